From an optimization exercise on the open Yosys and OpenROAD flow, aimed at small area and a short achievable clock period; shortcuts taken in it are not production practice. Only simulation tests tie the RTL to the original design; equivalence was not proved. Order is by start time. A run may have started before the one above it ended, and the first run may already hold edits. The series may have gaps, and a smaller design here may also do less where the tests do not look. Power figures rest on the tool's default switching activity, not on a simulated workload.

[flow/config.mk]
export PLATFORM = sky130hd
export DESIGN_NAME = cpu
export DESIGN_NICKNAME = cpu
export VERILOG_FILES = /design/flow/design.v
export SDC_FILE = /design/flow/constraint.sdc
export NUM_CORES = 4
export LEC_CHECK = 0
export CAP_MARGIN = 20
export CORE_MARGIN = 2
export CORE_UTILIZATION = 40
export SLEW_MARGIN = 20
[flow/constraint.sdc]
create_clock -name core_clock -period 20.0 [get_ports {clk}]
set_input_delay 4.0000 -clock core_clock [delete_from_list [all_inputs] [get_ports {clk}]]
set_output_delay 4.0000 -clock core_clock [all_outputs]
set_load 0.01 [all_outputs]
[flow/design.v]
module add (a, b, c, g, p, s);                    
    input  a, b, c;                               
    output g, p, s;                               
    assign s = a ^ b ^ c;                         
    assign g = a & b;                             
    assign p = a | b;                             
endmodule
module gp (g,p,c_in,g_out,p_out,c_out);  
    input [1:0] g, p;                        
    input       c_in;                        
    output      g_out,p_out,c_out;           
    assign      g_out = g[1] | p[1] & g[0];  
    assign      p_out = p[1] & p[0];         
    assign      c_out = g[0] | p[0] & c_in;  
endmodule
module cla_2 (a, b, c_in, g_out, p_out, s);    
    input  [1:0] a, b;                                   
    input        c_in;                                   
    output       g_out, p_out;                           
    output [1:0] s;                                      
    wire   [1:0] g, p;                                   
    wire         c_out;                                  
    add a0 (a[0], b[0], c_in,  g[0], p[0], s[0]);        
    add a1 (a[1], b[1], c_out, g[1], p[1], s[1]);        
    gp gp0 (g, p, c_in, g_out, p_out, c_out);            
endmodule
module cla_4 (a,b,c_in,g_out,p_out,s);         
    input  [3:0] a, b;                                   
    input        c_in;                                   
    output       g_out, p_out;                           
    output [3:0] s;                                      
    wire   [1:0] g, p;                                   
    wire         c_out;                                  
    cla_2 a0 (a[1:0],b[1:0],c_in, g[0],p[0],s[1:0]);     
    cla_2 a1 (a[3:2],b[3:2],c_out,g[1],p[1],s[3:2]);     
    gp   gp0 (g,p,c_in, g_out,p_out,c_out);              
endmodule
module cla_8 (a,b,c_in,g_out,p_out,s);         
    input  [7:0] a, b;                                   
    input        c_in;                                   
    output       g_out, p_out;                           
    output [7:0] s;                                      
    wire   [1:0] g, p;                                   
    wire         c_out;                                  
    cla_4 a0 (a[3:0],b[3:0],c_in, g[0],p[0],s[3:0]);     
    cla_4 a1 (a[7:4],b[7:4],c_out,g[1],p[1],s[7:4]);     
    gp   gp0 (g,p,c_in, g_out,p_out,c_out);              
endmodule
module cla_16 (a,b,c_in,g_out,p_out,s);       
    input  [15:0] a, b;                                  
    input         c_in;                                  
    output        g_out, p_out;                          
    output [15:0] s;                                     
    wire    [1:0] g, p;                                  
    wire          c_out;                                 
    cla_8 a0 (a[7:0], b[7:0], c_in, g[0],p[0],s[7:0]);   
    cla_8 a1 (a[15:8],b[15:8],c_out,g[1],p[1],s[15:8]);  
    gp   gp0 (g,p,c_in, g_out,p_out,c_out);              
endmodule
module cla_32 (a,b,c_in,g_out,p_out,s);       
    input  [31:0] a, b;                                  
    input         c_in;                                  
    output        g_out, p_out;                          
    output [31:0] s;                                     
    wire    [1:0] g, p;                                  
    wire          c_out;                                 
    cla_16 a0 (a[15:0], b[15:0], c_in, g[0],p[0],s[15:0]);    
    cla_16 a1 (a[31:16],b[31:16],c_out,g[1],p[1],s[31:16]);   
    gp    gp0 (g,p,c_in,g_out,p_out,c_out);
endmodule
module cla32 (a,b,ci,s, cout);     
    input  [31:0] a, b;                                  
    input         ci;                                    
    output [31:0] s;                                     
    output cout;
	 wire          g_out, p_out;                          
	 cla_32 cla (a, b, ci, g_out, p_out, s);              
	 assign cout = g_out | (p_out & ci);
endmodule
module addsub32 (a,b,sub,s, c);                       
    input  [31:0] a, b;                            
    input         sub;                             
    output [31:0] s;                               
	 output c;
    wire   [31:0] b_xor_sub = b ^ {32{sub}};       
    cla32 as32 (a, b_xor_sub, sub, s, c);             
endmodule
module mux2x32 (a0,a1,s,y);                     
    input  [31:0] a0, a1;                       
    input         s;                            
    output [31:0] y;                            
    assign        y = s ? a1 : a0;              
endmodule
module mux4x32 (a0,a1,a2,a3,s,y);  
    input  [31:0] a0, a1, a2, a3;  
    input   [1:0] s;               
    output [31:0] y;               
    function  [31:0] select;       
        input [31:0] a0,a1,a2,a3;  
        input  [1:0] s;            
        case (s)                   
            2'b00: select = a0;    
            2'b01: select = a1;    
            2'b10: select = a2;    
            2'b11: select = a3;    
        endcase
    endfunction
    assign y = select(a0,a1,a2,a3,s);    
endmodule
module mul_signed (a,b,z);                           
    input   [15:0] a, b;                              
    output [31:0] z;                                 
    wire    [15:0] ab0 = a & {16{b[0]}};               
    wire    [15:0] ab1 = a & {16{b[1]}};               
    wire    [15:0] ab2 = a & {16{b[2]}};               
    wire    [15:0] ab3 = a & {16{b[3]}};               
    wire    [15:0] ab4 = a & {16{b[4]}};               
    wire    [15:0] ab5 = a & {16{b[5]}};               
    wire    [15:0] ab6 = a & {16{b[6]}};               
    wire    [15:0] ab7 = a & {16{b[7]}};               
	 wire    [15:0]  ab8 = a & {16{b[8]}};               
    wire    [15:0]  ab9 = a & {16{b[9]}};               
    wire    [15:0] ab10 = a & {16{b[10]}};               
    wire    [15:0] ab11 = a & {16{b[11]}};               
    wire    [15:0] ab12 = a & {16{b[12]}};               
    wire    [15:0] ab13 = a & {16{b[13]}};               
    wire    [15:0] ab14 = a & {16{b[14]}};               
    wire    [15:0] ab15 = a & {16{b[15]}};               
	 assign z = (({16'b1,~ab0[15], ab0[14:0]}        +   
                 {15'b0,~ab1[15], ab1[14:0],1'b0})  +   
                ({14'b0,~ab2[15], ab2[14:0],2'b0}   +   
                 {13'b0,~ab3[15], ab3[14:0],3'b0})) +   
					(({12'b0,~ab4[15], ab4[14:0],4'b0}   +   
                 {11'b0,~ab5[15], ab5[14:0],5'b0})  +   
                ({10'b0,~ab6[15], ab6[14:0],6'b0}   +   
                 { 9'b0,~ab7[15], ab7[14:0],7'b0})) +   
					(({ 8'b0,~ab8[15], ab8[14:0],8'b0}   +   
                 { 7'b0,~ab9[15], ab9[14:0],9'b0})  +   
                ({ 6'b0,~ab10[15],ab10[14:0],10'b0}   +   
                 { 5'b0,~ab11[15], ab11[14:0],11'b0})) +   
					(({ 4'b0,~ab12[15], ab12[14:0],12'b0}   +   
                 { 3'b0,~ab13[15], ab13[14:0],13'b0})  +   
                ({ 2'b0,~ab14[15], ab14[14:0],14'b0}   +   
                 { 1'b1, ab15[15], ~ab15[14:0],15'b0}));   
endmodule
module shift_mux (d,sa,right,arith,sh, c);          
    input  [31:0] d;                             
    input   [4:0] sa;                            
    input         right;                         
    input         arith;                         
    output [31:0] sh;                            
	 output c;                                    
    wire   [31:0] t0, t1, t2, t3, t4;            
    wire   [31:0] s1, s2, s3, s4;                
    wire          a = d[31] & arith;             
    wire   [15:0] e = {16{a}};                   
    parameter     z = 16'b0;                     
	 wire   [31:0] sdl4,sdl3,sdl2,sdl1,sdl0;      
    wire   [31:0] sdr4,sdr3,sdr2,sdr1,sdr0;      
	 wire   c_sdl4,c_sdl3,c_sdl2,c_sdl1,c_sdl0;      
    wire   c_sdr4,c_sdr3,c_sdr2,c_sdr1,c_sdr0;      
	 wire clr0, clr1, clr2, clr3, clr4;                 
	 wire c1, c2, c3, c4;                         
	 assign  sdl4  =  {d[15:0],  z};              
    assign  sdl3  =  {s4[23:0], z[7:0]};         
    assign  sdl2  =  {s3[27:0], z[3:0]};         
    assign  sdl1  =  {s2[29:0], z[1:0]};         
    assign  sdl0  =  {s1[30:0], z[0]};           
	 assign  c_sdl4  =  d[16];          
    assign  c_sdl3  =  s4[24];         
    assign  c_sdl2  =  s3[28];         
    assign  c_sdl1  =  s2[30];         
    assign  c_sdl0  =  s1[31];         
	 assign  sdr4  =  {e,        d[31:16]};       
    assign  sdr3  =  {e[7:0],   s4[31:8]};       
    assign  sdr2  =  {e[3:0],   s3[31:4]};       
    assign  sdr1  =  {e[1:0],   s2[31:2]};       
    assign  sdr0  =  {e[0],     s1[31:1]};       
	 assign  c_sdr4  =  d[15];       
    assign  c_sdr3  =  s4[7];       
    assign  c_sdr2  =  s3[3];       
    assign  c_sdr1  =  s2[1];       
    assign  c_sdr0  =  s1[0];       
	 mux2x32 m_right4 (sdl4, sdr4, right, t4);    
    mux2x32 m_right3 (sdl3, sdr3, right, t3);    
    mux2x32 m_right2 (sdl2, sdr2, right, t2);    
    mux2x32 m_right1 (sdl1, sdr1, right, t1);    
    mux2x32 m_right0 (sdl0, sdr0, right, t0);    
	 mux2x32 c_right4 (c_sdl4, c_sdr4, right, clr4);    
    mux2x32 c_right3 (c_sdl3, c_sdr3, right, clr3);    
    mux2x32 c_right2 (c_sdl2, c_sdr2, right, clr2);    
    mux2x32 c_right1 (c_sdl1, c_sdr1, right, clr1);    
    mux2x32 c_right0 (c_sdl0, c_sdr0, right, clr0);    
	 mux2x32 m_shift4 (d,      t4, sa[4], s4);    
    mux2x32 m_shift3 (s4,     t3, sa[3], s3);    
    mux2x32 m_shift2 (s3,     t2, sa[2], s2);    
    mux2x32 m_shift1 (s2,     t1, sa[1], s1);    
    mux2x32 m_shift0 (s1,     t0, sa[0], sh);    
	 mux2x32 c_shift4 (1'b0,      clr4, sa[4], c4);    
    mux2x32 c_shift3 (c4,     clr3, sa[3], c3);    
    mux2x32 c_shift2 (c3,     clr2, sa[2], c2);    
    mux2x32 c_shift1 (c2,     clr1, sa[1], c1);    
    mux2x32 c_shift0 (c1,     clr0, sa[0], c);    
endmodule
module alu (a,b,op,r,zf,sf,cf);            
    input  [31:0] a, b;               
    input   [3:0] op;               
    output [31:0] r;                  
    output        zf;                  
	 output        sf;					   
	 output        cf; 					   
    wire   [31:0] d_and = a & b;                              
    wire   [31:0] d_or  = a | b;                              
    wire   [31:0] d_xor = a ^ b;                              
	 wire [31:0] d_andor, d_andor_xor;
    mux2x32 select_andor     (d_and   ,d_or  ,op[2] ,d_andor);	 
    mux2x32 select_andor_xor (d_andor ,d_xor ,op[3] ,d_andor_xor);	 
    wire   [31:0] d_as, d_sh, d_mul;  
	 wire cf1, cf2;
    addsub32 as32 (a,b,op[2],d_as, cf1);                         
	 mul_signed mul32 ( a[15:0], b[15:0], d_mul);          
    shift_mux shifter (a,b[4:0],op[2],op[3],d_sh, cf2);            
    mux4x32 res (d_as,d_mul,d_andor_xor,d_sh,op[1:0],r);   
    assign zf = ~|r;                 
	 assign cf = (cf1 & ~op[1] & ~op[0]) | (cf2 & op[1] & op[0]);				 
	 assign sf = r[31];
endmodule
module dff32 (d,clk,clrn,q);                             
    input      [31:0] d;                                 
    input             clk, clrn;                         
    output reg [31:0] q;                                 
    always @(negedge clrn or posedge clk)
        if (!clrn) q <= 0;                               
        else       q <= d;                               
endmodule
module dffe1 (d,clk,clrn,e,q);                          
    input             d;                                 
    input             e;                                 
    input             clk, clrn;                         
    output reg        q;                                 
    always @(negedge clrn or posedge clk)
        if (!clrn)  q <= 0;                              
        else if (e) q <= d;                              
endmodule
module flag_registers (zf,sf,cf,clk,clrn,dzf,dsf,dcf);
    input zf,sf,cf;                                 
    input clk, clrn;                                  
	 output dzf,dsf,dcf;                                 
	 wire [31:0] e = 32'b1;
    wire  register[2:0];  
	 dffe1 reg01  (zf,clk,clrn,e,register[0]);     
    dffe1 reg02  (sf,clk,clrn,e,register[1]);     
    dffe1 reg03  (cf,clk,clrn,e,register[2]);     
	 assign dzf = register[0];
	 assign dsf = register[1];
	 assign dcf = register[2];
endmodule
module regfile (ra1,ra2,rwd,rw,we,clk,clrn,rd1,rd2,reg1,reg2);
    input   [4:0] ra1,ra2,rw;                                 
    input  [31:0] rwd;                                          
    input         we;                                         
    input         clk, clrn;                                  
    output [31:0] rd1,rd2;                                      
    output [31:0] reg1,reg2;                                      
	 wire   [31:0] e;                                          
	 reg [31:0] register [1:5];  
	 assign rd1 = ((ra1 == 0) || (ra1 > 5))? 0 : register[ra1];  
	 assign rd2 = ((ra2 == 0) || (ra2 > 5))? 0 : register[ra2];  
	 assign reg1 = register[5];  
	 assign reg2 = register[4];  
	integer i;
	always @(posedge clk or negedge clrn)  
	if (!clrn)
		for (i = 1; i < 6; i = i + 1)
		register[i] <= 0;  
	else
		if ((rw != 0) && (rw <= 5) && we)  
			register[rw] <= rwd;  
endmodule
module controlunit (op,zf, sf, cf, alu_op, wreg, imm_select, jmp_select);             
	  input  [5:0] op;                           
	  input        zf;                               
	  input        sf;                               
	  input        cf;                               
	  output [3:0] alu_op;                               
	  output       wreg;                              	 
	  output       imm_select;                     		 
	  output       jmp_select;                     		 
	  wire i_add  = ~op[5] & ~op[4] & ~op[3] & ~op[2] & ~op[1] & ~op[0];  
	  wire i_sub  = ~op[5] & ~op[4] & ~op[3] & ~op[2] & ~op[1] &  op[0];  
	  wire i_mul  = ~op[5] & ~op[4] & ~op[3] & ~op[2] &  op[1] & ~op[0];  
	  wire i_and  = ~op[5] & ~op[4] & ~op[3] & ~op[2] &  op[1] &  op[0];  
	  wire i_or   = ~op[5] & ~op[4] & ~op[3] &  op[2] & ~op[1] & ~op[0];  
	  wire i_xor  = ~op[5] & ~op[4] & ~op[3] &  op[2] & ~op[1] &  op[0];  
	  wire i_sll  = ~op[5] & ~op[4] & ~op[3] &  op[2] &  op[1] & ~op[0];  
	  wire i_srl  = ~op[5] & ~op[4] & ~op[3] &  op[2] &  op[1] &  op[0];  
	  wire i_sra  = ~op[5] & ~op[4] &  op[3] & ~op[2] & ~op[1] & ~op[0];  
	  wire i_cmp  = ~op[5] & ~op[4] &  op[3] & ~op[2] & ~op[1] &  op[0];  
	  wire i_addi  = ~op[5] &  op[4] & ~op[3] & ~op[2] & ~op[1] & ~op[0];  
	  wire i_subi  = ~op[5] &  op[4] & ~op[3] & ~op[2] & ~op[1] &  op[0];  
	  wire i_muli  = ~op[5] &  op[4] & ~op[3] & ~op[2] &  op[1] & ~op[0];  
	  wire i_andi  = ~op[5] &  op[4] & ~op[3] & ~op[2] &  op[1] &  op[0];  
	  wire i_ori   = ~op[5] &  op[4] & ~op[3] &  op[2] & ~op[1] & ~op[0];  
	  wire i_xori  = ~op[5] &  op[4] & ~op[3] &  op[2] & ~op[1] &  op[0];  
	  wire i_slli  = ~op[5] &  op[4] & ~op[3] &  op[2] &  op[1] & ~op[0];  
	  wire i_srli  = ~op[5] &  op[4] & ~op[3] &  op[2] &  op[1] &  op[0];  
	  wire i_srai  = ~op[5] &  op[4] &  op[3] & ~op[2] & ~op[1] & ~op[0];  
	  wire i_cmpi  = ~op[5] &  op[4] &  op[3] & ~op[2] & ~op[1] &  op[0];  
	  wire i_jmp   =  op[5] &  op[4] & ~op[3] & ~op[2] & ~op[1] & ~op[0];  
	  wire i_je    =  op[5] &  op[4] & ~op[3] & ~op[2] & ~op[1] &  op[0];  
	  wire i_jne   =  op[5] &  op[4] & ~op[3] & ~op[2] &  op[1] & ~op[0];  
	  wire i_jl    =  op[5] &  op[4] & ~op[3] & ~op[2] &  op[1] &  op[0];  
	  wire i_jle   =  op[5] &  op[4] & ~op[3] &  op[2] & ~op[1] & ~op[0];  
	  wire i_jg    =  op[5] &  op[4] & ~op[3] &  op[2] & ~op[1] &  op[0];  
	  wire i_jge   =  op[5] &  op[4] & ~op[3] &  op[2] &  op[1] & ~op[0];  
	  wire i_jc    =  op[5] &  op[4] & ~op[3] &  op[2] &  op[1] &  op[0];  
	  wire i_jnc   =  op[5] &  op[4] &  op[3] & ~op[2] & ~op[1] & ~op[0];  
	  wire i_jz    =  op[5] &  op[4] &  op[3] & ~op[2] & ~op[1] &  op[0];  
	  wire i_jnz   =  op[5] &  op[4] &  op[3] & ~op[2] &  op[1] & ~op[0];  
	  assign wreg    = i_add  | i_sub  |  i_mul | i_and  | i_or  | i_xor  | i_sll  | i_srl  | i_sra  |
							 i_addi | i_subi |  i_muli| i_andi | i_ori | i_xori | i_slli | i_srli | i_srai;
	  assign imm_select = ~op[5] &  op[4];
	  assign alu_op[3] = i_sra | i_srai | i_xor | i_xori;                         
	  assign alu_op[2] = i_sub  | i_subi | i_srl  | i_srli  | i_or  | i_ori | i_sra | i_srai | i_cmp |i_cmpi;
	  assign alu_op[1] = i_and  | i_andi  | i_or  | i_ori  | i_xor | i_xori | 
							  i_sll | i_slli  | i_srl | i_srli | i_sra | i_srai;
	  assign alu_op[0] = i_mul  | i_muli | i_sll | i_slli  | i_srl | i_srli | i_sra | i_srai;
	  assign jmp_select = i_jmp | (i_je & zf & ~sf) | (i_jne & ~zf) | (i_jl & (sf & ~zf)) | (i_jle & (sf | zf)) |
								 (i_jg & ~sf & ~zf) | (i_jge & (~sf | zf)) | (i_jc & cf) | (i_jnc & ~cf) |
								  (i_jz & zf) | (i_jnz & ~zf);
endmodule
module cpu (clk,clrn,inst,pc,alu_out,reg1,reg2);
    input  [31:0] inst;                            
    input         clk, clrn;                       
	 output [31:0] pc;                              
    output [31:0] alu_out;                             
	 output [31:0] reg1,reg2;                                      
    wire    [5:0] op   = inst[31:26];              
    wire    [4:0] rc   = inst[25:21];              
    wire    [4:0] ra   = inst[20:16];              
    wire    [4:0] rb   = inst[15:11];              
    wire   [15:0] imm  = inst[15:00];              
    wire   [7:0] addr = inst[25:18];              
    wire    [3:0] alu_op;                          
	 wire          imm_select;                      
    wire          wreg;                            
    wire          jmp_select;                      
    wire   [31:0] p1;                              
    wire   [31:0] npc;                             
	 wire   [31:0] alua;                            
    wire   [31:0] alub;                            
    wire   [31:0] r;                               
	 wire   [31:0] rwd;                              
    wire   [31:0] rd1;                              
    wire   [31:0] rd2;                              
	 wire   [15:0] s16 = {16{imm_select & inst[15]}};     
	 wire   [31:0] i32 = {s16,imm};                 
	 wire   [23:0] s24  = {24{1'b0}};
	 wire   [31:0] addr_ext = {s24,addr};
	 wire          zf;                               
	 wire          sf;                               
	 wire          cf;                               
	 wire          dzf;                              
	 wire          dsf;                              
	 wire          dcf;                              
	 controlunit cu(op,dzf, dsf, dcf, alu_op, wreg, imm_select, jmp_select);
	 cla32 pcplus1 (pc,32'h1,1'b0,p1);                
	 mux2x32 ok(p1,addr_ext, jmp_select, npc);
    dff32 inst_pointer (npc,clk,clrn,pc);            
	 mux2x32 iselect (rd2,i32,imm_select,alub);
	 regfile rf (ra,rb,rwd,rc,wreg,clk,clrn,rd1,rd2,reg1,reg2);  
	 assign alua = rd1;
    alu alunit (alua,alub,alu_op,r,zf,sf,cf);   
    flag_registers flag (zf,sf,cf,clk,clrn,dzf,dsf,dcf);  
	 assign alu_out = r;
	 assign rwd = r;
endmodule
[flow/run.sh]
#!/bin/bash
# synth_recipe.tcl (not shown) runs the flow's synth.tcl, then flattens the netlist and writes it again
# the make line also repeats each setting of config.mk as NAME=value (left out here)
make -C /OpenROAD-flow-scripts/flow DESIGN_CONFIG=/design/flow/config.mk WORK_HOME=/design/flow/orfs CLKGATE_MAP_FILE= SYNTH_SCRIPT=/design/flow/synth_recipe.tcl finish
==> run summary, run 1 <==
STA:
- Final hold analysis gives a worst-case slack of 0.497 ns.
- The final-report hold violation count came to 0.
- The time the worst path needs with I/O delays and setup is 18.92 ns.
- The final critical path takes up 94.6% of the cycle.
- The final worst clock skew is 0.0300 ns.
- Setup repair after global routing left no endpoint under its margin.
- For the final routed database, the setup TNS stands at 0 ns.
- Setup violations remaining at the end of the flow were counted as 0.
- Headroom to the max-slew limit came out at 21.6%.
- The worst path meets setup with 1.08 ns of slack.
- The max-slew violation count came to 0.
- At the pin with the least slew margin, the transition time is 1.17 ns.
- The maximum frequency from static timing analysis is 52.9 MHz.

Final layout:
- In the final layout, the share of cells above drive strength 1 is 12.2%.
- The area growth from synthesis to layout is 10.9%.
- The final layout contains 3766 nets.
- Leaving out fill and tap cells, the most frequent cells in the layout are sky130_fd_sc_hd__nor2_1 (338), sky130_fd_sc_hd__inv_1 (318), sky130_fd_sc_hd__nand2_1 (304).
- The commonest non-fill, non-tap cell in the layout is sky130_fd_sc_hd__nor2_1.

Routing:
- The detailed-route vias per instance is 6.24.
- The count of unresolved DRC violations after routing is 0.
- The average wire per cell in the routed design is 28.5 um.
- The initial DRC count is 3433.
- The residual antenna-violating net count after detailed routing is 0.
- The total wirelength of the detailed-routed design is 120000 um.
- The first TritonRoute pass finished after 6 iterations.
- The total number of vias is 26395.

GRT:
- The number of antenna violations at the first check in global routing is 7.
- The global-route usage over all layers is 33.3%.
- The overall overflow remaining after global route is 0.
- The number of global-route vias before repair came to 25862.
- The first-pass GRT wire length is 176000 um.
- The largest net degree at the start of global routing is 97.

Critical path:
- The category of the critical setup timing path is in -> out.
- STA puts the critical path data arrival time at 14.92 ns.
- The critical path launch point type is a primary input.
- The element type at the critical path end is a primary output.
- STA puts the critical path data required time at 16.00 ns.
- In this run the worst path has a maximum fanout of 20.
- The largest single stage delay on the critical path is 1.08 ns.
- The most repeated library cell on the critical path is sky130_fd_sc_hd__fa_1.
- The depth of the most critical reg-to-reg path is 30.
- The slowest stage cell on the critical path is sky130_fd_sc_hd__and3b_1.

Run status:
- The flow ran to the end and the layout has no timing, DRC or antenna violations.

Synthesis:
- Summed over its instances, the top area cell type makes up 17.6% of the synthesized netlist area.
- Sequential cells were found to cover 17.6% of the synthesized design area.
- The most common flop cell mapped by yosys is sky130_fd_sc_hd__dfrtp_1.
- In the post-synthesis netlist, the biggest area contributors are sky130_fd_sc_hd__dfrtp_1 (18%), sky130_fd_sc_hd__fa_1 (15%), sky130_fd_sc_hd__ha_1 (11%).
- The most area-hungry cell type in the Yosys netlist is sky130_fd_sc_hd__dfrtp_1.
- The warning count from the yosys run is 38.
- Synthesis inferred 195 register bits.
- Counting flops with a built-in enable in the synthesized netlist gives 0.
- The fraction of registers with async set or reset after synthesis is 100%.
- Synthesis produced a netlist whose cell count is 3248.
- The cell area that synthesis handed to floorplanning was 0.0278 sq mm.
- The number of library cell types mapped by synthesis is 111.
- Dividing the synthesized area by the synthesized cell count gives 8.55 sq um.
- The number of nets in the synthesized netlist is 3734.

Placed design:
- The global placement routability congestion is 1.03.
- The worst setup timing slack at the placement stage is 1.42 ns.
- The post-DP HPWL is 90100 um.
- The total of buffers placed on input and output ports is 161.

Floorplanning:
- The floorplan step defined a core boundary enclosing 0.0687 sq mm.
- The die covers 0.0716 sq mm.
- For this configuration, the core starts out at a cell density of 40.4%.
- The die is 268 um wide.
- The number of top-level pins is 162.
- In this run the core area contains 96 standard-cell rows.
- From bottom edge to top edge, the die measures 268 um.

Clock tree:
- The number of hold buffers added after CTS was 0.
- The tree built by TritonCTS fans out to 195 sinks.
- The number of buffers created by CTS is 17.
- The maximum count of clock buffers along a single path is 2.
- The post-CTS clock slew at the launch and capture registers of the worst setup and hold paths is 0.08 ns.
- The buffer type at the clock tree root is sky130_fd_sc_hd__clkbuf_16.
- The H-tree was split into 4 levels.
- The number of setup buffers added after CTS is 0.
- The post-cts repair resize count is 0.
- TritonCTS built the clock tree.
- The later pin in the worst-skew pair is clocked with a latency of 0.46 ns.

Pwr:
- In this run the power spent charging and discharging nets is 608 uW.
- In this run the static leakage power is 0.0138 uW.
- The combinational share of power is 39.3%.
- IR analysis of the VDD net gives a maximum drop of 54.0 uV.
- The internal power is 823 uW.
- For this design the ratio of total power to cell area is 46.5 mW/mm^2.
- Of the total power, the share spent switching nets is 42.5%.
- The relative contribution of sequential cells to total power is 33.9%.
- The clock network is responsible for 26.8% of the overall power.

Run:
- The max-cap check violation count is 0.

Min path:
- The hold path depth is 1.
- The min-delay analysis places its worst path in the category reg -> reg.
-- Yosys cell counts (all sizes together), types with 20 or more instances --
cell and count:
inv 328, mux2i 72, buf 142, a211oi 69, mux2 169, o22ai 31
nor3 65, dfrtp 195, a31oi 20, o31ai 21, a22o 34, a22oi 37
and2 21, nand3 47, ha 239, o2bb2ai 30, a221oi 25, o211ai 40
o21ai 153, xnor2 61, a21oi 164, clkbuf 108, nor2 349, fa 213
nand2 305
-- per-stage QoR --
stage / cell area, sq um / total power [uW] / util [%] / instances
floorplan: 27800 / 790 / - / 3248
global placement: 30100 / 1030 / 43.8 / 4189
detailed placement: 30100 / 1030 / 43.9 / 4191
CTS: 30800 / 1420 / 44.8 / 4223
global route: 30800 / 1490 / 44.8 / 4224
finish: 30800 / 1430 / 44.8 / 4228
-- power groups by stage --
| stage | clock (uW) | combinational (uW) | sequential (uW) |
|---|---|---|---|
| floorplan | 0 | 309 | 481 |
| global placement | 0 | 542 | 491 |
| detailed placement | 0 | 543 | 492 |
| CTS | 389 | 546 | 484 |
| global route | 404 | 592 | 490 |
| finish | 383 | 563 | 485 |
-- worst max-delay path: cells and delay by family --
family,cells,cell delay [ns]
AOI/OAI and AO/OA,9,2.67
xor gates and xnor gates,1,0.11
adders and majority gates,7,3.17
buffers and inverters,9,2.70
and+or+nand+nor,5,2.20
-- worst paths after layout --
kind	startpoint	end	slack (ns)
worst max-delay path	inst[17]	alu_out[31]	1.08
worst min-delay path	inst_pointer.q[0]	inst_pointer.q[0]	0.50
worst max register to register	rf.register[2][13]	flag.reg01.q	9.89
worst min register to register	inst_pointer.q[0]	inst_pointer.q[0]	0.50
max in group asynchronous	clrn	rf.register[4][24]	15.28
min in group asynchronous	clrn	inst_pointer.q[24]	3.55
-- logic make-up (layout without fill, tap and decap cells) --
kind of cell	Yosys count	count (layout)	synth area share, %
simple gates	902	902	14.4
compound gates	793	793	20.6
buf+inv	585	630	9.31
fa+ha+maj	452	452	26.1
mux	241	241	9.45
flops	195	195	17.6
xor+xnor	80	80	2.52
other cells	0	4	0
-- cell type report --
cell class                      count  area (sq um)
Fill cell                        6924         37900
Multi-Input combinational cell   2468         20400
Sequential cell                   195          4880
Timing Repair Buffer              263          2430
Inverter                          335          1260
Tap cell                          931          1160
Clock buffer                       17           425
Clock inverter                     15           216
Antenna cell                        4          10.0
-- flip-flops by register name (all words and copies together) (netlist names) --
| name | cells |
|---|---|
| flag.reg01.q | 1 |
| flag.reg02.q | 1 |
| rf.register | 160 |
| inst_pointer.q | 32 |
| flag.reg03.q | 1 |
-- routing by layer --
layer	wire length [um]	part of all wire [%]	GRT usage, %
met4	7580	6.3	17.7
met3	12300	10	7.82
met1	48000	40	43.8
met2	52300	43	50.7
met5	54	0.045	0
==> run 2: changes to the inputs <==
==> flow/design.v (replaced) <==
module cpu (clk,clrn,inst,pc,alu_out,reg1,reg2);
    input  [31:0] inst;
    input         clk, clrn;
    output [31:0] pc;
    output [31:0] alu_out;
    output [31:0] reg1, reg2;
    wire [5:0] op = inst[31:26];
    wire [4:0] rc = inst[25:21];
    wire [4:0] ra = inst[20:16];
    wire [4:0] rb = inst[15:11];
    wire [3:0] f  = op[3:0];
    reg  [31:0] pc_q;
    reg  [31:0] r1, r2, r3, r4, r5;
    reg         zf_q, sf_q, cf_q;
    assign pc   = pc_q;
    assign reg1 = r5;
    assign reg2 = r4;
    wire [31:0] a = ({32{ra == 5'd1}} & r1) | ({32{ra == 5'd2}} & r2) |
                    ({32{ra == 5'd3}} & r3) | ({32{ra == 5'd4}} & r4) |
                    ({32{ra == 5'd5}} & r5);
    wire        imm_sel = ~op[5] & op[4];
    wire [31:0] b = ({32{~imm_sel & (rb == 5'd1)}} & r1) | ({32{~imm_sel & (rb == 5'd2)}} & r2) |
                    ({32{~imm_sel & (rb == 5'd3)}} & r3) | ({32{~imm_sel & (rb == 5'd4)}} & r4) |
                    ({32{~imm_sel & (rb == 5'd5)}} & r5) |
                    ({32{imm_sel}} & {{16{inst[15]}}, inst[15:0]});
    wire alu_grp = ~op[5];
    wire d_sub = alu_grp & ((f == 4'd1) | (f == 4'd9));
    wire d_mul = alu_grp & (f == 4'd2);
    wire d_and = alu_grp & (f == 4'd3);
    wire d_or  = alu_grp & (f == 4'd4);
    wire d_xor = alu_grp & (f == 4'd5);
    wire d_sll = alu_grp & (f == 4'd6);
    wire d_srl = alu_grp & (f == 4'd7);
    wire d_sra = alu_grp & (f == 4'd8);
    wire d_sum = ~(d_and | d_or | d_xor | d_sll | d_srl | d_sra);
    wire [15:0] ma = a[15:0];
    wire [15:0] mb = b[15:0];
    wire one0 = mb[0];
    wire two0 = mb[1] & ~mb[0];
    wire neg0 = mb[1];
    wire pp0_0 = (one0 & ma[0]) ^ neg0;
    wire pp0_1 = ((one0 & ma[1]) | (two0 & ma[0])) ^ neg0;
    wire pp0_2 = ((one0 & ma[2]) | (two0 & ma[1])) ^ neg0;
    wire pp0_3 = ((one0 & ma[3]) | (two0 & ma[2])) ^ neg0;
    wire pp0_4 = ((one0 & ma[4]) | (two0 & ma[3])) ^ neg0;
    wire pp0_5 = ((one0 & ma[5]) | (two0 & ma[4])) ^ neg0;
    wire pp0_6 = ((one0 & ma[6]) | (two0 & ma[5])) ^ neg0;
    wire pp0_7 = ((one0 & ma[7]) | (two0 & ma[6])) ^ neg0;
    wire pp0_8 = ((one0 & ma[8]) | (two0 & ma[7])) ^ neg0;
    wire pp0_9 = ((one0 & ma[9]) | (two0 & ma[8])) ^ neg0;
    wire pp0_10 = ((one0 & ma[10]) | (two0 & ma[9])) ^ neg0;
    wire pp0_11 = ((one0 & ma[11]) | (two0 & ma[10])) ^ neg0;
    wire pp0_12 = ((one0 & ma[12]) | (two0 & ma[11])) ^ neg0;
    wire pp0_13 = ((one0 & ma[13]) | (two0 & ma[12])) ^ neg0;
    wire pp0_14 = ((one0 & ma[14]) | (two0 & ma[13])) ^ neg0;
    wire pp0_15 = ((one0 & ma[15]) | (two0 & ma[14])) ^ neg0;
    wire pp0_16 = ((one0 & ma[15]) | (two0 & ma[15])) ^ neg0;
    wire one1 = mb[2] ^ mb[1];
    wire two1 = (mb[3] & ~mb[2] & ~mb[1]) | (~mb[3] & mb[2] & mb[1]);
    wire neg1 = mb[3];
    wire pp1_0 = (one1 & ma[0]) ^ neg1;
    wire pp1_1 = ((one1 & ma[1]) | (two1 & ma[0])) ^ neg1;
    wire pp1_2 = ((one1 & ma[2]) | (two1 & ma[1])) ^ neg1;
    wire pp1_3 = ((one1 & ma[3]) | (two1 & ma[2])) ^ neg1;
    wire pp1_4 = ((one1 & ma[4]) | (two1 & ma[3])) ^ neg1;
    wire pp1_5 = ((one1 & ma[5]) | (two1 & ma[4])) ^ neg1;
    wire pp1_6 = ((one1 & ma[6]) | (two1 & ma[5])) ^ neg1;
    wire pp1_7 = ((one1 & ma[7]) | (two1 & ma[6])) ^ neg1;
    wire pp1_8 = ((one1 & ma[8]) | (two1 & ma[7])) ^ neg1;
    wire pp1_9 = ((one1 & ma[9]) | (two1 & ma[8])) ^ neg1;
    wire pp1_10 = ((one1 & ma[10]) | (two1 & ma[9])) ^ neg1;
    wire pp1_11 = ((one1 & ma[11]) | (two1 & ma[10])) ^ neg1;
    wire pp1_12 = ((one1 & ma[12]) | (two1 & ma[11])) ^ neg1;
    wire pp1_13 = ((one1 & ma[13]) | (two1 & ma[12])) ^ neg1;
    wire pp1_14 = ((one1 & ma[14]) | (two1 & ma[13])) ^ neg1;
    wire pp1_15 = ((one1 & ma[15]) | (two1 & ma[14])) ^ neg1;
    wire pp1_16 = ((one1 & ma[15]) | (two1 & ma[15])) ^ neg1;
    wire one2 = mb[4] ^ mb[3];
    wire two2 = (mb[5] & ~mb[4] & ~mb[3]) | (~mb[5] & mb[4] & mb[3]);
    wire neg2 = mb[5];
    wire pp2_0 = (one2 & ma[0]) ^ neg2;
    wire pp2_1 = ((one2 & ma[1]) | (two2 & ma[0])) ^ neg2;
    wire pp2_2 = ((one2 & ma[2]) | (two2 & ma[1])) ^ neg2;
    wire pp2_3 = ((one2 & ma[3]) | (two2 & ma[2])) ^ neg2;
    wire pp2_4 = ((one2 & ma[4]) | (two2 & ma[3])) ^ neg2;
    wire pp2_5 = ((one2 & ma[5]) | (two2 & ma[4])) ^ neg2;
    wire pp2_6 = ((one2 & ma[6]) | (two2 & ma[5])) ^ neg2;
    wire pp2_7 = ((one2 & ma[7]) | (two2 & ma[6])) ^ neg2;
    wire pp2_8 = ((one2 & ma[8]) | (two2 & ma[7])) ^ neg2;
    wire pp2_9 = ((one2 & ma[9]) | (two2 & ma[8])) ^ neg2;
    wire pp2_10 = ((one2 & ma[10]) | (two2 & ma[9])) ^ neg2;
    wire pp2_11 = ((one2 & ma[11]) | (two2 & ma[10])) ^ neg2;
    wire pp2_12 = ((one2 & ma[12]) | (two2 & ma[11])) ^ neg2;
    wire pp2_13 = ((one2 & ma[13]) | (two2 & ma[12])) ^ neg2;
    wire pp2_14 = ((one2 & ma[14]) | (two2 & ma[13])) ^ neg2;
    wire pp2_15 = ((one2 & ma[15]) | (two2 & ma[14])) ^ neg2;
    wire pp2_16 = ((one2 & ma[15]) | (two2 & ma[15])) ^ neg2;
    wire one3 = mb[6] ^ mb[5];
    wire two3 = (mb[7] & ~mb[6] & ~mb[5]) | (~mb[7] & mb[6] & mb[5]);
    wire neg3 = mb[7];
    wire pp3_0 = (one3 & ma[0]) ^ neg3;
    wire pp3_1 = ((one3 & ma[1]) | (two3 & ma[0])) ^ neg3;
    wire pp3_2 = ((one3 & ma[2]) | (two3 & ma[1])) ^ neg3;
    wire pp3_3 = ((one3 & ma[3]) | (two3 & ma[2])) ^ neg3;
    wire pp3_4 = ((one3 & ma[4]) | (two3 & ma[3])) ^ neg3;
    wire pp3_5 = ((one3 & ma[5]) | (two3 & ma[4])) ^ neg3;
    wire pp3_6 = ((one3 & ma[6]) | (two3 & ma[5])) ^ neg3;
    wire pp3_7 = ((one3 & ma[7]) | (two3 & ma[6])) ^ neg3;
    wire pp3_8 = ((one3 & ma[8]) | (two3 & ma[7])) ^ neg3;
    wire pp3_9 = ((one3 & ma[9]) | (two3 & ma[8])) ^ neg3;
    wire pp3_10 = ((one3 & ma[10]) | (two3 & ma[9])) ^ neg3;
    wire pp3_11 = ((one3 & ma[11]) | (two3 & ma[10])) ^ neg3;
    wire pp3_12 = ((one3 & ma[12]) | (two3 & ma[11])) ^ neg3;
    wire pp3_13 = ((one3 & ma[13]) | (two3 & ma[12])) ^ neg3;
    wire pp3_14 = ((one3 & ma[14]) | (two3 & ma[13])) ^ neg3;
    wire pp3_15 = ((one3 & ma[15]) | (two3 & ma[14])) ^ neg3;
    wire pp3_16 = ((one3 & ma[15]) | (two3 & ma[15])) ^ neg3;
    wire one4 = mb[8] ^ mb[7];
    wire two4 = (mb[9] & ~mb[8] & ~mb[7]) | (~mb[9] & mb[8] & mb[7]);
    wire neg4 = mb[9];
    wire pp4_0 = (one4 & ma[0]) ^ neg4;
    wire pp4_1 = ((one4 & ma[1]) | (two4 & ma[0])) ^ neg4;
    wire pp4_2 = ((one4 & ma[2]) | (two4 & ma[1])) ^ neg4;
    wire pp4_3 = ((one4 & ma[3]) | (two4 & ma[2])) ^ neg4;
    wire pp4_4 = ((one4 & ma[4]) | (two4 & ma[3])) ^ neg4;
    wire pp4_5 = ((one4 & ma[5]) | (two4 & ma[4])) ^ neg4;
    wire pp4_6 = ((one4 & ma[6]) | (two4 & ma[5])) ^ neg4;
    wire pp4_7 = ((one4 & ma[7]) | (two4 & ma[6])) ^ neg4;
    wire pp4_8 = ((one4 & ma[8]) | (two4 & ma[7])) ^ neg4;
    wire pp4_9 = ((one4 & ma[9]) | (two4 & ma[8])) ^ neg4;
    wire pp4_10 = ((one4 & ma[10]) | (two4 & ma[9])) ^ neg4;
    wire pp4_11 = ((one4 & ma[11]) | (two4 & ma[10])) ^ neg4;
    wire pp4_12 = ((one4 & ma[12]) | (two4 & ma[11])) ^ neg4;
    wire pp4_13 = ((one4 & ma[13]) | (two4 & ma[12])) ^ neg4;
    wire pp4_14 = ((one4 & ma[14]) | (two4 & ma[13])) ^ neg4;
    wire pp4_15 = ((one4 & ma[15]) | (two4 & ma[14])) ^ neg4;
    wire pp4_16 = ((one4 & ma[15]) | (two4 & ma[15])) ^ neg4;
    wire one5 = mb[10] ^ mb[9];
    wire two5 = (mb[11] & ~mb[10] & ~mb[9]) | (~mb[11] & mb[10] & mb[9]);
    wire neg5 = mb[11];
    wire pp5_0 = (one5 & ma[0]) ^ neg5;
    wire pp5_1 = ((one5 & ma[1]) | (two5 & ma[0])) ^ neg5;
    wire pp5_2 = ((one5 & ma[2]) | (two5 & ma[1])) ^ neg5;
    wire pp5_3 = ((one5 & ma[3]) | (two5 & ma[2])) ^ neg5;
    wire pp5_4 = ((one5 & ma[4]) | (two5 & ma[3])) ^ neg5;
    wire pp5_5 = ((one5 & ma[5]) | (two5 & ma[4])) ^ neg5;
    wire pp5_6 = ((one5 & ma[6]) | (two5 & ma[5])) ^ neg5;
    wire pp5_7 = ((one5 & ma[7]) | (two5 & ma[6])) ^ neg5;
    wire pp5_8 = ((one5 & ma[8]) | (two5 & ma[7])) ^ neg5;
    wire pp5_9 = ((one5 & ma[9]) | (two5 & ma[8])) ^ neg5;
    wire pp5_10 = ((one5 & ma[10]) | (two5 & ma[9])) ^ neg5;
    wire pp5_11 = ((one5 & ma[11]) | (two5 & ma[10])) ^ neg5;
    wire pp5_12 = ((one5 & ma[12]) | (two5 & ma[11])) ^ neg5;
    wire pp5_13 = ((one5 & ma[13]) | (two5 & ma[12])) ^ neg5;
    wire pp5_14 = ((one5 & ma[14]) | (two5 & ma[13])) ^ neg5;
    wire pp5_15 = ((one5 & ma[15]) | (two5 & ma[14])) ^ neg5;
    wire pp5_16 = ((one5 & ma[15]) | (two5 & ma[15])) ^ neg5;
    wire one6 = mb[12] ^ mb[11];
    wire two6 = (mb[13] & ~mb[12] & ~mb[11]) | (~mb[13] & mb[12] & mb[11]);
    wire neg6 = mb[13];
    wire pp6_0 = (one6 & ma[0]) ^ neg6;
    wire pp6_1 = ((one6 & ma[1]) | (two6 & ma[0])) ^ neg6;
    wire pp6_2 = ((one6 & ma[2]) | (two6 & ma[1])) ^ neg6;
    wire pp6_3 = ((one6 & ma[3]) | (two6 & ma[2])) ^ neg6;
    wire pp6_4 = ((one6 & ma[4]) | (two6 & ma[3])) ^ neg6;
    wire pp6_5 = ((one6 & ma[5]) | (two6 & ma[4])) ^ neg6;
    wire pp6_6 = ((one6 & ma[6]) | (two6 & ma[5])) ^ neg6;
    wire pp6_7 = ((one6 & ma[7]) | (two6 & ma[6])) ^ neg6;
    wire pp6_8 = ((one6 & ma[8]) | (two6 & ma[7])) ^ neg6;
    wire pp6_9 = ((one6 & ma[9]) | (two6 & ma[8])) ^ neg6;
    wire pp6_10 = ((one6 & ma[10]) | (two6 & ma[9])) ^ neg6;
    wire pp6_11 = ((one6 & ma[11]) | (two6 & ma[10])) ^ neg6;
    wire pp6_12 = ((one6 & ma[12]) | (two6 & ma[11])) ^ neg6;
    wire pp6_13 = ((one6 & ma[13]) | (two6 & ma[12])) ^ neg6;
    wire pp6_14 = ((one6 & ma[14]) | (two6 & ma[13])) ^ neg6;
    wire pp6_15 = ((one6 & ma[15]) | (two6 & ma[14])) ^ neg6;
    wire pp6_16 = ((one6 & ma[15]) | (two6 & ma[15])) ^ neg6;
    wire one7 = mb[14] ^ mb[13];
    wire two7 = (mb[15] & ~mb[14] & ~mb[13]) | (~mb[15] & mb[14] & mb[13]);
    wire neg7 = mb[15];
    wire pp7_0 = (one7 & ma[0]) ^ neg7;
    wire pp7_1 = ((one7 & ma[1]) | (two7 & ma[0])) ^ neg7;
    wire pp7_2 = ((one7 & ma[2]) | (two7 & ma[1])) ^ neg7;
    wire pp7_3 = ((one7 & ma[3]) | (two7 & ma[2])) ^ neg7;
    wire pp7_4 = ((one7 & ma[4]) | (two7 & ma[3])) ^ neg7;
    wire pp7_5 = ((one7 & ma[5]) | (two7 & ma[4])) ^ neg7;
    wire pp7_6 = ((one7 & ma[6]) | (two7 & ma[5])) ^ neg7;
    wire pp7_7 = ((one7 & ma[7]) | (two7 & ma[6])) ^ neg7;
    wire pp7_8 = ((one7 & ma[8]) | (two7 & ma[7])) ^ neg7;
    wire pp7_9 = ((one7 & ma[9]) | (two7 & ma[8])) ^ neg7;
    wire pp7_10 = ((one7 & ma[10]) | (two7 & ma[9])) ^ neg7;
    wire pp7_11 = ((one7 & ma[11]) | (two7 & ma[10])) ^ neg7;
    wire pp7_12 = ((one7 & ma[12]) | (two7 & ma[11])) ^ neg7;
    wire pp7_13 = ((one7 & ma[13]) | (two7 & ma[12])) ^ neg7;
    wire pp7_14 = ((one7 & ma[14]) | (two7 & ma[13])) ^ neg7;
    wire pp7_15 = ((one7 & ma[15]) | (two7 & ma[14])) ^ neg7;
    wire pp7_16 = ((one7 & ma[15]) | (two7 & ma[15])) ^ neg7;
    wire hs1 = neg5 ^ pp0_10;
    wire hc2 = neg5 & pp0_10;
    wire hs3 = pp0_11 ^ pp1_9;
    wire hc4 = pp0_11 & pp1_9;
    wire fs5 = neg6 ^ pp0_12 ^ pp1_10;
    wire fc6 = (neg6 & pp0_12) | (neg6 & pp1_10) | (pp0_12 & pp1_10);
    wire hs7 = pp2_8 ^ pp3_6;
    wire hc8 = pp2_8 & pp3_6;
    wire fs9 = pp0_13 ^ pp1_11 ^ pp2_9;
    wire fc10 = (pp0_13 & pp1_11) | (pp0_13 & pp2_9) | (pp1_11 & pp2_9);
    wire hs11 = pp3_7 ^ pp4_5;
    wire hc12 = pp3_7 & pp4_5;
    wire fs13 = neg7 ^ pp0_14 ^ pp1_12;
    wire fc14 = (neg7 & pp0_14) | (neg7 & pp1_12) | (pp0_14 & pp1_12);
    wire fs15 = pp2_10 ^ pp3_8 ^ pp4_6;
    wire fc16 = (pp2_10 & pp3_8) | (pp2_10 & pp4_6) | (pp3_8 & pp4_6);
    wire hs17 = pp5_4 ^ pp6_2;
    wire hc18 = pp5_4 & pp6_2;
    wire fs19 = pp0_15 ^ pp1_13 ^ pp2_11;
    wire fc20 = (pp0_15 & pp1_13) | (pp0_15 & pp2_11) | (pp1_13 & pp2_11);
    wire fs21 = pp3_9 ^ pp4_7 ^ pp5_5;
    wire fc22 = (pp3_9 & pp4_7) | (pp3_9 & pp5_5) | (pp4_7 & pp5_5);
    wire hs23 = pp6_3 ^ pp7_1;
    wire hc24 = pp6_3 & pp7_1;
    wire fs25 = pp0_16 ^ pp1_14 ^ pp2_12;
    wire fc26 = (pp0_16 & pp1_14) | (pp0_16 & pp2_12) | (pp1_14 & pp2_12);
    wire fs27 = pp3_10 ^ pp4_8 ^ pp5_6;
    wire fc28 = (pp3_10 & pp4_8) | (pp3_10 & pp5_6) | (pp4_8 & pp5_6);
    wire hs29 = pp6_4 ^ pp7_2;
    wire hc30 = pp6_4 & pp7_2;
    wire fs31 = pp0_16 ^ pp1_15 ^ pp2_13;
    wire fc32 = (pp0_16 & pp1_15) | (pp0_16 & pp2_13) | (pp1_15 & pp2_13);
    wire fs33 = pp3_11 ^ pp4_9 ^ pp5_7;
    wire fc34 = (pp3_11 & pp4_9) | (pp3_11 & pp5_7) | (pp4_9 & pp5_7);
    wire hs35 = pp6_5 ^ pp7_3;
    wire hc36 = pp6_5 & pp7_3;
    wire fs37 = ~pp0_16 ^ ~pp1_16 ^ pp2_14;
    wire fc38 = (~pp0_16 & ~pp1_16) | (~pp0_16 & pp2_14) | (~pp1_16 & pp2_14);
    wire fs39 = pp3_12 ^ pp4_10 ^ pp5_8;
    wire fc40 = (pp3_12 & pp4_10) | (pp3_12 & pp5_8) | (pp4_10 & pp5_8);
    wire hs41 = pp6_6 ^ pp7_4;
    wire hc42 = pp6_6 & pp7_4;
    wire fs43 = 1'b1 ^ pp2_15 ^ pp3_13;
    wire fc44 = (1'b1 & pp2_15) | (1'b1 & pp3_13) | (pp2_15 & pp3_13);
    wire fs45 = pp4_11 ^ pp5_9 ^ pp6_7;
    wire fc46 = (pp4_11 & pp5_9) | (pp4_11 & pp6_7) | (pp5_9 & pp6_7);
    wire fs47 = ~pp2_16 ^ pp3_14 ^ pp4_12;
    wire fc48 = (~pp2_16 & pp3_14) | (~pp2_16 & pp4_12) | (pp3_14 & pp4_12);
    wire hs49 = 1'b1 ^ pp3_15;
    wire hc50 = 1'b1 & pp3_15;
    wire hs51 = neg3 ^ pp0_6;
    wire hc52 = neg3 & pp0_6;
    wire hs53 = pp0_7 ^ pp1_5;
    wire hc54 = pp0_7 & pp1_5;
    wire fs55 = neg4 ^ pp0_8 ^ pp1_6;
    wire fc56 = (neg4 & pp0_8) | (neg4 & pp1_6) | (pp0_8 & pp1_6);
    wire hs57 = pp2_4 ^ pp3_2;
    wire hc58 = pp2_4 & pp3_2;
    wire fs59 = pp0_9 ^ pp1_7 ^ pp2_5;
    wire fc60 = (pp0_9 & pp1_7) | (pp0_9 & pp2_5) | (pp1_7 & pp2_5);
    wire hs61 = pp3_3 ^ pp4_1;
    wire hc62 = pp3_3 & pp4_1;
    wire fs63 = pp1_8 ^ pp2_6 ^ pp3_4;
    wire fc64 = (pp1_8 & pp2_6) | (pp1_8 & pp3_4) | (pp2_6 & pp3_4);
    wire fs65 = pp4_2 ^ pp5_0 ^ hs1;
    wire fc66 = (pp4_2 & pp5_0) | (pp4_2 & hs1) | (pp5_0 & hs1);
    wire fs67 = pp2_7 ^ pp3_5 ^ pp4_3;
    wire fc68 = (pp2_7 & pp3_5) | (pp2_7 & pp4_3) | (pp3_5 & pp4_3);
    wire fs69 = pp5_1 ^ hc2 ^ hs3;
    wire fc70 = (pp5_1 & hc2) | (pp5_1 & hs3) | (hc2 & hs3);
    wire fs71 = pp4_4 ^ pp5_2 ^ pp6_0;
    wire fc72 = (pp4_4 & pp5_2) | (pp4_4 & pp6_0) | (pp5_2 & pp6_0);
    wire fs73 = hc4 ^ hs7 ^ fs5;
    wire fc74 = (hc4 & hs7) | (hc4 & fs5) | (hs7 & fs5);
    wire fs75 = pp5_3 ^ pp6_1 ^ hc8;
    wire fc76 = (pp5_3 & pp6_1) | (pp5_3 & hc8) | (pp6_1 & hc8);
    wire fs77 = hs11 ^ fc6 ^ fs9;
    wire fc78 = (hs11 & fc6) | (hs11 & fs9) | (fc6 & fs9);
    wire fs79 = pp7_0 ^ hc12 ^ hs17;
    wire fc80 = (pp7_0 & hc12) | (pp7_0 & hs17) | (hc12 & hs17);
    wire fs81 = fc10 ^ fs13 ^ fs15;
    wire fc82 = (fc10 & fs13) | (fc10 & fs15) | (fs13 & fs15);
    wire fs83 = hc18 ^ hs23 ^ fc14;
    wire fc84 = (hc18 & hs23) | (hc18 & fc14) | (hs23 & fc14);
    wire fs85 = fc16 ^ fs19 ^ fs21;
    wire fc86 = (fc16 & fs19) | (fc16 & fs21) | (fs19 & fs21);
    wire fs87 = hc24 ^ hs29 ^ fc20;
    wire fc88 = (hc24 & hs29) | (hc24 & fc20) | (hs29 & fc20);
    wire fs89 = fc22 ^ fs25 ^ fs27;
    wire fc90 = (fc22 & fs25) | (fc22 & fs27) | (fs25 & fs27);
    wire fs91 = hc30 ^ hs35 ^ fc26;
    wire fc92 = (hc30 & hs35) | (hc30 & fc26) | (hs35 & fc26);
    wire fs93 = fc28 ^ fs31 ^ fs33;
    wire fc94 = (fc28 & fs31) | (fc28 & fs33) | (fs31 & fs33);
    wire fs95 = hc36 ^ hs41 ^ fc32;
    wire fc96 = (hc36 & hs41) | (hc36 & fc32) | (hs41 & fc32);
    wire fs97 = fc34 ^ fs37 ^ fs39;
    wire fc98 = (fc34 & fs37) | (fc34 & fs39) | (fs37 & fs39);
    wire fs99 = pp7_5 ^ hc42 ^ fc38;
    wire fc100 = (pp7_5 & hc42) | (pp7_5 & fc38) | (hc42 & fc38);
    wire fs101 = fc40 ^ fs43 ^ fs45;
    wire fc102 = (fc40 & fs43) | (fc40 & fs45) | (fs43 & fs45);
    wire fs103 = pp5_10 ^ pp6_8 ^ pp7_6;
    wire fc104 = (pp5_10 & pp6_8) | (pp5_10 & pp7_6) | (pp6_8 & pp7_6);
    wire fs105 = fc44 ^ fc46 ^ fs47;
    wire fc106 = (fc44 & fc46) | (fc44 & fs47) | (fc46 & fs47);
    wire fs107 = pp4_13 ^ pp5_11 ^ pp6_9;
    wire fc108 = (pp4_13 & pp5_11) | (pp4_13 & pp6_9) | (pp5_11 & pp6_9);
    wire fs109 = pp7_7 ^ hs49 ^ fc48;
    wire fc110 = (pp7_7 & hs49) | (pp7_7 & fc48) | (hs49 & fc48);
    wire fs111 = ~pp3_16 ^ pp4_14 ^ pp5_12;
    wire fc112 = (~pp3_16 & pp4_14) | (~pp3_16 & pp5_12) | (pp4_14 & pp5_12);
    wire fs113 = pp6_10 ^ pp7_8 ^ hc50;
    wire fc114 = (pp6_10 & pp7_8) | (pp6_10 & hc50) | (pp7_8 & hc50);
    wire fs115 = 1'b1 ^ pp4_15 ^ pp5_13;
    wire fc116 = (1'b1 & pp4_15) | (1'b1 & pp5_13) | (pp4_15 & pp5_13);
    wire hs117 = pp6_11 ^ pp7_9;
    wire hc118 = pp6_11 & pp7_9;
    wire fs119 = ~pp4_16 ^ pp5_14 ^ pp6_12;
    wire fc120 = (~pp4_16 & pp5_14) | (~pp4_16 & pp6_12) | (pp5_14 & pp6_12);
    wire hs121 = 1'b1 ^ pp5_15;
    wire hc122 = 1'b1 & pp5_15;
    wire hs123 = neg2 ^ pp0_4;
    wire hc124 = neg2 & pp0_4;
    wire hs125 = pp0_5 ^ pp1_3;
    wire hc126 = pp0_5 & pp1_3;
    wire fs127 = pp1_4 ^ pp2_2 ^ pp3_0;
    wire fc128 = (pp1_4 & pp2_2) | (pp1_4 & pp3_0) | (pp2_2 & pp3_0);
    wire fs129 = pp2_3 ^ pp3_1 ^ hc52;
    wire fc130 = (pp2_3 & pp3_1) | (pp2_3 & hc52) | (pp3_1 & hc52);
    wire fs131 = pp4_0 ^ hc54 ^ hs57;
    wire fc132 = (pp4_0 & hc54) | (pp4_0 & hs57) | (hc54 & hs57);
    wire fs133 = hc58 ^ hs61 ^ fc56;
    wire fc134 = (hc58 & hs61) | (hc58 & fc56) | (hs61 & fc56);
    wire fs135 = hc62 ^ fc60 ^ fs63;
    wire fc136 = (hc62 & fc60) | (hc62 & fs63) | (fc60 & fs63);
    wire fs137 = fc64 ^ fs67 ^ fc66;
    wire fc138 = (fc64 & fs67) | (fc64 & fc66) | (fs67 & fc66);
    wire fs139 = fc68 ^ fs71 ^ fc70;
    wire fc140 = (fc68 & fs71) | (fc68 & fc70) | (fs71 & fc70);
    wire fs141 = fc72 ^ fs75 ^ fc74;
    wire fc142 = (fc72 & fs75) | (fc72 & fc74) | (fs75 & fc74);
    wire fs143 = fc76 ^ fs79 ^ fc78;
    wire fc144 = (fc76 & fs79) | (fc76 & fc78) | (fs79 & fc78);
    wire fs145 = fc80 ^ fs83 ^ fc82;
    wire fc146 = (fc80 & fs83) | (fc80 & fc82) | (fs83 & fc82);
    wire fs147 = fc84 ^ fs87 ^ fc86;
    wire fc148 = (fc84 & fs87) | (fc84 & fc86) | (fs87 & fc86);
    wire fs149 = fc88 ^ fs91 ^ fc90;
    wire fc150 = (fc88 & fs91) | (fc88 & fc90) | (fs91 & fc90);
    wire fs151 = fc92 ^ fs95 ^ fc94;
    wire fc152 = (fc92 & fs95) | (fc92 & fc94) | (fs95 & fc94);
    wire fs153 = fc96 ^ fs99 ^ fc98;
    wire fc154 = (fc96 & fs99) | (fc96 & fc98) | (fs99 & fc98);
    wire fs155 = fs103 ^ fc100 ^ fc102;
    wire fc156 = (fs103 & fc100) | (fs103 & fc102) | (fc100 & fc102);
    wire fs157 = fc104 ^ fs107 ^ fs109;
    wire fc158 = (fc104 & fs107) | (fc104 & fs109) | (fs107 & fs109);
    wire fs159 = fc108 ^ fs111 ^ fs113;
    wire fc160 = (fc108 & fs111) | (fc108 & fs113) | (fs111 & fs113);
    wire fs161 = hs117 ^ fc112 ^ fs115;
    wire fc162 = (hs117 & fc112) | (hs117 & fs115) | (fc112 & fs115);
    wire fs163 = pp7_10 ^ hc118 ^ fc116;
    wire fc164 = (pp7_10 & hc118) | (pp7_10 & fc116) | (hc118 & fc116);
    wire fs165 = pp6_13 ^ pp7_11 ^ hs121;
    wire fc166 = (pp6_13 & pp7_11) | (pp6_13 & hs121) | (pp7_11 & hs121);
    wire fs167 = ~pp5_16 ^ pp6_14 ^ pp7_12;
    wire fc168 = (~pp5_16 & pp6_14) | (~pp5_16 & pp7_12) | (pp6_14 & pp7_12);
    wire hs169 = 1'b1 ^ pp6_15;
    wire hc170 = 1'b1 & pp6_15;
    wire hs171 = neg1 ^ pp0_2;
    wire hc172 = neg1 & pp0_2;
    wire hs173 = pp0_3 ^ pp1_1;
    wire hc174 = pp0_3 & pp1_1;
    wire fs175 = pp1_2 ^ pp2_0 ^ hs123;
    wire fc176 = (pp1_2 & pp2_0) | (pp1_2 & hs123) | (pp2_0 & hs123);
    wire fs177 = pp2_1 ^ hc124 ^ hs125;
    wire fc178 = (pp2_1 & hc124) | (pp2_1 & hs125) | (hc124 & hs125);
    wire fs179 = hc126 ^ hs51 ^ fs127;
    wire fc180 = (hc126 & hs51) | (hc126 & fs127) | (hs51 & fs127);
    wire fs181 = hs53 ^ fc128 ^ fs129;
    wire fc182 = (hs53 & fc128) | (hs53 & fs129) | (fc128 & fs129);
    wire fs183 = fs55 ^ fc130 ^ fs131;
    wire fc184 = (fs55 & fc130) | (fs55 & fs131) | (fc130 & fs131);
    wire fs185 = fs59 ^ fc132 ^ fs133;
    wire fc186 = (fs59 & fc132) | (fs59 & fs133) | (fc132 & fs133);
    wire fs187 = fs65 ^ fc134 ^ fs135;
    wire fc188 = (fs65 & fc134) | (fs65 & fs135) | (fc134 & fs135);
    wire fs189 = fs69 ^ fc136 ^ fs137;
    wire fc190 = (fs69 & fc136) | (fs69 & fs137) | (fc136 & fs137);
    wire fs191 = fs73 ^ fc138 ^ fs139;
    wire fc192 = (fs73 & fc138) | (fs73 & fs139) | (fc138 & fs139);
    wire fs193 = fs77 ^ fc140 ^ fs141;
    wire fc194 = (fs77 & fc140) | (fs77 & fs141) | (fc140 & fs141);
    wire fs195 = fs81 ^ fc142 ^ fs143;
    wire fc196 = (fs81 & fc142) | (fs81 & fs143) | (fc142 & fs143);
    wire fs197 = fs85 ^ fc144 ^ fs145;
    wire fc198 = (fs85 & fc144) | (fs85 & fs145) | (fc144 & fs145);
    wire fs199 = fs89 ^ fc146 ^ fs147;
    wire fc200 = (fs89 & fc146) | (fs89 & fs147) | (fc146 & fs147);
    wire fs201 = fs93 ^ fc148 ^ fs149;
    wire fc202 = (fs93 & fc148) | (fs93 & fs149) | (fc148 & fs149);
    wire fs203 = fs97 ^ fc150 ^ fs151;
    wire fc204 = (fs97 & fc150) | (fs97 & fs151) | (fc150 & fs151);
    wire fs205 = fs101 ^ fc152 ^ fs153;
    wire fc206 = (fs101 & fc152) | (fs101 & fs153) | (fc152 & fs153);
    wire fs207 = fs105 ^ fc154 ^ fs155;
    wire fc208 = (fs105 & fc154) | (fs105 & fs155) | (fc154 & fs155);
    wire fs209 = fc106 ^ fc156 ^ fs157;
    wire fc210 = (fc106 & fc156) | (fc106 & fs157) | (fc156 & fs157);
    wire fs211 = fc110 ^ fs159 ^ fc158;
    wire fc212 = (fc110 & fs159) | (fc110 & fc158) | (fs159 & fc158);
    wire fs213 = fc114 ^ fs161 ^ fc160;
    wire fc214 = (fc114 & fs161) | (fc114 & fc160) | (fs161 & fc160);
    wire fs215 = fs119 ^ fs163 ^ fc162;
    wire fc216 = (fs119 & fs163) | (fs119 & fc162) | (fs163 & fc162);
    wire fs217 = fc120 ^ fs165 ^ fc164;
    wire fc218 = (fc120 & fs165) | (fc120 & fc164) | (fs165 & fc164);
    wire fs219 = hc122 ^ fs167 ^ fc166;
    wire fc220 = (hc122 & fs167) | (hc122 & fc166) | (fs167 & fc166);
    wire fs221 = pp7_13 ^ hs169 ^ fc168;
    wire fc222 = (pp7_13 & hs169) | (pp7_13 & fc168) | (hs169 & fc168);
    wire fs223 = ~pp6_16 ^ pp7_14 ^ hc170;
    wire fc224 = (~pp6_16 & pp7_14) | (~pp6_16 & hc170) | (pp7_14 & hc170);
    wire hs225 = 1'b1 ^ pp7_15;
    wire hc226 = 1'b1 & pp7_15;
    wire [31:0] ms = {1'b1, ~pp7_16, hs225, fs223, fs221, fs219, fs217, fs215, fs213, fs211, fs209, fs207, fs205, fs203, fs201, fs199, fs197, fs195, fs193, fs191, fs189, fs187, fs185, fs183, fs181, fs179, fs177, fs175, hs173, hs171, pp0_1, neg0};
    wire [31:0] mc = {1'b0, hc226, fc224, fc222, fc220, fc218, fc216, fc214, fc212, fc210, fc208, fc206, fc204, fc202, fc200, fc198, fc196, fc194, fc192, fc190, fc188, fc186, fc184, fc182, fc180, fc178, fc176, hc174, hc172, pp1_0, 1'b0, pp0_0};
    wire [31:0] x = d_mul ? ms : a;
    wire [31:0] y = d_mul ? mc : (b ^ {32{d_sub}});
    wire        cin = d_sub;
    wire g0_0 = x[0] & y[0];
    wire p0_0 = x[0] ^ y[0];
    wire g0_1 = x[1] & y[1];
    wire p0_1 = x[1] ^ y[1];
    wire g0_2 = x[2] & y[2];
    wire p0_2 = x[2] ^ y[2];
    wire g0_3 = x[3] & y[3];
    wire p0_3 = x[3] ^ y[3];
    wire g0_4 = x[4] & y[4];
    wire p0_4 = x[4] ^ y[4];
    wire g0_5 = x[5] & y[5];
    wire p0_5 = x[5] ^ y[5];
    wire g0_6 = x[6] & y[6];
    wire p0_6 = x[6] ^ y[6];
    wire g0_7 = x[7] & y[7];
    wire p0_7 = x[7] ^ y[7];
    wire g0_8 = x[8] & y[8];
    wire p0_8 = x[8] ^ y[8];
    wire g0_9 = x[9] & y[9];
    wire p0_9 = x[9] ^ y[9];
    wire g0_10 = x[10] & y[10];
    wire p0_10 = x[10] ^ y[10];
    wire g0_11 = x[11] & y[11];
    wire p0_11 = x[11] ^ y[11];
    wire g0_12 = x[12] & y[12];
    wire p0_12 = x[12] ^ y[12];
    wire g0_13 = x[13] & y[13];
    wire p0_13 = x[13] ^ y[13];
    wire g0_14 = x[14] & y[14];
    wire p0_14 = x[14] ^ y[14];
    wire g0_15 = x[15] & y[15];
    wire p0_15 = x[15] ^ y[15];
    wire g0_16 = x[16] & y[16];
    wire p0_16 = x[16] ^ y[16];
    wire g0_17 = x[17] & y[17];
    wire p0_17 = x[17] ^ y[17];
    wire g0_18 = x[18] & y[18];
    wire p0_18 = x[18] ^ y[18];
    wire g0_19 = x[19] & y[19];
    wire p0_19 = x[19] ^ y[19];
    wire g0_20 = x[20] & y[20];
    wire p0_20 = x[20] ^ y[20];
    wire g0_21 = x[21] & y[21];
    wire p0_21 = x[21] ^ y[21];
    wire g0_22 = x[22] & y[22];
    wire p0_22 = x[22] ^ y[22];
    wire g0_23 = x[23] & y[23];
    wire p0_23 = x[23] ^ y[23];
    wire g0_24 = x[24] & y[24];
    wire p0_24 = x[24] ^ y[24];
    wire g0_25 = x[25] & y[25];
    wire p0_25 = x[25] ^ y[25];
    wire g0_26 = x[26] & y[26];
    wire p0_26 = x[26] ^ y[26];
    wire g0_27 = x[27] & y[27];
    wire p0_27 = x[27] ^ y[27];
    wire g0_28 = x[28] & y[28];
    wire p0_28 = x[28] ^ y[28];
    wire g0_29 = x[29] & y[29];
    wire p0_29 = x[29] ^ y[29];
    wire g0_30 = x[30] & y[30];
    wire p0_30 = x[30] ^ y[30];
    wire g0_31 = x[31] & y[31];
    wire p0_31 = x[31] ^ y[31];
    wire gg0 = g0_0 | (p0_0 & cin);
    wire G227 = g0_1 | (p0_1 & gg0);
    wire G229 = g0_3 | (p0_3 & g0_2);
    wire P230 = p0_3 & p0_2;
    wire G231 = g0_5 | (p0_5 & g0_4);
    wire P232 = p0_5 & p0_4;
    wire G233 = g0_7 | (p0_7 & g0_6);
    wire P234 = p0_7 & p0_6;
    wire G235 = g0_9 | (p0_9 & g0_8);
    wire P236 = p0_9 & p0_8;
    wire G237 = g0_11 | (p0_11 & g0_10);
    wire P238 = p0_11 & p0_10;
    wire G239 = g0_13 | (p0_13 & g0_12);
    wire P240 = p0_13 & p0_12;
    wire G241 = g0_15 | (p0_15 & g0_14);
    wire P242 = p0_15 & p0_14;
    wire G243 = g0_17 | (p0_17 & g0_16);
    wire P244 = p0_17 & p0_16;
    wire G245 = g0_19 | (p0_19 & g0_18);
    wire P246 = p0_19 & p0_18;
    wire G247 = g0_21 | (p0_21 & g0_20);
    wire P248 = p0_21 & p0_20;
    wire G249 = g0_23 | (p0_23 & g0_22);
    wire P250 = p0_23 & p0_22;
    wire G251 = g0_25 | (p0_25 & g0_24);
    wire P252 = p0_25 & p0_24;
    wire G253 = g0_27 | (p0_27 & g0_26);
    wire P254 = p0_27 & p0_26;
    wire G255 = g0_29 | (p0_29 & g0_28);
    wire P256 = p0_29 & p0_28;
    wire G257 = g0_31 | (p0_31 & g0_30);
    wire P258 = p0_31 & p0_30;
    wire G259 = g0_2 | (p0_2 & G227);
    wire G261 = G229 | (P230 & G227);
    wire G263 = g0_6 | (p0_6 & G231);
    wire P264 = p0_6 & P232;
    wire G265 = G233 | (P234 & G231);
    wire P266 = P234 & P232;
    wire G267 = g0_10 | (p0_10 & G235);
    wire P268 = p0_10 & P236;
    wire G269 = G237 | (P238 & G235);
    wire P270 = P238 & P236;
    wire G271 = g0_14 | (p0_14 & G239);
    wire P272 = p0_14 & P240;
    wire G273 = G241 | (P242 & G239);
    wire P274 = P242 & P240;
    wire G275 = g0_18 | (p0_18 & G243);
    wire P276 = p0_18 & P244;
    wire G277 = G245 | (P246 & G243);
    wire P278 = P246 & P244;
    wire G279 = g0_22 | (p0_22 & G247);
    wire P280 = p0_22 & P248;
    wire G281 = G249 | (P250 & G247);
    wire P282 = P250 & P248;
    wire G283 = g0_26 | (p0_26 & G251);
    wire P284 = p0_26 & P252;
    wire G285 = G253 | (P254 & G251);
    wire P286 = P254 & P252;
    wire G287 = g0_30 | (p0_30 & G255);
    wire P288 = p0_30 & P256;
    wire G289 = G257 | (P258 & G255);
    wire P290 = P258 & P256;
    wire G291 = g0_4 | (p0_4 & G261);
    wire G293 = G231 | (P232 & G261);
    wire G295 = G263 | (P264 & G261);
    wire G297 = G265 | (P266 & G261);
    wire G299 = g0_12 | (p0_12 & G269);
    wire P300 = p0_12 & P270;
    wire G301 = G239 | (P240 & G269);
    wire P302 = P240 & P270;
    wire G303 = G271 | (P272 & G269);
    wire P304 = P272 & P270;
    wire G305 = G273 | (P274 & G269);
    wire P306 = P274 & P270;
    wire G307 = g0_20 | (p0_20 & G277);
    wire P308 = p0_20 & P278;
    wire G309 = G247 | (P248 & G277);
    wire P310 = P248 & P278;
    wire G311 = G279 | (P280 & G277);
    wire P312 = P280 & P278;
    wire G313 = G281 | (P282 & G277);
    wire P314 = P282 & P278;
    wire G315 = g0_28 | (p0_28 & G285);
    wire P316 = p0_28 & P286;
    wire G317 = G255 | (P256 & G285);
    wire P318 = P256 & P286;
    wire G319 = G287 | (P288 & G285);
    wire P320 = P288 & P286;
    wire G321 = G289 | (P290 & G285);
    wire P322 = P290 & P286;
    wire G323 = g0_8 | (p0_8 & G297);
    wire G325 = G235 | (P236 & G297);
    wire G327 = G267 | (P268 & G297);
    wire G329 = G269 | (P270 & G297);
    wire G331 = G299 | (P300 & G297);
    wire G333 = G301 | (P302 & G297);
    wire G335 = G303 | (P304 & G297);
    wire G337 = G305 | (P306 & G297);
    wire G339 = g0_24 | (p0_24 & G313);
    wire P340 = p0_24 & P314;
    wire G341 = G251 | (P252 & G313);
    wire P342 = P252 & P314;
    wire G343 = G283 | (P284 & G313);
    wire P344 = P284 & P314;
    wire G345 = G285 | (P286 & G313);
    wire P346 = P286 & P314;
    wire G347 = G315 | (P316 & G313);
    wire P348 = P316 & P314;
    wire G349 = G317 | (P318 & G313);
    wire P350 = P318 & P314;
    wire G351 = G319 | (P320 & G313);
    wire P352 = P320 & P314;
    wire G353 = G321 | (P322 & G313);
    wire P354 = P322 & P314;
    wire G355 = g0_16 | (p0_16 & G337);
    wire G357 = G243 | (P244 & G337);
    wire G359 = G275 | (P276 & G337);
    wire G361 = G277 | (P278 & G337);
    wire G363 = G307 | (P308 & G337);
    wire G365 = G309 | (P310 & G337);
    wire G367 = G311 | (P312 & G337);
    wire G369 = G313 | (P314 & G337);
    wire G371 = G339 | (P340 & G337);
    wire G373 = G341 | (P342 & G337);
    wire G375 = G343 | (P344 & G337);
    wire G377 = G345 | (P346 & G337);
    wire G379 = G347 | (P348 & G337);
    wire G381 = G349 | (P350 & G337);
    wire G383 = G351 | (P352 & G337);
    wire G385 = G353 | (P354 & G337);
    wire [31:0] g = {g0_31, g0_30, g0_29, g0_28, g0_27, g0_26, g0_25, g0_24, g0_23, g0_22, g0_21, g0_20, g0_19, g0_18, g0_17, g0_16, g0_15, g0_14, g0_13, g0_12, g0_11, g0_10, g0_9, g0_8, g0_7, g0_6, g0_5, g0_4, g0_3, g0_2, g0_1, g0_0};
    wire [31:0] p = {p0_31, p0_30, p0_29, p0_28, p0_27, p0_26, p0_25, p0_24, p0_23, p0_22, p0_21, p0_20, p0_19, p0_18, p0_17, p0_16, p0_15, p0_14, p0_13, p0_12, p0_11, p0_10, p0_9, p0_8, p0_7, p0_6, p0_5, p0_4, p0_3, p0_2, p0_1, p0_0};
    wire [31:0] c = {G383, G381, G379, G377, G375, G373, G371, G369, G367, G365, G363, G361, G359, G357, G355, G337, G335, G333, G331, G329, G327, G325, G323, G297, G295, G293, G291, G261, G259, G227, gg0, cin};
    wire        cout = G385;
    wire [31:0] sum = p ^ c;
    wire        right = d_srl | d_sra;
    wire        fill  = d_sra & a[31];
    reg  [31:0] a_rev;
    integer i;
    always @* for (i = 0; i < 32; i = i + 1) a_rev[i] = a[31-i];
    wire [32:0] sw = {right ? a : a_rev, 1'b0};
    wire [4:0]  n  = b[4:0];
    wire [32:0] s0 = n[0] ? {{1{fill}},  sw[32:1]}  : sw;
    wire [32:0] s1 = n[1] ? {{2{fill}},  s0[32:2]}  : s0;
    wire [32:0] s2 = n[2] ? {{4{fill}},  s1[32:4]}  : s1;
    wire [32:0] s3 = n[3] ? {{8{fill}},  s2[32:8]}  : s2;
    wire [32:0] s4 = n[4] ? {{16{fill}}, s3[32:16]} : s3;
    reg  [31:0] shl;
    always @* for (i = 0; i < 32; i = i + 1) shl[i] = s4[32-i];
    wire [31:0] r = ({32{d_sum}} & sum) |
                    ({32{d_and | d_or}} & g) |
                    ({32{d_or | d_xor}} & p) |
                    ({32{d_sll}} & shl) |
                    ({32{right}} & s4[32:1]);
    wire cf = (d_sum & ~d_mul & cout) | ((d_sll | right) & s4[0]);
    assign alu_out = r;
    wire wreg = alu_grp & (f <= 4'd8);
    always @(posedge clk or negedge clrn)
        if (!clrn) begin
            r1 <= 0; r2 <= 0; r3 <= 0; r4 <= 0; r5 <= 0;
        end else if (wreg) begin
            if (rc == 5'd1) r1 <= r;
            if (rc == 5'd2) r2 <= r;
            if (rc == 5'd3) r3 <= r;
            if (rc == 5'd4) r4 <= r;
            if (rc == 5'd5) r5 <= r;
        end
    always @(posedge clk or negedge clrn)
        if (!clrn) begin
            zf_q <= 0; sf_q <= 0; cf_q <= 0;
        end else begin
            zf_q <= ~|r; sf_q <= r[31]; cf_q <= cf;
        end
    reg take;
    always @* begin
        case (f)
            4'd0:  take = 1'b1;
            4'd1:  take = zf_q & ~sf_q;
            4'd2:  take = ~zf_q;
            4'd3:  take = sf_q & ~zf_q;
            4'd4:  take = sf_q | zf_q;
            4'd5:  take = ~sf_q & ~zf_q;
            4'd6:  take = ~sf_q | zf_q;
            4'd7:  take = cf_q;
            4'd8:  take = ~cf_q;
            4'd9:  take = zf_q;
            4'd10: take = ~zf_q;
            default: take = 1'b0;
        endcase
    end
    wire jmp = op[5] & op[4] & take;
    wire [32:0] ic;
    assign ic[0] = 1'b1;
    genvar k;
    generate for (k = 0; k < 32; k = k + 1) begin : inc
        assign ic[k+1] = ic[k] & pc_q[k];
    end endgenerate
    wire [31:0] pc1 = pc_q ^ ic[31:0];
    always @(posedge clk or negedge clrn)
        if (!clrn) pc_q <= 0;
        else       pc_q <= jmp ? {24'b0, inst[25:18]} : pc1;
endmodule
==> run 2 against run 1 <==
Effect of this change: still clean on timing, DRC and antenna; critical path depth is 3 lower; power is 2.0% higher; flip-flop and latch count stayed put; synthesized cell count is 13% lower; area after synthesis is 17% lower; setup slack better by 0.62 ns; fmax is 3.4% higher; critical endpoint is now alu_out[17]; largest power group unchanged.
==> run summary, run 2 <==
Run status:
- The run finished with no timing, DRC or antenna violations.

GRT:
- The number of global-route vias before repair came to 23421.
- The global-route usage over all layers is 36.6%.
- Global routing finished with a remaining overflow of 0.
- The number of antenna violations at the first check in global routing is 3.
- The largest net degree at the start of global routing is 114.
- The first-pass GRT wire length is 163000 um.

Critical path:
- Along the worst path, the maximum fanout reaches 31.
- The slowest stage cell on the critical path is sky130_fd_sc_hd__a211oi_1.
- The element type at the critical path end is a primary output.
- STA puts the critical path data required time at 16.00 ns.
- The critical path's largest stage delay is 0.85 ns.
- The critical path launch point type is a primary input.
- On the critical path the largest part of the delay comes from compound AO/OA/AOI/OAI gates.
- Counting both buffers and inverters, the worst setup path holds a total of 5.
- The arrival time reported for the critical path endpoint is 14.30 ns.
- In this design, the critical path's most frequently occurring cell is sky130_fd_sc_hd__fa_1.
- The worst register-to-register path begins at r4[2].
- The timing startpoint of the critical path is inst[30].
- The category of the critical setup timing path is in -> out.

Routing:
- The number of iterations in the first detailed-routing pass is 7.
- The count of unresolved DRC violations after routing is 0.
- The initial DRC count is 3104.
- The detailed-route vias per instance is 6.77.
- Wires add up to 111000 um.
- In the final routed layout, each cell accounts on average for 30.8 um.
- The total number of vias is 24447.
- The residual antenna-violating net count after detailed routing is 0.

STA:
- The time the worst path needs with I/O delays and setup is 18.30 ns.
- The final-report hold violation count is 0.
- After routing, the total negative slack on setup checks comes to 0 ns.
- The setup-violating endpoint count in the final report is 0.
- In this run the tightest slew margin relative to its limit is 19.6%.
- The final worst clock skew is 0.0155 ns.
- The measured slew at the worst slew-check pin is 1.20 ns.
- Setup repair after global routing left no endpoint under its margin.
- In the finished design, the share of the clock period the worst path needs comes to 91.5%.
- For this run, the top clock speed supported by timing is 54.7 MHz.
- The max-slew violation count was 0.

Final layout:
- The number of diodes added for antenna fixing is 0.
- The final core utilization is 45.6%.
- The final-stage net count is 3045.
- The post-synthesis to final-layout area growth is 13.3%.
- The commonest non-fill, non-tap cell in the layout is sky130_fd_sc_hd__o21ai_0.
- The ratio of cells with drive above 1 in the final layout is 12.5%.
- Leaving out fill and tap cells, the most frequent cells in the layout are sky130_fd_sc_hd__o21ai_0 (267), sky130_fd_sc_hd__a21oi_1 (249), sky130_fd_sc_hd__nor2_1 (237).

Synthesis:
- By count the netlist is led by sky130_fd_sc_hd__o21ai_0 (268), sky130_fd_sc_hd__a21oi_1 (249), sky130_fd_sc_hd__nor2_1 (238), sky130_fd_sc_hd__clkbuf_1 (222), sky130_fd_sc_hd__dfrtp_1 (195).
- The library cell with the highest instance count after synthesis is sky130_fd_sc_hd__o21ai_0.
- A synthesized cell averages 8.15 sq um.
- Sequential elements use 21.1% of the synthesized area.
- The synthesized netlist contains 97 unique library cells.
- After synthesis the cells add up to 0.0231 sq mm.
- The cell count after synthesis came out at 2840.
- The number of nets in the synthesized netlist is 3050.
- For this run, the number of Yosys warnings is 1.
- In the post-synthesis netlist, the biggest area contributors are sky130_fd_sc_hd__dfrtp_1 (21%), sky130_fd_sc_hd__fa_1 (8.2%), sky130_fd_sc_hd__mux2i_1 (7.0%).
- In this run the biggest area consumer among cell types represents 21.1% of the synthesized area.
- The synthesized design contains 195 register bits.
- Among all flip-flop cells after synthesis, the most frequent one is sky130_fd_sc_hd__dfrtp_1.
- The fraction of registers with async set or reset after synthesis is 100%.
- The most area-hungry cell type in the Yosys netlist is sky130_fd_sc_hd__dfrtp_1.
- The number of flops mapped to enable cells by yosys is 0.

Pwr:
- The maximum VDD drop is 64.1 uV.
- The internal power is 855 uW.
- The relative contribution of sequential cells to total power is 34.1%.
- The power per cell area is 55.7 mW/mm^2.
- The combinational share of power is 41.8%.
- The share of power burned in the clock network is 24.1%.
- In this run the static leakage power is 0.0109 uW.
- Summed over all nets, the switching power comes to 605 uW.
- In this run switching power makes up 41.4% of total power.

Floorplanning:
- The floorplan die width is 245 um.
- The full die area is 0.0598 sq mm.
- Pin placement for this block handled 162 I/O pins.
- The die outline height is 245 um.
- For this configuration, the core starts out at a cell density of 40.3%.
- The floorplan row count is 88.
- The placeable core region is 0.0575 sq mm.

Clock tree:
- TritonCTS created 17 clock buffers.
- The H-tree was split into 4 levels.
- The tree built by TritonCTS fans out to 195 sinks.
- The maximum count of clock buffers along a single path is 2.
- The post-CTS clock slew at the launch and capture registers of the worst setup and hold paths is 0.08 ns.
- Clock latency on the worst-skew pair, taken at its later pin, is 0.47 ns.
- The number of setup buffers added after CTS is 0.
- The post-cts repair resize count is 0.
- The number of hold buffers added after cts is 0.
- TritonCTS built the clock tree.
- In this run the clock root is driven by a sky130_fd_sc_hd__clkbuf_16.

Placed design:
- At the end of routability-driven placement, the weighted congestion stood at 1.01.
- The total of buffers placed on input and output ports is 161.
- Detailed placement ended at an HPWL of 81500 um.

Min path:
- The origin of the worst min-delay path is pc_q[0].
- The type of the tightest min-delay check is reg -> reg.

Run:
- The max-cap check violation count is 0.
-- run 2: changes by cell type in the layout (fill, tap and decap cells not counted), moves of 47 or more --
cell	change
sky130_fd_sc_hd__ha_1	-158
sky130_fd_sc_hd__o21ai_0	+140
sky130_fd_sc_hd__inv_1	-196
sky130_fd_sc_hd__nor2_1	-101
sky130_fd_sc_hd__mux2i_1	+90
sky130_fd_sc_hd__a21oi_1	+92
sky130_fd_sc_hd__o221ai_1	+47
sky130_fd_sc_hd__nand2_1	-131
sky130_fd_sc_hd__o22ai_1	+106
sky130_fd_sc_hd__fa_1	-118
-- run 2: layout make-up --
class / instances / area (sq um)
fill: 5762 / 31300
multi-input combinational: 2232 / 16900
sequential: 195 / 4880
timing repair buffer: 265 / 2380
tap: 765 / 957
inverter: 124 / 465
clock buffer: 19 / 443
clock inverter: 13 / 154
-- run 2: power by group through the flow --
stage	logic [uW]	registers [uW]	clock network (uW)
after floorplan	321	497	0
after global placement	588	502	0
after detailed placement	593	505	0
after CTS	599	498	357
after global routing	652	505	373
final	610	499	352
-- run 2: worst paths after layout --
| path | endpoint | slack [ns] | cells past startpoint |
|---|---|---|---|
| setup / recovery | alu_out[17] | 1.70 | 28 |
| hold / removal | pc_q[0] | 0.50 | 1 |
| setup reg to reg | zf_q | 10.31 | 31 |
| hold reg to reg | pc_q[0] | 0.50 | 1 |
| max in group asynchronous | r3[6] | 15.06 | 2 |
| min in group asynchronous | pc_q[11] | 3.65 | 1 |
-- run 2: stage by stage --
stage / power [uW] / hold WS (ns) / area, sq um / std cells / setup WS (ns)
2_1_floorplan: 817 / 0.467 / 23100 / 2840 / 4.65
3_3_place_gp: 1090 / 0.481 / 25600 / 3580 / 1.79
3_5_place_dp: 1100 / 0.487 / 25600 / 3580 / 1.90
4_1_cts: 1450 / 0.502 / 26200 / 3612 / 1.88
5_1_grt: 1530 / 0.537 / 26200 / 3613 / 1.26
6_report: 1460 / 0.499 / 26200 / 3613 / 1.70
-- run 2: per-layer routing --
layer / global-route usage, % / vias to the layer above / share of wire (%)
met3: 6.71 / 286 / 9.0
met1: 48.4 / 12168 / 40
li1: - / 10531 / -
met2: 57.8 / 1458 / 45
met5: 0 / - / 0.017
met4: 17.0 / 4 / 5.4
-- run 2: logic make-up after synthesis --
group           Yosys count  synth area share [%]
compound gates         1047                  29.2
xor+xnor                 61                  2.31
fa+ha+maj               192                  13.3
buf+inv                 413                  7.30
flops                   195                  21.1
mux                     296                  14.1
simple gates            636                  12.7
==> run 3: changes to the inputs <==
--- a/flow/config.mk
+++ b/flow/config.mk
@@ -5,6 +5,7 @@
 export SDC_FILE = /design/flow/constraint.sdc
 export NUM_CORES = 4
 export LEC_CHECK = 0
+export ABC_AREA = 1
 export CAP_MARGIN = 20
 export CORE_MARGIN = 2
 export CORE_UTILIZATION = 40
==> run 3 against run 2 <==
Effect of this change: wire length shrank 11%; power is 23% higher; largest cell class unchanged; highest routed layer unchanged; area after synthesis shrank 7.6%; combinational power rose by 48%; sequential power grew 6.8%; hold slack better by 0.025 ns.
==> run summary, run 3 <==
Final layout:
- The number of diodes added for antenna fixing is 0.
- The number of filler cells placed in the layout is 5497.
- The top cell types in the final layout, fill and taps aside, are sky130_fd_sc_hd__nand2_1 (550), sky130_fd_sc_hd__nand3_1 (470), sky130_fd_sc_hd__inv_1 (401).
- The ratio of cells with drive above 1 in the final layout is 6.84%.
- The final-stage net count is 3310.
- The area used by sequential logic in the layout is 0.00488 sq mm.
- The post-synthesis to final-layout area growth is 12.3%.
- The area used by multi-input combinational logic is 0.0141 sq mm.
- The final design area excluding fillers is 0.0240 sq mm.
- The commonest non-fill, non-tap cell in the layout is sky130_fd_sc_hd__nand2_1.

STA:
- Setup violations remaining at the end of the flow were counted as 0.
- The setup total negative slack is 0 ns.
- Setup repair after global routing left no endpoint under its margin.
- The worst path in the final design needs a cycle of 18.23 ns, including I/O delays and setup.
- The final-report hold violation count was 0.
- The setup slack after layout is 1.77 ns.
- The worst slew slack as a fraction of its limit is 22.8%.
- Between clock sinks in the finished design, the worst skew comes to 0.0163 ns.
- For this run, the top clock speed supported by timing is 54.9 MHz.
- In the finished design, the share of the clock period the worst path needs comes to 91.2%.
- The max-slew violation count is 0.
- For the pin with the worst max-slew slack, the measured transition is 1.13 ns.

Critical path:
- For this run, the slowest stage of the critical path takes 1.00 ns.
- STA classifies the critical path endpoint as a primary output.
- The reg-to-reg startpoint is r5[5].
- In this design, the largest share of critical-path delay is due to simple AND/OR/NAND/NOR gates.
- STA puts the critical path data required time at 16.00 ns.
- The depth of the most critical reg-to-reg path is 29.
- The end of the worst register-to-register path is zf_q.
- Setup slack on the worst reg-to-reg path comes out at 10.71 ns.
- The number of stages on the worst setup path is 29.
- Counting stages on the worst path, the most repeated cell is sky130_fd_sc_hd__fa_1.
- For this design, the slowest cell found on the critical path is sky130_fd_sc_hd__o21ai_1.
- The critical path ends at alu_out[17].
- The timing startpoint of the critical path is inst[30].
- The buffer and inverter count on the worst path is 6.
- The critical-path maximum fanout is 24.
- The critical path launch point type is a primary input.
- By startpoint and endpoint, the worst setup path is classified as in -> out.
- At the worst endpoint, the arrival time is 14.23 ns.

Pwr:
- The combinational share of power is 50.4%.
- VDD sags by at most 68.1 uV.
- The power spent charging and discharging nets is 808 uW.
- The clock network accounts for 19.8% of the total power.
- The power per cell area is 74.7 mW/mm^2.
- The analysis attributes to cell leakage a power of 0.0118 uW.
- The total design power is 1790 uW.
- The fraction of power spent switching nets is 45.1%.
- The relative contribution of sequential cells to total power is 29.8%.
- Internal power comes to 984 uW.

GRT:
- The global-route usage over all layers is 35.0%.
- The met1 demand-to-capacity share in global routing is 49.3%.
- The largest net degree at the start of global routing is 85.
- The number of global-route vias before repair was 21863.
- The number of antenna violations at the first check in global routing is 1.
- The global routing stage identified its most utilized layer as met2.
- Global routing used 6.94% of the available met3 tracks.
- The first-pass GRT wire length is 146000 um.
- The overall overflow remaining after global route is 0.
- The met2 usage is 51.8%.

Synthesis:
- The top cell type by area accounts for 22.8% of the synthesized area.
- The most area-hungry cell type in the Yosys netlist is sky130_fd_sc_hd__dfrtp_1.
- The library cell with the highest instance count after synthesis is sky130_fd_sc_hd__nand2_1.
- Sorting the synthesized cells by area gives the leading types as sky130_fd_sc_hd__dfrtp_1 (23%), sky130_fd_sc_hd__nand3_1 (11%), sky130_fd_sc_hd__nand2_1 (9.7%).
- The most common flop cell mapped by yosys is sky130_fd_sc_hd__dfrtp_1.
- The combined area of all synthesized cells is 0.0214 sq mm.
- The gate count of the mapped netlist is 3068.
- The number of flops mapped to enable cells by yosys is 0.
- The share of the Yosys chip area taken by registers is 22.8%.
- The number of nets in the synthesized netlist is 3278.
- For this run, the number of Yosys warnings is 1.
- Synthesis inferred 195 register bits.
- The commonest cells after synthesis are sky130_fd_sc_hd__nand2_1 (551), sky130_fd_sc_hd__nand3_1 (470), sky130_fd_sc_hd__inv_1 (402), sky130_fd_sc_hd__o21ai_0 (219), sky130_fd_sc_hd__nor2_1 (218).
- The fraction of registers with async set or reset after synthesis is 100%.
- The average size of a mapped cell is 6.97 sq um.
- The number of library cell types mapped by synthesis is 54.

Clock tree:
- After clock tree synthesis, the setup repair step added 0 buffers.
- The buffer type at the clock tree root is sky130_fd_sc_hd__clkbuf_16.
- Counting the buffers created by CTS gives 17.
- The maximum count of clock buffers along a single path is 2.
- The insertion delay to the later sink of the worst-skew pair is 0.46 ns.
- For this design, the sink count on the clock tree is 195.
- The post-CTS clock slew at the launch and capture registers of the worst setup and hold paths is 0.07 ns.
- TritonCTS built the clock tree.
- CTS built an H-tree with a depth of 4.
- The post-cts repair resize count is 0.
- In this run, post-CTS hold repair placed 0 buffers.

Routing:
- In the final routed layout, each cell accounts on average for 26.0 um.
- Once detail routing completed, the nets flagged for antenna violations numbered 0.
- The first TritonRoute pass finished after 6 iterations.
- The initial DRC count is 3000.
- The detailed-route vias per instance is 6.06.
- The total number of vias is 23023.
- The count of unresolved DRC violations after routing is 0.
- The total wirelength of the detailed-routed design is 98800 um.

Floorplanning:
- The floorplan die width is 235 um.
- The starting density of the core is 40.6%.
- The floorplan row count is 84.
- The placeable core region is 0.0527 sq mm.
- The die covers 0.0553 sq mm.
- The floorplan step set the die height to 235 um.
- 162 I/O pins were placed.

Placed design:
- The post-DP HPWL is 73300 um.
- In this run the tool buffered the top-level ports with 161 buffer cells.
- The congestion estimate from routability-driven global placement came to 1.02.
- Prior to clock tree synthesis, the placed netlist has a worst setup slack of 2.10 ns.
- After detailed placement, the total cell area comes to 0.0234 sq mm.

Min path:
- The origin of the worst min-delay path is pc_q[0].
- In this run the worst hold path is classified as reg -> reg.

Run:
- Max-cap violations in this run came to 0.

Run status:
- The flow ran to the end and the layout has no timing, DRC or antenna violations.
==> run 3: changes by cell type after synthesis, sizes merged, moves of 63 or more <==
cell    before  now
nand3       51  492
nand2      174  560
inv        123  415
a21oi      252   61
mux2i      163    0
xor2        20  143
clkbuf     222  101
mux2       122   39
a211oi      66    1
o221ai      66    3
==> run 3: cell type report <==
| cell class | count | share of cell area (%) |
|---|---|---|
| clock buffer | 18 | 1.83 |
| inverter | 423 | 6.64 |
| multi-input combinational | 2260 | 58.8 |
| sequential | 195 | 20.3 |
| tap | 688 | 3.59 |
| clock inverter | 13 | 0.615 |
| timing repair buffer | 203 | 8.18 |
==> run 3: cell families after synthesis <==
group | share of synthesized area (%)
XOR/XNOR | 6.27
adder cells (fa/ha/maj) | 13.6
buffers and inverters | 11.6
multiplexers | 2.05
AND/OR/NAND/NOR | 29.0
flip-flops | 22.8
AO/OA/AOI/OAI | 14.7
==> run 3: worst min-delay path by stage <==
stage                   end  depth (start not counted)
floorplan            r1[31]                          1
global placement    pc_q[0]                          1
detailed placement  pc_q[0]                          1
CTS                 pc_q[0]                          1
global route        pc_q[0]                          1
finish              pc_q[0]                          1
==> run 3: power groups by stage <==
| stage | Sequential (uW) | Clock (uW) | Combinational (uW) |
|---|---|---|---|
| after CTS | 532 | 360 | 887 |
| after global placement | 536 | 0 | 872 |
| after global routing | 542 | 376 | 981 |
| after floorplan | 538 | 0 | 487 |
| final | 533 | 355 | 903 |
| after detailed placement | 539 | 0 | 876 |
==> run 3: through the flow <==
step / hold slack, ns / utilization (%) / cells
after CTS: 0.532 / 45.5 / 3798
after detailed placement: 0.517 / 44.4 / 3767
final: 0.524 / 45.6 / 3800
after global routing: 0.554 / 45.6 / 3800
after global placement: 0.505 / 44.4 / 3767
after floorplan: 0.504 / - / 3068
==> run 3: metal layers <==
metal | part of all wire, % | vias up | wire length (um)
met1 | 42 | 11085 | 41900
li1 | - | 10254 | -
met5 | 0.013 | - | 13
met3 | 10 | 249 | 9950
met4 | 5.0 | 2 | 4920
met2 | 43 | 1433 | 42100
==> run 4: changes to the inputs <==
--- a/flow/config.mk
+++ b/flow/config.mk
@@ -9,4 +9,5 @@
 export CAP_MARGIN = 20
 export CORE_MARGIN = 2
 export CORE_UTILIZATION = 40
+export SETUP_SLACK_MARGIN = 5
 export SLEW_MARGIN = 20
==> run 4 against run 3 <==
Effect of this change: setup slack better by 3.3 ns; final area grew 11%; register-to-register slack improved by 1.7 ns; clock skew is 0.0014 ns higher; sequential power about the same; first-iteration DRC count grew 8.6%; wire length is 8.2% higher; synthesized cell count stayed put; combinational power rose by 13%; non-clock buffer count rose by 173; largest power group unchanged.
==> run summary, run 4 <==
STA:
- The final-report hold violation count is 0.
- Dividing the final minimum period by the clock period gives 74.5%.
- The setup total negative slack is 0 ns.
- After layout, the minimum clock period comes to 14.91 ns.
- Hold is met by 0.519 ns.
- The setup slack after layout is 5.09 ns.
- The worst slew slack as a fraction of its limit is 15.1%.
- The max-slew violation count is 0.
- Setup repair after global routing could not meet its margin everywhere.
- The maximum frequency from static timing analysis is 67.1 MHz.
- The measured slew at the worst slew-check pin is 1.27 ns.
- Setup violations remaining at the end of the flow were counted as 0.
- Clock skew on the completed layout was measured at 0.0177 ns.

Placed design:
- Detailed placement ended at an HPWL of 73300 um.
- The total placed instance area is 0.0234 sq mm.
- Port buffering added 161 buffers.
- Prior to clock tree synthesis, the placed netlist has a worst setup slack of 2.10 ns.
- The congestion estimate from routability-driven global placement came to 1.02.

Routing:
- The number of iterations in the first detailed-routing pass is 6.
- In the routed layout, each cell is associated on average with a via count of 6.14.
- Summed over all layers, the routed wires come to 107000 um.
- The initial DRC count is 3258.
- In the routed design, unresolved DRC markers number 0.
- The total number of vias is 24437.
- The average wire per cell in the routed design is 26.9 um.
- The residual antenna-violating net count after detailed routing is 0.

Floorplanning:
- The placeable core region is 0.0527 sq mm.
- 162 I/O pins were placed.
- The die is 235 um tall.
- The full die area is 0.0553 sq mm.
- The floorplan row count is 84.
- The initial utilization of the core area, before any placement, comes to 40.6%.
- In this run the horizontal extent of the chip is 235 um.

Critical path:
- The category of the critical setup timing path is in -> out.
- The worst setup path is launched from a primary input.
- The critical path's largest stage delay is 0.58 ns.
- The slowest stage of the critical path is the sky130_fd_sc_hd__clkdlybuf4s50_1 cell.
- For the worst setup path, the data arrival time is 10.91 ns.
- Of all nets on the critical path, the largest fanout is 17.
- At the worst endpoint, the required time is 16.00 ns.
- STA classifies the critical path endpoint as a primary output.
- Counting stages on the worst path, the most repeated cell is sky130_fd_sc_hd__nor2_1.

Clock tree:
- The number of buffers created by CTS is 17.
- The maximum count of clock buffers along a single path is 2.
- After clock tree synthesis, the clock-pin slew on the worst setup and hold paths is 0.07 ns.
- The number of hold buffers added after CTS was 0.
- CTS saw 195 sinks.
- The clock tree from TritonCTS is done.
- The number of H-tree branching levels is 4.
- The insertion delay to the later sink of the worst-skew pair is 0.47 ns.
- The buffer type at the clock tree root is sky130_fd_sc_hd__clkbuf_16.

GRT:
- The first global-routing pass estimated 153000 um of wire.
- The largest net degree at the start of global routing is 85.
- The number of antenna violations at the first check in global routing came to 3.
- Global routing finished with a remaining overflow of 0.
- The global-route usage over all layers is 36.9%.
- The number of global-route vias before repair is 22831.

Synthesis:
- The area share of the largest cell type after synthesis is 22.8%.
- After synthesis the cells add up to 0.0214 sq mm.
- The gate count of the mapped netlist is 3068.
- The fraction of registers with async set or reset after synthesis is 100%.
- Synthesis produced a netlist with a net count of 3278.
- In the post-synthesis netlist, the cell with the most instances is sky130_fd_sc_hd__nand2_1.
- Summed over all instances, the cell type with the most area after synthesis is sky130_fd_sc_hd__dfrtp_1.
- The number of library cell types mapped by synthesis is 54.
- The synthesized design contains 195 register bits.
- The share of the Yosys chip area taken by registers is 22.8%.
- The number of flops mapped to enable cells by yosys is 0.
- The warning count from the yosys run is 1.
- Yosys attributes the largest share of cell area to sky130_fd_sc_hd__dfrtp_1 (23%), sky130_fd_sc_hd__nand3_1 (11%), sky130_fd_sc_hd__nand2_1 (9.7%).
- The most common flop cell mapped by yosys is sky130_fd_sc_hd__dfrtp_1.
- A synthesized cell averages 6.97 sq um.
- In the synthesized netlist, the cells that appear most often are sky130_fd_sc_hd__nand2_1 (551), sky130_fd_sc_hd__nand3_1 (470), sky130_fd_sc_hd__inv_1 (402), sky130_fd_sc_hd__o21ai_0 (219), sky130_fd_sc_hd__nor2_1 (218).

Min path:
- The type of the tightest min-delay check is reg -> reg.

Run status:
- The flow ran to the end and the layout has no timing, DRC or antenna violations.

Final layout:
- In the final layout, flip-flops and latches occupy 0.00488 sq mm.
- Leaving out fill and tap cells, the most frequent cells in the layout are sky130_fd_sc_hd__nand2_1 (525), sky130_fd_sc_hd__nand3_1 (466), sky130_fd_sc_hd__inv_1 (373).
- In the final layout, the multi-input gates occupy 0.0150 sq mm.
- Compared with the post-synthesis result, the final layout area differs by 25.1%.
- Fill cells in the final layout number 5252.
- The ratio of cells with drive above 1 in the final layout is 16.3%.
- The final design area excluding fillers is 0.0268 sq mm.
- At the end of the flow, the number of nets in the layout was 3488.
- The library cell used most frequently in the layout, excluding fill and tap cells, is sky130_fd_sc_hd__nand2_1.

Run:
- The max-cap check violation count is 0.

Pwr:
- The worst-case IR drop observed on VDD is 66.0 uV.
- Power spread over the standard cell area amounts to 71.3 mW/mm^2.
- The analysis attributes to cell leakage a power of 0.0131 uW.
==> run 4: cell families after synthesis <==
group,share of synthesized area (%)
AOI/OAI and AO/OA,14.7
xor gates and xnor gates,6.27
adders and majority gates,13.6
DFF,22.8
and+or+nand+nor,29.0
muxes,2.05
buffers and inverters,11.6
==> run 4: critical path, delay by kind of cell <==
family | cells | cell delay (ns)
buf+inv | 8 | 2.14
xor+xnor | 1 | 0.20
fa+ha+maj | 4 | 2.05
simple gates | 8 | 1.20
compound gates | 7 | 1.28
==> run 4: final timing paths <==
check,depth (start not counted),endpoint,slack [ns],startpoint
min reg2reg,1,pc_q[0],0.52,pc_q[0]
min in group asynchronous,1,r3[4],3.46,clrn
min,1,pc_q[0],0.52,pc_q[0]
max reg2reg,34,zf_q,12.40,r4[11]
max,28,alu_out[13],5.09,inst[20]
max in group asynchronous,2,r5[21],15.16,clrn
==> run 4: report_power, final <==
group / switching, uW / internal, uW / leakage [uW]
sequential: 63.3 / 472 / 0.00230
clock: 177 / 180 / 0.000284
combinational: 622 / 393 / 0.0105
total: 863 / 1040 / 0.0131
==> run 4: metrics by stage <==
| stage | utilization [%] | power [uW] | std cells |
|---|---|---|---|
| floorplan | - | 1020 | 3068 |
| global placement | 44.4 | 1410 | 3767 |
| detailed placement | 44.4 | 1410 | 3767 |
| CTS | 48.9 | 1840 | 3911 |
| global route | 50.8 | 2010 | 3979 |
| finish | 50.8 | 1910 | 3979 |
==> run 4: timing repair <==
item / CTS / global route
pin swaps: 34 / 40
setup endpoints to repair: 26 / 22
gates resized for setup: 214 / 136
setup buffers: 105 / 60
gates cloned: 8 / 7
==> run 4: routing by layer <==
metal	GRT usage, %	share of wire (%)	vias up
li1	-	-	10628
met1	50.1	40	11757
met2	54.4	42	1718
met3	8.75	11	332
met4	19.4	6.7	2
met5	0	0.0094	-
==> run 4: layout make-up <==
class | count | area share [%]
antenna | 1 | 0.00935
clock buffer | 18 | 1.64
clock inverter | 13 | 0.552
inverter | 423 | 6.56
multi-input combinational | 2265 | 55.9
sequential | 195 | 18.2
tap | 688 | 3.22
timing repair buffer | 376 | 13.9
==> run 5: changes to the inputs <==
==> flow/flow/run.sh (new file) <==
#!/bin/bash
# The standard layout, with the port buffers made from sky130_fd_sc_hd__buf_1
# cells instead of the cell buffer_ports picks by default, and gates off the
# critical paths downsized after global routing (RECOVER_POWER).
set -euo pipefail
bash standard.sh synth > synth.log 2>&1
bash standard.sh "BUFFER_PORTS_ARGS=-buffer_cell sky130_fd_sc_hd__buf_1" RECOVER_POWER=100 finish > layout.log 2>&1
==> flow/standard.sh (new file) <==
#!/bin/bash
# synth_recipe.tcl (not shown) runs the flow's synth.tcl, then flattens the netlist and writes it again
# the make line also repeats each setting of config.mk as NAME=value (left out here)
make -C /OpenROAD-flow-scripts/flow DESIGN_CONFIG=/design/flow/config.mk WORK_HOME=/design/flow/orfs CLKGATE_MAP_FILE= SYNTH_SCRIPT=/design/flow/synth_recipe.tcl "${@:-finish}"
--- a/flow/config.mk
+++ b/flow/config.mk
@@ -9,5 +9,6 @@
 export CAP_MARGIN = 20
 export CORE_MARGIN = 2
 export CORE_UTILIZATION = 40
+export CTS_BUF_LIST = sky130_fd_sc_hd__clkbuf_4 sky130_fd_sc_hd__clkbuf_8
 export SETUP_SLACK_MARGIN = 5
 export SLEW_MARGIN = 20
removed: flow/run.sh
==> run 5 against run 4 <==
Effect of this change: the layout now fails its checks (capacitance limit, slew limit); combinational power fell by 11%; sequential share of layout area grew 1.5 points; fmax is 14% lower; area after synthesis did not move; critical path type unchanged.
==> run summary, run 5 <==
Placed design:
- Once detailed placement completed, the half-perimeter wirelength came to 73500 um.
- Port buffering added 161 buffers.
- At the end of routability-driven placement, the weighted congestion stood at 0.974.

Critical path:
- The critical path is of the in -> out type.
- For this design, the slowest cell found on the critical path is sky130_fd_sc_hd__clkbuf_1.
- The required arrival time at the worst endpoint is 16.00 ns.
- The critical-path maximum fanout is 28.
- The critical path launch point type is a primary input.
- The largest single stage delay on the critical path is 1.44 ns.
- In this design, the critical path's most frequently occurring cell is sky130_fd_sc_hd__nand2_1.
- The arrival time reported for the critical path endpoint is 13.25 ns.
- The element type at the critical path end is a primary output.
- The setup slack on the worst flop-to-flop path is 12.60 ns.

Synthesis:
- The number of flops mapped to enable cells by yosys is 0.
- The fraction of registers with async set or reset after synthesis is 100%.
- The commonest cells after synthesis are sky130_fd_sc_hd__nand2_1 (551), sky130_fd_sc_hd__nand3_1 (470), sky130_fd_sc_hd__inv_1 (402), sky130_fd_sc_hd__o21ai_0 (219), sky130_fd_sc_hd__nor2_1 (218).
- The area share of the largest cell type after synthesis is 22.8%.
- A synthesized cell averages 6.97 sq um.
- The synthesized netlist contains 54 unique library cells.
- The biggest area contributor in the post-synthesis netlist is sky130_fd_sc_hd__dfrtp_1.
- The number of nets handed over by synthesis was 3278.
- Yosys attributes the largest share of cell area to sky130_fd_sc_hd__dfrtp_1 (23%), sky130_fd_sc_hd__nand3_1 (11%), sky130_fd_sc_hd__nand2_1 (9.7%).
- The library cell with the highest instance count after synthesis is sky130_fd_sc_hd__nand2_1.
- The synthesis-stage register bit count is 195.
- For this run, the leading register cell type out of synthesis is sky130_fd_sc_hd__dfrtp_1.
- After synthesis the cells add up to 0.0214 sq mm.
- Summing the sequential cell areas from Yosys gives 22.8% of the chip area.
- For this run, the number of Yosys warnings is 1.
- After technology mapping, the gate count stands at 3068.

Routing:
- The first routing iteration left 3194 violations.
- The count of unresolved DRC violations after routing is 0.
- After detailed routing, the met3 layer carries 10700 um of wire.
- The top layer reached by signal wires is met4.
- The routed length on met1 is 42000 um.
- The total number of vias is 23890.
- The number of iterations in the first detailed-routing pass is 6.
- The count of nets left with antenna violations once routing finished came out at 0.
- Summed over all nets, wire length on met2 after detailed routing comes to 44900 um.
- The detailed-route vias per instance is 6.06.
- In the final routed layout, each cell accounts on average for 26.1 um.
- After detailed routing, the total wire length is 103000 um.

STA:
- After layout, the worst path uses 86.2% of the clock period.
- The maximum frequency from static timing analysis is 58.0 MHz.
- Setup repair after global routing left no endpoint under its margin.
- The max-slew violation count is 231.
- The tightest hold path in the finished design has a slack of 0.559 ns.
- The final-report hold violation count came to 0.
- Setup violations remaining at the end of the flow were counted as 0.
- For the finished layout, the period the worst path requires is 17.25 ns.
- The worst slew slack as a fraction of its limit is -173%.
- The final worst clock skew is 0.0265 ns.
- The measured slew at the worst slew-check pin is 4.09 ns.
- Setup total negative slack on the finished layout was measured at 0 ns.

Final layout:
- Leaving out fill and tap cells, the most frequent cell in the layout is sky130_fd_sc_hd__nand2_1.
- The post-synthesis to final-layout area growth is 15.8%.
- Leaving out fill and tap cells, the most frequent cells in the layout are sky130_fd_sc_hd__nand2_1 (537), sky130_fd_sc_hd__nand3_1 (479), sky130_fd_sc_hd__inv_1 (378).
- For this run, the post-layout net count is 3452.
- Counting the fill cells in the layout gives 5380.
- The ratio of cells with drive above 1 in the final layout is 13.0%.

Floorplanning:
- The starting density of the core is 40.6%.
- The floorplan step set the die height to 235 um.
- The placeable core region is 0.0527 sq mm.
- The full die area is 0.0553 sq mm.
- Pin placement for this block handled 162 I/O pins.
- In this run the horizontal extent of the chip is 235 um.
- The floorplan row count is 84.

Pwr:
- The maximum VDD drop is 85.5 uV.
- The leakage power of the design is 0.0120 uW.
- After layout, the design draws a total of 1720 uW.
- The power per cell area is 69.3 mW/mm^2.

Clock tree:
- The clock tree from TritonCTS is done.
- After clock tree synthesis, the clock-pin slew on the worst setup and hold paths is 0.11 ns.
- The buffer type at the clock tree root is sky130_fd_sc_hd__clkbuf_8.
- For the worst-skew pair, the clock arrives at the later sink with an insertion delay of 0.54 ns.
- The number of H-tree branching levels is 4.
- The number of hold buffers added after cts is 0.
- In this run the deepest clock path goes through 2 buffers.
- Counting every sink on the clock net gives 195.
- Buffers inserted during clock tree synthesis total 17.

GRT:
- The first global-routing pass estimated 150000 um of wire.
- The number of antenna violations at the first check in global routing is 1.
- The number of global-route vias before repair is 22755.
- The largest net degree at the start of global routing is 93.
- After global routing the overflow that remains totals 0.
- Across every metal layer, demand over resource in global routing totals 36.0%.

Run status:
- The reasons given for failing layout checks are capacitance limit, slew limit.
- The flow ran to the end, but the layout failed its checks.

Run:
- The max-cap check violation count is 5.

Min path:
- The type of the tightest min-delay check is reg -> reg.
-- run 5: cell counts after synthesis --
Identical to the previous run, type by type.
-- run 5: cell families (layout without fill, tap and decap cells) --
family / Yosys count / in the layout / share of synthesized area, %
XOR/XNOR: 153 / 153 / 6.27
AO/OA/AOI/OAI: 528 / 528 / 14.7
flip-flops: 195 / 195 / 22.8
AND/OR/NAND/NOR: 1364 / 1369 / 29.0
buffers and inverters: 613 / 795 / 11.6
other: 0 / 1 / 0
multiplexers: 39 / 39 / 2.05
adder cells (fa/ha/maj): 176 / 176 / 13.6
-- run 5: cell type report --
type | instances | area (sq um) | share of cell area (%)
diodes | 1 | 2.50 | 0.0101
clock buffers | 21 | 283 | 1.14
clock inverters | 11 | 115 | 0.465
inverters | 423 | 1720 | 6.93
multi-input cells | 2265 | 14600 | 59.0
flip-flops and latches | 195 | 4880 | 19.7
well taps | 688 | 861 | 3.48
repair buffers | 340 | 2300 | 9.31
-- run 5: report_power, final --
part           internal [uW]  switching, uW  leakage [uW]
combinational            306            604       0.00955
clock                    113            160      0.000204
sequential               472           60.8       0.00230
total                    891            825        0.0120
-- run 5: metal layers --
metal / track usage (%) / up-vias
li1: - / 10558
met4: 16.1 / 0
met5: 0 / -
met3: 7.38 / 244
met2: 54.8 / 1440
met1: 49.2 / 11648
-- run 5: what timing repair did --
action / 4_1_cts / 5_1_grt
gates resized for setup: 115 / 104
buffers inserted: 61 / 69
gates cloned: 6 / 4
endpoints found under the setup margin: 24 / 19
pin swaps: 14 / 43
-- run 5: critical path: cells and delay by family --
kind	cells	cell delay [ns]
compound gates	6	1.10
xor+xnor	1	0.13
fa+ha+maj	4	1.95
buf+inv	12	3.91
simple gates	13	2.07
-- run 5: final timing paths --
check	to	cells after the start	from
min in group asynchronous	r3[6]	1	clrn
max	alu_out[29]	36	inst[17]
max in group asynchronous	cf_q	3	clrn
min	r3[9]	1	r3[9]
max reg2reg	zf_q	33	r2[0]
min reg2reg	r3[9]	1	r3[9]
-- run 5: stage by stage --
step                      utilization (%)  instance area, sq um  std cells  setup slack (ns)
after floorplan                         -                 21400       3068              5.94
after global placement               42.5                 22400       3770              3.09
after detailed placement             42.5                 22400       3770              2.96
after CTS                            45.2                 23800       3869              5.01
after global routing                 47.0                 24800       3943              2.51
final                                47.0                 24800       3944              2.75
==> run 6: changes to the inputs <==
==> flow/flow/run.sh (replaced) <==
#!/bin/bash
# The standard layout, with the port buffers made from sky130_fd_sc_hd__buf_1
# cells instead of the cell buffer_ports picks by default.
set -euo pipefail
bash standard.sh synth > synth.log 2>&1
bash standard.sh "BUFFER_PORTS_ARGS=-buffer_cell sky130_fd_sc_hd__buf_1" finish > layout.log 2>&1
--- a/flow/config.mk
+++ b/flow/config.mk
@@ -9,6 +9,6 @@
 export CAP_MARGIN = 20
 export CORE_MARGIN = 2
 export CORE_UTILIZATION = 40
-export CTS_BUF_LIST = sky130_fd_sc_hd__clkbuf_4 sky130_fd_sc_hd__clkbuf_8
 export SETUP_SLACK_MARGIN = 5
 export SLEW_MARGIN = 20
+export TNS_END_PERCENT = 10
==> run 6 against run 5 <==
Effect of this change: the run now finishes clean; via count rose by 0.11%; wire length is 0.44% lower; synthesized cell count unchanged; register-to-register slack improved by 0.17 ns; flip-flop and latch count unchanged; global-route usage rose by 0.067 points; area after synthesis is the same; critical path type unchanged; highest routed layer is now met5.
==> run summary, run 6 <==
Pwr:
- Of the total power, the clock network draws 19.8%.
- In this run switching power makes up 46.5% of total power.
- The power spent charging and discharging nets is 834 uW.
- The analysis attributes to cell leakage a power of 0.0122 uW.
- The combinational share of power is 50.5%.
- The internal power is 960 uW.
- The worst-case IR drop observed on VDD is 75.1 uV.
- The power per cell area is 72.0 mW/mm^2.
- In this run, flip-flops and latches consume 29.8% of the power.

Synthesis:
- The synthesis-stage register bit count is 195.
- The most used flip-flop cell after synthesis is sky130_fd_sc_hd__dfrtp_1.
- The number of library cell types mapped by synthesis is 54.
- When the netlist entered floorplanning its net count stood at 3278.
- Sorting the synthesized cells by how often they occur yields sky130_fd_sc_hd__nand2_1 (551), sky130_fd_sc_hd__nand3_1 (470), sky130_fd_sc_hd__inv_1 (402), sky130_fd_sc_hd__o21ai_0 (219), sky130_fd_sc_hd__nor2_1 (218).
- For this run, asynchronously set or reset flops after synthesis account for 100%.
- Summing the sequential cell areas from Yosys gives 22.8% of the chip area.
- The gate count of the mapped netlist is 3068.
- Each instance of the synthesized netlist takes up on average 6.97 sq um.
- The area share of the largest cell type after synthesis is 22.8%.
- The number of flops mapped to enable cells by yosys is 0.
- The most area-hungry cell type in the Yosys netlist is sky130_fd_sc_hd__dfrtp_1.
- The combined area of all synthesized cells is 0.0214 sq mm.
- For this run, the number of Yosys warnings is 1.
- The library cell with the highest instance count after synthesis is sky130_fd_sc_hd__nand2_1.
- After synthesis, the cell types taking the most area are sky130_fd_sc_hd__dfrtp_1 (23%), sky130_fd_sc_hd__nand3_1 (11%), sky130_fd_sc_hd__nand2_1 (9.7%).

STA:
- For the pin with the worst max-slew slack, the measured transition is 1.12 ns.
- The worst slew slack as a fraction of its limit is 23.3%.
- Setup repair after global routing could not meet its margin everywhere.
- The maximum frequency from static timing analysis is 67.3 MHz.
- Dividing the final minimum period by the clock period gives 74.3%.
- After routing, the total negative slack on setup checks comes to 0 ns.
- On the final layout, the worst hold slack is 0.546 ns.
- The setup-violating endpoint count in the final report is 0.
- The max-slew violation count was 0.
- The final worst clock skew is 0.0199 ns.
- The time the worst path needs with I/O delays and setup is 14.86 ns.
- The final-report hold violation count is 0.

Placed design:
- The post-DP HPWL is 73500 um.
- The global placement routability congestion is 0.974.
- The total of buffers placed on input and output ports is 161.

Clock tree:
- After clock tree synthesis, the clock-pin slew on the worst setup and hold paths is 0.08 ns.
- The number of hold buffers added after cts is 0.
- The insertion delay to the later sink of the worst-skew pair is 0.47 ns.
- The H-tree was split into 4 levels.
- The number of sinks on the clock net is 195.
- The clock tree from TritonCTS is done.
- No sink is reached through more buffers than the 2 on the longest clock path.
- The buffer type at the clock tree root is sky130_fd_sc_hd__clkbuf_16.
- Buffers inserted during clock tree synthesis total 17.

Run:
- The max-cap check violation count is 0.

Critical path:
- The worst setup path is launched from a primary input.
- The reg-to-reg startpoint is r2[0].
- The setup slack on the worst flop-to-flop path is 12.77 ns.
- The worst setup path is captured at a primary output.
- The depth of the most critical reg-to-reg path is 33.
- In this run the worst setup path terminates at alu_out[17].
- Data on the critical path is required at its endpoint by 16.00 ns.
- On the worst path, the slowest cell contributes a delay of 0.56 ns.
- The timing startpoint of the critical path is inst[12].
- STA puts the critical path data arrival time at 10.86 ns.
- The largest individual stage delay along the critical path comes from the cell sky130_fd_sc_hd__fa_1.
- Along the worst path, the maximum fanout reaches 12.
- The end of the worst register-to-register path is zf_q.
- The setup path with the least slack is of type in -> out.
- The most repeated library cell on the critical path is sky130_fd_sc_hd__inv_1.

Floorplanning:
- The floorplan step defined a die boundary enclosing 0.0553 sq mm.
- The initialized floorplan defines 84 standard-cell rows.
- 162 I/O pins were placed.
- The core region is 0.0527 sq mm.
- Measured along the x axis, the die boundary spans 235 um.
- The starting density of the core is 40.6%.
- The die outline height is 235 um.

GRT:
- The number of global-route vias before repair is 22828.
- The first global-routing pass estimated 151000 um of wire.
- The number of antenna violations at the first check in global routing came to 1.
- Entering global routing, the biggest net connects 93 pins.
- The global-route usage over all layers is 36.1%.
- The overall overflow remaining after global route is 0.

Routing:
- Before antenna repair, the detailed router went through 6 iterations.
- The residual antenna-violating net count after detailed routing is 0.
- The detailed router finished its first iteration with 3159 violations.
- The total wirelength of the detailed-routed design is 103000 um.
- Dividing the detail-routed wire length by the instance count gives 26.1 um.
- For this block, the via count after detailed routing is 23916.
- After detailed routing, the number of remaining DRC violations is 0.
- The detailed-route vias per instance is 6.09.

Min path:
- The origin of the worst min-delay path is pc_q[0].
- The type of the tightest min-delay check is reg -> reg.

Final layout:
- The net count of the finished layout is 3435.
- The library cell used most frequently in the layout, excluding fill and tap cells, is sky130_fd_sc_hd__nand2_1.
- The area growth from synthesis to layout is 16.4%.
- Leaving out fill and tap cells, the most frequent cells in the layout are sky130_fd_sc_hd__nand2_1 (537), sky130_fd_sc_hd__nand3_1 (467), sky130_fd_sc_hd__inv_1 (379).
- Of the cells placed in the final design, the portion with a size suffix greater than 1 is 13.1%.
- Fill cells in the final layout number 5338.
- The number of antenna diodes in the final layout is 0.

Run status:
- The flow ran to the end and the layout has no timing, DRC or antenna violations.
-- run 6: final cells by class --
| class | instances | area [sq um] | share of cell area [%] |
|---|---|---|---|
| Clock buffer | 21 | 470 | 1.89 |
| Clock inverter | 11 | 115 | 0.463 |
| Inverter | 423 | 1720 | 6.90 |
| Multi-Input combinational cell | 2266 | 14700 | 59.0 |
| Sequential cell | 195 | 4880 | 19.6 |
| Tap cell | 688 | 861 | 3.46 |
| Timing Repair Buffer | 322 | 2170 | 8.71 |
-- run 6: worst max-delay path, delay by kind of cell --
| kind | cells | cell delay (ns) |
|---|---|---|
| xor+xnor | 2 | 0.30 |
| compound gates | 7 | 1.12 |
| fa+ha+maj | 5 | 2.38 |
| simple gates | 8 | 1.42 |
| buf+inv | 12 | 1.61 |
-- run 6: what timing repair did --
item | 4_1_cts | 5_1_grt
pin swaps | 12 | 38
resized for setup | 115 | 82
setup buffers | 55 | 58
setup endpoints to repair | 24 | 20
gates cloned | 6 | 4
-- run 6: how the worst min path moves through the flow --
stage,end,slack [ns],cells past startpoint
floorplan,r1[31],0.50,1
global placement,pc_q[0],0.50,1
detailed placement,r3[11],0.53,1
CTS,r3[11],0.54,1
global route,r1[30],0.57,1
finish,pc_q[0],0.55,1
-- run 6: per-stage QoR --
| stage | util (%) | instances | power (uW) | worst slack [ns] | cell area [sq um] |
|---|---|---|---|---|---|
| after global placement | 42.5 | 3770 | 1340 | 3.09 | 22400 |
| after floorplan | - | 3068 | 1020 | 5.94 | 21400 |
| after global routing | 47.3 | 3926 | 1900 | 4.90 | 24900 |
| final | 47.3 | 3926 | 1790 | 5.14 | 24900 |
| after detailed placement | 42.5 | 3770 | 1350 | 2.96 | 22400 |
| after CTS | 45.5 | 3863 | 1740 | 5.00 | 24000 |
-- run 6: layer usage --
layer,share of wire (%),global-route usage (%),vias up
li1,-,-,10532
met1,41,49.3,11645
met2,43,54.5,1492
met3,9.9,7.67,245
met4,5.4,16.6,2
met5,0.013,0,-
-- run 6: cell families after synthesis --
logic type | count (synthesis) | share of synthesized area [%]
AOI/OAI and AO/OA | 528 | 14.7
xor gates and xnor gates | 153 | 6.27
adders and majority gates | 176 | 13.6
buffers and inverters | 613 | 11.6
DFF | 195 | 22.8
muxes | 39 | 2.05
and+or+nand+nor | 1364 | 29.0
-- run 6: power by group through the flow --
| stage | logic (uW) | registers, uW | clock network [uW] |
|---|---|---|---|
| 2_1_floorplan | 487 | 538 | 0 |
| 3_5_place_dp | 811 | 538 | 0 |
| 3_3_place_gp | 805 | 535 | 0 |
| 6_report | 905 | 533 | 354 |
| 4_1_cts | 854 | 531 | 360 |
| 5_1_grt | 987 | 542 | 375 |
==> run 7: changes to the inputs <==
--- a/flow/config.mk
+++ b/flow/config.mk
@@ -8,7 +8,8 @@
 export ABC_AREA = 1
 export CAP_MARGIN = 20
 export CORE_MARGIN = 2
-export CORE_UTILIZATION = 40
+export CORE_UTILIZATION = 60
+export PLACE_DENSITY = 0.75
 export SETUP_SLACK_MARGIN = 5
 export SLEW_MARGIN = 20
 export TNS_END_PERCENT = 10
==> run 7 against run 6 <==
Effect of this change: area after synthesis unchanged; largest cell class unchanged; sequential power is 0.8% higher; still clean; register-to-register slack got worse by 0.25 ns; final area is 1.2% lower; critical path depth increased by 1; clock power is 1% lower.
==> run summary, run 7 <==
Floorplanning:
- The floorplan has 69 rows.
- The full die area is 0.0372 sq mm.
- The starting density of the core is 60.6%.
- In this run the vertical extent of the chip is 193 um.
- The number of top-level pins is 162.
- The floorplan die width is 193 um.
- The placeable core region is 0.0353 sq mm.

STA:
- Setup repair after global routing could not meet its margin everywhere.
- The worst slew slack as a fraction of its limit is 19.5%.
- For the pin with the worst max-slew slack, the measured transition is 1.20 ns.
- The final worst clock skew is 0.0170 ns.
- The setup total negative slack is 0 ns.
- The final-report hold violation count is 0.
- The max-slew violation count came to 0.
- Setup violations remaining at the end of the flow were counted as 0.
- The final critical path takes up 75.3% of the cycle.
- The maximum frequency from static timing analysis is 66.4 MHz.
- The smallest clock period supported by the final layout is computed as 15.05 ns.

Routing:
- Summed over all layers, the routed wires come to 97600 um.
- The total number of vias is 25022.
- In the final routed layout, each cell accounts on average for 26.4 um.
- The count of unresolved DRC violations after routing is 0.
- The initial DRC count is 4182.
- The pre-antenna-repair detailed-routing pass consisted of 10 iterations.
- The detailed-route vias per instance is 6.78.
- In this run the remaining antenna-violating nets after routing total 0.

Pwr:
- The maximum VDD drop is 105 uV.
- The leakage power of the design is 0.0122 uW.
- The internal power is 943 uW.
- Combinational cells account for 50.2% of the total power.
- Sequential cells burn 30.2% of the power.
- For this design the ratio of total power to cell area is 72.3 mW/mm^2.
- The fraction of power spent switching nets is 46.9%.
- The share of power burned in the clock network is 19.6%.
- The power spent charging and discharging nets is 833 uW.

Critical path:
- STA classifies the critical path startpoint as a primary input.
- Counting both buffers and inverters, the worst setup path holds a total of 10.
- The number of stages on the worst setup path is 35.
- The startpoint identified for the worst register-to-register timing path is r2[11].
- The largest single stage delay on the critical path is 0.48 ns.
- The worst setup path is of the in -> out kind.
- The setup slack on the worst flop-to-flop path is 12.52 ns.
- Along the worst path, the maximum fanout reaches 15.
- The depth of the most critical reg-to-reg path is 33.
- Data on the critical path is required at its endpoint by 16.00 ns.
- The slowest stage cell on the critical path is sky130_fd_sc_hd__fa_1.
- STA puts the critical path data arrival time at 11.05 ns.
- The end of the worst register-to-register path is zf_q.
- Among cell families on the critical path, the largest total delay comes from adder cells.
- The element type at the critical path end is a primary output.

Synthesis:
- Synthesis produced a netlist whose cell count is 3068.
- The average size of a mapped cell is 6.97 sq um.
- The most area-hungry cell type in the Yosys netlist is sky130_fd_sc_hd__dfrtp_1.
- Among all cell types in the netlist, the one instantiated most often is sky130_fd_sc_hd__nand2_1.
- For this run, the number of Yosys warnings is 1.
- The number of flops mapped to enable cells by yosys is 0.
- The fraction of registers with async set or reset after synthesis is 100%.
- By count the netlist is led by sky130_fd_sc_hd__nand2_1 (551), sky130_fd_sc_hd__nand3_1 (470), sky130_fd_sc_hd__inv_1 (402), sky130_fd_sc_hd__o21ai_0 (219), sky130_fd_sc_hd__nor2_1 (218).
- The sequential cell area fraction in the yosys report is 22.8%.
- The mapped netlist covers 0.0214 sq mm.
- In the synthesized netlist the dominant register cell turns out to be sky130_fd_sc_hd__dfrtp_1.
- Synthesis produced a netlist with a net count of 3278.
- By area the synthesized netlist is led by sky130_fd_sc_hd__dfrtp_1 (23%), sky130_fd_sc_hd__nand3_1 (11%), sky130_fd_sc_hd__nand2_1 (9.7%).
- The number of different library cells used by synthesis comes to 54.
- The synthesis-stage register bit count is 195.
- The area share of the largest cell type after synthesis is 22.8%.

Clock tree:
- In this run the number of H-tree levels came out at 4.
- Clock-pin slew was measured on the worst setup and hold paths at 0.09 ns.
- The number of buffers created by CTS is 17.
- The buffer type at the clock tree root is sky130_fd_sc_hd__clkbuf_16.
- The clock tree from TritonCTS is done.
- The number of hold buffers added after cts is 0.
- The maximum count of clock buffers along a single path is 2.
- The number of sinks on the clock net is 195.
- The insertion delay to the later sink of the worst-skew pair is 0.47 ns.

GRT:
- Global routing finished with a remaining overflow of 0.
- The largest net degree at the start of global routing is 101.
- The number of antenna violations at the first check in global routing came to 2.
- The number of global-route vias before repair is 22634.
- Global routing consumed, over all layers together, 50.2% of the routing resources.
- The first global-routing pass estimated 138000 um of wire.

Final layout:
- The ratio of cells with drive above 1 in the final layout is 13.4%.
- The top cell types in the final layout, fill and taps aside, are sky130_fd_sc_hd__nand2_1 (531), sky130_fd_sc_hd__nand3_1 (466), sky130_fd_sc_hd__inv_1 (376).
- Relative to the synthesized area, the layout overhead comes to 15.0%.
- Once layout is complete, the cells apart from fillers number 3693.
- The commonest non-fill, non-tap cell in the layout is sky130_fd_sc_hd__nand2_1.
- Cells fill 69.6% of the core in the end.
- Summing all non-filler instances in the final layout gives an area of 0.0246 sq mm.
- The number of diodes added for antenna fixing is 0.
- For this run, the post-layout net count is 3429.

Run status:
- The run finished with no timing, DRC or antenna violations.

Run:
- The tool flagged a number of max-cap violations equal to 0.

Min path:
- The hold path depth is 1.
- The min-delay analysis places its worst path in the category reg -> reg.
- The origin of the worst min-delay path is pc_q[0].
- The end point of the worst hold path is pc_q[0].

Placed design:
- The global placement routability congestion is 1.09.
- The post-DP HPWL is 65400 um.
- The placed instances occupy a cell area of 0.0220 sq mm.
- The total of buffers placed on input and output ports is 161.
- The number of placed instances, taps included is 3535.
[run 7: cell counts after synthesis]
No cell type changed its count.
[run 7: cell families after synthesis]
group	Yosys count	share of synthesized area, %
and+or+nand+nor	1364	29.0
buffers and inverters	613	11.6
AOI/OAI and AO/OA	528	14.7
DFF	195	22.8
adders and majority gates	176	13.6
xor gates and xnor gates	153	6.27
muxes	39	2.05
[run 7: timing repair]
item	4_1_cts	5_1_grt
resized for setup	90	119
buffers inserted	54	64
cloned	3	5
setup endpoints to repair	24	19
pin swaps	14	28
[run 7: how the worst max path moves through the flow]
stage	start	end	slack (ns)
3_5_place_dp	inst[30]	alu_out[17]	3.09
5_1_grt	inst[18]	alu_out[31]	4.61
6_report	inst[12]	alu_out[25]	4.95
4_1_cts	inst[31]	alu_out[17]	4.98
2_1_floorplan	inst[30]	alu_out[17]	5.94
3_3_place_gp	inst[30]	alu_out[24]	3.25
[run 7: worst reg2reg max path, delay by kind of cell, from the launching register on]
kind | cells | cell delay [ns]
flops | 1 | 0.41
buf+inv | 7 | 1.02
xor+xnor | 2 | 0.32
fa+ha+maj | 6 | 2.73
compound gates | 6 | 0.85
simple gates | 12 | 2.05
[run 7: per-layer routing]
metal	wire length, um	track usage, %	part of all wire (%)	vias to the layer above
met5	26	0	0.027	-
met4	8490	30.6	8.7	4
met3	15600	16.3	16	620
met2	39500	73.0	41	2343
met1	33900	64.6	35	11538
li1	-	-	-	10517
[run 7: layout make-up]
cell class / count / area, sq um
well taps: 461 / 577
flip-flops and latches: 195 / 4880
repair buffers: 318 / 2160
clock buffers: 18 / 439
multi-input cells: 2264 / 14700
fillers: 2841 / 10700
clock inverters: 14 / 138
inverters: 423 / 1710
[run 7: power groups by stage]
stage	sequential [uW]	clock, uW	combinational, uW
6_report	537	349	891
5_1_grt	541	365	957
4_1_cts	529	347	803
3_5_place_dp	536	0	770
3_3_place_gp	531	0	752
2_1_floorplan	538	0	487
[run 7: metrics by stage]
step / power, uW / hold slack [ns] / setup WS [ns]
CTS: 1680 / 0.504 / 4.98
floorplan: 1020 / 0.504 / 5.94
detailed placement: 1310 / 0.493 / 3.09
global placement: 1280 / 0.489 / 3.25
global route: 1860 / 0.532 / 4.61
finish: 1780 / 0.508 / 4.95
==> run 8: changes to the inputs <==
==> flow/config.mk (replaced) <==
export PLATFORM = sky130hd
export DESIGN_NAME = cpu
export DESIGN_NICKNAME = cpu
export VERILOG_FILES = /design/flow/design.v
export SDC_FILE = /design/flow/constraint.sdc
export NUM_CORES = 4
export LEC_CHECK = 0
export CAP_MARGIN = 20
export CORE_MARGIN = 2
export CORE_UTILIZATION = 40
export SETUP_SLACK_MARGIN = 5
export SLEW_MARGIN = 20
export TNS_END_PERCENT = 10
==> run 8 against run 7 <==
Effect of this change: largest power group unchanged; sequential share of layout area down 2.5 points; via count is 3.7% higher; area after synthesis is 8.3% higher.
==> run summary, run 8 <==
STA:
- The final-report hold violation count is 0.
- Setup violations remaining at the end of the flow were counted as 0.
- The worst slew slack as a fraction of its limit is 21.9%.
- The time the worst path needs with I/O delays and setup is 14.99 ns.
- The maximum frequency from static timing analysis is 66.7 MHz.
- The clock arrives with 0.0156 ns of skew.
- Of the available clock period, the critical path in the final layout requires 75.0%.
- At the pin with the least slew margin, the transition time is 1.17 ns.
- The max-slew violation count is 0.
- Setup repair after global routing could not meet its margin everywhere.
- Setup total negative slack on the finished layout was measured at 0 ns.

Placed design:
- The number of placed instances, taps included is 3573.
- Routability-driven placement finished with a final weighted congestion of 1.06.
- Detailed placement ended at an HPWL of 78200 um.
- The total of buffers placed on input and output ports is 161.

Min path:
- The type of the tightest min-delay check is reg -> reg.

Synthesis:
- Yosys attributes the largest share of cell area to sky130_fd_sc_hd__dfrtp_1 (21%), sky130_fd_sc_hd__fa_1 (8.2%), sky130_fd_sc_hd__mux2i_1 (7.0%).
- The sequential cell area fraction in the yosys report is 21.1%.
- After synthesis the netlist holds a flip-flop and latch count of 195.
- Averaged over all synthesized cells, the footprint is 8.15 sq um.
- The most area-hungry cell type in the Yosys netlist is sky130_fd_sc_hd__dfrtp_1.
- Synthesis produced a netlist whose cell count is 2840.
- Counting instances in the post-synthesis netlist gives the leading cell types as sky130_fd_sc_hd__o21ai_0 (268), sky130_fd_sc_hd__a21oi_1 (249), sky130_fd_sc_hd__nor2_1 (238), sky130_fd_sc_hd__clkbuf_1 (222), sky130_fd_sc_hd__dfrtp_1 (195).
- The top cell type by area accounts for 21.1% of the synthesized area.
- The fraction of registers with async set or reset after synthesis is 100%.
- The number of flops mapped to enable cells by yosys is 0.
- The most used flip-flop cell after synthesis is sky130_fd_sc_hd__dfrtp_1.
- The warning count from the yosys run is 1.
- Counting every net in the synthesized netlist gives 3050.
- The library cell with the highest instance count after synthesis is sky130_fd_sc_hd__o21ai_0.
- The cell area that synthesis handed to floorplanning was 0.0231 sq mm.
- The number of library cell types mapped by synthesis is 97.

Run:
- The max-cap check violation count is 0.

Final layout:
- The final-stage net count is 3187.
- The commonest non-fill, non-tap cell in the layout is sky130_fd_sc_hd__o21ai_0.
- Of the cells placed in the final design, the portion with a size suffix greater than 1 is 22.4%.
- The filler cells instantiated in the layout total 5552.
- The post-synthesis to final-layout area growth is 21.8%.
- For this run, the number of standard cells in the final layout without fillers is 3755.
- The library cells used most frequently in the layout, excluding fill and tap cells, are sky130_fd_sc_hd__o21ai_0 (245), sky130_fd_sc_hd__a21oi_1 (234), sky130_fd_sc_hd__nor2_1 (214).

Routing:
- The total number of vias is 25937.
- In the routed design, unresolved DRC markers number 0.
- The routed design has 116000 um of wire.
- The residual antenna-violating net count after detailed routing is 0.
- The initial DRC count is 3738.
- The detailed-route vias per instance is 6.91.
- After detailed routing, the average wire length per cell comes to 30.9 um.
- The number of iterations in the first detailed-routing pass is 6.

Floorplanning:
- The die outline height is 245 um.
- The floorplan row count is 88.
- The full die area is 0.0598 sq mm.
- The floorplan step set the die width to 245 um.
- The starting density of the core is 40.3%.
- The placeable core region is 0.0575 sq mm.
- The number of top-level pins is 162.

Run status:
- The flow ran to the end and the layout has no timing, DRC or antenna violations.

GRT:
- The number of antenna violations at the first check in global routing is 11.
- Entering global routing, the biggest net connects 78 pins.
- The first-pass GRT wire length is 163000 um.
- The overall overflow remaining after global route is 0.
- The global-route usage over all layers is 36.5%.
- The number of global-route vias before repair is 23841.

Critical path:
- The buffer and inverter count on the worst path is 12.
- Data on the critical path is required at its endpoint by 16.00 ns.
- On the critical path the largest part of the delay comes from compound AO/OA/AOI/OAI gates.
- The arrival time reported for the critical path endpoint is 10.99 ns.
- The element type at the critical path end is a primary output.
- The largest individual stage delay along the critical path comes from the cell sky130_fd_sc_hd__a211oi_2.
- The critical-path maximum fanout is 11.
- The critical path is of the in -> out type.
- The critical path's largest stage delay is 0.80 ns.
- The most repeated library cell on the critical path is sky130_fd_sc_hd__buf_4.
- The critical path launch point type is a primary input.

Clock tree:
- The maximum count of clock buffers along a single path is 2.
- At the later pin of the worst-skew pair, clock insertion delay measures 0.46 ns.
- In this run, post-CTS hold repair placed 0 buffers.
- Counting every sink on the clock net gives 195.
- The number of H-tree branching levels is 4.
- The clock tree from TritonCTS is done.
- The post-CTS clock slew at the launch and capture registers of the worst setup and hold paths is 0.08 ns.
- The buffer type at the clock tree root is sky130_fd_sc_hd__clkbuf_16.
- TritonCTS created 17 clock buffers.

Pwr:
- IR analysis of the VDD net gives a maximum drop of 61.5 uV.
- The power per cell area is 52.2 mW/mm^2.
- The leakage power of the design is 0.0117 uW.
## run 8: cell types whose count changed in the layout (fill, tap and decap cells not counted), moves of 123 or more
| cell | change |
|---|---|
| sky130_fd_sc_hd__nand3_1 | -419 |
| sky130_fd_sc_hd__a21oi_1 | +178 |
| sky130_fd_sc_hd__xor2_1 | -123 |
| sky130_fd_sc_hd__inv_1 | -264 |
| sky130_fd_sc_hd__nand2_1 | -378 |
| sky130_fd_sc_hd__mux2i_1 | +162 |
## run 8: layout make-up
cell class                 instances  area (sq um)  share of cell area (%)
timing repair buffer             400          3330                    11.8
sequential                       195          4880                    17.3
timing repair inverter             3          18.8                  0.0665
inverter                         124           510                    1.81
antenna                            2          5.00                  0.0177
clock inverter                    11           111                   0.395
clock buffer                      19           443                    1.57
tap                              765           957                    3.39
multi-input combinational       2236         18000                    63.6
## run 8: path summary, 6_finish.rpt
kind	from	end	slack, ns	cells past startpoint
worst min-delay path	pc_q[0]	pc_q[0]	0.48	1
min in group asynchronous	clrn	pc_q[8]	3.58	1
worst max register to register	r4[4]	zf_q	11.91	33
worst min register to register	pc_q[0]	pc_q[0]	0.48	1
max in group asynchronous	clrn	r2[8]	14.96	2
worst max-delay path	inst[30]	alu_out[13]	5.01	31
## run 8: cells by family after synthesis
group / after synthesis / synth area share, %
AND/OR/NAND/NOR: 636 / 12.7
buffers and inverters: 413 / 7.30
XOR/XNOR: 61 / 2.31
AO/OA/AOI/OAI: 1047 / 29.2
flip-flops: 195 / 21.1
multiplexers: 296 / 14.1
adder cells (fa/ha/maj): 192 / 13.3
## run 8: through the flow
step	util [%]	power, uW	setup WS (ns)	instance area, sq um	hold slack, ns
global route	49.1	1530	4.82	28200	0.521
CTS	46.1	1410	4.94	26500	0.486
global placement	42.8	1040	2.56	24600	0.472
floorplan	-	818	5.01	23200	0.467
finish	49.1	1470	5.01	28200	0.485
detailed placement	42.8	1040	2.32	24600	0.476
## run 8: layer usage
layer  global-route usage, %  part of all wire, %  vias to the layer above
met5                       0                0.054                        -
met2                    56.9                   44                     1953
met3                    8.00                   12                      525
met4                    22.2                  8.0                       10
li1                        -                    -                    10829
met1                    46.3                   37                    12620
## run 8: timing repair
| item | CTS | global route |
|---|---|---|
| endpoints found under the hold margin | 0 | 0 |
| buffers inserted | 57 | 65 |
| cloned | 11 | 17 |
| setup endpoints to repair | 25 | 20 |
| pin swaps | 28 | 90 |
| resized for setup | 188 | 205 |
## run 8: power by group
part	total, uW	internal, uW	switching (uW)
clock network	337	167	170
registers	500	443	57.3
logic	635	239	397
==> run 9: changes to the inputs <==
==> flow/flow/run.sh (replaced) <==
#!/bin/bash
# The standard layout, with the port buffers made from sky130_fd_sc_hd__buf_1
# cells instead of the cell buffer_ports picks by default, and timing repair
# aiming at a setup slack margin of 4.5 ns.
set -euo pipefail
bash standard.sh synth > synth.log 2>&1
bash standard.sh "BUFFER_PORTS_ARGS=-buffer_cell sky130_fd_sc_hd__buf_1" SETUP_SLACK_MARGIN=4.5 finish > layout.log 2>&1
--- a/flow/config.mk
+++ b/flow/config.mk
@@ -5,6 +5,7 @@
 export SDC_FILE = /design/flow/constraint.sdc
 export NUM_CORES = 4
 export LEC_CHECK = 0
+export ABC_AREA = 1
 export CAP_MARGIN = 20
 export CORE_MARGIN = 2
 export CORE_UTILIZATION = 40
==> run 9 against run 8 <==
Effect of this change: fmax shrank 3.3%; non-clock buffer count shrank 140; die area decreased by 7.5%; power is 19% higher; critical path type unchanged; largest cell class unchanged.
==> run summary, run 9 <==
Run status:
- The flow ran to the end and the layout has no timing, DRC or antenna violations.

Clock tree:
- The tree built by TritonCTS fans out to 195 sinks.
- The insertion delay to the later sink of the worst-skew pair is 0.47 ns.
- CTS placed an instance of sky130_fd_sc_hd__clkbuf_16 at the clock tree root.
- The post-CTS clock slew at the launch and capture registers of the worst setup and hold paths is 0.08 ns.
- The maximum count of clock buffers along a single path is 2.
- The number of hold buffers added after CTS was 0.
- TritonCTS built the clock tree.
- The number of H-tree branching levels is 4.
- The number of buffers created by CTS is 17.

Pwr:
- The internal power is 938 uW.
- Registers are responsible for 30.3% of the overall power.
- The share of power burned in the clock network is 20.2%.
- The share of total power dissipated in combinational logic is 49.5%.
- The maximum VDD drop is 75.1 uV.
- The power per cell area is 73.5 mW/mm^2.
- For this design the total switching power over the nets is 819 uW.
- The leakage power of the design is 0.0117 uW.
- Net switching is 46.6% of the power.

Critical path:
- The arrival time reported for the critical path endpoint is 11.51 ns.
- The timing startpoint of the critical path is inst[18].
- The critical path's largest stage delay is 0.56 ns.
- The cell that appears most often on the critical path is sky130_fd_sc_hd__fa_1.
- The startpoint identified for the worst register-to-register timing path is r5[8].
- The element type at the critical path end is a primary output.
- For the worst setup path, the data required time is 16.00 ns.
- The worst setup path is launched from a primary input.
- In this run the worst path has a maximum fanout of 37.
- The category of the critical setup timing path is in -> out.
- On the critical path the largest part of the delay comes from adder cells.
- The largest individual stage delay along the critical path comes from the cell sky130_fd_sc_hd__inv_1.
- The number of buffers and inverters on the critical path is 6.

Synthesis:
- The most common flop cell mapped by yosys is sky130_fd_sc_hd__dfrtp_1.
- After synthesis the netlist holds a flip-flop and latch count of 195.
- Ranked by instance count, the synthesized netlist is headed by sky130_fd_sc_hd__nand2_1 (551), sky130_fd_sc_hd__nand3_1 (470), sky130_fd_sc_hd__inv_1 (402), sky130_fd_sc_hd__o21ai_0 (219), sky130_fd_sc_hd__nor2_1 (218).
- The top cell type by area accounts for 22.8% of the synthesized area.
- The combined area of all synthesized cells is 0.0214 sq mm.
- For this run, the number of Yosys warnings is 1.
- The number of library cell types mapped by synthesis is 54.
- Sequential elements use 22.8% of the synthesized area.
- The number of flops mapped to enable cells by yosys is 0.
- Counting every instance in the synthesized netlist gives 3068.
- The number of nets in the synthesized netlist is 3278.
- The most area-hungry cell type in the Yosys netlist is sky130_fd_sc_hd__dfrtp_1.
- In the post-synthesis netlist, the biggest area contributors are sky130_fd_sc_hd__dfrtp_1 (23%), sky130_fd_sc_hd__nand3_1 (11%), sky130_fd_sc_hd__nand2_1 (9.7%).
- Of all flip-flops after synthesis, the portion carrying an async set or reset was 100%.
- sky130_fd_sc_hd__nand2_1 is the most common cell in the netlist.
- The average instance in the mapped netlist occupies 6.97 sq um.

Routing:
- The number of iterations in the first detailed-routing pass is 9.
- The count of unresolved DRC violations after routing is 0.
- Dividing the detail-routed via count by the number of cells gives 6.05.
- The total number of vias is 23377.
- The total wirelength of the detailed-routed design is 100000 um.
- The initial DRC count is 3020.
- The average wire per cell in the routed design is 26.0 um.
- Once detail routing completed, the nets flagged for antenna violations numbered 0.

STA:
- For this run, the top clock speed supported by timing is 64.5 MHz.
- The measured slew at the worst slew-check pin is 1.24 ns.
- The max-slew violation count is 0.
- Of the available clock period, the critical path in the final layout requires 77.5%.
- Setup violations remaining at the end of the flow were counted as 0.
- The worst path needs 15.51 ns of the cycle, external delays included.
- Setup repair after global routing could not meet its margin everywhere.
- The final worst clock skew is 0.0185 ns.
- The worst slew slack as a fraction of its limit is 15.5%.
- The final-report hold violation count is 0.
- The setup total negative slack is 0 ns.

Final layout:
- Measured on the finished design, the core utilization comes to 45.4%.
- The commonest non-fill, non-tap cell in the layout is sky130_fd_sc_hd__nand2_1.
- The number of diodes added for antenna fixing is 0.
- The library cells used most frequently in the layout, excluding fill and tap cells, are sky130_fd_sc_hd__nand2_1 (542), sky130_fd_sc_hd__nand3_1 (468), sky130_fd_sc_hd__inv_1 (386).
- The net count of the finished layout is 3371.
- The post-synthesis to final-layout area growth is 11.8%.
- Cells with a size suffix above 1 make up 10.1% of the layout.

Min path:
- In this run the most critical hold path is launched from pc_q[0].
- The min-delay analysis places its worst path in the category reg -> reg.

Floorplanning:
- For this configuration, the core starts out at a cell density of 40.6%.
- The floorplan row count is 84.
- The floorplan die width is 235 um.
- The full die area is 0.0553 sq mm.
- In this run the vertical extent of the chip is 235 um.
- The number of top-level pins is 162.
- The placeable core region is 0.0527 sq mm.

GRT:
- Across every metal layer, demand over resource in global routing totals 35.6%.
- The number of antenna violations at the first check in global routing was 0.
- The global-route track usage on met3 is 6.97%.
- Entering global routing, the biggest net connects 93 pins.
- Global routing consumed, on the met1 layer, 49.2% of the routing resources.
- The number of global-route vias before repair was 22525.
- The met2 usage is 54.1%.
- Global routing finished with a remaining overflow of 0.
- The first global-routing pass estimated 149000 um of wire.
- The layer carrying the most global-route usage is met2.

Placed design:
- The post-DP HPWL is 73500 um.
- The total of buffers placed on input and output ports is 161.
- The congestion estimate from routability-driven global placement came to 0.974.

Run:
- Across the run, the number of max-cap violations was 0.
## run 9: changes by cell type in the layout (fill, tap and decap cells not counted), moves of 80 or more
cell                      change
sky130_fd_sc_hd__mux2i_1    -162
sky130_fd_sc_hd__buf_4       -80
sky130_fd_sc_hd__a21oi_1    -175
sky130_fd_sc_hd__nand2_1    +389
sky130_fd_sc_hd__xor2_1     +123
sky130_fd_sc_hd__mux2_2      -83
sky130_fd_sc_hd__inv_1      +274
sky130_fd_sc_hd__nand3_1    +421
## run 9: per-stage QoR
stage          area [sq um]  worst slack (ns)  hold slack, ns  total power (uW)  instances
2_1_floorplan         21400              5.94           0.504              1020       3068
3_3_place_gp          22400              3.09           0.499              1340       3770
3_5_place_dp          22400              2.96           0.526              1350       3770
4_1_cts               23500              4.47           0.544              1730       3835
5_1_grt               23900              4.35           0.571              1870       3862
6_report              23900              4.49           0.549              1760       3862
## run 9: worst paths after layout
check,to,slack (ns),cells past startpoint
max in group asynchronous,pc_q[19],14.87,3
max reg2reg,zf_q,12.28,28
max,alu_out[17],4.49,27
min reg2reg,pc_q[0],0.55,1
min in group asynchronous,r3[6],3.52,1
min,pc_q[0],0.55,1
## run 9: cells by family after synthesis
family / after synthesis / share of synthesized area, %
fa+ha+maj: 176 / 13.6
mux: 39 / 2.05
flops: 195 / 22.8
xor+xnor: 153 / 6.27
simple gates: 1364 / 29.0
buf+inv: 613 / 11.6
compound gates: 528 / 14.7
## run 9: metal layers
metal | routed length [um] | share of wire [%]
met5 | 0 | 0
met4 | 4730 | 4.7
met3 | 10000 | 10
met2 | 43900 | 44
met1 | 41700 | 42
## run 9: timing repair
action | CTS | global route
gates cloned | 3 | 1
gates resized for setup | 55 | 46
setup endpoints to repair | 24 | 17
buffers inserted | 30 | 25
endpoints found under the hold margin | 0 | 0
pin swaps | 8 | 4
## run 9: layout make-up
type | instances | area (sq um)
fill | 5454 | 28800
sequential | 195 | 4880
clock buffer | 21 | 470
clock inverter | 11 | 115
timing repair buffer | 260 | 1500
tap | 688 | 861
inverter | 423 | 1670
multi-input combinational | 2264 | 14400
## run 9: power by group through the flow
stage          Clock [uW]  Combinational [uW]  Sequential (uW)
2_1_floorplan           0                 487              538
3_3_place_gp            0                 805              535
3_5_place_dp            0                 811              538
4_1_cts               360                 838              531
5_1_grt               374                 952              541
6_report              355                 869              533
==> run 10: changes to the inputs <==
==> flow/flow/run.sh (replaced) <==
#!/bin/bash
# The standard layout, with the port buffers made from sky130_fd_sc_hd__buf_1
# cells instead of the cell buffer_ports picks by default, and timing repair
# aiming at a setup slack margin of 5.5 ns.
set -euo pipefail
bash standard.sh synth > synth.log 2>&1
bash standard.sh "BUFFER_PORTS_ARGS=-buffer_cell sky130_fd_sc_hd__buf_1" SETUP_SLACK_MARGIN=5.5 finish > layout.log 2>&1
==> run 10 against run 9 <==
Effect of this change: non-clock buffer count up 163; clock-buffer cell count unchanged; combinational power up 14%; clock skew up 0.0023 ns; largest cell class unchanged.
==> run summary, run 10 <==
Run status:
- The run finished with no timing, DRC or antenna violations.

GRT:
- Entering global routing, the biggest net connects 93 pins.
- The number of global-route vias before repair is 23076.
- The first global-routing pass estimated 153000 um of wire.
- The overall overflow remaining after global route is 0.
- Global routing used 36.8% of the available tracks across all layers.
- The number of antenna violations at the first check in global routing is 1.

Min path:
- The min-delay analysis places its worst path in the category reg -> reg.
- The path with the worst hold slack has its endpoint at r3[11].
- Counting instances, the worst hold path has a depth of 1.
- In this run the most critical hold path is launched from r3[11].

STA:
- The final worst clock skew is 0.0208 ns.
- The final-report hold violation count is 0.
- For the pin with the worst max-slew slack, the measured transition is 1.05 ns.
- The maximum frequency from static timing analysis is 69.2 MHz.
- The max-slew violation count is 0.
- For the final routed database, the setup TNS stands at 0 ns.
- The final critical path takes up 72.2% of the cycle.
- Setup repair after global routing could not meet its margin everywhere.
- The clock period could shrink to 14.45 ns.
- The worst pin sits at a relative slew slack of 27.9%.
- Setup violations remaining at the end of the flow were counted as 0.

Routing:
- The initial DRC count is 3290.
- In this run the remaining antenna-violating nets after routing total 0.
- Wires add up to 107000 um.
- The routed layout has 24773 vias.
- The average wire per cell in the routed design is 26.5 um.
- The detailed-route vias per instance is 6.14.
- The count of unresolved DRC violations after routing is 0.
- The number of iterations in the first detailed-routing pass is 6.

Critical path:
- The arrival time reported for the critical path endpoint is 10.45 ns.
- The critical path's largest stage delay is 0.49 ns.
- At the worst endpoint, the required time is 16.00 ns.
- The critical path launch point type is a primary input.
- The reg-to-reg startpoint is r2[6].
- The worst setup path is captured at a primary output.
- In this run the critical register-to-register path is captured at zf_q.
- For this design, the slowest cell found on the critical path is sky130_fd_sc_hd__fa_1.
- For flop-to-flop paths, the worst setup slack is 12.97 ns.
- Counting cells, the worst reg-to-reg path comes to 37.
- Of all nets on the critical path, the largest fanout is 8.
- The category of the critical setup timing path is in -> out.

Synthesis:
- The portion of synthesized area spent on multiplexers is 2.05%.
- The warning count from the yosys run is 1.
- The fraction of registers with async set or reset after synthesis is 100%.
- The area share of the largest cell type after synthesis is 22.8%.
- The synthesis-stage register bit count is 195.
- The synthesized-area fraction occupied by ao, oa, aoi and oai cells is 14.7%.
- The number of nets in the synthesized netlist is 3278.
- The largest family of logic cells by synthesized area is simple AND/OR/NAND/NOR gates.
- In this run the cell area of the synthesized design comes to 0.0214 sq mm.
- The number of library cell types mapped by synthesis is 54.
- Ranked by instance count, the synthesized netlist is headed by sky130_fd_sc_hd__nand2_1 (551), sky130_fd_sc_hd__nand3_1 (470), sky130_fd_sc_hd__inv_1 (402), sky130_fd_sc_hd__o21ai_0 (219), sky130_fd_sc_hd__nor2_1 (218).
- The number of flops mapped to enable cells by yosys is 0.
- The most common cell in the synthesized netlist is sky130_fd_sc_hd__nand2_1.
- The sequential cell area fraction in the yosys report is 22.8%.
- The biggest area contributor in the post-synthesis netlist is sky130_fd_sc_hd__dfrtp_1.
- Synthesis produced a netlist whose cell count is 3068.
- After Yosys synthesis, full adders, half adders and majority gates account for 13.6% of the synthesized area.
- The basic-gate share of the synthesized area counting and, or, nand and nor cells is 29.0%.
- In the synthesized netlist the dominant register cell turns out to be sky130_fd_sc_hd__dfrtp_1.
- In the post-synthesis netlist, the biggest area contributors are sky130_fd_sc_hd__dfrtp_1 (23%), sky130_fd_sc_hd__nand3_1 (11%), sky130_fd_sc_hd__nand2_1 (9.7%).
- The xor/xnor share of the synthesized area is 6.27%.
- The average size of a mapped cell is 6.97 sq um.

Pwr:
- The worst-case IR drop observed on VDD is 75.7 uV.
- The power per cell area is 70.5 mW/mm^2.
- The analysis attributes to cell leakage a power of 0.0129 uW.

Run:
- Max-cap violations in this run came to 0.

Placed design:
- The global placement routability congestion is 0.974.
- The post-DP HPWL is 73500 um.
- The total of buffers placed on input and output ports is 161.
- The number of placed instances, taps included is 3770.

Clock tree:
- Clock latency on the worst-skew pair, taken at its later pin, is 0.47 ns.
- The number of sinks on the clock net is 195.
- The H-tree generated during clock tree synthesis spans 4 levels.
- The maximum count of clock buffers along a single path is 2.
- The post-CTS clock slew at the launch and capture registers of the worst setup and hold paths is 0.08 ns.
- The clock tree from TritonCTS is done.
- The number of buffers created by CTS is 17.
- The buffer type at the clock tree root is sky130_fd_sc_hd__clkbuf_16.

Floorplanning:
- The die outline height is 235 um.
- In this run the core area contains 84 standard-cell rows.
- In this run the standard cell core region covers 0.0527 sq mm.
- During I/O placement, the number of pins put on the boundary was 162.
- Measured along the x axis, the die boundary spans 235 um.
- The die covers 0.0553 sq mm.
- Once the floorplan was initialized, standard cells occupied 40.6% of the core.

Final layout:
- Leaving out fill and tap cells, the most frequent cell in the layout is sky130_fd_sc_hd__nand2_1.
- The final standard cell count with taps included and fillers excluded is 4032.
- The final-stage net count is 3540.
- The ratio of cells with drive above 1 in the final layout is 19.7%.
- The top cell types in the final layout, fill and taps aside, are sky130_fd_sc_hd__nand2_1 (520), sky130_fd_sc_hd__nand3_1 (461), sky130_fd_sc_hd__inv_1 (362).
- Relative to the synthesized area, the layout overhead comes to 24.8%.
- The layout has 5190 filler cells.
run 10: cell counts after synthesis:
No cell type changed its count.
run 10: critical path, delay by kind of cell:
kind	cells	cell delay, ns
xor gates and xnor gates	1	0.19
AOI/OAI and AO/OA	7	0.94
buffers and inverters	12	1.48
adders and majority gates	5	2.30
and+or+nand+nor	12	1.51
run 10: how the worst max path moves through the flow:
stage	from	endpoint
after floorplan	inst[30]	alu_out[17]
after global placement	inst[30]	alu_out[17]
after detailed placement	inst[30]	alu_out[17]
after CTS	inst[20]	alu_out[29]
after global routing	inst[13]	alu_out[18]
final	inst[12]	alu_out[29]
run 10: timing repair:
item / 4_1_cts / 5_1_grt
gates resized for setup: 207 / 226
gates cloned: 11 / 7
endpoints found under the setup margin: 26 / 22
buffers inserted: 103 / 107
pin swaps: 41 / 104
hold buffers: 0 / 0
run 10: report_power, final:
group | leakage, uW | switching [uW] | internal (uW) | total, uW
combinational | 0.0103 | 637 | 354 | 991
sequential | 0.00230 | 62.1 | 472 | 534
clock | 0.000287 | 171 | 185 | 356
run 10: layout make-up:
| cell class | count | area (sq um) | share of cell area (%) |
|---|---|---|---|
| repair buffers | 423 | 3290 | 12.3 |
| repair inverters | 1 | 8.76 | 0.0328 |
| multi-input cells | 2269 | 15300 | 57.3 |
| clock buffers | 21 | 470 | 1.76 |
| flip-flops and latches | 195 | 4880 | 18.3 |
| well taps | 688 | 861 | 3.23 |
| diodes | 1 | 2.50 | 0.00938 |
| clock inverters | 11 | 115 | 0.431 |
| inverters | 423 | 1770 | 6.64 |
run 10: per-layer routing:
metal,global-route usage [%],share of wire (%),up-vias
li1,-,-,10729
met1,49.4,40,12097
met2,56.0,44,1646
met3,8.26,11,299
met4,17.6,5.6,2
met5,0,0.016,-
run 10: cell families after synthesis:
| logic type | count (synthesis) |
|---|---|
| AO/OA/AOI/OAI | 528 |
| XOR/XNOR | 153 |
| adder cells (fa/ha/maj) | 176 |
| buffers and inverters | 613 |
| flip-flops | 195 |
| multiplexers | 39 |
| AND/OR/NAND/NOR | 1364 |
run 10: metrics by stage:
step / total power, uW / area [sq um] / setup slack (ns) / utilization (%) / hold WS (ns)
global route: 1990 / 26700 / 5.33 / 50.7 / 0.563
global placement: 1340 / 22400 / 3.09 / 42.5 / 0.499
CTS: 1770 / 24900 / 5.38 / 47.2 / 0.544
finish: 1880 / 26700 / 5.55 / 50.7 / 0.547
detailed placement: 1350 / 22400 / 2.96 / 42.5 / 0.526
floorplan: 1020 / 21400 / 5.94 / - / 0.504
==> run 11: changes to the inputs <==
==> flow/flow/run.sh (replaced) <==
#!/bin/bash
# The standard layout, with the port buffers made from sky130_fd_sc_hd__buf_1
# cells instead of the cell buffer_ports picks by default.
set -euo pipefail
bash standard.sh synth > synth.log 2>&1
bash standard.sh "BUFFER_PORTS_ARGS=-buffer_cell sky130_fd_sc_hd__buf_1" finish > layout.log 2>&1
--- a/flow/config.mk
+++ b/flow/config.mk
@@ -6,9 +6,9 @@
 export NUM_CORES = 4
 export LEC_CHECK = 0
 export ABC_AREA = 1
-export CAP_MARGIN = 20
+export CAP_MARGIN = 5
 export CORE_MARGIN = 2
 export CORE_UTILIZATION = 40
 export SETUP_SLACK_MARGIN = 5
-export SLEW_MARGIN = 20
+export SLEW_MARGIN = 5
 export TNS_END_PERCENT = 10
==> run 11 against run 10 <==
Effect of this change: still clean on timing, DRC and antenna; combinational power fell by 9.0%; synthesized cell count stayed put; fmax decreased by 3.3%; via count is 4.7% lower; largest cell class unchanged.
==> run summary, run 11 <==
Floorplanning:
- The floorplan die width is 235 um.
- The full die area is 0.0553 sq mm.
- The floorplan step set the die height to 235 um.
- Once the floorplan was initialized, standard cells occupied 40.6% of the core.
- The floorplan has 84 rows.
- The number of top-level pins is 162.
- The placeable core region is 0.0527 sq mm.

Final layout:
- The ratio of cells with drive above 1 in the final layout is 12.5%.
- For this run, the post-layout net count is 3424.
- The post-synthesis to final-layout area growth is 15.6%.
- The number of filler cells placed in the layout is 5444.
- The number of diodes added for antenna fixing is 0.
- The final core utilization is 46.9%.
- The commonest non-fill, non-tap cell in the layout is sky130_fd_sc_hd__nand2_1.
- After routing the design area is 0.0247 sq mm.
- The sequential cells in the finished layout cover a total of 0.00488 sq mm.
- In the final layout, the multi-input gates occupy 0.0146 sq mm.
- In the layout the commonest cells are sky130_fd_sc_hd__nand2_1 (539), sky130_fd_sc_hd__nand3_1 (468), sky130_fd_sc_hd__inv_1 (380).

Critical path:
- The required arrival time at the worst endpoint is 16.00 ns.
- The critical path in this run is classified as in -> out.
- The critical path's largest stage delay is 0.65 ns.
- In this run the critical register-to-register path is launched from r5[5].
- At the worst endpoint, the arrival time is 10.93 ns.
- The worst setup path is launched from a primary input.
- The depth of the most critical reg-to-reg path is 32.
- The largest individual stage delay along the critical path comes from the cell sky130_fd_sc_hd__fa_1.
- STA classifies the critical path endpoint as a primary output.
- The critical-path maximum fanout is 28.
- The end of the worst register-to-register path is zf_q.
- Setup slack on the worst reg-to-reg path comes out at 12.70 ns.
- Together, buffers and inverters on the worst path number 11.
- The top cell family by delay on the critical path is adder cells.

Placed design:
- Before CTS, the worst setup slack after placement is 2.94 ns.
- After legalization and detailed placement, the total HPWL measured 73500 um.
- The total placed instance area is 0.0224 sq mm.
- The total of buffers placed on input and output ports is 161.
- The global placement routability congestion is 0.974.

Clock tree:
- No sink is reached through more buffers than the 2 on the longest clock path.
- After clock tree synthesis, the clock-pin slew on the worst setup and hold paths is 0.08 ns.
- The insertion delay to the later sink of the worst-skew pair is 0.46 ns.
- The number of buffers created by CTS is 17.
- The number of H-tree branching levels is 4.
- TritonCTS built the clock tree.
- The tree is rooted in a sky130_fd_sc_hd__clkbuf_16.
- The clock drives 195 sinks.

Routing:
- Dividing the detail-routed wire length by the instance count gives 26.1 um.
- The total number of vias is 23603.
- The initial DRC count is 2895.
- Using the TritonRoute via totals, the vias-per-cell ratio works out to 6.03.
- Wires add up to 102000 um.
- The top layer reached by signal wires is met4.
- The residual antenna-violating net count after detailed routing is 0.
- The wire length on met3 is 10900 um.
- For this block, wires on met1 add up to 41000 um.
- Detailed routing placed a total of 44000 um of wire on met2.
- In the routed design, unresolved DRC markers number 0.
- Before antenna repair, the detailed router went through 6 iterations.

STA:
- The max-slew violation count is 0.
- Setup slack closes at 5.07 ns.
- The clock period could shrink to 14.93 ns.
- The final-report hold violation count is 0.
- Setup violations remaining at the end of the flow were counted as 0.
- Across the routed clock network, the largest skew measured is 0.0149 ns.
- Setup repair after global routing could not meet its margin everywhere.
- The maximum frequency from static timing analysis is 67.0 MHz.
- The worst slew slack as a fraction of its limit is 8.79%.
- The measured slew at the worst slew-check pin is 1.36 ns.
- For the final routed database, the setup TNS stands at 0 ns.
- After layout, the worst path uses 74.7% of the clock period.

Synthesis:
- sky130_fd_sc_hd__nand2_1 is the most common cell in the netlist.
- The number of nets in the synthesized netlist is 3278.
- Counting distinct cell types in the post-synthesis netlist gives 54.
- The synthesis-stage register bit count is 195.
- Dividing the synthesized area by the synthesized cell count gives 6.97 sq um.
- In the synthesized netlist the async set-or-reset flop fraction comes to 100%.
- By area the synthesized netlist is led by sky130_fd_sc_hd__dfrtp_1 (23%), sky130_fd_sc_hd__nand3_1 (11%), sky130_fd_sc_hd__nand2_1 (9.7%).
- In the synthesized netlist the dominant register cell turns out to be sky130_fd_sc_hd__dfrtp_1.
- The most area-hungry cell type in the Yosys netlist is sky130_fd_sc_hd__dfrtp_1.
- The commonest cells after synthesis are sky130_fd_sc_hd__nand2_1 (551), sky130_fd_sc_hd__nand3_1 (470), sky130_fd_sc_hd__inv_1 (402), sky130_fd_sc_hd__o21ai_0 (219), sky130_fd_sc_hd__nor2_1 (218).
- The sequential cell area fraction in the yosys report is 22.8%.
- The synthesized design devotes to its leading area cell type 22.8% of total area.
- After synthesis the cells add up to 0.0214 sq mm.
- The warning count from the yosys run is 1.
- The gate count of the mapped netlist is 3068.
- The number of flops mapped to enable cells by yosys is 0.

Run:
- Across the run, the number of max-cap violations was 0.

GRT:
- The overall overflow remaining after global route is 0.
- The number of global-route vias before repair came to 22841.
- Global routing used 36.1% of the available tracks across all layers.
- The first global-routing pass estimated 150000 um of wire.
- The largest net degree at the start of global routing is 93.
- The number of antenna violations at the first check in global routing is 2.

Run status:
- The flow ran to the end and the layout has no timing, DRC or antenna violations.

Pwr:
- The power per cell area is 71.9 mW/mm^2.
- Across the VDD grid, the largest voltage drop is 93.6 uV.
- Overall power consumption after layout is estimated at 1780 uW.
- The leakage power of the design is 0.0121 uW.

Min path:
- Along the worst hold path, the cell count comes to 1.
- For hold timing, the worst endpoint is r3[11].
- The type of the tightest min-delay check is reg -> reg.
- The origin of the worst min-delay path is r3[11].
## run 11: cell types whose count changed in the layout (fill, tap and decap cells not counted), sizes merged, moves of 2 or more
cell	change
buf	-108
nand2	-4
bufbuf	-3
clkbuf	-2
clkinv	+2
## run 11: final cells by class
cell class | count | area share, %
inverter | 423 | 6.95
tap | 688 | 3.48
clock inverter | 13 | 0.501
sequential | 195 | 19.7
multi-input combinational | 2264 | 59.2
clock buffer | 18 | 1.74
timing repair buffer | 313 | 8.41
## run 11: metal layers
metal / track usage (%) / up-vias
li1: - / 10495
met1: 48.9 / 11407
met2: 54.6 / 1450
met3: 7.83 / 251
met4: 17.5 / 0
met5: 0 / -
## run 11: worst max path at each step
stage | start | to | slack, ns | depth (start not counted)
after floorplan | inst[30] | alu_out[17] | 5.94 | 37
after global placement | inst[30] | alu_out[17] | 3.09 | 31
after detailed placement | inst[30] | alu_out[17] | 2.94 | 29
after CTS | inst[17] | alu_out[29] | 4.97 | 34
after global routing | inst[15] | alu_out[29] | 4.84 | 35
final | inst[17] | alu_out[29] | 5.07 | 34
## run 11: repair_timing
item | CTS | global route
buffers inserted | 65 | 41
pin swaps | 11 | 27
gates cloned | 5 | 2
endpoints found under the setup margin | 24 | 20
hold buffers | 0 | 0
resized for setup | 114 | 78
## run 11: through the flow
| stage | std cells | hold WS, ns |
|---|---|---|
| 5_1_grt | 3914 | 0.571 |
| 3_3_place_gp | 3770 | 0.499 |
| 4_1_cts | 3871 | 0.541 |
| 3_5_place_dp | 3770 | 0.525 |
| 2_1_floorplan | 3068 | 0.504 |
| 6_report | 3914 | 0.544 |
## run 11: kinds of logic (layout without fill, tap and decap cells)
logic type      count (synthesis)  count (layout)  share of synthesized area, %
compound gates                528             528                          14.7
xor+xnor                      153             153                          6.27
buf+inv                       613             767                          11.6
flops                         195             195                          22.8
mux                            39              39                          2.05
simple gates                 1364            1368                          29.0
fa+ha+maj                     176             176                          13.6
## run 11: worst register-to-register path, delay by kind of cell, from the launching register on
| family | cells | cell delay (ns) |
|---|---|---|
| compound gates | 5 | 0.71 |
| xor+xnor | 2 | 0.28 |
| fa+ha+maj | 6 | 2.75 |
| buf+inv | 5 | 0.65 |
| flops | 1 | 0.45 |
| simple gates | 14 | 2.32 |
## run 11: power breakdown
part	leakage [uW]	switching, uW	total (uW)	internal (uW)
clock network	0.000270	169	343	174
registers	0.00230	60.7	533	472
logic	0.00950	602	902	300
total	0.0121	832	1780	946
==> run 12: changes to the inputs <==
--- a/flow/config.mk
+++ b/flow/config.mk
@@ -6,9 +6,10 @@
 export NUM_CORES = 4
 export LEC_CHECK = 0
 export ABC_AREA = 1
-export CAP_MARGIN = 5
+export CAP_MARGIN = 20
 export CORE_MARGIN = 2
 export CORE_UTILIZATION = 40
+export PLACE_DENSITY = 0.45
 export SETUP_SLACK_MARGIN = 5
-export SLEW_MARGIN = 5
+export SLEW_MARGIN = 20
 export TNS_END_PERCENT = 10
==> run 12 against run 11 <==
Effect of this change: still clean on timing, DRC and antenna; sequential power is essentially flat; critical path depth grew 1; flip-flop and latch count is the same; non-clock buffer count grew 8; fmax shrank 0.12%; clock power grew 9.9%; sequential share of layout area shrank 0.24 points; power grew 1.5%; register-to-register slack lost 0.12 ns; via count shrank 0.36%.
==> run summary, run 12 <==
Pwr:
- The combinational share of power is 49.7%.
- The clock network is responsible for 20.9% of the overall power.
- The leakage power of the design is 0.0121 uW.
- The power per cell area is 72.1 mW/mm^2.
- Cell internal power was estimated by the tool at 951 uW.
- The fraction of power spent switching nets is 47.3%.
- The relative contribution of sequential cells to total power is 29.5%.
- The power spent charging and discharging nets is 853 uW.
- The maximum VDD drop is 97.5 uV.
- The total design power is 1800 uW.

Placed design:
- Once detailed placement completed, the half-perimeter wirelength came to 74200 um.
- The number of placed instances, taps included is 3767.
- Routability-driven placement finished with a final weighted congestion of 0.992.
- The total of buffers placed on input and output ports is 161.

Final layout:
- The ratio of cells with drive above 1 in the final layout is 13.0%.
- Counting the fill cells in the layout gives 5430.
- The commonest non-fill, non-tap cell in the layout is sky130_fd_sc_hd__nand2_1.
- The final standard cell count with taps included and fillers excluded is 3924.
- The final core utilization is 47.5%.
- The library cells used most frequently in the layout, excluding fill and tap cells, are sky130_fd_sc_hd__nand2_1 (536), sky130_fd_sc_hd__nand3_1 (467), sky130_fd_sc_hd__inv_1 (377).
- From synthesis to final layout, the design area changed by 17.0%.
- In the final design database the tool counted 3432 nets.

STA:
- The ratio of final minimum period to clock period is 74.8%.
- Derived from the worst setup path, the maximum achievable clock frequency is 66.9 MHz.
- In this run the tightest slew margin relative to its limit is 18.7%.
- The setup-violating endpoint count in the final report is 0.
- The routed design could run at a clock period as short as 14.95 ns.
- The final hold slack is 0.505 ns.
- Setup repair after global routing could not meet its margin everywhere.
- The max-slew violation count is 0.
- The final-report hold violation count came to 0.
- For the pin with the worst max-slew slack, the measured transition is 1.22 ns.
- The setup total negative slack is 0 ns.
- Clock skew on the completed layout was measured at 0.0202 ns.

GRT:
- The number of global-route vias before repair is 21922.
- The number of antenna violations at the first check in global routing is 1.
- After global routing the overflow that remains totals 0.
- In the global route stage, overall resource usage came out at 36.1%.
- The first global-routing pass estimated 149000 um of wire.
- The largest net degree at the start of global routing is 86.

Critical path:
- The arrival time reported for the critical path endpoint is 10.95 ns.
- Among all stages on the critical path, the largest delay is contributed by sky130_fd_sc_hd__fa_1.
- The required arrival time at the worst endpoint is 16.00 ns.
- In this run the worst path has a maximum fanout of 15.
- The worst setup path is launched from a primary input.
- The category of the critical setup timing path is in -> out.
- The largest single stage delay on the critical path is 0.55 ns.
- The worst setup path is captured at a primary output.

Synthesis:
- The average size of a mapped cell is 6.97 sq um.
- The sequential cell area fraction in the yosys report is 22.8%.
- The number of flops mapped to enable cells by yosys is 0.
- The area share of the largest cell type after synthesis is 22.8%.
- The number of library cell types mapped by synthesis is 54.
- Counting instances in the post-synthesis netlist gives the leading cell types as sky130_fd_sc_hd__nand2_1 (551), sky130_fd_sc_hd__nand3_1 (470), sky130_fd_sc_hd__inv_1 (402), sky130_fd_sc_hd__o21ai_0 (219), sky130_fd_sc_hd__nor2_1 (218).
- The fraction of registers with async set or reset after synthesis is 100%.
- The most area-hungry cell type in the Yosys netlist is sky130_fd_sc_hd__dfrtp_1.
- The synthesized design contains 195 register bits.
- In the synthesized netlist the dominant register cell turns out to be sky130_fd_sc_hd__dfrtp_1.
- The gate count of the mapped netlist is 3068.
- The library cell with the highest instance count after synthesis is sky130_fd_sc_hd__nand2_1.
- Sorting the synthesized cells by area gives the leading types as sky130_fd_sc_hd__dfrtp_1 (23%), sky130_fd_sc_hd__nand3_1 (11%), sky130_fd_sc_hd__nand2_1 (9.7%).
- The warning count from the yosys run is 1.
- Synthesis produced a netlist with a net count of 3278.
- The combined area of all synthesized cells is 0.0214 sq mm.

Routing:
- The count of unresolved DRC violations after routing is 0.
- The detailed router placed 23518 vias in this run.
- The initial DRC count is 2926.
- The residual antenna-violating net count after detailed routing is 0.
- In the final routed layout, each cell accounts on average for 26.2 um.
- The number of iterations in the first detailed-routing pass is 6.
- Using the TritonRoute via totals, the vias-per-cell ratio works out to 5.99.
- The total wirelength of the detailed-routed design is 103000 um.

Floorplanning:
- The die covers 0.0553 sq mm.
- The die outline height is 235 um.
- The floorplan step set the die width to 235 um.
- The floorplan row count is 84.
- The starting density of the core is 40.6%.
- For this design the top-level I/O count stands at 162.
- The region available for standard cell placement spans 0.0527 sq mm.

Clock tree:
- The later pin in the worst-skew pair is clocked with a latency of 0.51 ns.
- In this run, CTS created clock tree buffers numbering 17.
- After clock tree synthesis, the clock-pin slew on the worst setup and hold paths is 0.08 ns.
- TritonCTS built the clock tree.
- In this run the deepest clock path goes through 2 buffers.
- The buffer type at the clock tree root is sky130_fd_sc_hd__clkbuf_16.
- The clock drives 195 sinks.
- The number of hold buffers added after cts is 0.
- The H-tree was split into 4 levels.

Run status:
- The run finished with no timing, DRC or antenna violations.

Min path:
- The type of the tightest min-delay check is reg -> reg.

Run:
- The max-cap check violation count is 0.
-- run 12: changes by cell type in the layout (fill, tap and decap cells not counted), moves of 4 or more --
cell                       delta
sky130_fd_sc_hd__o21ai_0      +7
sky130_fd_sc_hd__o21ai_1      -6
sky130_fd_sc_hd__buf_12       +5
sky130_fd_sc_hd__clkinv_8     +5
sky130_fd_sc_hd__inv_12       +5
sky130_fd_sc_hd__buf_4        +4
sky130_fd_sc_hd__clkinv_2     -4
sky130_fd_sc_hd__nand2_2      +4
-- run 12: what timing repair did --
| item | CTS | global route |
|---|---|---|
| pin swaps | 13 | 19 |
| buffers inserted | 65 | 51 |
| setup endpoints to repair | 24 | 19 |
| cloned | 3 | 4 |
| gates resized for setup | 113 | 102 |
-- run 12: per-stage QoR --
step / cell area (sq um) / worst slack [ns]
6_report: 25000 / 5.05
5_1_grt: 25000 / 4.81
4_1_cts: 24100 / 4.91
3_5_place_dp: 22400 / 3.04
3_3_place_gp: 22400 / 2.89
2_1_floorplan: 21400 / 5.94
-- run 12: final timing paths --
check	start	end	slack, ns	cells past startpoint
max	inst[31]	alu_out[16]	5.05	35
min	pc_q[0]	pc_q[0]	0.50	1
max reg2reg	r5[5]	zf_q	12.58	37
min reg2reg	pc_q[0]	pc_q[0]	0.50	1
max in group asynchronous	clrn	r4[17]	13.85	4
min in group asynchronous	clrn	pc_q[15]	3.46	1
-- run 12: per-layer routing --
| metal | wire length (um) | vias up | track usage (%) |
|---|---|---|---|
| li1 | - | 10531 | - |
| met1 | 44000 | 11512 | 50.8 |
| met2 | 45300 | 1263 | 54.5 |
| met3 | 8980 | 212 | 7.19 |
| met4 | 4530 | 0 | 13.9 |
| met5 | 0 | - | 0 |
-- run 12: power by group through the flow --
stage / clock network [uW] / registers, uW / logic [uW]
2_1_floorplan: 0 / 538 / 487
3_3_place_gp: 0 / 535 / 802
3_5_place_dp: 0 / 537 / 804
4_1_cts: 386 / 530 / 848
5_1_grt: 401 / 540 / 979
6_report: 377 / 532 / 896
-- run 12: layout make-up --
type / instances / area [sq um] / area share, %
clock inverters: 15 / 209 / 0.835
inverters: 423 / 1730 / 6.92
clock buffers: 17 / 425 / 1.70
repair buffers: 321 / 2190 / 8.74
well taps: 688 / 861 / 3.44
multi-input cells: 2264 / 14700 / 58.8
flip-flops and latches: 195 / 4880 / 19.5
diodes: 1 / 2.50 / 0.0100
-- run 12: critical path: cells and delay by family --
kind	cells	cell delay (ns)
fa+ha+maj	6	2.62
xor+xnor	1	0.17
simple gates	8	1.02
buf+inv	12	1.64
compound gates	8	1.43
-- run 12: logic make-up (layout without fill, tap and decap cells) --
group,count (synthesis),count (layout),share of synthesized area [%]
adders and majority gates,176,176,13.6
and+or+nand+nor,1364,1368,29.0
AOI/OAI and AO/OA,528,528,14.7
buffers and inverters,613,776,11.6
DFF,195,195,22.8
xor gates and xnor gates,153,153,6.27
other,0,1,0
muxes,39,39,2.05
==> run 13: changes to the inputs <==
--- a/flow/design.v
+++ b/flow/design.v
@@ -624,7 +624,6 @@
     wire [31:0] p = {p0_31, p0_30, p0_29, p0_28, p0_27, p0_26, p0_25, p0_24, p0_23, p0_22, p0_21, p0_20, p0_19, p0_18, p0_17, p0_16, p0_15, p0_14, p0_13, p0_12, p0_11, p0_10, p0_9, p0_8, p0_7, p0_6, p0_5, p0_4, p0_3, p0_2, p0_1, p0_0};
     wire [31:0] c = {G383, G381, G379, G377, G375, G373, G371, G369, G367, G365, G363, G361, G359, G357, G355, G337, G335, G333, G331, G329, G327, G325, G323, G297, G295, G293, G291, G261, G259, G227, gg0, cin};
     wire        cout = G385;
-    wire [31:0] sum = p ^ c;
     wire        right = d_srl | d_sra;
     wire        fill  = d_sra & a[31];
     reg  [31:0] a_rev;
@@ -639,11 +638,11 @@
     wire [32:0] s4 = n[4] ? {{16{fill}}, s3[32:16]} : s3;
     reg  [31:0] shl;
     always @* for (i = 0; i < 32; i = i + 1) shl[i] = s4[32-i];
-    wire [31:0] r = ({32{d_sum}} & sum) |
-                    ({32{d_and | d_or}} & g) |
-                    ({32{d_or | d_xor}} & p) |
-                    ({32{d_sll}} & shl) |
-                    ({32{right}} & s4[32:1]);
+    wire [31:0] pr = ({32{d_sum | d_or | d_xor}} & p) |
+                     ({32{d_and | d_or}} & g) |
+                     ({32{d_sll}} & shl) |
+                     ({32{right}} & s4[32:1]);
+    wire [31:0] r = pr ^ ({32{d_sum}} & c);
     wire cf = (d_sum & ~d_mul & cout) | ((d_sll | right) & s4[0]);
     assign alu_out = r;
     wire wreg = alu_grp & (f <= 4'd8);
--- a/flow/config.mk
+++ b/flow/config.mk
@@ -9,7 +9,6 @@
 export CAP_MARGIN = 20
 export CORE_MARGIN = 2
 export CORE_UTILIZATION = 40
-export PLACE_DENSITY = 0.45
 export SETUP_SLACK_MARGIN = 5
 export SLEW_MARGIN = 20
 export TNS_END_PERCENT = 10
==> run 13 against run 12 <==
Effect of this change: still clean on timing, DRC and antenna; via count rose by 3.7%; synthesized cell count rose by 2.6%; final area fell by 2.6%; core utilization fell by 0.88 points; clock-buffer cell count rose by 1; fmax rose by 0.66%; non-clock buffer count fell by 2.
==> run summary, run 13 <==
Synthesis:
- Counting flops with an async set or reset pin after synthesis yields a share of 100%.
- Of the synthesized area, sequential elements account for 23.2%.
- The average size of a mapped cell is 6.68 sq um.
- The library cell with the highest instance count after synthesis is sky130_fd_sc_hd__nand2_1.
- By count the netlist is led by sky130_fd_sc_hd__nand2_1 (649), sky130_fd_sc_hd__nand3_1 (464), sky130_fd_sc_hd__inv_1 (404), sky130_fd_sc_hd__o21ai_0 (249), sky130_fd_sc_hd__nor2_1 (242).
- The area share of the largest cell type after synthesis is 23.2%.
- When the netlist entered floorplanning its net count stood at 3351.
- By area the synthesized netlist is led by sky130_fd_sc_hd__dfrtp_1 (23%), sky130_fd_sc_hd__nand2_1 (12%), sky130_fd_sc_hd__nand3_1 (11%).
- The most common flop cell mapped by yosys is sky130_fd_sc_hd__dfrtp_1.
- For this run, the number of Yosys warnings is 1.
- After synthesis the cells add up to 0.0210 sq mm.
- The most area-hungry cell type in the Yosys netlist is sky130_fd_sc_hd__dfrtp_1.
- Counting distinct cell types in the post-synthesis netlist gives 48.
- The number of flops mapped to enable cells by yosys is 0.
- The gate count of the mapped netlist is 3148.
- The synthesis-stage register bit count is 195.

Clock tree:
- The post-CTS clock slew at the launch and capture registers of the worst setup and hold paths is 0.08 ns.
- The number of buffers created by CTS is 17.
- TritonCTS built the clock tree.
- The insertion delay to the later sink of the worst-skew pair is 0.48 ns.
- In this run the number of H-tree levels came out at 4.
- The maximum count of clock buffers along a single path is 2.
- The number of hold buffers added after cts is 0.
- The buffer type at the clock tree root is sky130_fd_sc_hd__clkbuf_16.
- Clock tree synthesis found a total of 195 sinks.

Critical path:
- The critical-path maximum fanout is 20.
- The largest single stage delay on the critical path is 0.52 ns.
- STA classifies the critical path endpoint as a primary output.
- STA puts the critical path data arrival time at 10.85 ns.
- The critical path is of the in -> out type.
- STA puts the critical path data required time at 16.00 ns.
- The worst setup path is launched from a primary input.
- The most repeated library cell on the critical path is sky130_fd_sc_hd__inv_1.
- The slowest stage cell on the critical path is sky130_fd_sc_hd__fa_1.

GRT:
- The largest net degree at the start of global routing is 94.
- The first global-routing pass estimated 146000 um of wire.
- The global-route usage over all layers is 36.7%.
- The number of antenna violations at the first check in global routing is 2.
- The number of global-route vias before repair is 22133.
- The total overflow left after global routing is 0.

Final layout:
- Leaving out fill and tap cells, the most frequent cells in the layout are sky130_fd_sc_hd__nand2_1 (617), sky130_fd_sc_hd__nand3_1 (461), sky130_fd_sc_hd__inv_1 (390).
- The post-synthesis to final-layout area growth is 15.9%.
- Leaving out fill and tap cells, the most frequent cell in the layout is sky130_fd_sc_hd__nand2_1.
- The final design area excluding fillers is 0.0244 sq mm.
- Cells with a size suffix above 1 make up 10.7% of the layout.
- The final layout contains 3508 nets.
- The final standard cell count with taps included and fillers excluded is 4008.

Routing:
- The detailed router finished its first iteration with 3282 violations.
- The detailed-route vias per instance is 6.08.
- The total wirelength of the detailed-routed design is 103000 um.
- The final route contains 24381 vias.
- The residual antenna-violating net count after detailed routing is 0.
- Before antenna repair, the detailed router went through 7 iterations.
- The average wire per cell in the routed design is 25.7 um.
- For this run, design rule violations remaining after detail routing come to 0.

STA:
- The final-report hold violation count is 0.
- After layout, the minimum clock period comes to 14.85 ns.
- Setup violations remaining at the end of the flow were counted as 0.
- The ratio of final minimum period to clock period is 74.3%.
- The measured slew at the worst slew-check pin is 0.983 ns.
- The setup slack after layout is 5.15 ns.
- The setup total negative slack is 0 ns.
- The final worst clock skew is 0.0167 ns.
- The worst pin sits at a relative slew slack of 34.5%.
- Timing would allow up to 67.3 MHz.
- Setup repair after global routing could not meet its margin everywhere.
- Final hold analysis gives a worst-case slack of 0.533 ns.
- The max-slew violation count is 0.

Placed design:
- The global placement routability congestion is 1.04.
- Prior to clock tree synthesis, the placed netlist has a worst setup slack of 3.27 ns.
- The number of placed instances, taps included is 3861.
- The total of buffers placed on input and output ports is 161.
- The placed instances occupy a cell area of 0.0222 sq mm.
- Detailed placement ended at an HPWL of 76000 um.

Floorplanning:
- The floorplan die width is 233 um.
- The placeable core region is 0.0522 sq mm.
- The number of top-level pins is 162.
- The full die area is 0.0544 sq mm.
- The floorplan has 84 rows.
- The die outline height is 233 um.
- The initial utilization of the core area, before any placement, comes to 40.2%.

Pwr:
- Summed over all cells, the static leakage comes to 0.0119 uW.
- The maximum VDD drop is 56.7 uV.
- The combinational share of power is 53.3%.
- Per report_power, the clock group accounts for 18.6% of the total.
- The internal power is 981 uW.
- Of the total power, registers draw 28.0%.
- Power spread over the standard cell area amounts to 78.9 mW/mm^2.
- The power spent charging and discharging nets is 940 uW.
- The fraction of power spent switching nets is 48.9%.

Min path:
- In this run the worst hold path is classified as reg -> reg.

Run status:
- The flow ran to the end and the layout has no timing, DRC or antenna violations.

Run:
- The max-cap check violation count is 0.
## run 13: power by group through the flow
stage	combinational [uW]	sequential, uW	clock, uW
finish	1020	538	358
global route	1110	545	375
CTS	977	536	360
detailed placement	950	543	0
global placement	944	540	0
floorplan	570	540	0
## run 13: final cells by class
class	instances	area [sq um]
fill	5394	27900
multi-input combinational	2339	14200
sequential	195	4880
timing repair buffer	319	2100
inverter	433	1700
tap	688	861
clock buffer	18	439
clock inverter	14	135
antenna	2	5.00
## run 13: worst max-delay path: cells and delay by family
family | cells | cell delay [ns]
compound gates | 4 | 0.67
xor+xnor | 1 | 0.35
fa+ha+maj | 5 | 2.34
buf+inv | 10 | 1.36
simple gates | 13 | 2.09
## run 13: repair_timing
action | CTS | global route
setup endpoints to repair | 22 | 17
hold endpoints to repair | 0 | 0
cloned | 3 | 5
pin swaps | 7 | 34
setup buffers | 45 | 59
resized for setup | 89 | 90
## run 13: per-stage QoR
step	util, %	total power (uW)
CTS	44.9	1870
floorplan	-	1110
detailed placement	42.4	1490
global placement	42.4	1480
global route	46.6	2030
finish	46.6	1920
## run 13: kinds of logic (layout without fill, tap and decap cells)
logic type,Yosys count,after routing,synth area share [%]
simple gates,1461,1466,30.4
other cells,0,2,0
compound gates,564,564,15.7
fa+ha+maj,169,169,13.2
flops,195,195,23.2
xor+xnor,140,140,5.83
buf+inv,619,784,11.6
## run 13: final timing paths
check                          from     endpoint  slack, ns  depth (start not counted)
max                        inst[20]  alu_out[31]       5.15                         33
min                         pc_q[0]      pc_q[0]       0.53                          1
max reg2reg                   r5[3]         zf_q      12.46                         37
min reg2reg                 pc_q[0]      pc_q[0]       0.53                          1
max in group asynchronous      clrn        r3[1]      14.91                          2
min in group asynchronous      clrn       r1[28]       3.61                          1
## run 13: per-layer routing
metal  up-vias  part of all wire [%]  GRT usage, %
li1      10776                     -             -
met1     11789                    40          49.4
met2      1523                    45          58.0
met3       291                   8.9          4.87
met4         2                   5.8          17.6
met5         -                 0.013             0
==> run 14: changes to the inputs <==
--- a/flow/config.mk
+++ b/flow/config.mk
@@ -6,9 +6,9 @@
 export NUM_CORES = 4
 export LEC_CHECK = 0
 export ABC_AREA = 1
-export CAP_MARGIN = 20
+export CAP_MARGIN = 5
 export CORE_MARGIN = 2
 export CORE_UTILIZATION = 40
 export SETUP_SLACK_MARGIN = 5
-export SLEW_MARGIN = 20
+export SLEW_MARGIN = 5
 export TNS_END_PERCENT = 10
==> run 14 against run 13 <==
Effect of this change: flip-flop and latch count is the same; largest cell class unchanged; critical endpoint unchanged; highest routed layer unchanged; sequential power about the same; global-route usage unchanged; core utilization about the same.
==> run summary, run 14 <==
Routing:
- The total number of vias is 24339.
- In the routed design, unresolved DRC markers number 0.
- The initial DRC count is 3273.
- The residual antenna-violating net count after detailed routing is 0.
- Dividing the detail-routed wire length by the instance count gives 25.7 um.
- The wire length on met3 is 9050 um.
- In the detailed route, the total length drawn on met2 is 46100 um.
- The routed length on met1 is 41700 um.
- The first detailed-routing pass took 6 iterations.
- The total wirelength of the detailed-routed design is 103000 um.
- The detailed router used layers up to and including met5.
- After detailed routing, the number of vias per cell comes to 6.07.

Synthesis:
- In the synthesized netlist the async set-or-reset flop fraction comes to 100%.
- In the post-synthesis netlist, the biggest area contributors are sky130_fd_sc_hd__dfrtp_1 (23%), sky130_fd_sc_hd__nand2_1 (12%), sky130_fd_sc_hd__nand3_1 (11%).
- The number of flops mapped to enable cells by yosys is 0.
- The synthesized design devotes to its leading area cell type 23.2% of total area.
- The gate count of the mapped netlist is 3148.
- The most common flop cell mapped by yosys is sky130_fd_sc_hd__dfrtp_1.
- The warning count from the yosys run is 1.
- The commonest cells after synthesis are sky130_fd_sc_hd__nand2_1 (649), sky130_fd_sc_hd__nand3_1 (464), sky130_fd_sc_hd__inv_1 (404), sky130_fd_sc_hd__o21ai_0 (249), sky130_fd_sc_hd__nor2_1 (242).
- The cell area that synthesis handed to floorplanning was 0.0210 sq mm.
- The biggest area contributor in the post-synthesis netlist is sky130_fd_sc_hd__dfrtp_1.
- Dividing the synthesized area by the synthesized cell count gives 6.68 sq um.
- After synthesis, the netlist uses 48 different library cells.
- Among all cell types in the netlist, the one instantiated most often is sky130_fd_sc_hd__nand2_1.
- Counting flops and latches in the post-synthesis netlist gives 195.
- The number of nets handed over by synthesis was 3351.
- The sequential cell area fraction in the yosys report is 23.2%.

Pwr:
- The fraction of power spent switching nets is 48.9%.
- The power spent charging and discharging nets is 938 uW.
- The relative contribution of sequential cells to total power is 28.1%.
- The leakage power of the design is 0.0119 uW.
- The total design power is 1920 uW.
- Power spread over the standard cell area amounts to 78.8 mW/mm^2.
- The maximum VDD drop is 56.6 uV.
- The internal power is 981 uW.
- Combinational logic burns 53.3% of the power.
- The clock network is responsible for 18.7% of the overall power.

STA:
- The max-slew violation count is 0.
- The measured slew at the worst slew-check pin is 1.04 ns.
- The maximum frequency from static timing analysis is 67.4 MHz.
- The worst path meets setup with 5.17 ns of slack.
- Adding up every negative setup slack in the final design gives 0 ns.
- The time the worst path needs with I/O delays and setup is 14.83 ns.
- Between clock sinks in the finished design, the worst skew comes to 0.0180 ns.
- Setup violations remaining at the end of the flow were counted as 0.
- Setup repair after global routing could not meet its margin everywhere.
- The worst slew slack as a fraction of its limit is 30.7%.
- The final-report hold violation count is 0.
- The ratio of final minimum period to clock period is 74.1%.

Critical path:
- In this design, the critical path's most frequently occurring cell is sky130_fd_sc_hd__inv_1.
- The arrival time reported for the critical path endpoint is 10.83 ns.
- The end of the worst register-to-register path is zf_q.
- The depth of the most critical reg-to-reg path is 37.
- The reg-to-reg startpoint is r5[3].
- The largest individual stage delay along the critical path comes from the cell sky130_fd_sc_hd__fa_1.
- The setup slack on the worst flop-to-flop path is 12.45 ns.
- The category of the critical setup timing path is in -> out.
- The worst setup path is launched from a primary input.
- At the worst endpoint, the required time is 16.00 ns.
- The critical path's largest stage delay is 0.53 ns.
- The element type at the critical path end is a primary output.
- Of all nets on the critical path, the largest fanout is 19.

Clock tree:
- The number of sinks on the clock net is 195.
- The number of hold buffers added after cts is 0.
- The insertion delay to the later sink of the worst-skew pair is 0.48 ns.
- The number of buffers created by CTS is 17.
- CTS built an H-tree with a depth of 4.
- The root buffer cell chosen for the clock tree is sky130_fd_sc_hd__clkbuf_16.
- The maximum count of clock buffers along a single path is 2.
- After clock tree synthesis, the clock-pin slew on the worst setup and hold paths is 0.08 ns.
- TritonCTS built the clock tree.

Placed design:
- The post-DP HPWL is 76000 um.
- The worst setup timing slack at the placement stage is 3.27 ns.
- The global placement routability congestion is 1.04.
- The total of buffers placed on input and output ports is 161.

Floorplanning:
- The floorplan row count is 84.
- The placeable core region is 0.0522 sq mm.
- The full die area is 0.0544 sq mm.
- 162 I/O pins were placed.
- The starting density of the core is 40.2%.
- From left edge to right edge, the die measures 233 um.
- The die outline height is 233 um.

GRT:
- The first global-routing pass estimated 146000 um of wire.
- The number of global-route vias before repair is 22133.
- The global-route usage over all layers is 36.7%.
- The overall overflow remaining after global route is 0.
- The number of antenna violations at the first check in global routing is 2.
- Entering global routing, the biggest net connects 94 pins.

Final layout:
- The top cell types in the final layout, fill and taps aside, are sky130_fd_sc_hd__nand2_1 (617), sky130_fd_sc_hd__nand3_1 (461), sky130_fd_sc_hd__inv_1 (390).
- The number of filler cells placed in the layout is 5396.
- The final core utilization is 46.6%.
- The final-stage net count is 3507.
- Relative to the synthesized area, the layout overhead comes to 15.8%.
- The commonest non-fill, non-tap cell in the layout is sky130_fd_sc_hd__nand2_1.
- The post-route netlist has 10.6% of its cells at a drive strength greater than 1.

Min path:
- The worst hold path belongs to the class reg -> reg.
- The end point of the worst hold path is pc_q[0].
- The origin of the worst min-delay path is pc_q[0].
- Counting instances, the worst hold path has a depth of 1.

Run:
- Max-cap violations in this run came to 0.

Run status:
- The run finished with no timing, DRC or antenna violations.
-- run 14: worst max-delay path, delay by kind of cell --
| family | cells | cell delay [ns] |
|---|---|---|
| xor+xnor | 1 | 0.23 |
| fa+ha+maj | 5 | 2.28 |
| compound gates | 3 | 0.52 |
| simple gates | 15 | 1.91 |
| buf+inv | 12 | 1.86 |
-- run 14: area by class of cell --
class | count | area, sq um | share of cell area, %
Clock inverter | 14 | 135 | 0.555
Sequential cell | 195 | 4880 | 20.0
Timing Repair Buffer | 318 | 2080 | 8.56
Inverter | 433 | 1700 | 6.97
Clock buffer | 18 | 439 | 1.80
Multi-Input combinational cell | 2339 | 14200 | 58.5
Tap cell | 688 | 861 | 3.54
Antenna cell | 3 | 7.51 | 0.0308
-- run 14: power by group through the flow --
stage | Sequential (uW) | Combinational, uW | Clock [uW]
2_1_floorplan | 540 | 570 | 0
3_3_place_gp | 540 | 944 | 0
3_5_place_dp | 543 | 950 | 0
4_1_cts | 536 | 977 | 360
5_1_grt | 545 | 1110 | 375
6_report | 538 | 1020 | 358
-- run 14: how the worst max path moves through the flow --
stage             start     endpoint  slack (ns)  cells after the start
3_3_place_gp   inst[31]  alu_out[30]        3.42                     37
4_1_cts        inst[19]  alu_out[29]        5.00                     34
5_1_grt        inst[31]  alu_out[24]        4.88                     35
2_1_floorplan  inst[31]  alu_out[29]        5.86                     36
6_report       inst[18]  alu_out[31]        5.17                     36
3_5_place_dp   inst[31]  alu_out[29]        3.27                     37
-- run 14: cells by family (layout without fill, tap and decap cells) --
logic type	Yosys count	count (layout)	share of synthesized area (%)
fa+ha+maj	169	169	13.2
other cells	0	3	0
flops	195	195	23.2
buf+inv	619	783	11.6
simple gates	1461	1466	30.4
compound gates	564	564	15.7
xor+xnor	140	140	5.83
-- run 14: routing by layer --
layer  track usage (%)  vias up
met3              4.87      311
met1              49.4    11753
li1                  -    10788
met4              17.6        2
met2              58.0     1485
met5                 0        -
-- run 14: through the flow --
stage	hold WS [ns]	instance area (sq um)	std cells
6_report	0.535	24300	4008
5_1_grt	0.553	24300	4005
4_1_cts	0.528	23400	3941
3_5_place_dp	0.520	22200	3861
3_3_place_gp	0.495	22200	3861
2_1_floorplan	0.475	21000	3148
-- run 14: what timing repair did --
action / in CTS / in global routing
gates resized for setup: 89 / 89
setup endpoints to repair: 22 / 17
setup buffers: 45 / 59
gates cloned: 3 / 5
pin swaps: 7 / 33
==> run 15: changes to the inputs <==
==> flow/flow/run.sh (replaced) <==
#!/bin/bash
# The standard layout, with the port buffers made from sky130_fd_sc_hd__buf_1
# cells instead of the cell buffer_ports picks by default, and timing repair
# aiming at a setup slack margin of 4.5 ns.
set -euo pipefail
bash standard.sh synth > synth.log 2>&1
bash standard.sh "BUFFER_PORTS_ARGS=-buffer_cell sky130_fd_sc_hd__buf_1" SETUP_SLACK_MARGIN=4.5 finish > layout.log 2>&1
--- a/flow/config.mk
+++ b/flow/config.mk
@@ -6,9 +6,9 @@
 export NUM_CORES = 4
 export LEC_CHECK = 0
 export ABC_AREA = 1
-export CAP_MARGIN = 5
+export CAP_MARGIN = 20
 export CORE_MARGIN = 2
 export CORE_UTILIZATION = 40
 export SETUP_SLACK_MARGIN = 5
-export SLEW_MARGIN = 5
+export SLEW_MARGIN = 20
 export TNS_END_PERCENT = 10
==> run 15 against run 14 <==
Effect of this change: still clean; area after synthesis unchanged; combinational power about the same; synthesized cell count unchanged; first-iteration DRC count down 6.3%; critical path depth down 2; die area unchanged; register-to-register slack worse by 0.22 ns; clock power about the same; sequential share of layout area up 0.73 points; setup slack worse by 0.49 ns; final area down 3.5%; critical path type unchanged; critical endpoint unchanged.
==> run summary, run 15 <==
Synthesis:
- The synthesis-stage register bit count is 195.
- The gate count of the mapped netlist is 3148.
- The netlist uses 48 different library cells.
- In this run the mean area of a mapped cell was 6.68 sq um.
- By area the synthesized netlist is led by sky130_fd_sc_hd__dfrtp_1 (23%), sky130_fd_sc_hd__nand2_1 (12%), sky130_fd_sc_hd__nand3_1 (11%).
- The sequential cell area fraction in the yosys report is 23.2%.
- Counting flops with a built-in enable in the synthesized netlist gives 0.
- The fraction of registers with async set or reset after synthesis is 100%.
- By count the netlist is led by sky130_fd_sc_hd__nand2_1 (649), sky130_fd_sc_hd__nand3_1 (464), sky130_fd_sc_hd__inv_1 (404), sky130_fd_sc_hd__o21ai_0 (249), sky130_fd_sc_hd__nor2_1 (242).
- Of all cell types, the one taking the most synthesized area is sky130_fd_sc_hd__dfrtp_1.
- The warning count from the yosys run is 1.
- The top cell type by area accounts for 23.2% of the synthesized area.
- Among all cell types in the netlist, the one instantiated most often is sky130_fd_sc_hd__nand2_1.
- The number of nets in the synthesized netlist is 3351.
- The combined area of all synthesized cells is 0.0210 sq mm.
- Among all flip-flop cells after synthesis, the most frequent one is sky130_fd_sc_hd__dfrtp_1.

Placed design:
- Summed over all nets, the half-perimeter wirelength after detailed placement is 76000 um.
- The total of buffers placed on input and output ports is 161.
- The congestion estimate from routability-driven global placement came to 1.04.
- The total placed instance area is 0.0222 sq mm.

STA:
- The worst path needs 15.32 ns of the cycle, external delays included.
- For the final routed database, the setup TNS stands at 0 ns.
- Static timing analysis puts the maximum clock frequency at 65.3 MHz.
- Dividing the final minimum period by the clock period gives 76.6%.
- The max-slew violation count is 0.
- Setup violations remaining at the end of the flow were counted as 0.
- The final-report hold violation count is 0.
- Final hold analysis gives a worst-case slack of 0.526 ns.
- For the final database, setup skew stands at 0.0159 ns.
- Setup repair after global routing could not meet its margin everywhere.
- Measured against its own limit, the worst slew margin works out to 33.3%.
- The measured slew at the worst slew-check pin is 1.00 ns.

GRT:
- Global routing used 36.3% of the available tracks.
- Entering global routing, the biggest net connects 94 pins.
- The first global-routing pass estimated 145000 um of wire.
- The number of global-route vias before repair came to 21906.
- The number of antenna violations at the first check in global routing was 2.
- Global routing finished with a remaining overflow of 0.

Critical path:
- The critical path's largest stage delay is 0.53 ns.
- The required arrival time at the worst endpoint is 16.00 ns.
- Along the worst path, the maximum fanout reaches 19.
- Among all stages on the critical path, the largest delay is contributed by sky130_fd_sc_hd__fa_1.
- The arrival time reported for the critical path endpoint is 11.32 ns.
- The element type at the critical path end is a primary output.
- In this run the worst setup path begins at inst[18].
- The critical path is of the in -> out type.
- The critical path launch point type is a primary input.
- The worst register-to-register path begins at r2[2].

Floorplanning:
- The initial utilization of the core area, before any placement, comes to 40.2%.
- The die covers 0.0544 sq mm.
- The placeable core region is 0.0522 sq mm.
- The die outline height is 233 um.
- In this run the horizontal extent of the chip is 233 um.
- The floorplan has 84 rows.
- 162 I/O pins were placed.

Routing:
- In the routed design, unresolved DRC markers number 0.
- In this run the remaining antenna-violating nets after routing total 0.
- The number of iterations in the first detailed-routing pass is 6.
- Wires add up to 101000 um.
- The detailed-route vias per instance is 6.06.
- After detailed routing, the average wire length per cell comes to 25.5 um.
- The total number of vias is 23925.
- The initial DRC count is 3068.

Run status:
- The flow ran to the end and the layout has no timing, DRC or antenna violations.

Min path:
- The path class of the tightest hold or removal check is reg -> reg.
- The origin of the worst min-delay path is pc_q[0].

Final layout:
- The top cell types in the final layout, fill and taps aside, are sky130_fd_sc_hd__nand2_1 (627), sky130_fd_sc_hd__nand3_1 (462), sky130_fd_sc_hd__inv_1 (392).
- The final layout contains 3443 nets.
- Compared with the post-synthesis result, the final layout area differs by 11.8%.
- In the final layout, the share of cells above drive strength 1 is 7.69%.
- After routing the design area is 0.0235 sq mm.
- The commonest non-fill, non-tap cell in the layout is sky130_fd_sc_hd__nand2_1.

Clock tree:
- In this run, post-CTS hold repair placed 0 buffers.
- For the worst-skew pair, the clock arrives at the later sink with an insertion delay of 0.48 ns.
- In this run, CTS created clock tree buffers numbering 17.
- The clock tree from TritonCTS is done.
- In this run the deepest clock path goes through 2 buffers.
- The number of sinks on the clock net is 195.
- Clock-pin slew was measured on the worst setup and hold paths at 0.08 ns.
- CTS placed an instance of sky130_fd_sc_hd__clkbuf_16 at the clock tree root.
- The number of H-tree branching levels is 4.

Pwr:
- The power per cell area is 80.1 mW/mm^2.
- The design draws 1880 uW.
- The leakage power of the design is 0.0115 uW.
- Across the VDD grid, the largest voltage drop is 56.5 uV.

Run:
- The max-cap check violation count is 0.
run 15: area by class of cell:
type / count / area (sq um)
multi-input cells: 2337 / 14000
flip-flops and latches: 195 / 4880
inverters: 433 / 1680
well taps: 688 / 861
clock buffers: 18 / 439
repair buffers: 256 / 1470
fillers: 5452 / 28700
diodes: 4 / 10.0
clock inverters: 14 / 135
run 15: worst max-delay path, delay by kind of cell:
family                     cells  cell delay [ns]
buffers and inverters         12             2.08
and+or+nand+nor               13             2.20
xor gates and xnor gates       1             0.24
AOI/OAI and AO/OA              3             0.51
adders and majority gates      5             2.23
run 15: repair_timing:
action                     4_1_cts  5_1_grt
gates resized for setup         44       55
buffers inserted                 9       34
setup endpoints to repair       18       16
pin swaps                        2        5
cloned                           1        3
run 15: path summary, 6_finish.rpt:
kind / to / slack (ns) / cells past startpoint
worst min register to register: pc_q[0] / 0.53 / 1
max in group asynchronous: r4[1] / 14.90 / 2
worst max register to register: zf_q / 12.23 / 31
worst max-delay path: alu_out[31] / 4.68 / 34
worst min-delay path: pc_q[0] / 0.53 / 1
min in group asynchronous: r1[28] / 3.61 / 1
run 15: kinds of logic after synthesis:
| logic type | Yosys count | share of synthesized area (%) |
|---|---|---|
| flip-flops | 195 | 23.2 |
| AO/OA/AOI/OAI | 564 | 15.7 |
| XOR/XNOR | 140 | 5.83 |
| AND/OR/NAND/NOR | 1461 | 30.4 |
| adder cells (fa/ha/maj) | 169 | 13.2 |
| buffers and inverters | 619 | 11.6 |
run 15: metal layers:
| layer | track usage (%) | up-vias | part of all wire (%) | wire length (um) |
|---|---|---|---|---|
| met5 | 0 | - | 0 | 0 |
| li1 | - | 10649 | - | - |
| met1 | 49.0 | 11582 | 40 | 40800 |
| met3 | 4.85 | 256 | 9.0 | 9100 |
| met4 | 16.3 | 0 | 5.5 | 5500 |
| met2 | 57.9 | 1438 | 45 | 45400 |
run 15: power by group:
| group | switching (uW) | leakage [uW] | internal, uW | total [uW] |
|---|---|---|---|---|
| combinational | 671 | 0.00896 | 315 | 986 |
| sequential | 64.3 | 0.00225 | 474 | 538 |
| clock | 188 | 0.000283 | 169 | 357 |
| total | 923 | 0.0115 | 958 | 1880 |
run 15: per-stage QoR:
step                      util (%)  cells  setup slack [ns]
after global placement        42.4   3861              3.42
after CTS                     43.9   3903              4.50
final                         45.0   3945              4.68
after global routing          45.0   3941              4.44
after detailed placement      42.4   3861              3.27
after floorplan                  -   3148              5.86
==> run 16: changes to the inputs <==
--- a/flow/config.mk
+++ b/flow/config.mk
@@ -9,6 +9,7 @@
 export CAP_MARGIN = 20
 export CORE_MARGIN = 2
 export CORE_UTILIZATION = 40
+export CTS_BUF_LIST = sky130_fd_sc_hd__clkbuf_8 sky130_fd_sc_hd__clkbuf_16
 export SETUP_SLACK_MARGIN = 5
 export SLEW_MARGIN = 20
 export TNS_END_PERCENT = 10
==> run 16 against run 15 <==
Effect of this change: largest cell class unchanged; power is the same; critical endpoint unchanged; global-route usage is the same; register-to-register slack is essentially flat; fmax is the same; highest routed layer unchanged; area after synthesis is the same; combinational power is essentially flat; final cell count is the same.
==> run summary, run 16 <==
Routing:
- The first detailed-routing pass ran for 6 iterations.
- The detailed router placed 23925 vias in this run.
- The detailed-route vias per instance is 6.06.
- For this block, the initial DRC count from the detailed router was 3068.
- In the routed design, unresolved DRC markers number 0.
- In this run the remaining antenna-violating nets after routing total 0.
- The total wirelength of the detailed-routed design is 101000 um.
- The average wire per cell in the routed design is 25.5 um.

GRT:
- Global routing consumed, over all layers together, 36.3% of the routing resources.
- Entering global routing, the biggest net connects 94 pins.
- The number of antenna violations at the first check in global routing was 2.
- The number of global-route vias before repair is 21906.
- The overall overflow remaining after global route is 0.
- The first global-routing pass estimated 145000 um of wire.

Placed design:
- The global placement routability congestion is 1.04.
- The post-DP HPWL is 76000 um.
- The count of buffers added on input and output ports is 161.

Synthesis:
- The warning count from the yosys run is 1.
- The area share of the largest cell type after synthesis is 23.2%.
- Counting distinct cell types in the post-synthesis netlist gives 48.
- By count the netlist is led by sky130_fd_sc_hd__nand2_1 (649), sky130_fd_sc_hd__nand3_1 (464), sky130_fd_sc_hd__inv_1 (404), sky130_fd_sc_hd__o21ai_0 (249), sky130_fd_sc_hd__nor2_1 (242).
- The number of nets in the synthesized netlist is 3351.
- The sequential cell area fraction in the yosys report is 23.2%.
- The library cell with the highest instance count after synthesis is sky130_fd_sc_hd__nand2_1.
- Sorting the synthesized cells by area gives the leading types as sky130_fd_sc_hd__dfrtp_1 (23%), sky130_fd_sc_hd__nand2_1 (12%), sky130_fd_sc_hd__nand3_1 (11%).
- The combined area of all synthesized cells is 0.0210 sq mm.
- The average size of a mapped cell is 6.68 sq um.
- The most common flop cell mapped by yosys is sky130_fd_sc_hd__dfrtp_1.
- In this run, synthesis produced a sequential element count of 195.
- The most area-hungry cell type in the Yosys netlist is sky130_fd_sc_hd__dfrtp_1.
- For this run, asynchronously set or reset flops after synthesis account for 100%.
- Yosys mapped a number of flops with a built-in enable equal to 0.
- After technology mapping, the gate count stands at 3148.

Critical path:
- Tracing the worst setup path back leads to its startpoint at inst[18].
- The slowest stage of the critical path belongs to the cell sky130_fd_sc_hd__fa_1.
- The critical path launch point type is a primary input.
- The critical path's largest stage delay is 0.53 ns.
- The required arrival time at the worst endpoint is 16.00 ns.
- The critical path is of the in -> out type.
- The buffer and inverter count on the worst path is 12.
- The element type at the critical path end is a primary output.
- STA puts the critical path data arrival time at 11.32 ns.
- The critical-path maximum fanout is 19.
- In this run the critical register-to-register path is launched from r2[2].
- The top cell family by delay on the critical path is adder cells.

STA:
- The worst pin sits at a relative slew slack of 33.3%.
- Derived from the worst setup path, the maximum achievable clock frequency is 65.3 MHz.
- The measured slew at the worst slew-check pin is 1.00 ns.
- The setup total negative slack is 0 ns.
- The max-slew violation count is 0.
- Dividing the final minimum period by the clock period gives 76.6%.
- The final-report hold violation count is 0.
- Setup violations remaining at the end of the flow were counted as 0.
- The final worst clock skew is 0.0159 ns.
- The time the worst path needs with I/O delays and setup is 15.32 ns.
- Setup repair after global routing could not meet its margin everywhere.

Run status:
- The flow ran to the end and the layout has no timing, DRC or antenna violations.

Pwr:
- Of the total power, registers draw 28.6%.
- The internal power is 958 uW.
- Of the total power, the clock network draws 19.0%.
- Power spread over the standard cell area amounts to 80.1 mW/mm^2.
- Net switching is 49.1% of the power.
- VDD sags by at most 56.5 uV.
- In this run the power spent charging and discharging nets is 923 uW.
- The analysis attributes to cell leakage a power of 0.0115 uW.
- The combinational share of power is 52.4%.

Final layout:
- The library cell used most frequently in the layout, excluding fill and tap cells, is sky130_fd_sc_hd__nand2_1.
- The final core utilization is 45.0%.
- The filler cells instantiated in the layout total 5452.
- Compared with the post-synthesis result, the final layout area differs by 11.8%.
- In the layout the commonest cells are sky130_fd_sc_hd__nand2_1 (627), sky130_fd_sc_hd__nand3_1 (462), sky130_fd_sc_hd__inv_1 (392).
- The post-route netlist has 7.69% of its cells at a drive strength greater than 1.
- After the last flow step, the layout net total stands at 3443.

Clock tree:
- The number of buffers created by CTS is 17.
- The number of sinks on the clock net is 195.
- The number of H-tree branching levels is 4.
- TritonCTS built the clock tree.
- The later pin in the worst-skew pair is clocked with a latency of 0.48 ns.
- The clock passes through at most 2 buffers.
- Clock-pin slew was measured on the worst setup and hold paths at 0.08 ns.
- The number of hold buffers added after cts is 0.
- Clock tree synthesis selected as its root buffer the cell sky130_fd_sc_hd__clkbuf_16.

Floorplanning:
- The floorplan die width is 233 um.
- The number of top-level pins is 162.
- After floorplanning, the core was divided into 84 placement rows.
- The full die area is 0.0544 sq mm.
- The die outline height is 233 um.
- For this configuration, the core starts out at a cell density of 40.2%.
- The total area inside the core boundary comes to 0.0522 sq mm.

Min path:
- In this run the most critical hold path is launched from pc_q[0].
- The type of the tightest min-delay check is reg -> reg.

Run:
- The max-cap check violation count is 0.
run 16: cell counts in the layout (fill, tap and decap cells not counted):
Identical to the previous run, type by type.
run 16: final timing paths:
check,endpoint,slack (ns),depth (start not counted)
setup / recovery,alu_out[31],4.68,34
hold / removal,pc_q[0],0.53,1
setup reg to reg,zf_q,12.23,31
hold reg to reg,pc_q[0],0.53,1
max in group asynchronous,r4[1],14.90,2
min in group asynchronous,r1[28],3.61,1
run 16: cell type report:
| cell class | count | area [sq um] | share of cell area, % |
|---|---|---|---|
| Inverter | 433 | 1680 | 7.14 |
| Multi-Input combinational cell | 2337 | 14000 | 59.7 |
| Timing Repair Buffer | 256 | 1470 | 6.25 |
| Antenna cell | 4 | 10.0 | 0.0426 |
| Clock buffer | 18 | 439 | 1.87 |
| Sequential cell | 195 | 4880 | 20.8 |
| Tap cell | 688 | 861 | 3.66 |
| Clock inverter | 14 | 135 | 0.575 |
run 16: cells by family after synthesis:
logic type | synth area share [%]
simple gates | 30.4
buf+inv | 11.6
compound gates | 15.7
flops | 23.2
fa+ha+maj | 13.2
xor+xnor | 5.83
run 16: per-stage QoR:
| stage | setup WS, ns | cell area (sq um) | std cells | power, uW | hold slack, ns |
|---|---|---|---|---|---|
| 6_report | 4.68 | 23500 | 3945 | 1880 | 0.526 |
| 5_1_grt | 4.44 | 23500 | 3941 | 2000 | 0.553 |
| 4_1_cts | 4.50 | 22900 | 3903 | 1860 | 0.528 |
| 3_5_place_dp | 3.27 | 22200 | 3861 | 1490 | 0.520 |
| 3_3_place_gp | 3.42 | 22200 | 3861 | 1480 | 0.495 |
| 2_1_floorplan | 5.86 | 21000 | 3148 | 1110 | 0.475 |
run 16: what timing repair did:
item | 4_1_cts | 5_1_grt
buffers inserted | 9 | 34
gates cloned | 1 | 3
setup endpoints to repair | 18 | 16
pin swaps | 2 | 5
gates resized for setup | 44 | 55
run 16: power groups by stage:
stage / clock, uW / sequential, uW / combinational [uW]
after floorplan: 0 / 540 / 570
after global placement: 0 / 540 / 944
after detailed placement: 0 / 543 / 950
after CTS: 360 / 536 / 964
after global routing: 375 / 545 / 1080
final: 357 / 538 / 986
run 16: layer usage:
metal	vias to the layer above	track usage, %	part of all wire (%)
met3	256	4.85	9.0
met2	1438	57.9	45
met4	0	16.3	5.5
met1	11582	49.0	40
li1	10649	-	-
met5	-	0	0
==> run 17: changes to the inputs <==
==> flow/flow/run.sh (replaced) <==
#!/bin/bash
# The standard layout, with the port buffers made from sky130_fd_sc_hd__buf_1
# cells instead of the cell buffer_ports picks by default, and timing repair
# aiming at a setup slack margin of 4.75 ns.
set -euo pipefail
bash standard.sh synth > synth.log 2>&1
bash standard.sh "BUFFER_PORTS_ARGS=-buffer_cell sky130_fd_sc_hd__buf_1" SETUP_SLACK_MARGIN=4.75 finish > layout.log 2>&1
--- a/flow/config.mk
+++ b/flow/config.mk
@@ -9,7 +9,6 @@
 export CAP_MARGIN = 20
 export CORE_MARGIN = 2
 export CORE_UTILIZATION = 40
-export CTS_BUF_LIST = sky130_fd_sc_hd__clkbuf_8 sky130_fd_sc_hd__clkbuf_16
 export SETUP_SLACK_MARGIN = 5
 export SLEW_MARGIN = 20
-export TNS_END_PERCENT = 10
+export TNS_END_PERCENT = 0
==> run 17 against run 16 <==
Effect of this change: still clean on timing, DRC and antenna; power rose by 0.98%; core utilization is 1.0 points higher; register-to-register slack improved by 0.16 ns; final cell count rose by 0.89%; sequential share of layout area is 0.46 points lower; first-iteration DRC count increased by 1.0%; die area unchanged; combinational power about the same; non-clock buffer count increased by 32; hold slack better by 0.0082 ns; wire length up 1.9%; critical path type unchanged; highest routed layer unchanged.
==> run summary, run 17 <==
Min path:
- The type of the tightest min-delay check is reg -> reg.

Synthesis:
- The fraction of registers with async set or reset after synthesis is 100%.
- Yosys mapped a number of flops with a built-in enable equal to 0.
- Of the total synthesized cell area, the portion taken by XOR and XNOR cells is 5.83%.
- When the netlist entered floorplanning its net count stood at 3351.
- The gate count of the mapped netlist is 3148.
- The synthesized netlist devotes 30.4% of its cell area to simple gates.
- Yosys mapped the design onto 48 distinct sky130hd cell types.
- The adder-cell share of the synthesized area is 13.2%.
- In the synthesized netlist, the cells that appear most often are sky130_fd_sc_hd__nand2_1 (649), sky130_fd_sc_hd__nand3_1 (464), sky130_fd_sc_hd__inv_1 (404), sky130_fd_sc_hd__o21ai_0 (249), sky130_fd_sc_hd__nor2_1 (242).
- After synthesis, the cell types taking the most area are sky130_fd_sc_hd__dfrtp_1 (23%), sky130_fd_sc_hd__nand2_1 (12%), sky130_fd_sc_hd__nand3_1 (11%).
- After synthesis, the largest family of logic cells by area is simple AND/OR/NAND/NOR gates.
- The mapped netlist covers 0.0210 sq mm.
- After synthesis, the mean cell area works out to 6.68 sq um.
- For this run, the number of Yosys warnings is 1.
- The library cell with the highest instance count after synthesis is sky130_fd_sc_hd__nand2_1.
- The synthesized netlist devotes 15.7% of its cell area to compound gates.
- The proportion of synthesized area in mux cells is 0%.
- The sequential cell area fraction in the yosys report is 23.2%.
- The top cell type by area accounts for 23.2% of the synthesized area.
- The synthesis-stage register bit count is 195.
- The synthesized design spends more area on one cell type than any other, namely sky130_fd_sc_hd__dfrtp_1.
- The most common flop cell mapped by yosys is sky130_fd_sc_hd__dfrtp_1.

Routing:
- After the first detailed-routing iteration, the DRC count stood at 3100.
- The count of unresolved DRC violations after routing is 0.
- In this run the remaining antenna-violating nets after routing total 0.
- The final layout contains routed wiring with a total length of 103000 um.
- The first TritonRoute pass finished after 7 iterations.
- Using the TritonRoute via totals, the vias-per-cell ratio works out to 6.12.
- The average wire per cell in the routed design is 25.8 um.
- The routed layout has 24343 vias.

STA:
- Counting I/O delays and the setup requirement, the final critical path takes 15.04 ns.
- The measured slew at the worst slew-check pin is 0.998 ns.
- The worst slew slack as a fraction of its limit is 33.5%.
- The max-slew violation count is 0.
- The final worst clock skew is 0.0157 ns.
- Setup violations remaining at the end of the flow were counted as 0.
- For this run, the top clock speed supported by timing is 66.5 MHz.
- The ratio of final minimum period to clock period is 75.2%.
- The final-report hold violation count is 0.
- The setup total negative slack is 0 ns.
- Setup repair after global routing could not meet its margin everywhere.

Clock tree:
- After clock tree synthesis, the clock-pin slew on the worst setup and hold paths is 0.08 ns.
- For this design, the CTS-stage hold fixing added 0 buffers.
- The later pin in the worst-skew pair is clocked with a latency of 0.48 ns.
- The root buffer cell chosen for the clock tree is sky130_fd_sc_hd__clkbuf_16.
- The clock tree synthesis step divided the H-tree into 4 levels.
- The number of clock buffers added by TritonCTS is 17.
- The clock tree from TritonCTS is done.
- The number of sinks on the clock net is 195.
- The maximum count of clock buffers along a single path is 2.

Run status:
- The run finished with no timing, DRC or antenna violations.

Floorplanning:
- The number of top-level pins is 162.
- Once the floorplan was initialized, standard cells occupied 40.2% of the core.
- The die covers 0.0544 sq mm.
- After floorplanning, the core was divided into 84 placement rows.
- The die is 233 um tall.
- The placeable core region is 0.0522 sq mm.
- The floorplan die width is 233 um.

Critical path:
- At the worst endpoint, the required time is 16.00 ns.
- In this run the critical register-to-register path is launched from r2[2].
- The slowest stage of the critical path belongs to the cell sky130_fd_sc_hd__fa_1.
- The category of the critical setup timing path is in -> out.
- The cell that appears most often on the critical path is sky130_fd_sc_hd__inv_1.
- STA classifies the critical path startpoint as a primary input.
- The timing startpoint of the critical path is inst[16].
- The critical path's largest stage delay is 0.55 ns.
- The critical-path maximum fanout is 14.
- The critical path ends at alu_out[30].
- The element type at the critical path end is a primary output.
- The number of cells on the worst reg-to-reg path is 32.
- The arrival time reported for the critical path endpoint is 11.04 ns.
- The setup slack on the worst flop-to-flop path is 12.39 ns.
- The end of the worst register-to-register path is zf_q.

Pwr:
- In this run, the combinational gates consume 52.8% of the power.
- Across the VDD grid, the largest voltage drop is 56.8 uV.
- The fraction of power spent switching nets is 49.1%.
- The clock network accounts for 18.8% of the total power.
- Power spread over the standard cell area amounts to 79.1 mW/mm^2.
- The total design power is 1900 uW.
- The analysis attributes to net switching a power of 932 uW.
- In this run the static leakage power is 0.0117 uW.
- Registers are responsible for 28.3% of the overall power.
- The internal portion of the total power is 967 uW.

Final layout:
- The library cell used most frequently in the layout, excluding fill and tap cells, is sky130_fd_sc_hd__nand2_1.
- In the final design database the tool counted 3478 nets.
- The post-synthesis to final-layout area growth is 14.3%.
- Leaving out fill and tap cells, the most frequent cells in the layout are sky130_fd_sc_hd__nand2_1 (618), sky130_fd_sc_hd__nand3_1 (462), sky130_fd_sc_hd__inv_1 (391).
- The ratio of cells with drive above 1 in the final layout is 9.34%.

Placed design:
- Summed over all nets, the half-perimeter wirelength after detailed placement is 76000 um.
- At the end of routability-driven placement, the weighted congestion stood at 1.04.
- During placement, the flow inserted port buffers numbering 161.

GRT:
- The first global-routing pass estimated 146000 um of wire.
- Across every metal layer, demand over resource in global routing totals 36.4%.
- The number of antenna violations at the first check in global routing was 2.
- Entering global routing, the biggest net connects 94 pins.
- The number of global-route vias before repair came to 22043.
- For this run the aggregate overflow at the end of global routing stands at 0.

Run:
- The tool flagged a number of max-cap violations equal to 0.
==> run 17: changes by cell type in the layout (fill, tap and decap cells not counted), moves of 3 or more <==
cell	before	now
sky130_fd_sc_hd__o21ai_1	15	18
sky130_fd_sc_hd__nor4_1	5	2
sky130_fd_sc_hd__nand2_2	27	32
sky130_fd_sc_hd__buf_4	77	101
sky130_fd_sc_hd__nand2_1	627	618
sky130_fd_sc_hd__nor4_2	2	5
sky130_fd_sc_hd__o21ai_0	243	239
sky130_fd_sc_hd__nor2_4	13	17
sky130_fd_sc_hd__buf_12	6	9
sky130_fd_sc_hd__nand2_4	12	18
sky130_fd_sc_hd__buf_6	8	11
sky130_fd_sc_hd__nor2_1	233	228
==> run 17: area by class of cell <==
cell class | instances | area (sq um)
fillers | 5399 | 28200
multi-input cells | 2340 | 14200
flip-flops and latches | 195 | 4880
repair buffers | 288 | 1790
inverters | 433 | 1700
well taps | 688 | 861
clock buffers | 18 | 439
clock inverters | 14 | 135
diodes | 4 | 10.0
==> run 17: how the worst min path moves through the flow <==
stage / depth (start not counted) / from / to / slack (ns)
6_report: 1 / pc_q[0] / pc_q[0] / 0.53
5_1_grt: 1 / pc_q[0] / pc_q[0] / 0.55
4_1_cts: 1 / pc_q[0] / pc_q[0] / 0.53
3_5_place_dp: 1 / pc_q[0] / pc_q[0] / 0.52
3_3_place_gp: 1 / pc_q[0] / pc_q[0] / 0.50
2_1_floorplan: 2 / r1[6] / r1[6] / 0.48
==> run 17: worst max-delay path, delay by kind of cell <==
| kind | cells | cell delay [ns] |
|---|---|---|
| buf+inv | 12 | 1.33 |
| simple gates | 13 | 2.41 |
| compound gates | 5 | 0.93 |
| fa+ha+maj | 5 | 2.35 |
==> run 17: layer usage <==
layer | global-route usage [%] | vias to the layer above | routed length [um]
met5 | 0 | - | 0
met4 | 16.2 | 0 | 5610
met3 | 4.99 | 277 | 9240
met2 | 58.0 | 1518 | 46200
met1 | 49.1 | 11821 | 41600
li1 | - | 10727 | -
==> run 17: cell families after synthesis <==
family / count (synthesis)
and+or+nand+nor: 1461
AOI/OAI and AO/OA: 564
buffers and inverters: 619
adders and majority gates: 169
xor gates and xnor gates: 140
DFF: 195
==> run 17: power groups by stage <==
stage	logic (uW)	clock network [uW]	registers (uW)
finish	1000	358	538
global route	1090	375	545
CTS	969	360	536
detailed placement	950	0	543
global placement	944	0	540
floorplan	570	0	540
==> run 17: through the flow <==
stage	util [%]	instance area (sq um)	hold slack (ns)	setup slack [ns]	std cells
2_1_floorplan	-	21000	0.475	5.86	3148
6_report	46.0	24000	0.535	4.96	3980
4_1_cts	44.4	23200	0.528	4.72	3925
5_1_grt	46.0	24000	0.553	4.69	3976
3_5_place_dp	42.4	22200	0.520	3.27	3861
3_3_place_gp	42.4	22200	0.495	3.42	3861
==> run 17: timing repair <==
| item | 4_1_cts | 5_1_grt |
|---|---|---|
| gates cloned | 1 | 8 |
| setup endpoints to repair | 19 | 17 |
| gates resized for setup | 64 | 89 |
| buffers inserted | 31 | 42 |
| pin swaps | 5 | 15 |
==> run 18: changes to the inputs <==
==> flow/flow/run.sh (replaced) <==
#!/bin/bash
# The standard layout, with the port buffers made from sky130_fd_sc_hd__buf_1
# cells instead of the cell buffer_ports picks by default, and timing repair
# aiming at a setup slack margin of 4.5 ns.
set -euo pipefail
bash standard.sh synth > synth.log 2>&1
bash standard.sh "BUFFER_PORTS_ARGS=-buffer_cell sky130_fd_sc_hd__buf_1" SETUP_SLACK_MARGIN=4.5 finish > layout.log 2>&1
==> run 18 against run 17 <==
Effect of this change: setup slack got worse by 0.28 ns; largest cell class unchanged; sequential share of layout area rose by 0.46 points; critical path depth fell by 1; sequential power barely moved; synthesized cell count did not move; final cell count fell by 0.88%; power fell by 0.97%; global-route usage fell by 0.15 points; flip-flop and latch count did not move; final area fell by 2.2%; combinational power barely moved; still clean on timing, DRC and antenna.
==> run summary, run 18 <==
STA:
- The ratio of final minimum period to clock period is 76.6%.
- The final hold slack is 0.526 ns.
- Setup repair after global routing could not meet its margin everywhere.
- The setup-violating endpoint count in the final report is 0.
- The max-slew violation count was 0.
- The final-report hold violation count came to 0.
- The worst slew slack as a fraction of its limit is 33.3%.
- The measured slew at the worst slew-check pin is 1.00 ns.
- The time the worst path needs with I/O delays and setup is 15.32 ns.
- The clock arrives with 0.0159 ns of skew.
- Derived from the worst setup path, the maximum achievable clock frequency is 65.3 MHz.
- In the final timing run, aggregate negative setup slack is 0 ns.

Synthesis:
- Among all cell types in the netlist, the one instantiated most often is sky130_fd_sc_hd__nand2_1.
- Yosys attributes the largest share of cell area to sky130_fd_sc_hd__dfrtp_1 (23%), sky130_fd_sc_hd__nand2_1 (12%), sky130_fd_sc_hd__nand3_1 (11%).
- Synthesis produced 3148 cells.
- The number of flops mapped to enable cells by yosys is 0.
- The warning count from the yosys run is 1.
- The number of nets handed over by synthesis was 3351.
- In the synthesized netlist the dominant register cell turns out to be sky130_fd_sc_hd__dfrtp_1.
- Of all cell types, the one taking the most synthesized area is sky130_fd_sc_hd__dfrtp_1.
- Of the synthesized area, sequential elements account for 23.2%.
- Counting flops with an async set or reset pin after synthesis yields a share of 100%.
- The netlist uses 48 different library cells.
- The synthesis-stage register bit count is 195.
- The combined area of all synthesized cells is 0.0210 sq mm.
- The synthesized design devotes to its leading area cell type 23.2% of total area.
- By count the netlist is led by sky130_fd_sc_hd__nand2_1 (649), sky130_fd_sc_hd__nand3_1 (464), sky130_fd_sc_hd__inv_1 (404), sky130_fd_sc_hd__o21ai_0 (249), sky130_fd_sc_hd__nor2_1 (242).
- Dividing the synthesized area by the synthesized cell count gives 6.68 sq um.

Clock tree:
- The insertion delay to the later sink of the worst-skew pair is 0.48 ns.
- The cell sitting at the root of the clock tree is a sky130_fd_sc_hd__clkbuf_16.
- Counting along the longest clock path gives a buffer depth of 2.
- The number of buffers created by CTS is 17.
- The number of H-tree branching levels is 4.
- Clock tree synthesis found a total of 195 sinks.
- The clock tree from TritonCTS is done.
- After clock tree synthesis, the clock-pin slew on the worst setup and hold paths is 0.08 ns.
- Buffers inserted to repair hold after CTS numbered 0.

Final layout:
- The area growth from synthesis to layout is 11.8%.
- After filler insertion, the fill cell instance count of the layout stands at 5452.
- Summing all flip-flop and latch instances after layout gives 0.00488 sq mm.
- At the end of the flow, the number of nets in the layout was 3443.
- The final standard cell count with taps included and fillers excluded is 3945.
- The final design area excluding fillers is 0.0235 sq mm.
- Leaving out fill and tap cells, the most frequent cells in the layout are sky130_fd_sc_hd__nand2_1 (627), sky130_fd_sc_hd__nand3_1 (462), sky130_fd_sc_hd__inv_1 (392).
- The commonest non-fill, non-tap cell in the layout is sky130_fd_sc_hd__nand2_1.
- The area used by multi-input combinational logic is 0.0140 sq mm.
- Cells with a size suffix above 1 make up 7.69% of the layout.

Floorplanning:
- The full die area is 0.0544 sq mm.
- The placeable core region is 0.0522 sq mm.
- The starting density of the core is 40.2%.
- The die is 233 um wide.
- The die outline height is 233 um.
- The number of top-level pins is 162.
- The floorplan row count is 84.

GRT:
- The largest net degree at the start of global routing is 94.
- The number of antenna violations at the first check in global routing came to 2.
- The global-route usage over all layers is 36.3%.
- The first global-routing pass estimated 145000 um of wire.
- Summed over all layers, the global routing overflow is 0.
- The number of global-route vias before repair is 21906.

Pwr:
- The total design power is 1880 uW.
- The leakage power of the design is 0.0115 uW.
- The power per cell area is 80.1 mW/mm^2.
- The maximum VDD drop is 56.5 uV.

Routing:
- The average wire per cell in the routed design is 25.5 um.
- In the routed layout, each cell is associated on average with a via count of 6.06.
- The first detailed-routing pass took 6 iterations.
- The count of unresolved DRC violations after routing is 0.
- After the first detailed-routing iteration, the DRC count stood at 3068.
- The total wirelength of the detailed-routed design is 101000 um.
- The routed layout has 23925 vias.
- Once detail routing completed, the nets flagged for antenna violations numbered 0.

Critical path:
- For this run, the slowest stage of the critical path takes 0.53 ns.
- The slowest stage cell on the critical path is sky130_fd_sc_hd__fa_1.
- The category of the critical setup timing path is in -> out.
- The arrival time reported for the critical path endpoint is 11.32 ns.
- In this run the worst path has a maximum fanout of 19.
- The worst setup path is launched from a primary input.
- The element type at the critical path end is a primary output.
- The required arrival time at the worst endpoint is 16.00 ns.

Run:
- The max-cap check violation count is 0.

Placed design:
- The total of buffers placed on input and output ports is 161.
- Routability-driven placement finished with a final weighted congestion of 1.04.
- In this run the cell area measured after placement is 0.0222 sq mm.
- Once placement completed, the tool counted placed cells totaling 3861.
- The HPWL after detailed placement is 76000 um.

Run status:
- The run finished with no timing, DRC or antenna violations.

Min path:
- The worst hold path belongs to the class reg -> reg.
run 18: cell types whose count changed in the layout (fill, tap and decap cells not counted), sizes merged:
cell and change:
buf -31, nand2 -3, inv +2, clkbuf -1, clkinv -1, clkinvlp -1
run 18: logic make-up after synthesis:
group,Yosys count,synth area share (%)
and+or+nand+nor,1461,30.4
DFF,195,23.2
AOI/OAI and AO/OA,564,15.7
buffers and inverters,619,11.6
xor gates and xnor gates,140,5.83
adders and majority gates,169,13.2
run 18: final timing paths:
kind / start / to / slack (ns) / cells after the start
worst max-delay path: inst[18] / alu_out[31] / 4.68 / 34
worst min-delay path: pc_q[0] / pc_q[0] / 0.53 / 1
worst max register to register: r2[2] / zf_q / 12.23 / 31
min in group asynchronous: clrn / r1[28] / 3.61 / 1
worst min register to register: pc_q[0] / pc_q[0] / 0.53 / 1
max in group asynchronous: clrn / r4[1] / 14.90 / 2
run 18: where the power goes:
part / internal [uW] / leakage [uW] / switching (uW)
combinational: 315 / 0.00896 / 671
clock: 169 / 0.000283 / 188
sequential: 474 / 0.00225 / 64.3
run 18: repair_timing:
action,4_1_cts,5_1_grt
cloned,1,3
endpoints found under the setup margin,18,16
resized for setup,44,55
pin swaps,2,5
buffers inserted,9,34
run 18: stage by stage:
step,utilization (%),setup WS [ns]
5_1_grt,45.0,4.44
4_1_cts,43.9,4.50
6_report,45.0,4.68
2_1_floorplan,-,5.86
3_5_place_dp,42.4,3.27
3_3_place_gp,42.4,3.42
run 18: final cells by class:
cell class / count / area share, %
multi-input combinational: 2337 / 59.7
sequential: 195 / 20.8
inverter: 433 / 7.14
timing repair buffer: 256 / 6.25
tap: 688 / 3.66
clock buffer: 18 / 1.87
clock inverter: 14 / 0.575
antenna: 4 / 0.0426
run 18: worst max-delay path, delay by kind of cell:
kind / cells / cell delay (ns)
xor+xnor: 1 / 0.24
simple gates: 13 / 2.20
fa+ha+maj: 5 / 2.23
buf+inv: 12 / 2.08
compound gates: 3 / 0.51
run 18: per-layer routing:
| metal | up-vias | wire, um | track usage, % |
|---|---|---|---|
| li1 | 10649 | - | - |
| met3 | 256 | 9100 | 4.85 |
| met1 | 11582 | 40800 | 49.0 |
| met5 | - | 0 | 0 |
| met4 | 0 | 5500 | 16.3 |
| met2 | 1438 | 45400 | 57.9 |

## re-timing with driven ports
The results above use ideal ports. As a check the final layouts listed here were re-extracted and re-timed, cells and wires unchanged. Step 1: set_driving_cell puts a clkbuf_16 on clk and a buf_2 on each other input, an assumption about the parent block. Step 2 also shifts input and output timing later by t, the mid clock arrival at the registers, as if the neighbouring blocks saw the same clock. Slacks: no drivers / after step 1 / after step 2; pairs: no drivers / after step 1.
run	t, ns	slack for setup (ns)	hold slack, ns
run 1	0.509	1.083 / 1.057 / 1.057	0.497 / 0.497 / 0.497
run 2	0.525	1.704 / 1.681 / 1.681	0.499 / 0.499 / 0.499
run 3	0.512	1.770 / 1.747 / 1.747	0.524 / 0.524 / 0.524
run 4	0.514	5.093 / 5.033 / 5.033	0.519 / 0.519 / 0.519
run 5	0.576	2.754 / 2.731 / 2.731	0.559 / 0.559 / 0.559
run 6	0.516	5.141 / 5.117 / 5.117	0.546 / 0.546 / 0.546
run 7	0.520	4.947 / 4.892 / 4.892	0.508 / 0.508 / 0.508
run 8	0.510	5.005 / 4.929 / 4.929	0.485 / 0.485 / 0.485
run 9	0.518	4.492 / 4.464 / 4.464	0.549 / 0.549 / 0.549
run 10	0.518	5.552 / 5.505 / 5.505	0.547 / 0.547 / 0.547
run 11	0.514	5.066 / 5.044 / 5.044	0.544 / 0.544 / 0.544
run 12	0.562	5.048 / 5.016 / 5.016	0.505 / 0.505 / 0.505
run 13	0.526	5.145 / 5.110 / 5.110	0.533 / 0.533 / 0.533
run 14	0.527	5.171 / 5.138 / 5.138	0.535 / 0.535 / 0.535
run 15	0.525	4.676 / 4.643 / 4.643	0.526 / 0.526 / 0.526
run 16	0.525	4.676 / 4.643 / 4.643	0.526 / 0.526 / 0.526
run 17	0.528	4.957 / 4.913 / 4.913	0.535 / 0.535 / 0.535
run 18	0.525	4.676 / 4.643 / 4.643	0.526 / 0.526 / 0.526
The setup slack of run 8, which loses most, moves by -0.076 ns with the drivers and by -0.076 ns with both steps.
